This is an optimization exercise on Yosys and OpenROAD, whose aim is small area, not a production implementation.
RTL that was checked went through simulation tests only; none was proved equivalent to the original.
Runs are listed by start time; runs that overlapped did not see each other's results, and the first one shown may already differ from the original design.
Not every run is shown, and edits may drop behaviour that the tests do not exercise.
The RTL of runs 3 to 6, 11 and 12 was laid out without a check of its function.
Power and IR drop assume default switching activity. No driver is modelled on the clock port, so clocking that relies on it looks cheaper here than on a real chip.

==> design/flow/design.v <==
module vga_timing(clk, rst, row, col, in_video, hsync, vsync);
	input clk;
	input rst;
	output [15:0] row, col;
	output in_video;
	output hsync, vsync;
	reg [9:0] CounterX;
	reg [8:0] CounterY;
	always @(posedge clk)
	begin
		if(rst) begin
			CounterX <= 0;
			CounterY <= 0;
		end else if(CounterX == 799) begin
			CounterX <= 0;
			if(CounterY == 524)  
				CounterY <= 0;
			else
				CounterY <= CounterY + 1;
		end else begin
			CounterX <= CounterX + 1;
		end
	end
	assign col = CounterX;
	assign row = CounterY;
	assign hsync = (656 <= CounterX && CounterX <= 752);
	assign vsync = (490 <= CounterY && CounterY <= 492);  
	assign in_video = CounterX < 640 && CounterY < 480;
endmodule
module capture_interface(clk, rst, in_vsync, in_hsync, in_video, row_index, row_data, row_ready);
	input clk, rst;
	input in_vsync, in_hsync, in_video;
	output reg [7:0] row_index;
	output reg [319:0] row_data;
	output row_ready;
	reg [7:0] pre_sync_pulses;
	reg [8:0] col_index;
	reg flag;
	reg flag2;
	reg hsync_q;
	wire hsync_fall;
	assign hsync_fall = hsync_q && !in_hsync;
	assign row_ready = in_hsync;
	always @(posedge clk) begin
		if(rst) begin
			hsync_q <= 0;
		end else begin
			hsync_q <= in_hsync;
		end
	end
	always @(posedge clk) begin
		if(rst) begin
			row_index <= 0;
			pre_sync_pulses <= 12;
			flag <= 1;
		end else if(hsync_fall) begin
			if(in_vsync == 0) begin
				row_index <= 0;		
				pre_sync_pulses <= 12;
			end
			if(pre_sync_pulses > 0) begin
				pre_sync_pulses <= pre_sync_pulses - 1;
			end else begin
				row_index <= row_index + 1;
				flag <= ~flag;
			end
		end
	end
	reg [8:0] col_next;
	reg [319:0] row_next;
	always @(*) begin
		col_next = col_index;
		row_next = row_data;
		if(flag2 != flag) begin
			col_next = 0;
			row_next = 320'd0;
		end
		if(col_next < 321) begin
			if(col_next < 320)
				row_next[col_next] = in_video;
			col_next = col_next + 1;
		end
	end
	always @(posedge clk) begin
		if(rst) begin
			flag2 <= 0;
			col_index <= 0;
			row_data <= 320'd0;
		end else begin
			flag2 <= flag;
			col_index <= col_next;
			row_data <= row_next;
		end
	end
endmodule
module capture_ram_interface(clk, rst, row_index, row_data, row_ready, ram_address, ram_data, write_enable);
	input clk, rst;
	input [7:0] row_index;
	input [319:0] row_data;
	input row_ready;
	output reg [7:0] ram_address;
	output reg [319:0] ram_data;
	output reg write_enable;
	reg state;  
	always @(posedge clk) begin
		if(rst) begin
			state <= 0;
			ram_address <= 0;
			ram_data <= 0;
			write_enable <= 0;
		end else if(row_ready == 1) begin
			if(state == 0) begin
				state <= 1;
				ram_address <= row_index;
				ram_data <= row_data;
				write_enable <= 1;
			end
		end else begin
			state <= 0;
			ram_address <= 0;
			ram_data <= 0;
			write_enable <= 0;
		end
	end
endmodule
module ram_vga_interface(vga_clk, rst, vga_row, vga_col, ram_address, ram_data, vga_data);
	input vga_clk, rst;
	input [15:0] vga_row, vga_col;
	output reg [7:0] ram_address;
	input [319:0] ram_data;
	output reg vga_data;
	wire next_col_next_row;
	assign next_col_next_row = vga_col+1 >= 639;
	always @(posedge vga_clk) begin 
		if(rst) begin
			vga_data <= 0;
			ram_address <= 0;
		end else begin
			if(vga_col / 2 < 320)
				vga_data <= ram_data[vga_col / 2];
			else
				vga_data <= 0;
			if(next_col_next_row) begin
				ram_address <= vga_row/2 + 1;
			end else begin
				ram_address <= vga_row/2;
			end
		end
	end
endmodule
module vga_adapter(clk, rst, video_in, hsync_in, vsync_in, video_out, hsync_out, vsync_out,
	vga_hsync, vga_vsync, vga_R, vga_G, vga_B,
	fb_waddr, fb_wdata, fb_we, fb_raddr, fb_rdata);
	input clk, rst;
	input video_in, hsync_in, vsync_in;
	output video_out, hsync_out, vsync_out;
	assign video_out = video_in;
	assign hsync_out = hsync_in;
	assign vsync_out = vsync_in;
	output vga_hsync, vga_vsync;
	output reg [3:0] vga_R, vga_G, vga_B;
	output [7:0] fb_waddr;
	output [319:0] fb_wdata;
	output fb_we;
	output [7:0] fb_raddr;
	input [319:0] fb_rdata;
	wire [15:0] vga_row, vga_col;
	wire vga_in_video_area;
	wire vga_hs, vga_vs;
	vga_timing timing1(.clk(clk), .rst(rst), .row(vga_row), .col(vga_col), .in_video(vga_in_video_area), .hsync(vga_hs), .vsync(vga_vs));
	assign vga_vsync = ~vga_vs;
	assign vga_hsync = ~vga_hs;
	wire vga_video;
	wire video;
	wire border;
	assign border = (vga_row < 3) || (vga_col < 3) || (vga_row > 480-3) || (vga_col > 640-3);
	assign video = vga_in_video_area && (border || vga_video);
	always @(posedge clk) begin
		if(rst) begin
			vga_R <= 0;
			vga_G <= 0;
			vga_B <= 0;
		end else begin
			vga_R[0] <= video;
			vga_R[1] <= video;
			vga_R[2] <= video;
			vga_R[3] <= video;
			vga_G[0] <= video;
			vga_G[1] <= video;
			vga_G[2] <= video;
			vga_G[3] <= video;
			vga_B[0] <= video;
			vga_B[1] <= video;
			vga_B[2] <= video;
			vga_B[3] <= video;
		end
	end
	ram_vga_interface ramvgaif(.vga_clk(clk), .rst(rst), .vga_row(vga_row), .vga_col(vga_col), .ram_address(fb_raddr), .ram_data(fb_rdata), .vga_data(vga_video));
	wire [7:0] capture_row_index;
	wire [319:0] capture_row_data;
	wire capture_row_ready;
	capture_interface c_if1(.clk(clk), .rst(rst), .in_vsync(vsync_in), .in_hsync(hsync_in), .in_video(video_in), .row_index(capture_row_index), .row_data(capture_row_data), .row_ready(capture_row_ready));
	capture_ram_interface c_ram_if(.clk(clk), .rst(rst), .row_index(capture_row_index), .row_data(capture_row_data), .row_ready(capture_row_ready), .ram_address(fb_waddr), .ram_data(fb_wdata), .write_enable(fb_we));
endmodule
==> design/flow/run.sh <==
#!/bin/bash
# synth_recipe.tcl (not shown) runs the flow's synth.tcl, then flattens the netlist and writes it again
# the make line also repeats each setting of config.mk as NAME=value (left out here)
make -C /OpenROAD-flow-scripts/flow DESIGN_CONFIG=/design/flow/config.mk WORK_HOME=/design/flow/orfs CLKGATE_MAP_FILE= SYNTH_SCRIPT=/design/flow/synth_recipe.tcl finish
==> design/flow/config.mk <==
export PLATFORM = sky130hd
export DESIGN_NAME = vga_adapter
export DESIGN_NICKNAME = vga_adapter
export VERILOG_FILES = /design/flow/design.v
export SDC_FILE = /design/flow/constraint.sdc
export NUM_CORES = 4
export LEC_CHECK = 0
export CAP_MARGIN = 30
export CORE_MARGIN = 2
export CORE_UTILIZATION = 40
export SLEW_MARGIN = 50
==> design/flow/constraint.sdc <==
create_clock -name core_clock -period 7.5 [get_ports {clk}]
set_input_delay 1.5000 -clock core_clock [delete_from_list [all_inputs] [get_ports {clk}]]
set_output_delay 1.5000 -clock core_clock [all_outputs]
set_load 0.01 [all_outputs]
==> Implementation_results.wiki, run 1 <==
{| class="wikitable"
! Metric !! Value
|-
| Crit Path Max Fanout || 29
|-
| Post-Syn Instances || 3307
|-
| Final setup violation count || 0
|-
| Share of the synthesized area in the top cell type || 0.4591
|-
| Synthesized area || 30790 µm²
|-
| NumNets Final || 4126
|-
| Placed Instance Area || 38620 µm²
|-
| Main synth FF type || dfxtp_1
|-
| Number of buffer cells added on primary ports || 678
|-
| Detail Placement HPWL || 87570 µm
|-
| Endpoint required time on the critical path || 6000 ps
|-
| Endpoint kind of the worst setup timing path || primary output
|-
| Arrival time of data at the critical path endpoint || 2900 ps
|-
| Number of synthesized register bits || 706
|-
| CTS tree || built
|-
| Classification of the worst-slack hold path || flip-flop to flip-flop
|-
| Area of combinational cells with multiple inputs || 15520 µm²
|-
| Net switching share of the total power || 0.2471
|-
| Sequential cell area || 14150 µm²
|-
| Post-synth top area cell || dfxtp_1
|-
| Number of instances resized during post-cts repair || 0
|-
| Overall track demand over capacity in global routing || 0.3006
|-
| Worst-case clock buffer depth || 3
|-
| Count of different cell masters after synthesis || 69
|-
| Slowest cell on the critical path || clkdlybuf4s50_1
|-
| Effective utilization at floorplan || 0.4047
|-
| Antenna violations before repair || 9
|-
| Register-to-register setup slack || 3260 ps
|-
| Power per unit of standard cell area || 202.9 nW/µm²
|-
| Largest stage delay on the critical path || 720 ps
|-
| Result of the run || timing/DRC/antenna clean
|-
| Count of buffer and inverter cells on the critical path || 3
|-
| I/O pin total || 679
|-
| Hold Violations, Final || 0
|-
| Cell count after placement || 4736
|-
| Layout cells sized above 1 || 0.08861
|-
| Startpoint Class || flip-flop
|-
| Clock net sink count || 706
|-
| Gate family responsible for the most delay along the worst path || buffers and inverters
|-
| Final routed wirelength across all metal layers || 123000 µm
|-
| Combinational share of power || 0.098
|-
| Non-filler instance count after layout || 4874
|-
| Clock root buffer master || clkbuf_16
|-
| Nets in the synthesized netlist || 3650
|-
| Via count || 27635
|-
| Vias per std cell || 5.670
|-
| Post-route standard cell area excluding fillers || 41130 µm²
|-
| Largest net degree at the start of global routing || 106
|-
| Final core utilization || 0.5406
|-
| Maximum VDD drop || 0.1593 mV
|-
| Synth warnings || 5
|-
| Final TNS setup || 0 ps
|-
| Die boundary width || 281.4 µm
|-
| Slew Limit Fails || 0
|-
| Time the worst path needs with I/O delays and setup || 4399 ps
|-
| Count of flip-flops with a built-in enable after synthesis || 0
|-
| Routability congestion estimate || 0.9257
|-
| Per-cell routed wire length || 25.24 µm
|-
| Fraction of synthesis flops using an asynchronous set or reset pin || 0
|-
| Total clock buffers created by CTS || 74
|-
| Internal power of the cells || 6.282 mW
|-
| Crit path kind || flip-flop to primary output
|-
| # Max-Cap Violations || 0
|-
| DRC errors left || 0
|-
| Worst Tran Pin Value || 791.2 ps
|-
| Number of rows created at floorplan || 101
|-
| Core Area || 76080 µm²
|-
| Worst max-slew margin expressed relative to the limit || 0.4725
|-
| Area added between synthesis and finish || 33.58%
|-
| Ranking of synthesized cells by area || dfxtp_1, mux2i_1, nand3_1
|-
| Source-to-sink clock delay at the later pin of the worst-skew pair || 630 ps
|-
| Fin Clk Skew || 27.49 ps
|-
| Ordered list of cells on the worst path || buf_12, inv_1, ha_1, a21oi_1, or3_1, clkdlybuf4s50_1
|-
| Vias in the first global route || 25958
|-
| Routed Antenna Nets || 0
|-
| Final cycle utilization of the critical path || 0.5865
|-
| DRC marker count from the first detailed-route iteration || 2759
|-
| Hold buffer count at cts || 0
|-
| Clk slew on worst S/H paths || 60 ps
|-
| Avg Synthesized Cell Area || 9.310 µm²
|-
| Filler cell count || 6975
|-
| Clock share of power || 0.450
|-
| Leakage power figure || 13.98 nW
|-
| GRT Residual Overflow || 0
|-
| Deepest level of the CTS H-tree || 3
|-
| First-pass DRT Iterations || 6
|-
| Global-route wire length before repair || 177000 µm
|-
| Die height || 281.4 µm
|-
| Reported net switching power || 2.062 mW
|-
| Achievable clock frequency || 0.2273 GHz
|-
| Sequential share of the synthesized area || 0.4591
|-
| Part of the total power dissipated in sequential elements || 0.452
|-
| RSZ-0062 raised after global routing || false
|-
| Post-CTS Setup Inserts || 0
|-
| Die area || 79210 µm²
|}
[routing by layer]
metal,global-route usage,vias up,wire (µm)
met5,0,-,0
met4,0.1598,0,7334
met3,0.04665,239,8129
met2,0.5044,1207,59590
met1,0.3716,13361,47950
li1,-,12828,-
[layout make-up]
cell class                      instances  share of cell area
Antenna cell                            7           0.0004259
Clock buffer                          104             0.05193
Clock inverter                         26            0.007514
Inverter                               20            0.001825
Multi-Input combinational cell       2236              0.3773
Sequential cell                       706              0.3440
Tap cell                             1030             0.03134
Timing Repair Buffer                  745              0.1856
[cell usage after synthesis (4+ instances only)]
cell      number
dfxtp_1      706
nor2_1       535
nand3_1      435
mux2i_1      411
clkbuf_1     203
a32oi_1      113
a21oi_1      112
nand2_1      108
buf_2         90
mux4_2        63
o21ai_0       51
a22oi_1       41
o211ai_1      41
a211oi_1      39
buf_1         36
xnor2_1       24
and3_1        23
nor3_1        22
inv_1         19
o21ai_1       19
ha_1          18
xor2_1        17
buf_4         16
nand4_1       13
nand2b_1      12
nor2b_1       12
and2_1        10
nor3_2        10
o311ai_0      10
a31oi_1        9
or3_1          9
mux2_2         8
nor4_1         6
a221oi_1       4
nand3b_1       4
o21a_1         4
o221ai_1       4
[path summary, 6_finish.rpt]
check | startpoint | to | cells past startpoint
min | c_ram_if.write_enable | c_ram_if.write_enable | 1
min reg2reg | c_ram_if.write_enable | c_ram_if.write_enable | 1
max | timing1.CounterX[1] | vga_hsync | 6
max reg2reg | c_if1.flag | c_if1.row_data[262] | 11
[state kept, by name, indices dropped and copies added, names as in the netlist]
name,cells
c_if1.flag2,1
c_if1.pre_sync_pulses,8
ramvgaif.ram_address,8
vga_B,1
c_ram_if.ram_address,8
c_if1.col_index,9
timing1.CounterX,10
c_if1.row_index,8
timing1.CounterY,9
c_ram_if.ram_data,320
ramvgaif.vga_data,1
c_if1.row_data,320
c_if1.flag,1
c_ram_if.write_enable,1
c_ram_if.state,1
[per-stage QoR]
stage	total power [mW]	setup WS (ps)	hold WS, ps
floorplan	4.290	4225	437.2
global placement	4.627	3029	444.8
detailed placement	4.660	3289	445.6
CTS	8.375	3051	460.9
global route	8.568	2896	480.9
finish	8.344	3101	458.8
[power by group through the flow]
| stage | registers (mW) | logic, mW | clock network (mW) |
|---|---|---|---|
| after floorplan | 3.84 | 0.446 | 0 |
| after global placement | 3.87 | 0.759 | 0 |
| after detailed placement | 3.86 | 0.804 | 0 |
| after CTS | 3.77 | 0.806 | 3.80 |
| after global routing | 3.77 | 0.853 | 3.94 |
| final | 3.77 | 0.816 | 3.76 |
[logic make-up after synthesis]
logic type                 synth area share
and+or+nand+nor                      0.1798
muxes                                0.1826
AOI/OAI and AO/OA                    0.1084
buffers and inverters               0.05011
xor gates and xnor gates            0.01272
DFF                                  0.4591
adders and majority gates          0.007315
[placed cells by master (no fill, tap or decap), types with 41 or more instances in the layout]
cell	count
a21oi_1	112
clkdlybuf4s50_1	676
nor2_1	518
o21ai_0	51
a22oi_1	41
dfxtp_1	701
nand3_1	433
mux2i_1	411
a32oi_1	113
o211ai_1	41
nand2_1	108
mux4_2	63
clkbuf_16	75
==> run 2, diff against run 1 <==
==> design/flow/design.v (replaced) <==
module vga_timing(clk, rst, row, col, in_video, hsync, vsync);
	input clk;
	input rst;
	output [8:0] row;
	output [9:0] col;
	output in_video;
	output hsync, vsync;
	reg [9:0] CounterX;
	reg [8:0] CounterY;
	wire x_end = CounterX[9] & CounterX[8] & (&CounterX[4:0]);   
	always @(posedge clk) begin
		if(rst) begin
			CounterX <= 0;
			CounterY <= 0;
		end else if(x_end) begin
			CounterX <= 0;
			CounterY <= CounterY + 1;
		end else begin
			CounterX <= CounterX + 1;
		end
	end
	assign col = CounterX;
	assign row = CounterY;
	assign hsync = (656 <= CounterX && CounterX <= 752);
	assign vsync = (490 <= CounterY && CounterY <= 492);
	assign in_video = CounterX < 640 && CounterY < 480;
endmodule
module capture_interface(clk, rst, in_vsync, in_hsync, in_video, row_index, row_data, row_ready);
	input clk, rst;
	input in_vsync, in_hsync, in_video;
	output reg [7:0] row_index;
	output reg [319:0] row_data;
	output row_ready;
	assign row_ready = in_hsync;
	reg hsync_q;
	reg [3:0] pre_sync_pulses;	 
	reg line_start;			 
	reg [8:0] col_index;		 
	wire hsync_fall = hsync_q & ~in_hsync;
	wire pre_zero = (pre_sync_pulses == 0);
	always @(posedge clk) begin
		if(rst) begin
			hsync_q <= 0;
			row_index <= 0;
			pre_sync_pulses <= 12;
			line_start <= 0;
		end else begin
			hsync_q <= in_hsync;
			line_start <= hsync_fall & pre_zero;
			if(hsync_fall) begin
				if(!pre_zero) begin
					pre_sync_pulses <= pre_sync_pulses - 1;
					if(!in_vsync)
						row_index <= 0;
				end else begin
					row_index <= row_index + 1;
					if(!in_vsync)
						pre_sync_pulses <= 12;
				end
			end
		end
	end
	wire [8:0] idx = line_start ? 9'd0 : col_index;
	wire idx_sat = idx[8] & idx[6] & idx[0];	 
	always @(posedge clk) begin
		if(rst)
			col_index <= 0;
		else if(!idx_sat)
			col_index <= idx + 1;
		else
			col_index <= idx;
	end
	wire clr = rst | line_start;
	reg [19:0] hi;
	reg [15:0] lo;
	integer j;
	always @(*) begin
		for(j = 0; j < 20; j = j + 1)
			hi[j] = (idx[8:4] == j) & in_video & ~rst;
		for(j = 0; j < 16; j = j + 1)
			lo[j] = (idx[3:0] == j);
	end
	integer i;
	always @(posedge clk) begin
		for(i = 0; i < 320; i = i + 1)
			row_data[i] <= (row_data[i] & ~clr) | (hi[i / 16] & lo[i % 16]);
	end
endmodule
module capture_ram_interface(clk, rst, row_index, row_data, row_ready, ram_address, ram_data, write_enable);
	input clk, rst;
	input [7:0] row_index;
	input [319:0] row_data;
	input row_ready;
	output [7:0] ram_address;
	output reg [319:0] ram_data;
	output reg write_enable;
	assign ram_address = row_index;
	wire load = row_ready & ~write_enable;
	always @(posedge clk) begin
		if(rst)
			write_enable <= 0;
		else
			write_enable <= row_ready;
	end
	always @(posedge clk) begin
		if(load)
			ram_data <= row_data;
	end
endmodule
module ram_vga_interface(vga_clk, rst, vga_row, vga_col, ram_address, ram_data, vga_data);
	input vga_clk, rst;
	input [8:0] vga_row;
	input [9:0] vga_col;
	output reg [7:0] ram_address;
	input [319:0] ram_data;
	output reg vga_data;
	wire [8:0] px = vga_col[9:1];
	always @(posedge vga_clk) begin
		vga_data <= px[8] ? ram_data[{3'b100, px[5:0]}] : ram_data[px[7:0]];
	end
	always @(posedge vga_clk) begin
		if(rst)
			ram_address <= 0;
		else if(vga_col >= 638)
			ram_address <= vga_row[8:1] + 1;
		else
			ram_address <= vga_row[8:1];
	end
endmodule
module vga_adapter(clk, rst, video_in, hsync_in, vsync_in, video_out, hsync_out, vsync_out,
	vga_hsync, vga_vsync, vga_R, vga_G, vga_B,
	fb_waddr, fb_wdata, fb_we, fb_raddr, fb_rdata);
	input clk, rst;
	input video_in, hsync_in, vsync_in;
	output video_out, hsync_out, vsync_out;
	assign video_out = video_in;
	assign hsync_out = hsync_in;
	assign vsync_out = vsync_in;
	output vga_hsync, vga_vsync;
	output [3:0] vga_R, vga_G, vga_B;
	output [7:0] fb_waddr;
	output [319:0] fb_wdata;
	output fb_we;
	output [7:0] fb_raddr;
	input [319:0] fb_rdata;
	wire [8:0] vga_row;
	wire [9:0] vga_col;
	wire vga_in_video_area;
	wire vga_hs, vga_vs;
	vga_timing timing1(.clk(clk), .rst(rst), .row(vga_row), .col(vga_col), .in_video(vga_in_video_area), .hsync(vga_hs), .vsync(vga_vs));
	assign vga_vsync = ~vga_vs;
	assign vga_hsync = ~vga_hs;
	wire vga_video;
	wire video;
	wire border;
	assign border = (vga_row < 3) || (vga_col < 3) || (vga_row > 480-3) || (vga_col > 640-3);
	assign video = vga_in_video_area && (border || vga_video);
	reg pixel;
	always @(posedge clk) begin
		if(rst)
			pixel <= 0;
		else
			pixel <= video;
	end
	assign vga_R = {4{pixel}};
	assign vga_G = {4{pixel}};
	assign vga_B = {4{pixel}};
	ram_vga_interface ramvgaif(.vga_clk(clk), .rst(rst), .vga_row(vga_row), .vga_col(vga_col), .ram_address(fb_raddr), .ram_data(fb_rdata), .vga_data(vga_video));
	wire [7:0] capture_row_index;
	wire [319:0] capture_row_data;
	wire capture_row_ready;
	capture_interface c_if1(.clk(clk), .rst(rst), .in_vsync(vsync_in), .in_hsync(hsync_in), .in_video(video_in), .row_index(capture_row_index), .row_data(capture_row_data), .row_ready(capture_row_ready));
	capture_ram_interface c_ram_if(.clk(clk), .rst(rst), .row_index(capture_row_index), .row_data(capture_row_data), .row_ready(capture_row_ready), .ram_address(fb_waddr), .ram_data(fb_wdata), .write_enable(fb_we));
endmodule
==> Implementation_results.wiki, run 2 <==
{| class="wikitable"
! Metric !! Value
|-
| Result of the run || timing/DRC/antenna clean
|-
| Count of different cell masters after synthesis || 64 (-7.2%)
|-
| Hold buffer count at cts || 0 (unchanged)
|-
| Synthesized area || 24800 µm² (-19%)
|-
| Nets in the synthesized netlist || 2287 (-37%)
|-
| Most repeated library cell on the critical path || clkdlybuf4s50_1
|-
| Post-synth top area cell || edfxtp_1
|-
| Fraction of synthesis flops using an asynchronous set or reset pin || 0 (unchanged)
|-
| Filler cell count || 5120 (-27%)
|-
| Hold Violations, Final || 0 (unchanged)
|-
| Number of rows created at floorplan || 91 (-9.9%)
|-
| Largest net degree at the start of global routing || 101 (-4.7%)
|-
| Worst max-slew margin expressed relative to the limit || 0.4663 (-0.006219)
|-
| Clock root buffer master || clkbuf_16
|-
| Achievable clock frequency || 0.2367 GHz (+4.1%)
|-
| Routed Antenna Nets || 0 (unchanged)
|-
| Post-CTS Setup Inserts || 0 (unchanged)
|-
| Routability congestion estimate || 0.8919 (-3.7%)
|-
| Via count || 17628 (-36%)
|-
| Count of buffer and inverter cells on the critical path || 2 (-1)
|-
| Core Area || 61480 µm² (-19%)
|-
| Post-Syn Instances || 1946 (-41%)
|-
| Cell with the most instances after synthesis || nand2_1
|-
| Ordered list of cells on the worst path || clkdlybuf4s50_1, clkdlybuf4s50_1
|-
| Share of the synthesized area in the top cell type || 0.3875 (-0.07155)
|-
| Count of flip-flops with a built-in enable after synthesis || 320 (+320)
|-
| Crit path kind || input port to primary output
|-
| Synth warnings || 5 (unchanged)
|-
| Registers with the most flip-flops || c_if1.row_data x320, c_ram_if.ram_data x320, timing1.CounterX x10
|-
| Antenna violations before repair || 1 (-8)
|-
| Effective utilization at floorplan || 0.4033 (-0.001390)
|-
| Crit Path Max Fanout || 4 (-86%)
|-
| Gate family responsible for the most delay along the worst path || buffers and inverters
|-
| Die area || 64000 µm² (-19%)
|-
| Final routed wirelength across all metal layers || 79060 µm (-36%)
|-
| Per-cell routed wire length || 23.10 µm (-8.5%)
|-
| DRC marker count from the first detailed-route iteration || 1085 (-61%)
|-
| NumNets Final || 2916 (-29%)
|-
| Power per unit of standard cell area || 239.0 nW/µm² (+18%)
|-
| Clk slew on worst S/H paths || 60 ps (about the same)
|-
| Clock net sink count || 692 (-2.0%)
|-
| Vias per std cell || 5.150 (-9.2%)
|-
| Number of instances resized during post-cts repair || 0 (unchanged)
|-
| Area added between synthesis and finish || 39.10%
|-
| Maximum VDD drop || 0.1380 mV (-13%)
|-
| Vias in the first global route || 17655 (-32%)
|-
| Slowest cell on the critical path || clkdlybuf4s50_1
|-
| Layout cells sized above 1 || 0.08473 (-0.003884)
|-
| Fin Clk Skew || 27.69 ps (+0.2008 ps)
|-
| Largest stage delay on the critical path || 630 ps (-90 ps)
|-
| Endpoint kind of the worst setup timing path || primary output
|-
| Final setup violation count || 0 (unchanged)
|-
| Top cell types by occurrence after synthesis || nand2_1, dfxtp_1, o21ai_0
|-
| Arrival time of data at the critical path endpoint || 2730 ps (-170 ps)
|-
| Die height || 253.0 µm (-10%)
|-
| Slew Limit Fails || 0 (unchanged)
|-
| Overall track demand over capacity in global routing || 0.2427 (-0.05783)
|-
| Leakage power figure || 11.95 nW (-15%)
|-
| DRC errors left || 0 (unchanged)
|-
| Final TNS setup || 0 ps (unchanged)
|-
| First-pass DRT Iterations || 7 (+1)
|-
| Worst Tran Pin Value || 778.3 ps (-12.94 ps)
|-
| Final cycle utilization of the critical path || 0.5634 (-0.02309)
|-
| Deepest level of the CTS H-tree || 3 (unchanged)
|-
| Number of synthesized register bits || 692 (-2.0%)
|-
| # Max-Cap Violations || 0 (unchanged)
|-
| RSZ-0062 raised after global routing || false
|-
| Number of buffer cells added on primary ports || 678 (unchanged)
|-
| Worst hold slack across all endpoints || 412.6 ps (-46.17 ps)
|-
| Avg Synthesized Cell Area || 12.74 µm² (+37%)
|-
| Top library cells by usage in the layout, fill and taps aside || clkdlybuf4s50_1, nand2_1, dfxtp_1
|-
| Main synth FF type || dfxtp_1
|-
| Source-to-sink clock delay at the later pin of the worst-skew pair || 600 ps (-30 ps)
|-
| CTS tree || built
|-
| Sequential share of the synthesized area || 0.6878 (+0.2288)
|-
| GRT Residual Overflow || 0 (unchanged)
|-
| I/O pin total || 679 (unchanged)
|-
| Startpoint Class || input port
|-
| Endpoint required time on the critical path || 6000 ps (about the same)
|-
| Total clock buffers created by CTS || 72 (-2.7%)
|-
| Global-route wire length before repair || 113500 µm (-36%)
|-
| Worst-case clock buffer depth || 3 (unchanged)
|-
| Die boundary width || 253.0 µm (-10%)
|-
| Detail Placement HPWL || 58040 µm (-34%)
|-
| Ranking of synthesized cells by area || edfxtp_1, dfxtp_1, o21ai_0
|-
| Time the worst path needs with I/O delays and setup || 4225 ps (-173.2 ps)
|-
| Classification of the worst-slack hold path || flip-flop to flip-flop
|-
| Most common cell after layout, fill and taps aside || clkdlybuf4s50_1
|}
run 2: changes by cell type in the layout (fill, tap and decap cells not counted), sizes merged, moves of 90 or more:
cell | previous run | this run
a32oi | 113 | 0
nand3 | 437 | 18
nor2 | 535 | 66
edfxtp | 0 | 320
o21ai | 70 | 333
a21oi | 113 | 23
dfxtp | 706 | 372
nand2 | 108 | 382
mux2i | 411 | 25
run 2: path summary, 6_finish.rpt:
path / start / endpoint / slack, ps / cells past startpoint
worst min-delay path: c_if1.row_data[91] / c_ram_if.ram_data[91] / 410 / 0
worst max register to register: timing1.CounterX[1] / ramvgaif.vga_data / 4190 / 7
worst min register to register: c_if1.row_data[91] / c_ram_if.ram_data[91] / 410 / 0
worst max-delay path: vsync_in / vsync_out / 3270 / 2
run 2: layout make-up:
class	count	area (µm²)	area share
inverters	15	56.30	0.001632
multi-input cells	1093	7041	0.2041
flip-flops and latches	692	17070	0.4947
diodes	1	2.502	0.00007255
clock inverters	29	291.5	0.008452
clock buffers	102	2017	0.05847
repair buffers	701	7033	0.2039
well taps	790	988.4	0.02866
run 2: layer usage:
layer	wire length [µm]	vias to the layer above	GRT usage
li1	-	8213	-
met1	28310	8646	0.2595
met2	43140	641	0.4633
met3	3787	128	0.03649
met4	3818	0	0.1182
met5	0	-	0
run 2: per-stage QoR:
step / worst slack, ps / instances / total power, mW / utilization / area, µm²
2_1_floorplan: 781.7 / 1946 / 4.442 / - / 24810
5_1_grt: 3224 / 3423 / 8.498 / 0.5610 / 34490
3_3_place_gp: 3304 / 3289 / 4.848 / 0.5215 / 32060
3_5_place_dp: 3286 / 3291 / 4.864 / 0.5231 / 32160
4_1_cts: 3280 / 3422 / 8.322 / 0.5607 / 34470
6_report: 3275 / 3423 / 8.244 / 0.5610 / 34490
run 2: logic make-up after synthesis:
| group | synth area share |
|---|---|
| DFF | 0.6878 |
| muxes | 0.08684 |
| adders and majority gates | 0.008073 |
| buffers and inverters | 0.03078 |
| AOI/OAI and AO/OA | 0.08542 |
| xor gates and xnor gates | 0.009183 |
| and+or+nand+nor | 0.09188 |
run 2: power by group:
part | internal, mW | leakage [nW] | switching, mW | total (mW)
sequential | 4.02 | 6.20 | 0.0511 | 4.07
combinational | 0.393 | 4.62 | 0.306 | 0.700
clock | 2.05 | 1.13 | 1.42 | 3.47
==> run 3, diff against run 2 <==
--- a/design/flow/design.v
+++ b/design/flow/design.v
@@ -111,20 +111,42 @@
 	input vga_clk, rst;
 	input [8:0] vga_row;
 	input [9:0] vga_col;
-	output reg [7:0] ram_address;
+	output [7:0] ram_address;
 	input [319:0] ram_data;
 	output reg vga_data;
+	wire inc = (vga_col >= 639) | ((vga_col == 0) & vga_row[0]);
+	assign ram_address = vga_row[8:1] + inc;
 	wire [8:0] px = vga_col[9:1];
-	always @(posedge vga_clk) begin
-		vga_data <= px[8] ? ram_data[{3'b100, px[5:0]}] : ram_data[px[7:0]];
+	reg [7:0] s0;
+	reg [39:0] g;
+	reg [7:0] s1;
+	reg [4:0] h;
+	integer i, k;
+	always @(*) begin
+		for(i = 0; i < 8; i = i + 1)
+			s0[i] = (px[2:0] == i);
+		for(i = 0; i < 40; i = i + 1) begin
+			g[i] = 1'b0;
+			for(k = 0; k < 8; k = k + 1)
+				g[i] = g[i] | (ram_data[8*i + k] & s0[k]);
+		end
+		for(i = 0; i < 8; i = i + 1)
+			s1[i] = (px[5:3] == i);
+		for(i = 0; i < 5; i = i + 1) begin
+			h[i] = 1'b0;
+			for(k = 0; k < 8; k = k + 1)
+				if(8*i + k < 40)
+					h[i] = h[i] | (g[8*i + k] & s1[k]);
+		end
 	end
 	always @(posedge vga_clk) begin
-		if(rst)
-			ram_address <= 0;
-		else if(vga_col >= 638)
-			ram_address <= vga_row[8:1] + 1;
-		else
-			ram_address <= vga_row[8:1];
+		case(px[8:6])
+			3'd0: vga_data <= h[0];
+			3'd1: vga_data <= h[1];
+			3'd2: vga_data <= h[2];
+			3'd3: vga_data <= h[3];
+			default: vga_data <= h[4];
+		endcase
 	end
 endmodule
 module vga_adapter(clk, rst, video_in, hsync_in, vsync_in, video_out, hsync_out, vsync_out,
==> design/flow/flow/run.sh (new file) <==
#!/bin/bash
# Standard ORFS layout (standard.sh, unchanged synthesis), with the
# port buffers made from the smallest buffer cell instead of the default.
set -euo pipefail
bash standard.sh BUFFER_PORTS_ARGS="-buffer_cell sky130_fd_sc_hd__buf_1" finish > orfs_make.log 2>&1
==> design/flow/standard.sh (new file) <==
#!/bin/bash
# synth_recipe.tcl (not shown) runs the flow's synth.tcl, then flattens the netlist and writes it again
# the make line also repeats each setting of config.mk as NAME=value (left out here)
make -C /OpenROAD-flow-scripts/flow DESIGN_CONFIG=/design/flow/config.mk WORK_HOME=/design/flow/orfs CLKGATE_MAP_FILE= SYNTH_SCRIPT=/design/flow/synth_recipe.tcl "${@:-finish}"
removed: design/flow/run.sh
==> Implementation_results.wiki, run 3 <==
{| class="wikitable"
! Metric !! Value
|-
| Result of the run || timing/DRC/antenna clean
|-
| Routed Antenna Nets || 0 (unchanged)
|-
| Final cycle utilization of the critical path || 0.7189 (+0.1555)
|-
| Achievable clock frequency || 0.1855 GHz (-22%)
|-
| Overall track demand over capacity in global routing || 0.2515 (+0.008741)
|-
| Most common cell after layout, fill and taps aside || buf_1
|-
| Final routed wirelength across all metal layers || 83070 µm (+5.1%)
|-
| Length of routed met2 wiring || 44020 µm (+2.0%)
|-
| DRC errors left || 0 (unchanged)
|-
| Top library cells by usage in the layout, fill and taps aside || buf_1, nand2_1, dfxtp_1
|-
| Post-CTS Setup Inserts || 0 (unchanged)
|-
| Time the worst path needs with I/O delays and setup || 5392 ps (+1166 ps)
|-
| # Max-Cap Violations || 0 (unchanged)
|-
| Sequential share of the synthesized area || 0.6810 (-0.006871)
|-
| Main synth FF type || dfxtp_1
|-
| Number of buffer cells added on primary ports || 678 (unchanged)
|-
| Source of the worst register-to-register timing path || timing1.CounterX[3]
|-
| Synthesized-area fraction occupied by ao, oa, aoi and oai cells || 0.1221 (+0.03671)
|-
| Source-to-sink clock delay at the later pin of the worst-skew pair || 610 ps (about the same)
|-
| Total clock buffers created by CTS || 68 (-5.6%)
|-
| Classification of the worst-slack hold path || flip-flop to flip-flop
|-
| Startpoint Class || flip-flop
|-
| Top cell types by occurrence after synthesis || nand2_1, dfxtp_1, o21ai_0
|-
| Post-synth top area cell || edfxtp_1
|-
| Arrival time of data at the critical path endpoint || 3890 ps (+1160 ps)
|-
| Post-Syn Instances || 2095 (+7.7%)
|-
| Share of the synthesized area in the top cell type || 0.3873 (about the same)
|-
| Avg Synthesized Cell Area || 11.84 µm² (-7.1%)
|-
| Via count || 18815 (+6.7%)
|-
| Deepest level of the CTS H-tree || 3 (unchanged)
|-
| Largest net degree at the start of global routing || 84 (-17%)
|-
| Vias per std cell || 5.273 (+2.4%)
|-
| Final setup violation count || 0 (unchanged)
|-
| Routability congestion estimate || 1.015 (+14%)
|-
| Core Area || 61480 µm² (unchanged)
|-
| Die boundary width || 253.1 µm (about the same)
|-
| Clk slew on worst S/H paths || 70 ps (about the same)
|-
| Per-cell routed wire length || 23.28 µm (+0.80%)
|-
| Effective utilization at floorplan || 0.4036 (about the same)
|-
| Worst hold slack across all endpoints || 401.3 ps (-11.34 ps)
|-
| Count of different cell masters after synthesis || 68 (+6.3%)
|-
| Global-route wire length before repair || 118200 µm (+4.1%)
|-
| Leakage power figure || 10.23 nW (-14%)
|-
| Number of rows created at floorplan || 91 (unchanged)
|-
| Power per unit of standard cell area || 263.1 nW/µm² (+10%)
|-
| Count of flip-flops with a built-in enable after synthesis || 320 (unchanged)
|-
| Fin Clk Skew || 28.27 ps (+0.5770 ps)
|-
| Clock net sink count || 684 (-1.2%)
|-
| CTS tree || built
|-
| Uppermost metal layer occupied by signal nets || met4
|-
| Crit Path Max Fanout || 40 (+36)
|-
| GRT Residual Overflow || 0 (unchanged)
|-
| First-pass DRT Iterations || 7 (unchanged)
|-
| Wl on met1 || 29690 µm (+4.9%)
|-
| Final TNS setup || 0 ps (unchanged)
|-
| DRC marker count from the first detailed-route iteration || 1557 (+44%)
|-
| Critical path destination || fb_raddr[6]
|-
| Combinational family with the most area after synthesis || compound AO/OA/AOI/OAI gates
|-
| RSZ-0062 raised after global routing || false
|-
| Endpoint required time on the critical path || 6000 ps (about the same)
|-
| Nets in the synthesized netlist || 2434 (+6.4%)
|-
| Maximum VDD drop || 0.1644 mV (+19%)
|-
| Ranking of synthesized cells by area || edfxtp_1, dfxtp_1, o21ai_0
|-
| Die area || 64040 µm² (about the same)
|-
| Fraction of synthesis flops using an asynchronous set or reset pin || 0 (unchanged)
|-
| Endpoint kind of the worst setup timing path || primary output
|-
| Area share of fa/ha/maj cells after synthesis || 0.007060 (-0.001013)
|-
| Worst Tran Pin Value || 717.8 ps (-60.51 ps)
|-
| Area added between synthesis and finish || 22.38%
|-
| I/O pin total || 679 (unchanged)
|-
| Cell depth of the worst flop-to-flop path || 8 (+1)
|-
| Die height || 253.1 µm (about the same)
|-
| Detail Placement HPWL || 60280 µm (+3.8%)
|-
| Synthesized area || 24810 µm² (about the same)
|-
| Slew Limit Fails || 0 (unchanged)
|-
| Synthesized-area fraction occupied by xor and xnor cells || 0.009884 (+0.0007004)
|-
| Launch point of the critical path || timing1.CounterX[2]
|-
| Worst-case clock buffer depth || 3 (unchanged)
|-
| Antenna violations before repair || 4 (+3)
|-
| Hold buffer count at cts || 0 (unchanged)
|-
| Number of synthesized register bits || 684 (-1.2%)
|-
| Clock root buffer master || clkbuf_16
|-
| Mux contribution to synthesized area || 0.04881 (-0.03802)
|-
| NumNets Final || 3056 (+4.8%)
|-
| Worst max-slew margin expressed relative to the limit || 0.5215 (+0.05518)
|-
| Vias in the first global route || 18329 (+3.8%)
|-
| Crit path kind || flip-flop to primary output
|-
| Registers with the most flip-flops || c_if1.row_data x320, c_ram_if.ram_data x320, timing1.CounterX x10
|-
| Met3 routed wirelength || 4460 µm (+18%)
|-
| Number of instances resized during post-cts repair || 0 (unchanged)
|-
| Synth warnings || 5 (unchanged)
|-
| Simple-gate share of the synthesized area || 0.09697 (+0.005088)
|-
| Cell with the most instances after synthesis || nand2_1
|-
| Capturing point of the worst reg2reg path || ramvgaif.vga_data
|-
| Hold Violations, Final || 0 (unchanged)
|-
| Layout cells sized above 1 || 0.08439 (-0.0003413)
|-
| Register-to-register setup slack || 3970 ps (-220 ps)
|}
run 3: cell types whose count changed after synthesis, sizes merged, moves of 12 or more:
| cell | previous run | this run |
|---|---|---|
| a221oi | 1 | 33 |
| a22oi | 9 | 30 |
| mux2 | 3 | 58 |
| mux4 | 81 | 11 |
| nand2 | 382 | 394 |
| o21ai | 333 | 347 |
run 3: logic make-up (layout without fill, tap and decap cells):
kind of cell | count (synthesis) | in the layout
buffers and inverters | 182 | 860
DFF | 684 | 684
adders and majority gates | 14 | 14
other | 0 | 5
xor gates and xnor gates | 28 | 28
muxes | 100 | 100
and+or+nand+nor | 573 | 573
AOI/OAI and AO/OA | 514 | 514
run 3: layer usage:
layer | vias up | global-route usage
met3 | 169 | 0.03814
li1 | 8741 | -
met4 | 0 | 0.1437
met1 | 9134 | 0.2730
met5 | - | 0
met2 | 771 | 0.4648
run 3: area by class of cell:
class                           count  area [µm²]
Fill cell                        5586       31120
Sequential cell                   684       16910
Multi-Input combinational cell   1229        7128
Timing Repair Buffer              716        2972
Clock buffer                      101        1981
Tap cell                          790       988.4
Clock inverter                     25       311.5
Inverter                           18       67.56
Antenna cell                        5       12.51
run 3: critical path, stage by stage, from the launching register on:
cell and delay, ps:
dfxtp_4 500, nor2_1 560, nor4b_1 520, a31oi_1 150, a21oi_1 440, ha_1 320
ha_1 200, nand3_1 130, nor2_1 160, xor2_1 140, buf_1 160
run 3: stage by stage:
step	std cells	area, µm²	utilization	total power [mW]	setup WS (ps)
6_report	3568	30370	0.4939	7.990	2108
5_1_grt	3566	30360	0.4938	8.223	1904
4_1_cts	3562	30320	0.4932	8.042	2080
3_3_place_gp	3430	27850	0.4529	4.601	2844
2_1_floorplan	2095	24820	-	4.365	781.7
3_5_place_dp	3436	28030	0.4559	4.614	2734
run 3: power by group:
group	switching, mW	total (mW)	internal, mW
sequential	0.0376	4.02	3.98
combinational	0.347	0.518	0.171
clock	1.41	3.46	2.05
run 3: how the worst min path moves through the flow:
stage,startpoint,endpoint,slack [ps],cells past startpoint
2_1_floorplan,c_if1.row_data[0],c_ram_if.ram_data[0],410,0
3_3_place_gp,c_if1.row_data[112],c_ram_if.ram_data[112],410,0
3_5_place_dp,c_if1.row_data[169],c_ram_if.ram_data[169],410,0
4_1_cts,c_if1.row_data[152],c_ram_if.ram_data[152],400,0
5_1_grt,c_if1.row_data[71],c_ram_if.ram_data[71],420,0
6_report,c_if1.row_data[152],c_ram_if.ram_data[152],400,0
==> run 4, diff against run 3 <==
--- a/design/flow/config.mk
+++ b/design/flow/config.mk
@@ -7,5 +7,6 @@
 export LEC_CHECK = 0
 export CAP_MARGIN = 30
 export CORE_MARGIN = 2
-export CORE_UTILIZATION = 40
+export CORE_UTILIZATION = 60
+export CTS_BUF_LIST = sky130_fd_sc_hd__clkbuf_4 sky130_fd_sc_hd__clkbuf_8
 export SLEW_MARGIN = 50
==> Implementation_results.wiki, run 4 <==
{| class="wikitable"
! Metric !! Value
|-
| Result of the run || timing/DRC/antenna clean
|-
| Post-CTS Setup Inserts || 0 (unchanged)
|-
| Routed Antenna Nets || 0 (unchanged)
|-
| Avg Synthesized Cell Area || 11.84 µm² (unchanged)
|-
| NumNets Final || 3068 (+0.39%)
|-
| RSZ-0062 raised after global routing || false
|-
| Count of flip-flops with a built-in enable after synthesis || 320 (unchanged)
|-
| Vias per std cell || 6.318 (+20%)
|-
| Cell count after placement || 3160 (-8.0%)
|-
| Number of synthesized register bits || 684 (unchanged)
|-
| Post-synth top area cell || edfxtp_1
|-
| Ranking of synthesized cells by area || edfxtp_1, dfxtp_1, o21ai_0
|-
| Per-cell routed wire length || 28.47 µm (+22%)
|-
| Filler cell count || 2511 (-55%)
|-
| Clk slew on worst S/H paths || 70 ps (about the same)
|-
| Post-Syn Instances || 2095 (unchanged)
|-
| Hold Violations, Final || 0 (unchanged)
|-
| Number of rows created at floorplan || 74 (-19%)
|-
| Final setup violation count || 0 (unchanged)
|-
| Hold buffer count at cts || 0 (unchanged)
|-
| Via count || 21260 (+13%)
|-
| Area of combinational cells with multiple inputs || 7157 µm² (+0.40%)
|-
| Endpoint required time on the critical path || 6000 ps (about the same)
|-
| Most common cell after layout, fill and taps aside || buf_1
|-
| Endpoint kind of the worst setup timing path || primary output
|-
| Achievable clock frequency || 0.1858 GHz (+0.18%)
|-
| DRC marker count from the first detailed-route iteration || 2913 (+87%)
|-
| First-pass DRT Iterations || 7 (unchanged)
|-
| Area added between synthesis and finish || 19.88%
|-
| Layout cells sized above 1 || 0.1098 (+0.02542)
|-
| Final routed wirelength across all metal layers || 95790 µm (+15%)
|-
| Worst max-slew margin expressed relative to the limit || 0.4839 (-0.03756)
|-
| GRT Residual Overflow || 0 (unchanged)
|-
| Sequential share of the synthesized area || 0.6810 (unchanged)
|-
| Fin Clk Skew || 49.91 ps (+21.64 ps)
|-
| CTS tree || built
|-
| Vias in the first global route || 20826 (+14%)
|-
| Registers with the most flip-flops || c_if1.row_data x320, c_ram_if.ram_data x320, timing1.CounterX x10
|-
| Top library cells by usage in the layout, fill and taps aside || buf_1, nand2_1, dfxtp_1
|-
| Routability congestion estimate || 1.128 (+11%)
|-
| Worst Tran Pin Value || 771.4 ps (+53.61 ps)
|-
| Worst-case clock buffer depth || 3 (unchanged)
|-
| Global-route wire length before repair || 137800 µm (+17%)
|-
| Time the worst path needs with I/O delays and setup || 5382 ps (-9.710 ps)
|-
| Power consumption || 7.692 mW (-3.7%)
|-
| Worst hold slack across all endpoints || 410.0 ps (+8.683 ps)
|-
| Crit path kind || flip-flop to primary output
|-
| Final core utilization || 0.7285 (+0.2346)
|-
| Core Area || 40830 µm² (-34%)
|-
| Deepest level of the CTS H-tree || 3 (unchanged)
|-
| Cell with the most instances after synthesis || nand2_1
|-
| Power per unit of standard cell area || 258.6 nW/µm² (-1.7%)
|-
| Clock root buffer master || clkbuf_8
|-
| Die height || 207.4 µm (-18%)
|-
| Synth warnings || 5 (unchanged)
|-
| Sequential cell area || 16910 µm² (about the same)
|-
| Synthesized area || 24810 µm² (unchanged)
|-
| Total clock buffers created by CTS || 98 (+44%)
|-
| I/O pin total || 679 (unchanged)
|-
| Slew Limit Fails || 0 (unchanged)
|-
| Reported net switching power || 1.912 mW (+6.7%)
|-
| Arrival time of data at the critical path endpoint || 3880 ps (about the same)
|-
| Part of the total power dissipated in sequential elements || 0.524 (+0.021)
|-
| Main synth FF type || dfxtp_1
|-
| Clock net sink count || 684 (unchanged)
|-
| Internal power of the cells || 5.780 mW (-6.8%)
|-
| Count of different cell masters after synthesis || 68 (unchanged)
|-
| DRC errors left || 0 (unchanged)
|-
| Die boundary width || 207.4 µm (-18%)
|-
| Share of the synthesized area in the top cell type || 0.3873 (unchanged)
|-
| Number of buffer cells added on primary ports || 678 (unchanged)
|-
| Largest net degree at the start of global routing || 116 (+38%)
|-
| Antenna violations before repair || 20 (+16)
|-
| Net switching share of the total power || 0.2486 (+0.02437)
|-
| Classification of the worst-slack hold path || flip-flop to flip-flop
|-
| Nets in the synthesized netlist || 2434 (unchanged)
|-
| # Max-Cap Violations || 0 (unchanged)
|-
| Final TNS setup || 0 ps (unchanged)
|-
| Overall track demand over capacity in global routing || 0.4349 (+0.1834)
|-
| Detail Placement HPWL || 63680 µm (+5.7%)
|-
| Crit Path Max Fanout || 46 (+15%)
|-
| Combinational share of power || 0.068 (+0.003)
|-
| Startpoint Class || flip-flop
|-
| Die area || 43000 µm² (-33%)
|-
| Number of instances resized during post-cts repair || 0 (unchanged)
|-
| Final cycle utilization of the critical path || 0.7176 (-0.001295)
|-
| Maximum VDD drop || 0.1722 mV (+4.8%)
|-
| Effective utilization at floorplan || 0.6077 (+0.2041)
|-
| Non-filler instance count after layout || 3365 (-5.7%)
|-
| Source-to-sink clock delay at the later pin of the worst-skew pair || 710 ps (+100 ps)
|-
| Clock share of power || 0.408 (-0.025)
|-
| Fraction of synthesis flops using an asynchronous set or reset pin || 0 (unchanged)
|-
| Top cell types by occurrence after synthesis || nand2_1, dfxtp_1, o21ai_0
|-
| Leakage power figure || 10.16 nW (-0.77%)
|}
[run 4: cell counts after synthesis]
Identical to the previous run, type by type.
[run 4: stage by stage]
stage	area, µm²	setup WS, ps
5_1_grt	29730	1883
3_3_place_gp	27400	2750
4_1_cts	29670	2138
2_1_floorplan	24820	781.7
3_5_place_dp	27580	2877
6_report	29750	2118
[run 4: kinds of logic after synthesis]
family,synth area share
AO/OA/AOI/OAI,0.1221
multiplexers,0.04881
buffers and inverters,0.03419
flip-flops,0.6810
XOR/XNOR,0.009883
adder cells (fa/ha/maj),0.007060
AND/OR/NAND/NOR,0.09697
[run 4: layout make-up]
| cell class | count | area share |
|---|---|---|
| Antenna cell | 19 | 0.001598 |
| Clock buffer | 164 | 0.06452 |
| Clock inverter | 21 | 0.005636 |
| Inverter | 18 | 0.002271 |
| Multi-Input combinational cell | 1229 | 0.2406 |
| Sequential cell | 684 | 0.5683 |
| Tap cell | 532 | 0.02238 |
| Timing Repair Buffer | 698 | 0.09468 |
[run 4: power by group through the flow]
stage	clock network [mW]	registers, mW	logic, mW
floorplan	0	4.14	0.228
global placement	0	4.10	0.482
detailed placement	0	4.11	0.502
CTS	3.11	4.03	0.507
global route	3.27	4.03	0.542
finish	3.14	4.03	0.521
[run 4: worst max-delay path, cell delays in order (launching register included)]
cell	delay [ps]
dfxtp_4	750
and2_1	700
nand2_1	170
nor2_1	170
nor3_1	60
a21oi_1	230
ha_1	270
ha_1	210
nand3_1	120
nor2_1	160
xor2_1	170
buf_1	180
[run 4: final timing paths]
path	startpoint	to	slack, ps	cells after the start
setup / recovery	timing1.CounterX[2]	fb_raddr[6]	2120	11
hold / removal	c_if1.row_data[253]	c_ram_if.ram_data[253]	410	0
setup reg to reg	timing1.CounterX[3]	ramvgaif.vga_data	4120	8
hold reg to reg	c_if1.row_data[253]	c_ram_if.ram_data[253]	410	0
[run 4: routing by layer]
metal  part of all wire  track usage  wire [µm]
met1               0.33       0.5057      31910
met2               0.48       0.7186      46000
met3               0.12       0.1295      11630
met4              0.065       0.2505       6216
met5            0.00037     0.007786         35
==> run 5, diff against run 4 <==
--- a/design/flow/design.v
+++ b/design/flow/design.v
@@ -102,10 +102,16 @@
 		else
 			write_enable <= row_ready;
 	end
-	always @(posedge clk) begin
-		if(load)
-			ram_data <= row_data;
-	end
+	wire [319:0] ram_next;
+	snapshot_select snap(.a(row_data), .sel_a(load), .b(ram_data), .sel_b(~load), .y(ram_next));
+	always @(posedge clk)
+		ram_data <= ram_next;
+endmodule
+module snapshot_select(a, sel_a, b, sel_b, y);
+	input [319:0] a, b;
+	input sel_a, sel_b;
+	output [319:0] y;
+	assign y = ({320{sel_a}} & a) | ({320{sel_b}} & b);
 endmodule
 module ram_vga_interface(vga_clk, rst, vga_row, vga_col, ram_address, ram_data, vga_data);
 	input vga_clk, rst;
@@ -117,37 +123,47 @@
 	wire inc = (vga_col >= 639) | ((vga_col == 0) & vga_row[0]);
 	assign ram_address = vga_row[8:1] + inc;
 	wire [8:0] px = vga_col[9:1];
-	reg [7:0] s0;
+	reg [7:0] s0, s1;
+	reg [4:0] s2;
+	integer i;
+	always @(*) begin
+		for(i = 0; i < 8; i = i + 1) begin
+			s0[i] = (px[2:0] == i);
+			s1[i] = (px[5:3] == i);
+		end
+		for(i = 0; i < 5; i = i + 1)
+			s2[i] = (px[8:6] == i);
+	end
+	wire pix;
+	pixel_select sel(.d(ram_data), .s0(s0), .s1(s1), .s2(s2), .y(pix));
+	always @(posedge vga_clk)
+		vga_data <= pix;
+endmodule
+module pixel_select(d, s0, s1, s2, y);
+	input [319:0] d;
+	input [7:0] s0, s1;
+	input [4:0] s2;
+	output y;
 	reg [39:0] g;
-	reg [7:0] s1;
 	reg [4:0] h;
+	reg r;
 	integer i, k;
 	always @(*) begin
-		for(i = 0; i < 8; i = i + 1)
-			s0[i] = (px[2:0] == i);
 		for(i = 0; i < 40; i = i + 1) begin
 			g[i] = 1'b0;
 			for(k = 0; k < 8; k = k + 1)
-				g[i] = g[i] | (ram_data[8*i + k] & s0[k]);
-		end
-		for(i = 0; i < 8; i = i + 1)
-			s1[i] = (px[5:3] == i);
+				g[i] = g[i] | (d[8*i + k] & s0[k]);
+		end
 		for(i = 0; i < 5; i = i + 1) begin
 			h[i] = 1'b0;
 			for(k = 0; k < 8; k = k + 1)
-				if(8*i + k < 40)
-					h[i] = h[i] | (g[8*i + k] & s1[k]);
-		end
-	end
-	always @(posedge vga_clk) begin
-		case(px[8:6])
-			3'd0: vga_data <= h[0];
-			3'd1: vga_data <= h[1];
-			3'd2: vga_data <= h[2];
-			3'd3: vga_data <= h[3];
-			default: vga_data <= h[4];
-		endcase
-	end
+				h[i] = h[i] | (g[8*i + k] & s1[k]);
+		end
+		r = 1'b0;
+		for(i = 0; i < 5; i = i + 1)
+			r = r | (h[i] & s2[i]);
+	end
+	assign y = r;
 endmodule
 module vga_adapter(clk, rst, video_in, hsync_in, vsync_in, video_out, hsync_out, vsync_out,
 	vga_hsync, vga_vsync, vga_R, vga_G, vga_B,
==> design/flow/flow/run.sh (replaced) <==
#!/bin/bash
# Standard ORFS layout (standard.sh, unchanged synthesis) with:
#  - port buffers made from the smallest buffer cell;
#  - clock tree from small clock buffers, larger sink clusters and no dummy loads.
set -euo pipefail
CTS="-sink_clustering_enable -repair_clock_nets -dont_use_dummy_load"
CTS="$CTS -buf_list {sky130_fd_sc_hd__clkbuf_4 sky130_fd_sc_hd__clkbuf_8}"
CTS="$CTS -sink_clustering_size 16 -sink_clustering_max_diameter 60"
bash standard.sh \
  BUFFER_PORTS_ARGS="-buffer_cell sky130_fd_sc_hd__buf_1" \
  CTS_ARGS="$CTS" \
  finish > orfs_make.log 2>&1
--- a/design/flow/config.mk
+++ b/design/flow/config.mk
@@ -7,6 +7,7 @@
 export LEC_CHECK = 0
 export CAP_MARGIN = 30
 export CORE_MARGIN = 2
-export CORE_UTILIZATION = 60
-export CTS_BUF_LIST = sky130_fd_sc_hd__clkbuf_4 sky130_fd_sc_hd__clkbuf_8
+export CORE_UTILIZATION = 45
 export SLEW_MARGIN = 50
+export SYNTH_HIERARCHICAL = 1
+export SYNTH_MINIMUM_KEEP_SIZE = 0
==> Implementation_results.wiki, run 5 <==
{| class="wikitable"
! Metric !! Value
|-
| Clock share of power || 0.295 (-0.113)
|-
| Final TNS setup || 0 ps (unchanged)
|-
| Combinational share of power || 0.074 (+0.006)
|-
| GRT Residual Overflow || 0 (unchanged)
|-
| Vias per std cell || 5.851 (-7.4%)
|-
| Die area || 56460 µm² (+31%)
|-
| Clock root buffer master || clkbuf_8
|-
| Part of the total power dissipated in sequential elements || 0.631 (+0.107)
|-
| Net switching share of the total power || 0.2469 (-0.001692)
|-
| Avg Synthesized Cell Area || 10.24 µm² (-14%)
|-
| Core Area || 53920 µm² (+32%)
|-
| Reported net switching power || 1.433 mW (-25%)
|-
| Number of instances resized during post-cts repair || 0 (unchanged)
|-
| Final setup violation count || 0 (unchanged)
|-
| Leakage power figure || 9.687 nW (-4.6%)
|-
| Achievable clock frequency || 0.2047 GHz (+10%)
|-
| Post-CTS Setup Inserts || 0 (unchanged)
|-
| Via count || 21422 (+0.76%)
|-
| Count of buffer and inverter cells on the critical path || 1 (unchanged)
|-
| Most repeated library cell on the critical path || nand3_1
|-
| Startpoint Class || flip-flop
|-
| Register-to-register setup slack || 4470 ps (+350 ps)
|-
| Final cycle utilization of the critical path || 0.6512 (-0.06635)
|-
| NumNets Final || 3295 (+7.4%)
|-
| Endpoint required time on the critical path || 6000 ps (about the same)
|-
| Total clock buffers created by CTS || 50 (-49%)
|-
| Number of buffer cells added on primary ports || 678 (unchanged)
|-
| Hold Violations, Final || 0 (unchanged)
|-
| Filler cell count || 5087 (+100%)
|-
| Worst-case clock buffer depth || 3 (unchanged)
|-
| Source-to-sink clock delay at the later pin of the worst-skew pair || 670 ps (-40 ps)
|-
| Most common cell after layout, fill and taps aside || dfxtp_1
|-
| Crit path kind || flip-flop to primary output
|-
| I/O pin total || 679 (unchanged)
|-
| Clock net sink count || 685 (+0.15%)
|-
| Arrival time of data at the critical path endpoint || 3380 ps (-500 ps)
|-
| Worst Slack Setup Final || 2616 ps (+497.7 ps)
|-
| Power per unit of standard cell area || 207.8 nW/µm² (-20%)
|-
| Post-place setup slack || 3305 ps (+427.9 ps)
|-
| Internal power of the cells || 4.369 mW (-24%)
|-
| Gate family responsible for the most delay along the worst path || simple AND/OR/NAND/NOR gates
|-
| Ranking of synthesized cells by area || dfxtp_1, a22o_1, o21ai_0
|-
| Crit Path Max Fanout || 41 (-11%)
|-
| Share of the synthesized area in the top cell type || 0.5584 (+0.1711)
|-
| Routability congestion estimate || 0.9519 (-16%)
|-
| Top library cells by usage in the layout, fill and taps aside || dfxtp_1, buf_1, nand2_1
|-
| Sequential share of the synthesized area || 0.5584 (-0.1225)
|-
| Result of the run || timing/DRC/antenna clean
|-
| Endpoint kind of the worst setup timing path || primary output
|-
| Main synth FF type || dfxtp_1
|-
| First-pass DRT Iterations || 6 (-1)
|-
| Area added between synthesis and finish || 13.69%
|-
| Post-route standard cell area excluding fillers || 27920 µm² (-6.1%)
|-
| Die height || 237.6 µm (+15%)
|-
| Count of flip-flops with a built-in enable after synthesis || 0 (-100%)
|-
| Worst max-slew margin expressed relative to the limit || 0.5218 (+0.03784)
|-
| Placed Instance Area || 27100 µm² (-1.7%)
|-
| # Max-Cap Violations || 0 (unchanged)
|-
| Routed Antenna Nets || 0 (unchanged)
|-
| Fraction of synthesis flops using an asynchronous set or reset pin || 0 (unchanged)
|-
| Final core utilization || 0.5178 (-0.2107)
|-
| Post-synth top area cell || dfxtp_1
|-
| Largest stage delay on the critical path || 750 ps (about the same)
|-
| Number of synthesized register bits || 685 (+0.15%)
|-
| Count of different cell masters after synthesis || 65 (-4.4%)
|-
| Classification of the worst-slack hold path || flip-flop to flip-flop
|-
| Per-cell routed wire length || 25.65 µm (-9.9%)
|-
| Die boundary width || 237.6 µm (+15%)
|-
| Global-route wire length before repair || 136600 µm (-0.86%)
|-
| Cell with the most instances after synthesis || dfxtp_1
|-
| Detail Placement HPWL || 66630 µm (+4.6%)
|-
| Ordered list of cells on the worst path || and3_4, nand3_1, a21oi_1, ha_1, and3_1, nand3_1, xnor2_1, buf_1
|-
| Fin Clk Skew || 88.67 ps (+38.76 ps)
|-
| Antenna violations before repair || 10 (-50%)
|-
| Post-Syn Instances || 2399 (+15%)
|-
| Slowest cell on the critical path || and3_4
|-
| Layout cells sized above 1 || 0.04873 (-0.06108)
|-
| Overall track demand over capacity in global routing || 0.3204 (-0.1146)
|-
| Number of rows created at floorplan || 85 (+15%)
|-
| DRC errors left || 0 (unchanged)
|-
| Non-filler instance count after layout || 3661 (+8.8%)
|-
| Hold buffer count at cts || 0 (unchanged)
|-
| Top cell types by occurrence after synthesis || dfxtp_1, nand2_1, a22o_1
|-
| Synthesized area || 24560 µm² (-1.0%)
|-
| Maximum VDD drop || 0.1509 mV (-12%)
|-
| Time the worst path needs with I/O delays and setup || 4884 ps (-497.7 ps)
|-
| Slew Limit Fails || 0 (unchanged)
|-
| DRC marker count from the first detailed-route iteration || 1743 (-40%)
|-
| Registers with the most flip-flops || c_if1.row_data x320, c_ram_if.ram_data x320, timing1.CounterX x10
|-
| RSZ-0062 raised after global routing || false
|-
| Vias in the first global route || 20401 (-2.0%)
|-
| Nets in the synthesized netlist || 2737 (+12%)
|-
| Synth warnings || 12 (+7)
|-
| CTS tree || built
|-
| Clk slew on worst S/H paths || 100 ps (+30 ps)
|-
| Largest net degree at the start of global routing || 155 (+34%)
|-
| Effective utilization at floorplan || 0.4554 (-0.1522)
|-
| Deepest level of the CTS H-tree || 2 (-1)
|-
| Worst Tran Pin Value || 715.6 ps (-55.76 ps)
|-
| Cell count after placement || 3599 (+14%)
|-
| Final routed wirelength across all metal layers || 93890 µm (-2.0%)
|}
[run 5: changes by cell type after synthesis, sizes merged, moves of 29 or more]
cell / before / now
buf: 53 / 149
nand2: 394 / 338
a221oi: 33 / 1
o21ai: 347 / 318
nor2: 75 / 21
a22oi: 30 / 182
a22o: 2 / 324
mux2: 58 / 2
clkbuf: 111 / 73
edfxtp: 320 / 0
nand4: 10 / 60
dfxtp: 364 / 685
[run 5: per-module statistics from Yosys, one instance, submodules excluded]
module	flops+latches	cell area, µm²	cells inside	copies in the design
snapshot_select	0	3582	392	1
vga_adapter	1	241.5	34	1
vga_timing	19	952.2	111	1
capture_interface	343	11160	1225	1
ram_vga_interface	1	319.1	44	1
pixel_select	0	1793	261	1
capture_ram_interface	321	6507	332	1
[run 5: stage by stage]
step	power, mW	hold slack (ps)
floorplan	3.988	425.4
global placement	4.142	434.7
detailed placement	4.160	443.1
CTS	5.832	438.0
global route	6.006	456.1
finish	5.802	441.8
[run 5: worst paths after layout]
check                      startpoint                    end  depth (start not counted)
setup / recovery  timing1.CounterX[3]            fb_raddr[7]                          8
setup reg to reg  timing1.CounterX[2]      ramvgaif.vga_data                          8
hold reg to reg    c_if1.row_data[47]  c_ram_if.ram_data[47]                          1
hold / removal     c_if1.row_data[47]  c_ram_if.ram_data[47]                          1
[run 5: kinds of logic after synthesis]
logic type,after synthesis,synth area share
compound gates,890,0.2558
xor+xnor,10,0.003566
fa+ha+maj,13,0.006624
buf+inv,238,0.06364
flops,685,0.5584
mux,11,0.004586
simple gates,552,0.1074
[run 5: final cells by class]
cell class | instances | area [µm²] | area share
Tap cell | 696 | 870.8 | 0.03119
Inverter | 16 | 60.06 | 0.002151
Timing Repair Buffer | 728 | 3128 | 0.1120
Sequential cell | 685 | 13710 | 0.4912
Antenna cell | 10 | 25.02 | 0.0008963
Multi-Input combinational cell | 1476 | 9433 | 0.3379
Clock buffer | 50 | 688.2 | 0.02465
[run 5: power by group through the flow]
stage | combinational, mW | clock [mW] | sequential, mW
6_report | 0.431 | 1.71 | 3.66
5_1_grt | 0.455 | 1.89 | 3.66
2_1_floorplan | 0.250 | 0 | 3.74
3_5_place_dp | 0.418 | 0 | 3.74
4_1_cts | 0.420 | 1.75 | 3.66
3_3_place_gp | 0.401 | 0 | 3.74
[run 5: per-layer routing]
layer	track usage	vias to the layer above	share of wire
met1	0.4460	10594	0.45
li1	-	9876	-
met2	0.4882	832	0.44
met4	0.1018	0	0.030
met5	0	-	0
met3	0.07932	120	0.078
[run 5: worst register-to-register path, delay by kind of cell, from the launching register on]
kind,cells,cell delay [ps]
and+or+nand+nor,4,960
AOI/OAI and AO/OA,3,900
DFF,1,720
buffers and inverters,1,300
==> run 6, diff against run 5 <==
--- a/design/flow/config.mk
+++ b/design/flow/config.mk
@@ -5,9 +5,9 @@
 export SDC_FILE = /design/flow/constraint.sdc
 export NUM_CORES = 4
 export LEC_CHECK = 0
-export CAP_MARGIN = 30
+export CAP_MARGIN = 10
 export CORE_MARGIN = 2
 export CORE_UTILIZATION = 45
-export SLEW_MARGIN = 50
+export SLEW_MARGIN = 10
 export SYNTH_HIERARCHICAL = 1
 export SYNTH_MINIMUM_KEEP_SIZE = 0
==> Implementation_results.wiki, run 6 <==
{| class="wikitable"
! Metric !! Value
|-
| Result of the run || timing/DRC/antenna clean
|-
| Maximum VDD drop || 0.1510 mV (about the same)
|-
| Cell with the most instances after synthesis || dfxtp_1
|-
| Routability congestion estimate || 0.9519 (unchanged)
|-
| Startpoint Class || flip-flop
|-
| Via count || 21465 (+0.20%)
|-
| Number of instances resized during post-cts repair || 0 (unchanged)
|-
| Internal power of the cells || 4.365 mW (-0.11%)
|-
| DRC marker count from the first detailed-route iteration || 1887 (+8.3%)
|-
| Classification of the worst-slack hold path || flip-flop to flip-flop
|-
| Global-route wire length before repair || 136000 µm (-0.41%)
|-
| Count of buffer and inverter cells on the critical path || 1 (unchanged)
|-
| Gate family responsible for the most delay along the worst path || simple AND/OR/NAND/NOR gates
|-
| Clock net sink count || 685 (unchanged)
|-
| Area share of fa/ha/maj cells after synthesis || 0.006624 (unchanged)
|-
| Synth warnings || 12 (unchanged)
|-
| Slew Limit Fails || 0 (unchanged)
|-
| NumNets Final || 3283 (-0.36%)
|-
| Reported net switching power || 1.427 mW (-0.42%)
|-
| Per-cell routed wire length || 25.63 µm (about the same)
|-
| Power per unit of standard cell area || 209.9 nW/µm² (+1.0%)
|-
| Most repeated library cell on the critical path || nand3_1
|-
| Number of buffer cells added on primary ports || 678 (unchanged)
|-
| Worst Slack Setup Final || 2335 ps (-280.7 ps)
|-
| Main synth FF type || dfxtp_1
|-
| Endpoint kind of the worst setup timing path || primary output
|-
| # Max-Cap Violations || 0 (unchanged)
|-
| Count of flip-flops with a built-in enable after synthesis || 0 (unchanged)
|-
| Count of different cell masters after synthesis || 65 (unchanged)
|-
| Clock root buffer master || clkbuf_8
|-
| Hold Violations, Final || 0 (unchanged)
|-
| Arrival time of data at the critical path endpoint || 3660 ps (+280 ps)
|-
| Clk slew on worst S/H paths || 100 ps (about the same)
|-
| Synthesized-area fraction occupied by xor and xnor cells || 0.003567 (unchanged)
|-
| Endpoint required time on the critical path || 6000 ps (about the same)
|-
| Sequential cell area || 13710 µm² (unchanged)
|-
| Vias per std cell || 5.879 (+0.48%)
|-
| Synthesized area || 24560 µm² (unchanged)
|-
| Filler cell count || 5169 (+1.6%)
|-
| Layout cells sized above 1 || 0.04077 (-0.007956)
|-
| Worst-case clock buffer depth || 3 (unchanged)
|-
| Post-synth top area cell || dfxtp_1
|-
| RSZ-0062 raised after global routing || false
|-
| Part of the total power dissipated in sequential elements || 0.632 (about the same)
|-
| Post-Syn Instances || 2399 (unchanged)
|-
| Ordered list of cells on the worst path || and3_2, nand3_1, a21oi_1, ha_1, and3_1, nand3_1, xnor2_1, buf_1
|-
| Deepest level of the CTS H-tree || 2 (unchanged)
|-
| Fin Clk Skew || 73.82 ps (-14.85 ps)
|-
| Share of the synthesized area in the top cell type || 0.5584 (unchanged)
|-
| Net switching share of the total power || 0.2464 (-0.0005782)
|-
| Worst Tran Pin Value || 1449 ps (+733.7 ps)
|-
| Simple-gate share of the synthesized area || 0.1074 (unchanged)
|-
| Top cell types by occurrence after synthesis || dfxtp_1, nand2_1, a22o_1
|-
| Combinational share of power || 0.071 (-0.003)
|-
| Source-to-sink clock delay at the later pin of the worst-skew pair || 670 ps (about the same)
|-
| Hold buffer count at cts || 0 (unchanged)
|-
| Number of synthesized register bits || 685 (unchanged)
|-
| Post-place setup slack || 3006 ps (-298.2 ps)
|-
| Final cycle utilization of the critical path || 0.6887 (+0.03743)
|-
| Total stage count of the critical path || 8 (unchanged)
|-
| Achievable clock frequency || 0.1936 GHz (-5.4%)
|-
| Core Area || 53920 µm² (unchanged)
|-
| Largest stage delay on the critical path || 1040 ps (+290 ps)
|-
| Fraction of synthesis flops using an asynchronous set or reset pin || 0 (unchanged)
|-
| Slowest cell on the critical path || and3_2
|-
| Crit path kind || flip-flop to primary output
|-
| Area added between synthesis and finish || 12.33%
|-
| Die boundary width || 237.6 µm (unchanged)
|-
| Overall track demand over capacity in global routing || 0.3185 (-0.001852)
|-
| First-pass DRT Iterations || 5 (-1)
|-
| Top library cells by usage in the layout, fill and taps aside || dfxtp_1, buf_1, nand2_1
|-
| Cell count of the worst hold path || 1 (unchanged)
|-
| Largest net degree at the start of global routing || 233 (+50%)
|-
| Clock share of power || 0.297 (+0.002)
|-
| Nets in the synthesized netlist || 2737 (unchanged)
|-
| CTS tree || built
|-
| Ranking of synthesized cells by area || dfxtp_1, a22o_1, o21ai_0
|-
| Registers with the most flip-flops || c_if1.row_data x320, c_ram_if.ram_data x320, timing1.CounterX x10
|-
| Antenna violations before repair || 11 (+1)
|-
| Vias in the first global route || 20274 (-0.62%)
|-
| Effective utilization at floorplan || 0.4554 (unchanged)
|-
| Final core utilization || 0.5116 (-0.006172)
|-
| Die height || 237.6 µm (unchanged)
|-
| GRT Residual Overflow || 0 (unchanged)
|-
| Cell depth of the worst flop-to-flop path || 7 (-1)
|-
| Final routed wirelength across all metal layers || 93570 µm (-0.35%)
|-
| Combinational family with the most area after synthesis || compound AO/OA/AOI/OAI gates
|-
| Area of combinational cells with multiple inputs || 9348 µm² (-0.90%)
|-
| Number of rows created at floorplan || 85 (unchanged)
|-
| Leakage power figure || 9.543 nW (-1.5%)
|-
| Total clock buffers created by CTS || 51 (+2.0%)
|-
| Sequential share of the synthesized area || 0.5584 (unchanged)
|-
| Crit Path Max Fanout || 41 (unchanged)
|-
| Avg Synthesized Cell Area || 10.24 µm² (unchanged)
|-
| Routed Antenna Nets || 0 (unchanged)
|-
| DRC errors left || 0 (unchanged)
|-
| Final TNS setup || 0 ps (unchanged)
|-
| I/O pin total || 679 (unchanged)
|-
| Detail Placement HPWL || 65540 µm (-1.6%)
|-
| Synthesized-area fraction occupied by ao, oa, aoi and oai cells || 0.2558 (unchanged)
|-
| Mux contribution to synthesized area || 0.004586 (unchanged)
|-
| Launch point of the critical path || timing1.CounterX[3]
|-
| Time the worst path needs with I/O delays and setup || 5165 ps (+280.7 ps)
|-
| Worst max-slew margin expressed relative to the limit || 0.03382 (-0.4880)
|-
| Startpoint of the most critical hold path || c_if1.row_data[248]
|-
| Die area || 56460 µm² (unchanged)
|-
| Most common cell after layout, fill and taps aside || dfxtp_1
|-
| Final setup violation count || 0 (unchanged)
|-
| Post-CTS Setup Inserts || 0 (unchanged)
|-
| Source of the worst register-to-register timing path || timing1.CounterX[3]
|}
==> run 6: cell counts after synthesis <==
Identical to the previous run, type by type.
==> run 6: metal layers <==
metal  part of all wire  vias up  global-route usage  routed length [µm]
met5            0.00013        -                   0                  12
li1                   -     9862                   -                   -
met4              0.026        2             0.09682                2454
met3              0.077      123             0.07235                7183
met2               0.45      844              0.4876               41660
met1               0.45    10634              0.4474               42250
==> run 6: area by class of cell <==
| type | instances | share of cell area |
|---|---|---|
| inverter | 16 | 0.002177 |
| sequential | 685 | 0.4971 |
| tap | 696 | 0.03157 |
| timing repair buffer | 715 | 0.1037 |
| clock buffer | 51 | 0.02545 |
| multi-input combinational | 1476 | 0.3389 |
| antenna | 12 | 0.001089 |
==> run 6: final timing paths <==
kind	slack [ps]	end
worst min register to register	420	c_ram_if.ram_data[248]
worst max-delay path	2340	fb_raddr[7]
worst max register to register	4500	ramvgaif.vga_data
worst min-delay path	420	c_ram_if.ram_data[248]
==> run 6: power groups by stage <==
stage	clock network (mW)	registers (mW)	logic, mW
after floorplan	0	3.74	0.250
final	1.72	3.66	0.412
after CTS	1.76	3.66	0.405
after global placement	0	3.74	0.401
after detailed placement	0	3.74	0.404
after global routing	1.89	3.66	0.435
==> run 6: per-module statistics from Yosys (local to each module, per instance) <==
module / flops+latches / area [µm²] / cells
pixel_select: 0 / 1793 / 261
vga_adapter: 1 / 241.5 / 34
capture_interface: 343 / 11160 / 1225
vga_timing: 19 / 952.2 / 111
snapshot_select: 0 / 3582 / 392
capture_ram_interface: 321 / 6507 / 332
ram_vga_interface: 1 / 319.1 / 44
==> run 6: through the flow <==
step | instances | hold slack [ps] | area [µm²] | total power, mW
5_1_grt | 3648 | 450.5 | 27580 | 5.983
6_report | 3651 | 420.7 | 27590 | 5.791
3_5_place_dp | 3588 | 443.3 | 26850 | 4.146
4_1_cts | 3639 | 430.3 | 27560 | 5.821
2_1_floorplan | 2399 | 425.4 | 24560 | 3.988
3_3_place_gp | 3588 | 434.7 | 26850 | 4.142
==> run 6: logic make-up (layout without fill, tap and decap cells) <==
family,Yosys count,count (layout)
other cells,0,12
flops,685,685
mux,11,11
fa+ha+maj,13,13
xor+xnor,10,10
simple gates,552,552
buf+inv,238,782
compound gates,890,890
==> run 6: worst register-to-register path, cell delays in order, from the launching register on <==
cell     delay [ps]
dfxtp_1         730
and3_2         1040
a22oi_1         390
nand4_1         300
a22oi_1         130
nand4_1         140
a22oi_1          70
nand3_1          80
==> run 7, diff against run 6 <==
--- a/design/flow/design.v
+++ b/design/flow/design.v
@@ -34,19 +34,17 @@
 	assign row_ready = in_hsync;
 	reg hsync_q;
 	reg [3:0] pre_sync_pulses;	 
-	reg line_start;			 
 	reg [8:0] col_index;		 
 	wire hsync_fall = hsync_q & ~in_hsync;
 	wire pre_zero = (pre_sync_pulses == 0);
+	wire line_end = hsync_fall & pre_zero;	 
 	always @(posedge clk) begin
 		if(rst) begin
 			hsync_q <= 0;
 			row_index <= 0;
 			pre_sync_pulses <= 12;
-			line_start <= 0;
 		end else begin
 			hsync_q <= in_hsync;
-			line_start <= hsync_fall & pre_zero;
 			if(hsync_fall) begin
 				if(!pre_zero) begin
 					pre_sync_pulses <= pre_sync_pulses - 1;
@@ -60,25 +58,21 @@
 			end
 		end
 	end
-	wire [8:0] idx = line_start ? 9'd0 : col_index;
-	wire idx_sat = idx[8] & idx[6] & idx[0];	 
-	always @(posedge clk) begin
-		if(rst)
+	always @(posedge clk) begin
+		if(rst | line_end)
 			col_index <= 0;
-		else if(!idx_sat)
-			col_index <= idx + 1;
-		else
-			col_index <= idx;
-	end
-	wire clr = rst | line_start;
+		else if(!(col_index[8] & col_index[6]))
+			col_index <= col_index + 1;
+	end
+	wire clr = rst | (col_index == 0);
 	reg [19:0] hi;
 	reg [15:0] lo;
 	integer j;
 	always @(*) begin
 		for(j = 0; j < 20; j = j + 1)
-			hi[j] = (idx[8:4] == j) & in_video & ~rst;
+			hi[j] = (col_index[8:4] == j) & in_video & ~rst;
 		for(j = 0; j < 16; j = j + 1)
-			lo[j] = (idx[3:0] == j);
+			lo[j] = (col_index[3:0] == j);
 	end
 	integer i;
 	always @(posedge clk) begin
==> Implementation_results.wiki, run 7 <==
{| class="wikitable"
! Metric !! Value
|-
| Simple-gate share of the synthesized area || 0.05814 (-0.04921)
|-
| Die boundary width || 237.2 µm (-0.17%)
|-
| Endpoint required time on the critical path || 6000 ps (about the same)
|-
| GRT Residual Overflow || 0 (unchanged)
|-
| Slew Limit Fails || 0 (unchanged)
|-
| Via count || 20367 (-5.1%)
|-
| Startpoint of the most critical hold path || c_if1.row_data[306]
|-
| Source-to-sink clock delay at the later pin of the worst-skew pair || 660 ps (about the same)
|-
| Mux contribution to synthesized area || 0.004551 (-0.00003472)
|-
| Fraction of synthesis flops using an asynchronous set or reset pin || 0 (unchanged)
|-
| Worst max-slew margin expressed relative to the limit || 0.1868 (+0.1530)
|-
| Number of buffer cells added on primary ports || 678 (unchanged)
|-
| Top library cells by usage in the layout, fill and taps aside || dfxtp_1, buf_1, a22o_1
|-
| Worst hold slack across all endpoints || 442.1 ps (+21.39 ps)
|-
| Clock net sink count || 684 (-0.15%)
|-
| Achievable clock frequency || 0.2131 GHz (+10%)
|-
| Cell with the most instances after synthesis || dfxtp_1
|-
| Die area || 56260 µm² (-0.35%)
|-
| Registers with the most flip-flops || c_if1.row_data x320, c_ram_if.ram_data x320, timing1.CounterX x10
|-
| Result of the run || timing/DRC/antenna clean
|-
| Post-place setup slack || 3403 ps (+396.3 ps)
|-
| NumNets Final || 2965 (-9.7%)
|-
| Avg Synthesized Cell Area || 11.70 µm² (+14%)
|-
| Count of different cell masters after synthesis || 56 (-14%)
|-
| Final TNS setup || 0 ps (unchanged)
|-
| Combinational family with the most area after synthesis || compound AO/OA/AOI/OAI gates
|-
| Post-synth top area cell || dfxtp_1
|-
| Crit path kind || flip-flop to primary output
|-
| Startpoint Class || flip-flop
|-
| Worst Slack Setup Final || 2808 ps (+473.1 ps)
|-
| Arrival time of data at the critical path endpoint || 3190 ps (-470 ps)
|-
| Area added between synthesis and finish || 11.92%
|-
| Layout cells sized above 1 || 0.03924 (-0.001537)
|-
| Routed Antenna Nets || 0 (unchanged)
|-
| Nets in the synthesized netlist || 2430 (-11%)
|-
| Source of the worst register-to-register timing path || timing1.CounterX[2]
|-
| Endpoint kind of the worst setup timing path || primary output
|-
| Post-Syn Instances || 2092 (-13%)
|-
| I/O pin total || 679 (unchanged)
|-
| RSZ-0062 raised after global routing || false
|-
| Routability congestion estimate || 1.063 (+12%)
|-
| Share of the synthesized area in the top cell type || 0.5596 (+0.001181)
|-
| Hold buffer count at cts || 0 (unchanged)
|-
| Core Area || 53810 µm² (-0.20%)
|-
| Synth warnings || 12 (unchanged)
|-
| Per-cell routed wire length || 27.42 µm (+7.0%)
|-
| Worst-case clock buffer depth || 3 (unchanged)
|-
| Ranking of synthesized cells by area || dfxtp_1, a22o_1, o2bb2ai_1
|-
| Classification of the worst-slack hold path || flip-flop to flip-flop
|-
| Area share of fa/ha/maj cells after synthesis || 0.006647 (+0.00002371)
|-
| Final setup violation count || 0 (unchanged)
|-
| Fin Clk Skew || 88.90 ps (+15.08 ps)
|-
| Vias in the first global route || 19187 (-5.4%)
|-
| Number of rows created at floorplan || 85 (unchanged)
|-
| Most common cell after layout, fill and taps aside || dfxtp_1
|-
| Clock root buffer master || clkbuf_8
|-
| Leakage power figure || 9.195 nW (-3.6%)
|-
| Post-CTS Setup Inserts || 0 (unchanged)
|-
| DRC errors left || 0 (unchanged)
|-
| Largest net degree at the start of global routing || 207 (-11%)
|-
| Clk slew on worst S/H paths || 100 ps (about the same)
|-
| Crit Path Max Fanout || 15 (-63%)
|-
| First-pass DRT Iterations || 5 (unchanged)
|-
| Die height || 237.2 µm (-0.17%)
|-
| Launch point of the critical path || timing1.CounterX[4]
|-
| Maximum VDD drop || 0.1091 mV (-28%)
|-
| Synthesized area || 24470 µm² (-0.36%)
|-
| Overall track demand over capacity in global routing || 0.3115 (-0.007033)
|-
| Count of flip-flops with a built-in enable after synthesis || 0 (unchanged)
|-
| Worst Tran Pin Value || 1217 ps (-232.3 ps)
|-
| Synthesized-area fraction occupied by xor and xnor cells || 0.004295 (+0.0007286)
|-
| Time the worst path needs with I/O delays and setup || 4692 ps (-473.1 ps)
|-
| Final cycle utilization of the critical path || 0.6256 (-0.06307)
|-
| Deepest level of the CTS H-tree || 2 (unchanged)
|-
| Final routed wirelength across all metal layers || 91410 µm (-2.3%)
|-
| Hold Violations, Final || 0 (unchanged)
|-
| Detail Placement HPWL || 63150 µm (-3.7%)
|-
| CTS tree || built
|-
| Top cell types by occurrence after synthesis || dfxtp_1, a22o_1, o2bb2ai_1
|-
| Effective utilization at floorplan || 0.4547 (-0.0007275)
|-
| Global-route wire length before repair || 131900 µm (-3.0%)
|-
| Total clock buffers created by CTS || 50 (-2.0%)
|-
| Vias per std cell || 6.109 (+3.9%)
|-
| Number of instances resized during post-cts repair || 0 (unchanged)
|-
| Antenna violations before repair || 14 (+3)
|-
| Sequential share of the synthesized area || 0.5596 (+0.001181)
|-
| Power per unit of standard cell area || 212.3 nW/µm² (+1.1%)
|-
| Synthesized-area fraction occupied by ao, oa, aoi and oai cells || 0.3017 (+0.04586)
|-
| DRC marker count from the first detailed-route iteration || 1653 (-12%)
|-
| # Max-Cap Violations || 0 (unchanged)
|-
| Number of synthesized register bits || 684 (-0.15%)
|-
| Main synth FF type || dfxtp_1
|}
-- run 7: critical path: stages, from the launching register on --
cell	delay, ps
dfxtp_1	620
and3_1	410
nand3_1	120
a21oi_1	250
ha_1	220
ha_1	200
nand3_1	110
xnor2_1	420
buf_1	210
-- run 7: Yosys stat by module (local to each module, per instance) --
module,flip-flops and latches,area (µm²),cells inside,times used
vga_timing,19,952.2,111,1
vga_adapter,1,241.5,34,1
snapshot_select,0,3582,392,1
capture_ram_interface,321,6507,332,1
ram_vga_interface,1,319.1,44,1
capture_interface,342,11070,918,1
pixel_select,0,1793,261,1
-- run 7: through the flow --
step / cells / utilization / power, mW / instance area (µm²)
after floorplan: 2092 / - / 4.028 / 24470
after global placement: 3271 / 0.4955 / 4.176 / 26670
after detailed placement: 3271 / 0.4955 / 4.180 / 26670
after CTS: 3321 / 0.5083 / 5.853 / 27360
after global routing: 3333 / 0.5089 / 6.027 / 27390
final: 3334 / 0.5089 / 5.814 / 27390
-- run 7: final timing paths --
check / endpoint / slack, ps / cells after the start
min: c_ram_if.ram_data[306] / 440 / 1
max: fb_raddr[4] / 2810 / 8
max reg2reg: ramvgaif.vga_data / 4450 / 8
min reg2reg: c_ram_if.ram_data[306] / 440 / 1
-- run 7: kinds of logic (layout without fill, tap and decap cells) --
kind of cell / after synthesis / count (layout)
AOI/OAI and AO/OA: 882 / 882
buffers and inverters: 241 / 774
xor gates and xnor gates: 12 / 12
other: 0 / 13
and+or+nand+nor: 249 / 249
muxes: 11 / 11
adders and majority gates: 13 / 13
DFF: 684 / 684
-- run 7: where the power goes --
group | leakage [nW] | internal, mW | switching, mW
sequential | 5.51 | 3.64 | 0.0158
clock | 0.360 | 0.598 | 1.11
combinational | 3.33 | 0.121 | 0.327
total | 9.19 | 4.36 | 1.46
-- run 7: final cells by class --
class,instances,area [µm²]
antenna,13,32.53
tap,696,870.8
inverter,17,63.81
timing repair buffer,707,2800
sequential,684,13690
fill,5026,26430
multi-input combinational,1167,9239
clock buffer,50,688.2
-- run 7: layer usage --
metal,wire [µm],vias to the layer above,track usage
li1,-,9256,-
met1,38380,10180,0.4047
met2,43890,764,0.5196
met3,5038,165,0.04912
met4,4086,2,0.1260
met5,13,-,0
==> run 8, diff against run 7 <==
==> design/flow/config.mk (replaced) <==
export PLATFORM = sky130hd
export DESIGN_NAME = vga_adapter
export DESIGN_NICKNAME = vga_adapter
export VERILOG_FILES = /design/flow/design.v
export SDC_FILE = /design/flow/constraint.sdc
export NUM_CORES = 4
export LEC_CHECK = 0
export CAP_MARGIN = 0
export CORE_MARGIN = 2
export CORE_UTILIZATION = 50
export SLEW_MARGIN = 0
export SYNTH_HIERARCHICAL = 1
export SYNTH_MINIMUM_KEEP_SIZE = 0
==> Implementation_results.wiki, run 8 <==
{| class="wikitable"
! Metric !! Value
|-
| Registers with the most flip-flops || c_if1.row_data x320, c_ram_if.ram_data x320, timing1.CounterX x10
|-
| Final cycle utilization of the critical path || 0.6342 (+0.008605)
|-
| Count of buffer and inverter cells on the critical path || 2 (+1)
|-
| Achievable clock frequency || 0.2102 GHz (-1.4%)
|-
| Source-to-sink clock delay at the later pin of the worst-skew pair || 680 ps (+20 ps)
|-
| Die height || 225.2 µm (-5.0%)
|-
| Simple-gate share of the synthesized area || 0.05814 (unchanged)
|-
| Vias in the first global route || 19421 (+1.2%)
|-
| Cell depth of the worst flop-to-flop path || 7 (-1)
|-
| Reported net switching power || 1.446 mW (-0.74%)
|-
| Ranking of synthesized cells by area || dfxtp_1, a22o_1, o2bb2ai_1
|-
| Source of the worst register-to-register timing path || c_if1.col_index[0]
|-
| Layout cells sized above 1 || 0.03924 (unchanged)
|-
| Combinational family with the most area after synthesis || compound AO/OA/AOI/OAI gates
|-
| Detail Placement HPWL || 66770 µm (+5.7%)
|-
| DRC marker count from the first detailed-route iteration || 2039 (+23%)
|-
| Number of buffer cells added on primary ports || 678 (unchanged)
|-
| Hold Violations, Final || 0 (unchanged)
|-
| Clock net sink count || 684 (unchanged)
|-
| Slew Limit Fails || 0 (unchanged)
|-
| Top cell types by occurrence after synthesis || dfxtp_1, a22o_1, o2bb2ai_1
|-
| Global-route wire length before repair || 133200 µm (+0.96%)
|-
| Routability congestion estimate || 1.049 (-1.3%)
|-
| Count of different cell masters after synthesis || 56 (unchanged)
|-
| Part of the total power dissipated in sequential elements || 0.630 (about the same)
|-
| Per-cell routed wire length || 28.58 µm (+4.3%)
|-
| Worst Tran Pin Value || 1245 ps (+28.52 ps)
|-
| Routed Antenna Nets || 0 (unchanged)
|-
| Number of rows created at floorplan || 81 (-4.7%)
|-
| Final TNS setup || 0 ps (unchanged)
|-
| # Max-Cap Violations || 0 (unchanged)
|-
| GRT Residual Overflow || 0 (unchanged)
|-
| DRC errors left || 0 (unchanged)
|-
| Nets in the synthesized netlist || 2430 (unchanged)
|-
| Launch point of the critical path || timing1.CounterX[3]
|-
| Die boundary width || 225.2 µm (-5.0%)
|-
| Leakage power figure || 9.201 nW (about the same)
|-
| Crit path kind || flip-flop to primary output
|-
| Die area || 50720 µm² (-9.8%)
|-
| Classification of the worst-slack hold path || flip-flop to flip-flop
|-
| Effective utilization at floorplan || 0.5030 (+0.04830)
|-
| Hold buffer count at cts || 0 (unchanged)
|-
| Endpoint required time on the critical path || 6000 ps (about the same)
|-
| Final routed wirelength across all metal layers || 93240 µm (+2.0%)
|-
| Capturing point of the worst reg2reg path || c_if1.row_data[144]
|-
| Area share of fa/ha/maj cells after synthesis || 0.006647 (unchanged)
|-
| Cell count after placement || 3197 (-2.3%)
|-
| Time the worst path needs with I/O delays and setup || 4756 ps (+64.54 ps)
|-
| Post-Syn Instances || 2092 (unchanged)
|-
| Overall track demand over capacity in global routing || 0.3530 (+0.04149)
|-
| Sequential share of the synthesized area || 0.5596 (unchanged)
|-
| Deepest level of the CTS H-tree || 2 (unchanged)
|-
| Top library cells by usage in the layout, fill and taps aside || dfxtp_1, buf_1, a22o_1
|-
| Clock share of power || 0.294 (about the same)
|-
| I/O pin total || 679 (unchanged)
|-
| Worst-case clock buffer depth || 3 (unchanged)
|-
| Slowest cell on the critical path || buf_4
|-
| Largest net degree at the start of global routing || 222 (+7.2%)
|-
| Cell count of the worst hold path || 1 (unchanged)
|-
| Crit Path Max Fanout || 41 (+26)
|-
| Net switching share of the total power || 0.2493 (-0.001327)
|-
| Via count || 20643 (+1.4%)
|-
| Synthesized-area fraction occupied by ao, oa, aoi and oai cells || 0.3017 (unchanged)
|-
| Register-to-register setup slack || 3880 ps (-570 ps)
|-
| Startpoint Class || flip-flop
|-
| Synthesized area || 24470 µm² (unchanged)
|-
| Synth warnings || 12 (unchanged)
|-
| Clock root buffer master || clkbuf_8
|-
| Ordered list of cells on the worst path || nor3_4, buf_4, a31oi_1, a21oi_1, ha_1, ha_1, nand3_1, xnor2_1, buf_1
|-
| Most repeated library cell on the critical path || ha_1
|-
| Antenna violations before repair || 15 (+1)
|-
| Gate family responsible for the most delay along the worst path || buffers and inverters
|-
| Largest stage delay on the critical path || 510 ps (-110 ps)
|-
| Power per unit of standard cell area || 212.6 nW/µm² (+0.12%)
|-
| Total clock buffers created by CTS || 50 (unchanged)
|-
| Main synth FF type || dfxtp_1
|-
| Synthesized-area fraction occupied by xor and xnor cells || 0.004295 (unchanged)
|-
| Count of flip-flops with a built-in enable after synthesis || 0 (unchanged)
|-
| Startpoint of the most critical hold path || c_if1.row_data[128]
|-
| Avg Synthesized Cell Area || 11.70 µm² (unchanged)
|-
| Most common cell after layout, fill and taps aside || dfxtp_1
|-
| Worst max-slew margin expressed relative to the limit || 0.1674 (-0.01941)
|-
| Clk slew on worst S/H paths || 100 ps (about the same)
|-
| Number of instances resized during post-cts repair || 0 (unchanged)
|-
| Maximum VDD drop || 0.1792 mV (+64%)
|-
| Cell with the most instances after synthesis || dfxtp_1
|-
| First-pass DRT Iterations || 5 (unchanged)
|-
| CTS tree || built
|-
| RSZ-0062 raised after global routing || false
|-
| Fin Clk Skew || 139.5 ps (+50.65 ps)
|-
| Area added between synthesis and finish || 11.55%
|-
| Endpoint of the worst hold-timing path || c_ram_if.ram_data[128]
|-
| Fraction of synthesis flops using an asynchronous set or reset pin || 0 (unchanged)
|-
| Final setup violation count || 0 (unchanged)
|-
| Internal power of the cells || 4.356 mW (about the same)
|-
| Result of the run || timing/DRC/antenna clean
|-
| Post-synth top area cell || dfxtp_1
|-
| Combinational share of power || 0.076 (about the same)
|-
| Vias per std cell || 6.328 (+3.6%)
|-
| Number of synthesized register bits || 684 (unchanged)
|-
| Core Area || 48650 µm² (-9.6%)
|-
| Arrival time of data at the critical path endpoint || 3260 ps (+70 ps)
|-
| Endpoint kind of the worst setup timing path || primary output
|-
| Post-CTS Setup Inserts || 0 (unchanged)
|-
| Non-filler instance count after layout || 3262 (-2.2%)
|-
| Share of the synthesized area in the top cell type || 0.5596 (unchanged)
|-
| Mux contribution to synthesized area || 0.004551 (unchanged)
|-
| NumNets Final || 2965 (unchanged)
|}
## run 8: changes by cell type in the layout (fill, tap and decap cells not counted)
cell / before / now
diode_2: 13 / 15
nor3b_2: 3 / 4
nor2_4: 2 / 1
nor2_2: 0 / 1
nor3b_1: 9 / 8
nand3_2: 2 / 1
nand3_1: 37 / 38
## run 8: metrics by stage
step / worst slack, ps / cell area (µm²) / utilization / power [mW] / hold WS [ps]
3_5_place_dp: 3304 / 26570 / 0.5462 / 4.173 / 447.5
5_1_grt: 2626 / 27290 / 0.5609 / 5.978 / 446.4
6_report: 2744 / 27290 / 0.5611 / 5.802 / 437.3
4_1_cts: 2802 / 27260 / 0.5603 / 5.811 / 437.4
3_3_place_gp: 2816 / 26560 / 0.5461 / 4.167 / 444.7
2_1_floorplan: 4249 / 24470 / - / 4.028 / 432.7
## run 8: per-layer routing
| metal | share of wire | global-route usage | wire length, µm |
|---|---|---|---|
| met1 | 0.41 | 0.4574 | 38350 |
| met2 | 0.47 | 0.5805 | 44130 |
| met3 | 0.067 | 0.05450 | 6206 |
| met4 | 0.049 | 0.1628 | 4544 |
| met5 | 0 | 0 | 0 |
## run 8: cells by family (layout without fill, tap and decap cells)
group	Yosys count	in the layout
DFF	684	684
xor gates and xnor gates	12	12
adders and majority gates	13	13
other	0	15
AOI/OAI and AO/OA	882	882
muxes	11	11
and+or+nand+nor	249	249
buffers and inverters	241	774
## run 8: final cells by class
cell class,instances,area (µm²)
repair buffers,707,2800
clock buffers,50,688.2
inverters,17,63.81
flip-flops and latches,684,13690
multi-input cells,1167,9234
fillers,4308,21350
well taps,622,778.2
diodes,15,37.54
## run 8: how the worst max path moves through the flow
stage	endpoint	slack, ps	cells after the start
final	fb_raddr[4]	2740	9
after global routing	fb_raddr[4]	2630	9
after CTS	fb_raddr[4]	2800	9
after detailed placement	c_if1.row_data[280]	3300	6
after global placement	c_if1.row_data[278]	2820	5
after floorplan	fb_raddr[5]	4250	7
## run 8: power groups by stage
stage / logic (mW) / clock network [mW] / registers [mW]
after detailed placement: 0.435 / 0 / 3.74
after floorplan: 0.295 / 0 / 3.73
after CTS: 0.436 / 1.72 / 3.65
final: 0.443 / 1.70 / 3.65
after global routing: 0.470 / 1.85 / 3.66
after global placement: 0.429 / 0 / 3.74
## run 8: worst register-to-register path: stages, from the launching register on
cell and delay (ps):
dfxtp_1 400, inv_1 100, ha_1 350, or3b_1 220
buf_4 360, o31a_2 780, buf_4 960, o2bb2ai_1 220
## run 8: modules after synthesis, one instance, submodules excluded
module	cells inside	times used	area (µm²)	flip-flops and latches
ram_vga_interface	44	1	319.1	1
vga_timing	111	1	952.2	19
capture_ram_interface	332	1	6507	321
pixel_select	261	1	1793	0
snapshot_select	392	1	3582	0
capture_interface	918	1	11070	342
vga_adapter	34	1	241.5	1
==> run 9, diff against run 8 <==
--- a/design/flow/design.v
+++ b/design/flow/design.v
@@ -65,20 +65,40 @@
 			col_index <= col_index + 1;
 	end
 	wire clr = rst | (col_index == 0);
+	wire wbit = in_video & ~rst;
+	reg [4:0] a;	 
+	reg [3:0] b, c, d;	 
 	reg [19:0] hi;
 	reg [15:0] lo;
 	integer j;
 	always @(*) begin
+		for(j = 0; j < 5; j = j + 1)
+			a[j] = (col_index[8:6] == j);
+		for(j = 0; j < 4; j = j + 1) begin
+			b[j] = (col_index[5:4] == j);
+			c[j] = (col_index[3:2] == j);
+			d[j] = (col_index[1:0] == j) & wbit;
+		end
 		for(j = 0; j < 20; j = j + 1)
-			hi[j] = (col_index[8:4] == j) & in_video & ~rst;
+			hi[j] = a[j / 4] & b[j % 4];
 		for(j = 0; j < 16; j = j + 1)
-			lo[j] = (col_index[3:0] == j);
-	end
+			lo[j] = c[j / 4] & d[j % 4];
+	end
+	wire [319:0] row_next;
+	line_update upd(.row(row_data), .keep(~clr), .hi(hi), .lo(lo), .y(row_next));
+	always @(posedge clk)
+		row_data <= row_next;
+endmodule
+module line_update(row, keep, hi, lo, y);
+	input [319:0] row;
+	input keep;
+	input [19:0] hi;
+	input [15:0] lo;
+	output reg [319:0] y;
 	integer i;
-	always @(posedge clk) begin
+	always @(*)
 		for(i = 0; i < 320; i = i + 1)
-			row_data[i] <= (row_data[i] & ~clr) | (hi[i / 16] & lo[i % 16]);
-	end
+			y[i] = (row[i] & keep) | (hi[i / 16] & lo[i % 16]);
 endmodule
 module capture_ram_interface(clk, rst, row_index, row_data, row_ready, ram_address, ram_data, write_enable);
 	input clk, rst;
==> Implementation_results.wiki, run 9 <==
{| class="wikitable"
! Metric !! Value
|-
| Result of the run || timing/DRC/antenna clean
|-
| Sequential share of the synthesized area || 0.5533 (-0.006253)
|-
| Source-to-sink clock delay at the later pin of the worst-skew pair || 660 ps (-20 ps)
|-
| Clk slew on worst S/H paths || 100 ps (about the same)
|-
| Fraction of synthesis flops using an asynchronous set or reset pin || 0 (unchanged)
|-
| Number of rows created at floorplan || 81 (unchanged)
|-
| Leakage power figure || 9.933 nW (+8.0%)
|-
| Post-CTS Setup Inserts || 0 (unchanged)
|-
| Detail Placement HPWL || 65540 µm (-1.8%)
|-
| CTS tree || built
|-
| Antenna violations before repair || 12 (-3)
|-
| Worst-case clock buffer depth || 3 (unchanged)
|-
| Core Area || 48850 µm² (+0.42%)
|-
| Filler cell count || 4352 (+1.0%)
|-
| Area added between synthesis and finish || 11.13%
|-
| Time the worst path needs with I/O delays and setup || 5311 ps (+554.7 ps)
|-
| RSZ-0062 raised after global routing || false
|-
| Effective utilization at floorplan || 0.5066 (+0.003573)
|-
| Worst Slack Setup Final || 2189 ps (-554.7 ps)
|-
| Worst Tran Pin Value || 1346 ps (+100.2 ps)
|-
| Ranking of synthesized cells by area || dfxtp_1, a22o_1, a22oi_1
|-
| Global-route wire length before repair || 132700 µm (-0.31%)
|-
| Clock root buffer master || clkbuf_8
|-
| Routability congestion estimate || 1.058 (+0.90%)
|-
| Layout cells sized above 1 || 0.05448 (+0.01525)
|-
| Reported net switching power || 1.413 mW (-2.3%)
|-
| Endpoint kind of the worst setup timing path || primary output
|-
| Register-to-register setup slack || 4450 ps (+570 ps)
|-
| I/O pin total || 679 (unchanged)
|-
| Net switching share of the total power || 0.2459 (-0.003387)
|-
| Vias in the first global route || 19673 (+1.3%)
|-
| Post-place setup slack || 2950 ps (-354.0 ps)
|-
| Final setup violation count || 0 (unchanged)
|-
| Nets in the synthesized netlist || 2454 (+0.99%)
|-
| Sequential cell area || 13690 µm² (unchanged)
|-
| Per-cell routed wire length || 27.93 µm (-2.3%)
|-
| Share of the synthesized area in the top cell type || 0.5533 (-0.006253)
|-
| Main synth FF type || dfxtp_1
|-
| Synth warnings || 13 (+1)
|-
| Maximum VDD drop || 0.1353 mV (-24%)
|-
| # Max-Cap Violations || 0 (unchanged)
|-
| Number of synthesized register bits || 684 (unchanged)
|-
| Post-synth top area cell || dfxtp_1
|-
| Routed Antenna Nets || 0 (unchanged)
|-
| Final core utilization || 0.5630 (+0.001898)
|-
| Avg Synthesized Cell Area || 11.69 µm² (about the same)
|-
| Synthesized area || 24750 µm² (+1.1%)
|-
| Crit Path Max Fanout || 41 (unchanged)
|-
| DRC marker count from the first detailed-route iteration || 2038 (-0.049%)
|-
| Die height || 226.5 µm (+0.56%)
|-
| Largest stage delay on the critical path || 740 ps (+230 ps)
|-
| GRT Residual Overflow || 0 (unchanged)
|-
| Total clock buffers created by CTS || 49 (-2.0%)
|-
| Final cycle utilization of the critical path || 0.7081 (+0.07395)
|-
| NumNets Final || 2983 (+0.61%)
|-
| Final routed wirelength across all metal layers || 92690 µm (-0.59%)
|-
| First-pass DRT Iterations || 5 (unchanged)
|-
| Most common cell after layout, fill and taps aside || dfxtp_1
|-
| Top cell types by occurrence after synthesis || dfxtp_1, a22o_1, a22oi_1
|-
| Slew Limit Fails || 0 (unchanged)
|-
| Slowest cell on the critical path || dfxtp_1
|-
| Die area || 51290 µm² (+1.1%)
|-
| Area of combinational cells with multiple inputs || 9263 µm² (+0.31%)
|-
| Fin Clk Skew || 110.4 ps (-29.17 ps)
|-
| Startpoint Class || flip-flop
|-
| Combinational share of power || 0.071 (-0.005)
|-
| Clock net sink count || 684 (unchanged)
|-
| Die boundary width || 226.5 µm (+0.56%)
|-
| Classification of the worst-slack hold path || flip-flop to flip-flop
|-
| Post-Syn Instances || 2116 (+1.1%)
|-
| Vias per std cell || 6.196 (-2.1%)
|-
| Power per unit of standard cell area || 209.0 nW/µm² (-1.7%)
|-
| Count of different cell masters after synthesis || 57 (+1.8%)
|-
| Crit path kind || flip-flop to primary output
|-
| Hold Violations, Final || 0 (unchanged)
|-
| Part of the total power dissipated in sequential elements || 0.635 (+0.005)
|-
| Number of instances resized during post-cts repair || 0 (unchanged)
|-
| Count of flip-flops with a built-in enable after synthesis || 0 (unchanged)
|-
| DRC errors left || 0 (unchanged)
|-
| Endpoint required time on the critical path || 6000 ps (about the same)
|-
| Overall track demand over capacity in global routing || 0.3475 (-0.005431)
|-
| Arrival time of data at the critical path endpoint || 3810 ps (+550 ps)
|-
| Top library cells by usage in the layout, fill and taps aside || dfxtp_1, buf_1, a22o_1
|-
| Deepest level of the CTS H-tree || 2 (unchanged)
|-
| Internal power of the cells || 4.335 mW (-0.48%)
|-
| Power consumption || 5.748 mW (-0.92%)
|-
| Achievable clock frequency || 0.1883 GHz (-10%)
|-
| Cell with the most instances after synthesis || dfxtp_1
|-
| Registers with the most flip-flops || c_if1.row_data x320, c_ram_if.ram_data x320, timing1.CounterX x10
|-
| Via count || 20566 (-0.37%)
|-
| Ordered list of cells on the worst path || and3_4, nand3_1, a21oi_1, ha_1, and4_1, nand4_1, xnor2_1, buf_1
|-
| Worst max-slew margin expressed relative to the limit || 0.09804 (-0.06933)
|-
| Number of buffer cells added on primary ports || 678 (unchanged)
|-
| Largest net degree at the start of global routing || 274 (+23%)
|-
| Final TNS setup || 0 ps (unchanged)
|-
| Clock share of power || 0.294 (about the same)
|-
| Hold buffer count at cts || 0 (unchanged)
|}
-- run 9: modules after synthesis, one instance, submodules excluded, excerpt --
module,times used,flops+latches,cells
pixel_select,1,0,261
vga_adapter,1,1,34
line_update,1,0,428
capture_interface,1,342,514
ram_vga_interface,1,1,44
vga_timing,1,19,111
-- run 9: through the flow --
step / cells / hold WS [ps] / cell area [µm²]
final: 3319 / 430.9 / 27500
after global routing: 3317 / 452.1 / 27500
after CTS: 3307 / 425.8 / 27470
after detailed placement: 3258 / 450.7 / 26800
after global placement: 3258 / 450.9 / 26790
after floorplan: 2116 / 439.6 / 24750
-- run 9: logic make-up (layout without fill, tap and decap cells) --
| family | Yosys count | in the layout | synth area share |
|---|---|---|---|
| xor gates and xnor gates | 12 | 12 | 0.004247 |
| adders and majority gates | 13 | 13 | 0.006573 |
| and+or+nand+nor | 246 | 246 | 0.05648 |
| muxes | 9 | 9 | 0.003843 |
| other | 0 | 12 | 0 |
| AOI/OAI and AO/OA | 885 | 885 | 0.2969 |
| DFF | 684 | 684 | 0.5533 |
| buffers and inverters | 267 | 794 | 0.07862 |
-- run 9: area by class of cell --
type	count	share of cell area
sequential	684	0.4979
clock buffer	49	0.02452
timing repair buffer	728	0.1071
multi-input combinational	1165	0.3368
tap	664	0.03021
antenna	12	0.001092
inverter	17	0.002320
-- run 9: power by group through the flow --
stage	clock network (mW)	registers (mW)	logic, mW
final	1.69	3.65	0.407
after floorplan	0	3.73	0.297
after detailed placement	0	3.74	0.400
after CTS	1.71	3.65	0.401
after global routing	1.84	3.65	0.434
after global placement	0	3.73	0.397
-- run 9: path summary, 6_finish.rpt --
check / end / cells past startpoint / start
setup reg to reg: ramvgaif.vga_data / 8 / timing1.CounterX[2]
setup / recovery: fb_raddr[7] / 8 / timing1.CounterX[3]
hold reg to reg: c_ram_if.ram_data[286] / 1 / c_if1.row_data[286]
hold / removal: c_ram_if.ram_data[286] / 1 / c_if1.row_data[286]
-- run 9: routing by layer --
layer / GRT usage / wire length [µm]
met1: 0.4452 / 37410
met2: 0.5711 / 44090
met3: 0.06933 / 7028
met4: 0.1477 / 4164
met5: 0 / 0
-- run 9: worst max-delay path: cells and delay by family (launching register included) --
kind | cells | cell delay [ps]
buf+inv | 1 | 200
simple gates | 4 | 1200
compound gates | 1 | 390
fa+ha+maj | 1 | 290
xor+xnor | 1 | 330
flops | 1 | 740
==> run 10, diff against run 9 <==
==> design/flow/flow/run.sh (replaced) <==
#!/bin/bash
# Standard ORFS layout (standard.sh, unchanged synthesis) with:
#  - port buffers made from the smallest buffer cell;
#  - clock tree from small clock buffers, larger sink clusters and no dummy loads.
set -euo pipefail
CTS="-sink_clustering_enable -repair_clock_nets -dont_use_dummy_load"
CTS="$CTS -buf_list {sky130_fd_sc_hd__clkbuf_16}"
CTS="$CTS -sink_clustering_size 30 -sink_clustering_max_diameter 80"
bash standard.sh \
  BUFFER_PORTS_ARGS="-buffer_cell sky130_fd_sc_hd__buf_1" \
  CTS_ARGS="$CTS" \
  finish > orfs_make.log 2>&1
==> Implementation_results.wiki, run 10 <==
{| class="wikitable"
! Metric !! Value
|-
| Result of the run || timing/DRC/antenna clean
|-
| Area added between synthesis and finish || 11.14% (about the same)
|-
| Count of flip-flops with a built-in enable after synthesis || 0 (unchanged)
|-
| RSZ-0062 raised after global routing || false
|-
| Sequential share of the synthesized area || 0.5533 (unchanged)
|-
| Overall track demand over capacity in global routing || 0.3447 (-0.002870)
|-
| Cell with the most instances after synthesis || dfxtp_1
|-
| Maximum VDD drop || 0.1865 mV (+38%)
|-
| Clock root buffer master || clkbuf_16
|-
| Deepest level of the CTS H-tree || 1 (-1)
|-
| Vias in the first global route || 19487 (-0.95%)
|-
| Net switching share of the total power || 0.2368 (-0.009139)
|-
| Combinational share of power || 0.070 (about the same)
|-
| Die boundary width || 226.5 µm (unchanged)
|-
| Per-cell routed wire length || 28.01 µm (+0.29%)
|-
| Routability congestion estimate || 1.058 (unchanged)
|-
| Fraction of synthesis flops using an asynchronous set or reset pin || 0 (unchanged)
|-
| Share of the synthesized area in the top cell type || 0.5533 (unchanged)
|-
| Crit Path Max Fanout || 41 (unchanged)
|-
| Clk slew on worst S/H paths || 110 ps (about the same)
|-
| Vias per std cell || 6.228 (+0.51%)
|-
| Crit path kind || flip-flop to primary output
|-
| Startpoint of the most critical hold path || c_if1.row_data[58]
|-
| Most common cell after layout, fill and taps aside || dfxtp_1
|-
| DRC marker count from the first detailed-route iteration || 1946 (-4.5%)
|-
| DRC errors left || 0 (unchanged)
|-
| Die area || 51290 µm² (unchanged)
|-
| Number of synthesized register bits || 684 (unchanged)
|-
| Reported net switching power || 1.364 mW (-3.5%)
|-
| Final cycle utilization of the critical path || 0.6957 (-0.01241)
|-
| Via count || 20533 (-0.16%)
|-
| Clock share of power || 0.296 (+0.002)
|-
| Largest net degree at the start of global routing || 274 (unchanged)
|-
| Number of buffer cells added on primary ports || 678 (unchanged)
|-
| Final setup violation count || 0 (unchanged)
|-
| Number of rows created at floorplan || 81 (unchanged)
|-
| Source of the worst register-to-register timing path || timing1.CounterX[2]
|-
| Final TNS setup || 0 ps (unchanged)
|-
| Layout cells sized above 1 || 0.04655 (-0.007936)
|-
| NumNets Final || 2961 (-0.74%)
|-
| First-pass DRT Iterations || 7 (+2)
|-
| Registers with the most flip-flops || c_if1.row_data x320, c_ram_if.ram_data x320, timing1.CounterX x10
|-
| Number of instances resized during post-cts repair || 0 (unchanged)
|-
| Top cell types by occurrence after synthesis || dfxtp_1, a22o_1, a22oi_1
|-
| Endpoint required time on the critical path || 6000 ps (about the same)
|-
| Synthesized area || 24750 µm² (unchanged)
|-
| Power consumption || 5.763 mW (+0.26%)
|-
| Total clock buffers created by CTS || 27 (-45%)
|-
| Endpoint kind of the worst setup timing path || primary output
|-
| Clock net sink count || 684 (unchanged)
|-
| GRT Residual Overflow || 0 (unchanged)
|-
| Effective utilization at floorplan || 0.5066 (unchanged)
|-
| Antenna violations before repair || 13 (+1)
|-
| Worst hold slack across all endpoints || 460.3 ps (+29.37 ps)
|-
| Power per unit of standard cell area || 209.5 nW/µm² (+0.25%)
|-
| Slew Limit Fails || 0 (unchanged)
|-
| Post-CTS Setup Inserts || 0 (unchanged)
|-
| Main synth FF type || dfxtp_1
|-
| Worst Tran Pin Value || 1382 ps (+36.52 ps)
|-
| # Max-Cap Violations || 0 (unchanged)
|-
| Avg Synthesized Cell Area || 11.69 µm² (unchanged)
|-
| Achievable clock frequency || 0.1916 GHz (+1.8%)
|-
| Hold buffer count at cts || 0 (unchanged)
|-
| I/O pin total || 679 (unchanged)
|-
| Nets in the synthesized netlist || 2454 (unchanged)
|-
| Post-route standard cell area excluding fillers || 27500 µm² (about the same)
|-
| CTS tree || built
|-
| Worst max-slew margin expressed relative to the limit || 0.07858 (-0.01946)
|-
| Launch point of the critical path || timing1.CounterX[2]
|-
| Top library cells by usage in the layout, fill and taps aside || dfxtp_1, buf_1, a22o_1
|-
| Startpoint Class || flip-flop
|-
| Global-route wire length before repair || 132200 µm (-0.45%)
|-
| Part of the total power dissipated in sequential elements || 0.634 (about the same)
|-
| Fin Clk Skew || 55.64 ps (-54.74 ps)
|-
| Ranking of synthesized cells by area || dfxtp_1, a22o_1, a22oi_1
|-
| Arrival time of data at the critical path endpoint || 3720 ps (-90 ps)
|-
| Die height || 226.5 µm (unchanged)
|-
| Core Area || 48850 µm² (unchanged)
|-
| Synth warnings || 13 (unchanged)
|-
| Hold Violations, Final || 0 (unchanged)
|-
| Placed Instance Area || 26800 µm² (unchanged)
|-
| Count of different cell masters after synthesis || 57 (unchanged)
|-
| Classification of the worst-slack hold path || flip-flop to flip-flop
|-
| Worst-case clock buffer depth || 3 (unchanged)
|-
| Final routed wirelength across all metal layers || 92340 µm (-0.38%)
|-
| Detail Placement HPWL || 65540 µm (unchanged)
|-
| Time the worst path needs with I/O delays and setup || 5218 ps (-93.07 ps)
|-
| Post-Syn Instances || 2116 (unchanged)
|-
| Internal power of the cells || 4.399 mW (+1.5%)
|-
| Leakage power figure || 9.913 nW (-0.20%)
|-
| Post-synth top area cell || dfxtp_1
|-
| Source-to-sink clock delay at the later pin of the worst-skew pair || 610 ps (-50 ps)
|-
| Routed Antenna Nets || 0 (unchanged)
|}
run 10: cell counts after synthesis:
Identical to the previous run, type by type.
run 10: worst paths after layout:
| path | endpoint | slack [ps] | cells after the start |
|---|---|---|---|
| worst max-delay path | fb_raddr[7] | 2280 | 8 |
| worst max register to register | ramvgaif.vga_data | 4410 | 8 |
| worst min register to register | c_ram_if.ram_data[58] | 460 | 1 |
| worst min-delay path | c_ram_if.ram_data[58] | 460 | 1 |
run 10: metrics by stage:
stage | utilization | worst slack, ps | cells
6_report | 0.5630 | 2282 | 3297
5_1_grt | 0.5629 | 2165 | 3295
4_1_cts | 0.5624 | 2351 | 3285
3_5_place_dp | 0.5486 | 2950 | 3258
3_3_place_gp | 0.5484 | 3033 | 3258
2_1_floorplan | - | 4084 | 2116
run 10: per-module statistics from Yosys, one instance, submodules excluded:
module | cells | area, µm² | flops+latches
capture_interface | 514 | 7816 | 342
capture_ram_interface | 332 | 6507 | 321
line_update | 428 | 3527 | 0
pixel_select | 261 | 1793 | 0
ram_vga_interface | 44 | 326.6 | 1
snapshot_select | 392 | 3582 | 0
vga_adapter | 34 | 241.5 | 1
vga_timing | 111 | 952.2 | 19
run 10: logic make-up after synthesis:
family                   Yosys count  share of synthesized area
AO/OA/AOI/OAI                    885                     0.2969
XOR/XNOR                          12                   0.004247
adder cells (fa/ha/maj)           13                   0.006573
buffers and inverters            267                    0.07862
flip-flops                       684                     0.5533
multiplexers                       9                   0.003843
AND/OR/NAND/NOR                  246                    0.05648
run 10: final cells by class:
cell class	instances	area [µm²]
tap	664	830.8
multi-input combinational	1165	9263
fill	4354	21350
sequential	684	13690
inverter	17	63.81
timing repair buffer	728	2947
antenna	12	30.03
clock buffer	27	675.6
run 10: worst max-delay path: stages, from the launching register on:
cell and delay, ps:
dfxtp_1 740, and3_4 680, nand3_1 140, a21oi_1 390
ha_1 290, and4_1 240, nand4_1 120, xnor2_1 330
buf_1 200
run 10: metal layers:
metal  share of wire  track usage  vias up
li1                -            -     9177
met1            0.40       0.4421    10241
met2            0.48       0.5641      958
met4           0.046       0.1505        0
met3           0.077      0.06842      157
met5               0            0        -
run 10: power by group through the flow:
stage | Sequential, mW | Combinational [mW] | Clock, mW
after detailed placement | 3.74 | 0.400 | 0
after global routing | 3.66 | 0.435 | 1.85
after global placement | 3.73 | 0.397 | 0
final | 3.65 | 0.406 | 1.70
after CTS | 3.65 | 0.401 | 1.72
after floorplan | 3.73 | 0.297 | 0
==> run 11, diff against run 10 <==
--- a/design/flow/design.v
+++ b/design/flow/design.v
@@ -7,7 +7,9 @@
 	output hsync, vsync;
 	reg [9:0] CounterX;
 	reg [8:0] CounterY;
-	wire x_end = CounterX[9] & CounterX[8] & (&CounterX[4:0]);   
+	wire [9:0] X = CounterX;
+	wire [8:0] Y = CounterY;
+	wire x_end = X[9] & X[8] & (&X[4:0]);	 
 	always @(posedge clk) begin
 		if(rst) begin
 			CounterX <= 0;
@@ -21,9 +23,9 @@
 	end
 	assign col = CounterX;
 	assign row = CounterY;
-	assign hsync = (656 <= CounterX && CounterX <= 752);
-	assign vsync = (490 <= CounterY && CounterY <= 492);
-	assign in_video = CounterX < 640 && CounterY < 480;
+	assign hsync = X[9] & ~X[8] & X[7] & (X[6] | X[5] | X[4]) & ~(X[6] & X[5] & X[4] & (|X[3:0]));
+	assign vsync = (Y[8:4] == 5'b11110) & Y[3] & (Y[2] ? ~(Y[1] | Y[0]) : Y[1]);
+	assign in_video = ~(X[9] & (X[8] | X[7])) & ~(&Y[8:5]);
 endmodule
 module capture_interface(clk, rst, in_vsync, in_hsync, in_video, row_index, row_data, row_ready);
 	input clk, rst;
@@ -65,40 +67,20 @@
 			col_index <= col_index + 1;
 	end
 	wire clr = rst | (col_index == 0);
-	wire wbit = in_video & ~rst;
-	reg [4:0] a;	 
-	reg [3:0] b, c, d;	 
 	reg [19:0] hi;
 	reg [15:0] lo;
 	integer j;
 	always @(*) begin
-		for(j = 0; j < 5; j = j + 1)
-			a[j] = (col_index[8:6] == j);
-		for(j = 0; j < 4; j = j + 1) begin
-			b[j] = (col_index[5:4] == j);
-			c[j] = (col_index[3:2] == j);
-			d[j] = (col_index[1:0] == j) & wbit;
-		end
 		for(j = 0; j < 20; j = j + 1)
-			hi[j] = a[j / 4] & b[j % 4];
+			hi[j] = (col_index[8:4] == j) & in_video & ~rst;
 		for(j = 0; j < 16; j = j + 1)
-			lo[j] = c[j / 4] & d[j % 4];
-	end
-	wire [319:0] row_next;
-	line_update upd(.row(row_data), .keep(~clr), .hi(hi), .lo(lo), .y(row_next));
-	always @(posedge clk)
-		row_data <= row_next;
-endmodule
-module line_update(row, keep, hi, lo, y);
-	input [319:0] row;
-	input keep;
-	input [19:0] hi;
-	input [15:0] lo;
-	output reg [319:0] y;
+			lo[j] = (col_index[3:0] == j);
+	end
 	integer i;
-	always @(*)
+	always @(posedge clk) begin
 		for(i = 0; i < 320; i = i + 1)
-			y[i] = (row[i] & keep) | (hi[i / 16] & lo[i % 16]);
+			row_data[i] <= (row_data[i] & ~clr) | (hi[i / 16] & lo[i % 16]);
+	end
 endmodule
 module capture_ram_interface(clk, rst, row_index, row_data, row_ready, ram_address, ram_data, write_enable);
 	input clk, rst;
==> design/flow/flow/run.sh (replaced) <==
#!/bin/bash
# Standard ORFS layout (standard.sh, unchanged synthesis) with:
#  - port buffers made from the smallest buffer cell;
#  - clock tree from small clock buffers, larger sink clusters and no dummy loads.
set -euo pipefail
CTS="-sink_clustering_enable -repair_clock_nets -dont_use_dummy_load"
CTS="$CTS -buf_list {sky130_fd_sc_hd__clkbuf_4 sky130_fd_sc_hd__clkbuf_8}"
CTS="$CTS -sink_clustering_size 16 -sink_clustering_max_diameter 60"
bash standard.sh \
  BUFFER_PORTS_ARGS="-buffer_cell sky130_fd_sc_hd__buf_1" \
  CTS_ARGS="$CTS" \
  finish > orfs_make.log 2>&1
--- a/design/flow/config.mk
+++ b/design/flow/config.mk
@@ -8,6 +8,8 @@
 export CAP_MARGIN = 0
 export CORE_MARGIN = 2
 export CORE_UTILIZATION = 50
+export GPL_ROUTABILITY_DRIVEN = 0
+export GPL_TIMING_DRIVEN = 0
 export SLEW_MARGIN = 0
 export SYNTH_HIERARCHICAL = 1
 export SYNTH_MINIMUM_KEEP_SIZE = 0
==> Implementation_results.wiki, run 11 <==
{| class="wikitable"
! Metric !! Value
|-
| Number of buffer cells added on primary ports || 678 (unchanged)
|-
| Routed Antenna Nets || 0 (unchanged)
|-
| Maximum VDD drop || 0.1525 mV (-18%)
|-
| GRT Residual Overflow || 0 (unchanged)
|-
| Power consumption || 5.931 mW (+2.9%)
|-
| Count of flip-flops with a built-in enable after synthesis || 0 (unchanged)
|-
| Hold Violations, Final || 0 (unchanged)
|-
| Post-route standard cell area excluding fillers || 28590 µm² (+3.9%)
|-
| Detail Placement HPWL || 73710 µm (+12%)
|-
| Cell with the most instances after synthesis || dfxtp_1
|-
| NumNets Final || 3159 (+6.7%)
|-
| Clk slew on worst S/H paths || 100 ps (about the same)
|-
| Per-cell routed wire length || 28.29 µm (+1.0%)
|-
| Result of the run || timing/DRC/antenna clean
|-
| Effective utilization at floorplan || 0.5031 (-0.003496)
|-
| Final cycle utilization of the critical path || 0.6120 (-0.08374)
|-
| Arrival time of data at the critical path endpoint || 3090 ps (-630 ps)
|-
| Deepest level of the CTS H-tree || 2 (+1)
|-
| Leakage power figure || 9.921 nW (about the same)
|-
| Time the worst path needs with I/O delays and setup || 4590 ps (-628.1 ps)
|-
| Vias in the first global route || 20443 (+4.9%)
|-
| Most common cell after layout, fill and taps aside || dfxtp_1
|-
| Die boundary width || 225.2 µm (-0.54%)
|-
| Crit path kind || flip-flop to primary output
|-
| Core Area || 48650 µm² (-0.41%)
|-
| Final TNS setup || 0 ps (unchanged)
|-
| Startpoint Class || flip-flop
|-
| Post-Syn Instances || 2091 (-1.2%)
|-
| Die height || 225.2 µm (-0.54%)
|-
| Endpoint of the worst hold-timing path || c_ram_if.ram_data[187]
|-
| Source of the worst register-to-register timing path || c_if1.col_index[0]
|-
| Endpoint required time on the critical path || 6000 ps (about the same)
|-
| Largest stage delay on the critical path || 630 ps (-110 ps)
|-
| Count of different cell masters after synthesis || 56 (-1.8%)
|-
| Worst max-slew margin expressed relative to the limit || 0.2263 (+0.1477)
|-
| # Max-Cap Violations || 0 (unchanged)
|-
| Part of the total power dissipated in sequential elements || 0.616 (-0.018)
|-
| Global-route wire length before repair || 139400 µm (+5.5%)
|-
| Achievable clock frequency || 0.2179 GHz (+14%)
|-
| Slowest cell on the critical path || dfxtp_1
|-
| Number of instances resized during post-cts repair || 0 (unchanged)
|-
| Reported net switching power || 1.507 mW (+10%)
|-
| Avg Synthesized Cell Area || 11.70 µm² (about the same)
|-
| Combinational share of power || 0.091 (+0.021)
|-
| Cell count of the worst hold path || 1 (unchanged)
|-
| Fraction of synthesis flops using an asynchronous set or reset pin || 0 (unchanged)
|-
| Slew Limit Fails || 0 (unchanged)
|-
| Top cell types by occurrence after synthesis || dfxtp_1, a22o_1, o2bb2ai_1
|-
| DRC errors left || 0 (unchanged)
|-
| Largest net degree at the start of global routing || 17 (-94%)
|-
| CTS tree || built
|-
| Number of synthesized register bits || 684 (unchanged)
|-
| Total clock buffers created by CTS || 51 (+89%)
|-
| Worst-case clock buffer depth || 3 (unchanged)
|-
| Overall track demand over capacity in global routing || 0.3756 (+0.03099)
|-
| Antenna violations before repair || 30 (+17)
|-
| Classification of the worst-slack hold path || flip-flop to flip-flop
|-
| Placed Instance Area || 27800 µm² (+3.7%)
|-
| Clock net sink count || 684 (unchanged)
|-
| Via count || 22108 (+7.7%)
|-
| Ranking of synthesized cells by area || dfxtp_1, a22o_1, o2bb2ai_1
|-
| Hold buffer count at cts || 0 (unchanged)
|-
| Die area || 50730 µm² (-1.1%)
|-
| Crit Path Max Fanout || 16 (-61%)
|-
| Post-place setup slack || 3641 ps (+690.6 ps)
|-
| Capturing point of the worst reg2reg path || c_if1.row_data[138]
|-
| Share of the synthesized area in the top cell type || 0.5595 (+0.006167)
|-
| Internal power of the cells || 4.424 mW (+0.58%)
|-
| Endpoint kind of the worst setup timing path || primary output
|-
| Registers with the most flip-flops || c_if1.row_data x320, c_ram_if.ram_data x320, timing1.CounterX x10
|-
| Main synth FF type || dfxtp_1
|-
| Fin Clk Skew || 95.56 ps (+39.92 ps)
|-
| Worst Slack Setup Final || 2910 ps (+628.1 ps)
|-
| Area added between synthesis and finish || 16.80%
|-
| Synth warnings || 12 (-1)
|-
| Worst Tran Pin Value || 1161 ps (-221.6 ps)
|-
| Final setup violation count || 0 (unchanged)
|-
| Source-to-sink clock delay at the later pin of the worst-skew pair || 680 ps (+70 ps)
|-
| Top library cells by usage in the layout, fill and taps aside || dfxtp_1, buf_1, a22o_1
|-
| Clock root buffer master || clkbuf_8
|-
| Final routed wirelength across all metal layers || 98360 µm (+6.5%)
|-
| Power per unit of standard cell area || 207.5 nW/µm² (-0.98%)
|-
| RSZ-0062 raised after global routing || false
|-
| Sequential share of the synthesized area || 0.5595 (+0.006167)
|-
| Clock share of power || 0.294 (-0.002)
|-
| Number of rows created at floorplan || 81 (unchanged)
|-
| Synthesized area || 24470 µm² (-1.1%)
|-
| Startpoint of the most critical hold path || c_if1.row_data[187]
|-
| Layout cells sized above 1 || 0.07730 (+0.03076)
|-
| Filler cell count || 4277 (-1.8%)
|-
| Register-to-register setup slack || 4520 ps (+110 ps)
|-
| Nets in the synthesized netlist || 2428 (-1.1%)
|-
| Net switching share of the total power || 0.2541 (+0.01735)
|-
| Final core utilization || 0.5876 (+0.02462)
|-
| DRC marker count from the first detailed-route iteration || 2348 (+21%)
|-
| Ordered list of cells on the worst path || and3_1, nand3_1, a21oi_1, ha_1, ha_1, nand3_1, xnor2_1, buf_1
|-
| Post-synth top area cell || dfxtp_1
|-
| Vias per std cell || 6.358 (+2.1%)
|-
| First-pass DRT Iterations || 9 (+2)
|-
| I/O pin total || 679 (unchanged)
|-
| Post-CTS Setup Inserts || 0 (unchanged)
|-
| Cell depth of the worst flop-to-flop path || 6 (-2)
|}
==> run 11: how the worst max path moves through the flow <==
stage | startpoint | endpoint | slack, ps | cells past startpoint
final | timing1.CounterX[4] | fb_raddr[6] | 2910 | 8
after CTS | timing1.CounterX[4] | fb_raddr[6] | 2930 | 8
after floorplan | timing1.CounterX[4] | fb_raddr[5] | 4220 | 7
after global placement | timing1.CounterX[4] | fb_raddr[6] | 3670 | 8
after detailed placement | timing1.CounterX[4] | fb_raddr[6] | 3640 | 8
after global routing | timing1.CounterX[4] | fb_raddr[5] | 2740 | 8
==> run 11: layout make-up <==
class / count / area [µm²] / share of cell area
inverters: 17 / 63.81 / 0.002232
plain buffers: 228 / 1548 / 0.05414
flip-flops and latches: 684 / 13690 / 0.4790
multi-input cells: 1162 / 9169 / 0.3207
clock buffers: 51 / 701.9 / 0.02455
well taps: 622 / 778.2 / 0.02722
repair buffers: 678 / 2545 / 0.08903
diodes: 35 / 87.58 / 0.003064
==> run 11: stage by stage <==
| stage | instances | hold slack (ps) |
|---|---|---|
| 2_1_floorplan | 2091 | 432.7 |
| 3_3_place_gp | 3391 | 445.1 |
| 3_5_place_dp | 3391 | 447.7 |
| 4_1_cts | 3442 | 425.7 |
| 5_1_grt | 3460 | 429.1 |
| 6_report | 3477 | 411.9 |
==> run 11: cell families after synthesis <==
kind of cell    count (synthesis)  share of synthesized area
simple gates                  244                    0.05818
fa+ha+maj                      12                   0.006135
flops                         684                     0.5595
xor+xnor                       12                   0.004294
compound gates                885                     0.3024
buf+inv                       245                    0.06585
mux                             9                   0.003681
==> run 11: power by group through the flow <==
stage	clock (mW)	sequential, mW	combinational, mW
3_3_place_gp	0	3.74	0.510
3_5_place_dp	0	3.74	0.518
2_1_floorplan	0	3.73	0.294
4_1_cts	1.76	3.65	0.519
5_1_grt	1.90	3.66	0.563
6_report	1.74	3.65	0.537
==> run 11: worst max-delay path: cells and delay by family, from the launching register on <==
| family | cells | cell delay, ps |
|---|---|---|
| fa+ha+maj | 2 | 420 |
| simple gates | 3 | 710 |
| buf+inv | 1 | 240 |
| xor+xnor | 1 | 190 |
| compound gates | 1 | 270 |
| flops | 1 | 630 |
==> run 11: metal layers <==
| layer | GRT usage | part of all wire | wire length [µm] |
|---|---|---|---|
| met5 | 0.01760 | 0.0035 | 346 |
| met4 | 0.1970 | 0.067 | 6570 |
| met3 | 0.1172 | 0.094 | 9212 |
| met2 | 0.5868 | 0.44 | 43320 |
| met1 | 0.4645 | 0.40 | 38910 |
==> run 11: Yosys stat by module (local to each module, per instance) <==
module / cells inside / copies in the design / cell area [µm²]
capture_interface: 918 / 1 / 11070
capture_ram_interface: 332 / 1 / 6507
vga_adapter: 34 / 1 / 241.5
vga_timing: 110 / 1 / 955.9
snapshot_select: 392 / 1 / 3582
ram_vga_interface: 44 / 1 / 319.1
pixel_select: 261 / 1 / 1793
==> run 12, diff against run 11 <==
--- a/design/flow/config.mk
+++ b/design/flow/config.mk
@@ -8,8 +8,6 @@
 export CAP_MARGIN = 0
 export CORE_MARGIN = 2
 export CORE_UTILIZATION = 50
-export GPL_ROUTABILITY_DRIVEN = 0
-export GPL_TIMING_DRIVEN = 0
 export SLEW_MARGIN = 0
 export SYNTH_HIERARCHICAL = 1
 export SYNTH_MINIMUM_KEEP_SIZE = 0
==> Implementation_results.wiki, run 12 <==
{| class="wikitable"
! Metric !! Value
|-
| # Max-Cap Violations || 0 (unchanged)
|-
| Cell depth of the worst flop-to-flop path || 6 (unchanged)
|-
| Antenna violations before repair || 12 (-60%)
|-
| Final setup violation count || 0 (unchanged)
|-
| Nets in the synthesized netlist || 2428 (unchanged)
|-
| Arrival time of data at the critical path endpoint || 3450 ps (+360 ps)
|-
| Global-route wire length before repair || 131900 µm (-5.4%)
|-
| Ranking of synthesized cells by area || dfxtp_1, a22o_1, o2bb2ai_1
|-
| Number of buffer cells added on primary ports || 678 (unchanged)
|-
| Number of instances resized during post-cts repair || 0 (unchanged)
|-
| Die height || 225.2 µm (unchanged)
|-
| Final cycle utilization of the critical path || 0.6595 (+0.04750)
|-
| Top cell types by occurrence after synthesis || dfxtp_1, a22o_1, o2bb2ai_1
|-
| Final core utilization || 0.5610 (-0.02659)
|-
| Fin Clk Skew || 98.74 ps (+3.180 ps)
|-
| Worst-case clock buffer depth || 3 (unchanged)
|-
| Worst Slack Setup Final || 2554 ps (-356.3 ps)
|-
| Startpoint of the most critical hold path || c_if1.row_data[317]
|-
| GRT Residual Overflow || 0 (unchanged)
|-
| Final routed wirelength across all metal layers || 92520 µm (-5.9%)
|-
| Layout cells sized above 1 || 0.04156 (-0.03575)
|-
| RSZ-0062 raised after global routing || false
|-
| Top library cells by usage in the layout, fill and taps aside || dfxtp_1, buf_1, a22o_1
|-
| CTS tree || built
|-
| Worst Tran Pin Value || 1231 ps (+70.76 ps)
|-
| Count of flip-flops with a built-in enable after synthesis || 0 (unchanged)
|-
| Via count || 20808 (-5.9%)
|-
| Post-place setup slack || 3241 ps (-400.2 ps)
|-
| Maximum VDD drop || 0.1366 mV (-10%)
|-
| Main synth FF type || dfxtp_1
|-
| Result of the run || timing/DRC/antenna clean
|-
| Vias per std cell || 6.391 (+0.51%)
|-
| Clock net sink count || 684 (unchanged)
|-
| Registers with the most flip-flops || c_if1.row_data x320, c_ram_if.ram_data x320, timing1.CounterX x10
|-
| Core Area || 48650 µm² (unchanged)
|-
| Per-cell routed wire length || 28.42 µm (+0.45%)
|-
| Effective utilization at floorplan || 0.5031 (unchanged)
|-
| Hold Violations, Final || 0 (unchanged)
|-
| Die boundary width || 225.2 µm (unchanged)
|-
| Synthesized area || 24470 µm² (unchanged)
|-
| Routed Antenna Nets || 0 (unchanged)
|-
| Endpoint required time on the critical path || 6000 ps (about the same)
|-
| Hold buffer count at cts || 0 (unchanged)
|-
| NumNets Final || 2962 (-6.2%)
|-
| Slew Limit Fails || 0 (unchanged)
|-
| Post-Syn Instances || 2091 (unchanged)
|-
| Overall track demand over capacity in global routing || 0.3502 (-0.02545)
|-
| Clock root buffer master || clkbuf_8
|-
| I/O pin total || 679 (unchanged)
|-
| Post-synth top area cell || dfxtp_1
|-
| Worst max-slew margin expressed relative to the limit || 0.1773 (-0.04895)
|-
| Capturing point of the worst reg2reg path || c_if1.row_data[144]
|-
| Detail Placement HPWL || 64510 µm (-12%)
|-
| Area added between synthesis and finish || 11.52%
|-
| DRC marker count from the first detailed-route iteration || 2266 (-3.5%)
|-
| Die area || 50730 µm² (unchanged)
|-
| Count of different cell masters after synthesis || 56 (unchanged)
|-
| Endpoint kind of the worst setup timing path || primary output
|-
| Final TNS setup || 0 ps (unchanged)
|-
| Cell with the most instances after synthesis || dfxtp_1
|-
| Power per unit of standard cell area || 213.0 nW/µm² (+2.7%)
|-
| Largest net degree at the start of global routing || 191 (+174)
|-
| Source of the worst register-to-register timing path || c_if1.col_index[0]
|-
| Total clock buffers created by CTS || 51 (unchanged)
|-
| Clk slew on worst S/H paths || 100 ps (about the same)
|-
| Source-to-sink clock delay at the later pin of the worst-skew pair || 690 ps (about the same)
|-
| Filler cell count || 4381 (+2.4%)
|-
| Post-CTS Setup Inserts || 0 (unchanged)
|-
| Register-to-register setup slack || 4350 ps (-170 ps)
|-
| Leakage power figure || 9.196 nW (-7.3%)
|-
| Number of synthesized register bits || 684 (unchanged)
|-
| Achievable clock frequency || 0.2022 GHz (-7.2%)
|-
| Number of rows created at floorplan || 81 (unchanged)
|-
| Routability congestion estimate || 1.021
|-
| Most common cell after layout, fill and taps aside || dfxtp_1
|-
| Vias in the first global route || 19339 (-5.4%)
|-
| Synth warnings || 12 (unchanged)
|-
| Launch point of the critical path || timing1.CounterX[3]
|-
| First-pass DRT Iterations || 5 (-4)
|-
| Critical path destination || fb_raddr[3]
|-
| Time the worst path needs with I/O delays and setup || 4946 ps (+356.3 ps)
|-
| Crit Path Max Fanout || 41 (+25)
|-
| DRC errors left || 0 (unchanged)
|-
| Deepest level of the CTS H-tree || 2 (unchanged)
|-
| Share of the synthesized area in the top cell type || 0.5595 (unchanged)
|-
| Classification of the worst-slack hold path || flip-flop to flip-flop
|-
| Avg Synthesized Cell Area || 11.70 µm² (unchanged)
|-
| Sequential share of the synthesized area || 0.5595 (unchanged)
|-
| Startpoint Class || flip-flop
|-
| Fraction of synthesis flops using an asynchronous set or reset pin || 0 (unchanged)
|-
| Crit path kind || flip-flop to primary output
|}
## run 12: cell counts after synthesis
No cell type changed its count.
## run 12: metrics by stage
stage	hold slack (ps)	cells	power, mW	area, µm²
2_1_floorplan	432.7	2091	4.027	24470
3_3_place_gp	445.0	3194	4.165	26560
3_5_place_dp	447.5	3194	4.171	26560
4_1_cts	443.5	3245	5.831	27260
5_1_grt	474.9	3252	6.002	27280
6_report	447.2	3256	5.813	27290
## run 12: cell families after synthesis
kind of cell	count (synthesis)	synth area share
AO/OA/AOI/OAI	885	0.3024
flip-flops	684	0.5595
buffers and inverters	245	0.06585
AND/OR/NAND/NOR	244	0.05818
XOR/XNOR	12	0.004294
adder cells (fa/ha/maj)	12	0.006135
multiplexers	9	0.003681
## run 12: cell type report
| class | instances | area (µm²) | share of cell area |
|---|---|---|---|
| sequential | 684 | 13690 | 0.5017 |
| multi-input combinational | 1162 | 9225 | 0.3380 |
| timing repair buffer | 709 | 2803 | 0.1027 |
| tap | 622 | 778.2 | 0.02852 |
| clock buffer | 51 | 701.9 | 0.02572 |
| inverter | 17 | 63.81 | 0.002338 |
| antenna | 11 | 27.53 | 0.001009 |
## run 12: worst max-delay path, cell delays in order, from the launching register on
cell and delay (ps):
dfxtp_1 510, nor3_4 250, buf_4 510, a31oi_1 140
a21oi_1 180, ha_1 190, and3_1 230, xor2_1 500
buf_1 230
## run 12: how the worst min path moves through the flow
stage / to / slack, ps / depth (start not counted)
after floorplan: c_if1.row_data[318] / 430 / 1
after global placement: c_if1.row_data[170] / 450 / 1
after detailed placement: c_if1.row_data[65] / 450 / 1
after CTS: c_ram_if.ram_data[47] / 440 / 1
after global routing: c_ram_if.ram_data[273] / 470 / 1
final: c_ram_if.ram_data[317] / 450 / 1
## run 12: per-module statistics from Yosys, one instance, submodules excluded
module	cells inside	area [µm²]	copies in the design	flip-flops and latches
vga_timing	110	955.9	1	19
capture_interface	918	11070	1	342
vga_adapter	34	241.5	1	1
capture_ram_interface	332	6507	1	321
pixel_select	261	1793	1	0
ram_vga_interface	44	319.1	1	1
snapshot_select	392	3582	1	0
## run 12: where the power goes
group	internal, mW	switching, mW	leakage [nW]	total (mW)
logic	0.120	0.323	3.32	0.442
registers	3.64	0.0145	5.51	3.65
clock network	0.608	1.11	0.367	1.72
## run 12: routing by layer
layer | wire (µm) | track usage
met5 | 8 | 0
met1 | 38370 | 0.4692
met2 | 43060 | 0.5595
met4 | 4018 | 0.1444
met3 | 7067 | 0.06232
==> run 13, diff against run 12 <==
--- a/design/flow/design.v
+++ b/design/flow/design.v
@@ -1,10 +1,10 @@
-module vga_timing(clk, rst, row, col, in_video, hsync, vsync);
+module vga_timing(clk, rst, ram_address, ram_data, hsync_n, vsync_n, pixel);
 	input clk;
 	input rst;
-	output [8:0] row;
-	output [9:0] col;
-	output in_video;
-	output hsync, vsync;
+	output [7:0] ram_address;
+	input [319:0] ram_data;
+	output hsync_n, vsync_n;
+	output reg pixel;
 	reg [9:0] CounterX;
 	reg [8:0] CounterY;
 	wire [9:0] X = CounterX;
@@ -21,11 +21,38 @@
 			CounterX <= CounterX + 1;
 		end
 	end
-	assign col = CounterX;
-	assign row = CounterY;
-	assign hsync = X[9] & ~X[8] & X[7] & (X[6] | X[5] | X[4]) & ~(X[6] & X[5] & X[4] & (|X[3:0]));
-	assign vsync = (Y[8:4] == 5'b11110) & Y[3] & (Y[2] ? ~(Y[1] | Y[0]) : Y[1]);
-	assign in_video = ~(X[9] & (X[8] | X[7])) & ~(&Y[8:5]);
+	wire hsync = X[9] & ~X[8] & X[7] & (X[6] | X[5] | X[4]) & ~(X[6] & X[5] & X[4] & (|X[3:0]));
+	wire vsync = (Y[8:4] == 5'b11110) & Y[3] & (Y[2] ? ~(Y[1] | Y[0]) : Y[1]);
+	wire in_video = ~(X[9] & (X[8] | X[7])) & ~(&Y[8:5]);
+	assign hsync_n = ~hsync;
+	assign vsync_n = ~vsync;
+	wire inc = (X >= 639) | ((X == 0) & Y[0]);
+	assign ram_address = Y[8:1] + inc;
+	wire [8:0] px = X[9:1];
+	reg [7:0] s0, s1;
+	reg [4:0] s2;
+	integer i;
+	always @(*) begin
+		for(i = 0; i < 8; i = i + 1) begin
+			s0[i] = (px[2:0] == i);
+			s1[i] = (px[5:3] == i);
+		end
+		for(i = 0; i < 5; i = i + 1)
+			s2[i] = (px[8:6] == i);
+	end
+	wire pix;
+	pixel_select sel(.d(ram_data), .s0(s0), .s1(s1), .s2(s2), .y(pix));
+	reg vga_data;
+	always @(posedge clk)
+		vga_data <= pix;
+	wire border = (Y < 3) || (X < 3) || (Y > 480-3) || (X > 640-3);
+	wire video = in_video && (border || vga_data);
+	always @(posedge clk) begin
+		if(rst)
+			pixel <= 0;
+		else
+			pixel <= video;
+	end
 endmodule
 module capture_interface(clk, rst, in_vsync, in_hsync, in_video, row_index, row_data, row_ready);
 	input clk, rst;
@@ -99,7 +126,7 @@
 			write_enable <= row_ready;
 	end
 	wire [319:0] ram_next;
-	snapshot_select snap(.a(row_data), .sel_a(load), .b(ram_data), .sel_b(~load), .y(ram_next));
+	snapshot_select snap(.a(row_data), .sel_a(load), .b(ram_data), .sel_b(write_enable), .y(ram_next));
 	always @(posedge clk)
 		ram_data <= ram_next;
 endmodule
@@ -108,32 +135,6 @@
 	input sel_a, sel_b;
 	output [319:0] y;
 	assign y = ({320{sel_a}} & a) | ({320{sel_b}} & b);
-endmodule
-module ram_vga_interface(vga_clk, rst, vga_row, vga_col, ram_address, ram_data, vga_data);
-	input vga_clk, rst;
-	input [8:0] vga_row;
-	input [9:0] vga_col;
-	output [7:0] ram_address;
-	input [319:0] ram_data;
-	output reg vga_data;
-	wire inc = (vga_col >= 639) | ((vga_col == 0) & vga_row[0]);
-	assign ram_address = vga_row[8:1] + inc;
-	wire [8:0] px = vga_col[9:1];
-	reg [7:0] s0, s1;
-	reg [4:0] s2;
-	integer i;
-	always @(*) begin
-		for(i = 0; i < 8; i = i + 1) begin
-			s0[i] = (px[2:0] == i);
-			s1[i] = (px[5:3] == i);
-		end
-		for(i = 0; i < 5; i = i + 1)
-			s2[i] = (px[8:6] == i);
-	end
-	wire pix;
-	pixel_select sel(.d(ram_data), .s0(s0), .s1(s1), .s2(s2), .y(pix));
-	always @(posedge vga_clk)
-		vga_data <= pix;
 endmodule
 module pixel_select(d, s0, s1, s2, y);
 	input [319:0] d;
@@ -177,29 +178,12 @@
 	output fb_we;
 	output [7:0] fb_raddr;
 	input [319:0] fb_rdata;
-	wire [8:0] vga_row;
-	wire [9:0] vga_col;
-	wire vga_in_video_area;
-	wire vga_hs, vga_vs;
-	vga_timing timing1(.clk(clk), .rst(rst), .row(vga_row), .col(vga_col), .in_video(vga_in_video_area), .hsync(vga_hs), .vsync(vga_vs));
-	assign vga_vsync = ~vga_vs;
-	assign vga_hsync = ~vga_hs;
-	wire vga_video;
-	wire video;
-	wire border;
-	assign border = (vga_row < 3) || (vga_col < 3) || (vga_row > 480-3) || (vga_col > 640-3);
-	assign video = vga_in_video_area && (border || vga_video);
-	reg pixel;
-	always @(posedge clk) begin
-		if(rst)
-			pixel <= 0;
-		else
-			pixel <= video;
-	end
+	wire pixel;
+	vga_timing timing1(.clk(clk), .rst(rst), .ram_address(fb_raddr), .ram_data(fb_rdata),
+		.hsync_n(vga_hsync), .vsync_n(vga_vsync), .pixel(pixel));
 	assign vga_R = {4{pixel}};
 	assign vga_G = {4{pixel}};
 	assign vga_B = {4{pixel}};
-	ram_vga_interface ramvgaif(.vga_clk(clk), .rst(rst), .vga_row(vga_row), .vga_col(vga_col), .ram_address(fb_raddr), .ram_data(fb_rdata), .vga_data(vga_video));
 	wire [7:0] capture_row_index;
 	wire [319:0] capture_row_data;
 	wire capture_row_ready;
==> Implementation_results.wiki, run 13 <==
{| class="wikitable"
! Metric !! Value
|-
| Register-to-register setup slack || 4430 ps (+80 ps)
|-
| Crit Path Max Fanout || 8 (-80%)
|-
| Cell depth of the worst flop-to-flop path || 4 (-2)
|-
| Avg Synthesized Cell Area || 11.72 µm² (+0.12%)
|-
| Net switching share of the total power || 0.2485 (-0.0004417)
|-
| Internal power of the cells || 4.377 mW (+0.26%)
|-
| Clock net sink count || 684 (unchanged)
|-
| Antenna violations before repair || 16 (+4)
|-
| Synthesized area || 24500 µm² (+0.12%)
|-
| Final TNS setup || 0 ps (unchanged)
|-
| Launch point of the critical path || timing1.CounterX[1]
|-
| Hold Violations, Final || 0 (unchanged)
|-
| Worst hold slack across all endpoints || 429.9 ps (-17.25 ps)
|-
| Worst max-slew margin expressed relative to the limit || 0.1331 (-0.04420)
|-
| Final routed wirelength across all metal layers || 94070 µm (+1.7%)
|-
| Achievable clock frequency || 0.2205 GHz (+9.1%)
|-
| Crit path kind || flip-flop to primary output
|-
| DRC marker count from the first detailed-route iteration || 2066 (-8.8%)
|-
| Source-to-sink clock delay at the later pin of the worst-skew pair || 680 ps (about the same)
|-
| Ranking of synthesized cells by area || dfxtp_1, a22o_1, o2bb2ai_1
|-
| Combinational share of power || 0.074 (-0.002)
|-
| Clock root buffer master || clkbuf_8
|-
| Post-route standard cell area excluding fillers || 27300 µm² (about the same)
|-
| Arrival time of data at the critical path endpoint || 3030 ps (-420 ps)
|-
| Number of synthesized register bits || 684 (unchanged)
|-
| Worst Slack Setup Final || 2965 ps (+411.3 ps)
|-
| I/O pin total || 679 (unchanged)
|-
| Die boundary width || 225.4 µm (about the same)
|-
| Cell count after placement || 3184 (-0.31%)
|-
| Registers with the most flip-flops || c_if1.row_data x320, c_ram_if.ram_data x320, timing1.CounterX x10
|-
| NumNets Final || 2956 (-0.20%)
|-
| Core Area || 48650 µm² (unchanged)
|-
| Layout cells sized above 1 || 0.04132 (-0.0002395)
|-
| Via count || 20543 (-1.3%)
|-
| Final core utilization || 0.5612 (about the same)
|-
| Vias per std cell || 6.319 (-1.1%)
|-
| Detail Placement HPWL || 66690 µm (+3.4%)
|-
| Classification of the worst-slack hold path || flip-flop to flip-flop
|-
| Synth warnings || 10 (-2)
|-
| GRT Residual Overflow || 0 (unchanged)
|-
| Placed Instance Area || 26550 µm² (about the same)
|-
| Area added between synthesis and finish || 11.42% (about the same)
|-
| Nets in the synthesized netlist || 2431 (+0.12%)
|-
| Sequential share of the synthesized area || 0.5589 (-0.0006571)
|-
| Top cell types by occurrence after synthesis || dfxtp_1, a22o_1, o2bb2ai_1
|-
| Vias in the first global route || 19419 (+0.41%)
|-
| Leakage power figure || 9.213 nW (+0.17%)
|-
| Critical path destination || fb_raddr[6]
|-
| Routed Antenna Nets || 0 (unchanged)
|-
| Post-Syn Instances || 2091 (unchanged)
|-
| Global-route wire length before repair || 133600 µm (+1.3%)
|-
| Power consumption || 5.825 mW (+0.20%)
|-
| Main synth FF type || dfxtp_1
|-
| Hold buffer count at cts || 0 (unchanged)
|-
| Effective utilization at floorplan || 0.5037 (+0.0005916)
|-
| Die area || 50790 µm² (+0.12%)
|-
| Time the worst path needs with I/O delays and setup || 4535 ps (-411.3 ps)
|-
| DRC errors left || 0 (unchanged)
|-
| Endpoint required time on the critical path || 6000 ps (about the same)
|-
| Worst-case clock buffer depth || 3 (unchanged)
|-
| First-pass DRT Iterations || 5 (unchanged)
|-
| Clk slew on worst S/H paths || 100 ps (about the same)
|-
| CTS tree || built
|-
| Part of the total power dissipated in sequential elements || 0.628 (about the same)
|-
| Result of the run || timing/DRC/antenna clean
|-
| Endpoint kind of the worst setup timing path || primary output
|-
| Capturing point of the worst reg2reg path || c_if1.row_data[150]
|-
| Worst Tran Pin Value || 1297 ps (+65.82 ps)
|-
| Number of instances resized during post-cts repair || 0 (unchanged)
|-
| Deepest level of the CTS H-tree || 2 (unchanged)
|-
| Number of buffer cells added on primary ports || 678 (unchanged)
|-
| Fin Clk Skew || 113.6 ps (+14.82 ps)
|-
| Per-cell routed wire length || 28.94 µm (+1.8%)
|-
| Filler cell count || 4293 (-2.0%)
|-
| Top library cells by usage in the layout, fill and taps aside || dfxtp_1, buf_1, a22o_1
|-
| Die height || 225.4 µm (about the same)
|-
| Maximum VDD drop || 0.1270 mV (-7.0%)
|-
| Clock share of power || 0.298 (+0.002)
|-
| Post-synth top area cell || dfxtp_1
|-
| Total clock buffers created by CTS || 52 (+2.0%)
|-
| Share of the synthesized area in the top cell type || 0.5589 (-0.0006571)
|-
| Slew Limit Fails || 0 (unchanged)
|-
| Number of rows created at floorplan || 81 (unchanged)
|-
| Most common cell after layout, fill and taps aside || dfxtp_1
|-
| Reported net switching power || 1.447 mW (about the same)
|-
| Final cycle utilization of the critical path || 0.6046 (-0.05485)
|-
| Largest net degree at the start of global routing || 218 (+14%)
|-
| Post-place setup slack || 3592 ps (+350.7 ps)
|-
| Count of different cell masters after synthesis || 58 (+3.6%)
|-
| RSZ-0062 raised after global routing || false
|-
| Count of flip-flops with a built-in enable after synthesis || 0 (unchanged)
|-
| Post-CTS Setup Inserts || 0 (unchanged)
|-
| # Max-Cap Violations || 0 (unchanged)
|-
| Non-filler instance count after layout || 3251 (-0.15%)
|-
| Final setup violation count || 0 (unchanged)
|-
| Cell with the most instances after synthesis || dfxtp_1
|-
| Routability congestion estimate || 1.040 (+1.8%)
|-
| Startpoint Class || flip-flop
|-
| Overall track demand over capacity in global routing || 0.3539 (+0.003756)
|-
| Fraction of synthesis flops using an asynchronous set or reset pin || 0 (unchanged)
|-
| Source of the worst register-to-register timing path || c_if1.col_index[2]
|-
| Power per unit of standard cell area || 213.4 nW/µm² (+0.17%)
|}
[run 13: area by class of cell]
cell class	instances	area [µm²]	area share
tap	622	778.2	0.02851
antenna	15	37.54	0.001375
timing repair buffer	710	2823	0.1034
inverter	16	60.06	0.002200
clock buffer	52	715.7	0.02622
multi-input combinational	1152	9189	0.3366
sequential	684	13700	0.5017
[run 13: how the worst min path moves through the flow]
stage | from | cells after the start | to | slack, ps
after detailed placement | c_if1.row_data[111] | 1 | c_if1.row_data[111] | 450
after floorplan | c_if1.row_data[318] | 1 | c_if1.row_data[318] | 430
after global placement | c_if1.row_data[139] | 1 | c_if1.row_data[139] | 450
after CTS | c_if1.row_data[139] | 1 | c_ram_if.ram_data[139] | 430
final | c_if1.row_data[139] | 1 | c_ram_if.ram_data[139] | 430
after global routing | c_if1.row_data[139] | 1 | c_ram_if.ram_data[139] | 440
[run 13: modules after synthesis (local to each module, per instance)]
module                 cells  area, µm²
snapshot_select          392       3582
capture_interface        918      11070
vga_adapter               15      112.6
vga_timing               174       1426
pixel_select             261       1793
capture_ram_interface    331       6514
[run 13: metal layers]
layer  global-route usage  vias up  part of all wire  wire (µm)
met5                    0        -                 0          0
met4               0.1512        0             0.042       3930
met3              0.06206      166             0.064       6066
met2               0.5970      918              0.49      45900
met1               0.4460    10281              0.41      38170
li1                     -     9178                 -          -
[run 13: power by group through the flow]
stage / logic, mW / clock network (mW) / registers (mW)
5_1_grt: 0.453 / 1.88 / 3.66
4_1_cts: 0.423 / 1.76 / 3.66
3_3_place_gp: 0.419 / 0 / 3.74
6_report: 0.430 / 1.74 / 3.66
3_5_place_dp: 0.421 / 0 / 3.74
2_1_floorplan: 0.287 / 0 / 3.73
[run 13: critical path, stage by stage (launching register included)]
cell	delay, ps
dfxtp_1	540
ha_1	280
nand3_1	150
nor2_1	150
o31ai_1	70
o21ai_0	130
ha_1	290
ha_1	240
nand2_1	70
nor2_1	130
xor2_1	200
buf_1	180
[run 13: cells by family (layout without fill, tap and decap cells)]
group,after synthesis,after routing,synth area share
AO/OA/AOI/OAI,864,864,0.2972
XOR/XNOR,21,21,0.007507
adder cells (fa/ha/maj),15,15,0.007660
buffers and inverters,255,778,0.06802
flip-flops,684,684,0.5589
multiplexers,9,9,0.003677
other,0,15,0
AND/OR/NAND/NOR,243,243,0.05709
==> run 14, diff against run 13 <==
--- a/design/flow/design.v
+++ b/design/flow/design.v
@@ -1,10 +1,10 @@
-module vga_timing(clk, rst, ram_address, ram_data, hsync_n, vsync_n, pixel);
+module vga_timing(clk, rst, row, col, in_video, hsync, vsync);
 	input clk;
 	input rst;
-	output [7:0] ram_address;
-	input [319:0] ram_data;
-	output hsync_n, vsync_n;
-	output reg pixel;
+	output [8:0] row;
+	output [9:0] col;
+	output in_video;
+	output hsync, vsync;
 	reg [9:0] CounterX;
 	reg [8:0] CounterY;
 	wire [9:0] X = CounterX;
@@ -21,38 +21,11 @@
 			CounterX <= CounterX + 1;
 		end
 	end
-	wire hsync = X[9] & ~X[8] & X[7] & (X[6] | X[5] | X[4]) & ~(X[6] & X[5] & X[4] & (|X[3:0]));
-	wire vsync = (Y[8:4] == 5'b11110) & Y[3] & (Y[2] ? ~(Y[1] | Y[0]) : Y[1]);
-	wire in_video = ~(X[9] & (X[8] | X[7])) & ~(&Y[8:5]);
-	assign hsync_n = ~hsync;
-	assign vsync_n = ~vsync;
-	wire inc = (X >= 639) | ((X == 0) & Y[0]);
-	assign ram_address = Y[8:1] + inc;
-	wire [8:0] px = X[9:1];
-	reg [7:0] s0, s1;
-	reg [4:0] s2;
-	integer i;
-	always @(*) begin
-		for(i = 0; i < 8; i = i + 1) begin
-			s0[i] = (px[2:0] == i);
-			s1[i] = (px[5:3] == i);
-		end
-		for(i = 0; i < 5; i = i + 1)
-			s2[i] = (px[8:6] == i);
-	end
-	wire pix;
-	pixel_select sel(.d(ram_data), .s0(s0), .s1(s1), .s2(s2), .y(pix));
-	reg vga_data;
-	always @(posedge clk)
-		vga_data <= pix;
-	wire border = (Y < 3) || (X < 3) || (Y > 480-3) || (X > 640-3);
-	wire video = in_video && (border || vga_data);
-	always @(posedge clk) begin
-		if(rst)
-			pixel <= 0;
-		else
-			pixel <= video;
-	end
+	assign col = CounterX;
+	assign row = CounterY;
+	assign hsync = X[9] & ~X[8] & X[7] & (X[6] | X[5] | X[4]) & ~(X[6] & X[5] & X[4] & (|X[3:0]));
+	assign vsync = (Y[8:4] == 5'b11110) & Y[3] & (Y[2] ? ~(Y[1] | Y[0]) : Y[1]);
+	assign in_video = ~(X[9] & (X[8] | X[7])) & ~(&Y[8:5]);
 endmodule
 module capture_interface(clk, rst, in_vsync, in_hsync, in_video, row_index, row_data, row_ready);
 	input clk, rst;
@@ -136,6 +109,32 @@
 	output [319:0] y;
 	assign y = ({320{sel_a}} & a) | ({320{sel_b}} & b);
 endmodule
+module ram_vga_interface(vga_clk, rst, vga_row, vga_col, ram_address, ram_data, vga_data);
+	input vga_clk, rst;
+	input [8:0] vga_row;
+	input [9:0] vga_col;
+	output [7:0] ram_address;
+	input [319:0] ram_data;
+	output reg vga_data;
+	wire inc = (vga_col >= 639) | ((vga_col == 0) & vga_row[0]);
+	assign ram_address = vga_row[8:1] + inc;
+	wire [8:0] px = vga_col[9:1];
+	reg [7:0] s0, s1;
+	reg [4:0] s2;
+	integer i;
+	always @(*) begin
+		for(i = 0; i < 8; i = i + 1) begin
+			s0[i] = (px[2:0] == i);
+			s1[i] = (px[5:3] == i);
+		end
+		for(i = 0; i < 5; i = i + 1)
+			s2[i] = (px[8:6] == i);
+	end
+	wire pix;
+	pixel_select sel(.d(ram_data), .s0(s0), .s1(s1), .s2(s2), .y(pix));
+	always @(posedge vga_clk)
+		vga_data <= pix;
+endmodule
 module pixel_select(d, s0, s1, s2, y);
 	input [319:0] d;
 	input [7:0] s0, s1;
@@ -178,12 +177,29 @@
 	output fb_we;
 	output [7:0] fb_raddr;
 	input [319:0] fb_rdata;
-	wire pixel;
-	vga_timing timing1(.clk(clk), .rst(rst), .ram_address(fb_raddr), .ram_data(fb_rdata),
-		.hsync_n(vga_hsync), .vsync_n(vga_vsync), .pixel(pixel));
+	wire [8:0] vga_row;
+	wire [9:0] vga_col;
+	wire vga_in_video_area;
+	wire vga_hs, vga_vs;
+	vga_timing timing1(.clk(clk), .rst(rst), .row(vga_row), .col(vga_col), .in_video(vga_in_video_area), .hsync(vga_hs), .vsync(vga_vs));
+	assign vga_vsync = ~vga_vs;
+	assign vga_hsync = ~vga_hs;
+	wire vga_video;
+	wire video;
+	wire border;
+	assign border = (vga_row < 3) || (vga_col < 3) || (vga_row > 480-3) || (vga_col > 640-3);
+	assign video = vga_in_video_area && (border || vga_video);
+	reg pixel;
+	always @(posedge clk) begin
+		if(rst)
+			pixel <= 0;
+		else
+			pixel <= video;
+	end
 	assign vga_R = {4{pixel}};
 	assign vga_G = {4{pixel}};
 	assign vga_B = {4{pixel}};
+	ram_vga_interface ramvgaif(.vga_clk(clk), .rst(rst), .vga_row(vga_row), .vga_col(vga_col), .ram_address(fb_raddr), .ram_data(fb_rdata), .vga_data(vga_video));
 	wire [7:0] capture_row_index;
 	wire [319:0] capture_row_data;
 	wire capture_row_ready;
==> Implementation_results.wiki, run 14 <==
{| class="wikitable"
! Metric !! Value
|-
| Result of the run || timing/DRC/antenna clean
|-
| Overall track demand over capacity in global routing || 0.3432 (-0.01078)
|-
| Synthesized area || 24480 µm² (about the same)
|-
| Cell count after placement || 3190 (+0.19%)
|-
| Source of the worst register-to-register timing path || timing1.CounterX[2]
|-
| Area added between synthesis and finish || 11.38% (about the same)
|-
| Per-cell routed wire length || 27.89 µm (-3.6%)
|-
| Endpoint kind of the worst setup timing path || primary output
|-
| Total clock buffers created by CTS || 49 (-5.8%)
|-
| Non-filler instance count after layout || 3258 (+0.22%)
|-
| GRT Residual Overflow || 0 (unchanged)
|-
| Maximum VDD drop || 0.1116 mV (-12%)
|-
| Effective utilization at floorplan || 0.5032 (about the same)
|-
| Arrival time of data at the critical path endpoint || 3800 ps (+770 ps)
|-
| Time the worst path needs with I/O delays and setup || 5299 ps (+764.2 ps)
|-
| Final setup violation count || 0 (unchanged)
|-
| CTS tree || built
|-
| Sequential cell area || 13700 µm² (unchanged)
|-
| Share of the synthesized area in the top cell type || 0.5594 (about the same)
|-
| Count of flip-flops with a built-in enable after synthesis || 0 (unchanged)
|-
| Classification of the worst-slack hold path || flip-flop to flip-flop
|-
| Count of different cell masters after synthesis || 56 (-3.4%)
|-
| Largest net degree at the start of global routing || 251 (+15%)
|-
| Worst hold slack across all endpoints || 466.6 ps (+36.65 ps)
|-
| Final cycle utilization of the critical path || 0.7065 (+0.1019)
|-
| I/O pin total || 679 (unchanged)
|-
| DRC marker count from the first detailed-route iteration || 2484 (+20%)
|-
| Power consumption || 5.782 mW (-0.73%)
|-
| Fraction of synthesis flops using an asynchronous set or reset pin || 0 (unchanged)
|-
| Vias per std cell || 6.388 (+1.1%)
|-
| Die area || 50740 µm² (about the same)
|-
| Ranking of synthesized cells by area || dfxtp_1, a22o_1, o2bb2ai_1
|-
| Achievable clock frequency || 0.1887 GHz (-14%)
|-
| Placed Instance Area || 26540 µm² (about the same)
|-
| Leakage power figure || 9.139 nW (-0.80%)
|-
| Global-route wire length before repair || 129900 µm (-2.7%)
|-
| Slowest cell on the critical path || dfxtp_1
|-
| Number of instances resized during post-cts repair || 0 (unchanged)
|-
| Die boundary width || 225.3 µm (about the same)
|-
| Endpoint required time on the critical path || 6000 ps (about the same)
|-
| Source-to-sink clock delay at the later pin of the worst-skew pair || 660 ps (-20 ps)
|-
| Via count || 20813 (+1.3%)
|-
| Count of buffer and inverter cells on the critical path || 2 (+1)
|-
| Post-synth top area cell || dfxtp_1
|-
| Crit Path Max Fanout || 41 (+33)
|-
| Final TNS setup || 0 ps (unchanged)
|-
| Vias in the first global route || 19356 (-0.32%)
|-
| Core Area || 48650 µm² (unchanged)
|-
| Deepest level of the CTS H-tree || 2 (unchanged)
|-
| Clock root buffer master || clkbuf_8
|-
| # Max-Cap Violations || 0 (unchanged)
|-
| Nets in the synthesized netlist || 2427 (-0.16%)
|-
| Routed Antenna Nets || 0 (unchanged)
|-
| Cell with the most instances after synthesis || dfxtp_1
|-
| Startpoint Class || flip-flop
|-
| Cell depth of the worst flop-to-flop path || 7 (+3)
|-
| Area of combinational cells with multiple inputs || 9213 µm² (+0.26%)
|-
| Length of routed met2 wiring || 40970 µm (-11%)
|-
| Slew Limit Fails || 0 (unchanged)
|-
| Synth warnings || 12 (+2)
|-
| Clock net sink count || 684 (unchanged)
|-
| Power per unit of standard cell area || 212.1 nW/µm² (-0.60%)
|-
| NumNets Final || 2956 (unchanged)
|-
| Wl on met1 || 38040 µm (-0.36%)
|-
| Cell count of the worst hold path || 1 (unchanged)
|-
| Capturing point of the worst reg2reg path || ramvgaif.vga_data
|-
| DRC errors left || 0 (unchanged)
|-
| Routability congestion estimate || 1.220 (+17%)
|-
| Largest stage delay on the critical path || 710 ps (+170 ps)
|-
| Filler cell count || 4335 (+0.98%)
|-
| Crit path kind || flip-flop to primary output
|-
| RSZ-0062 raised after global routing || false
|-
| Post-Syn Instances || 2090 (-0.048%)
|-
| Number of rows created at floorplan || 81 (unchanged)
|-
| Layout cells sized above 1 || 0.03936 (-0.001958)
|-
| Sequential share of the synthesized area || 0.5594 (about the same)
|-
| Detail Placement HPWL || 63300 µm (-5.1%)
|-
| Final routed wirelength across all metal layers || 90880 µm (-3.4%)
|-
| Registers with the most flip-flops || c_if1.row_data x320, c_ram_if.ram_data x320, timing1.CounterX x10
|-
| Main synth FF type || dfxtp_1
|-
| Post-route standard cell area excluding fillers || 27270 µm² (-0.12%)
|-
| Clk slew on worst S/H paths || 100 ps (about the same)
|-
| Gate family responsible for the most delay along the worst path || simple AND/OR/NAND/NOR gates
|-
| Number of buffer cells added on primary ports || 678 (unchanged)
|-
| Top library cells by usage in the layout, fill and taps aside || dfxtp_1, buf_1, a22o_1
|-
| First-pass DRT Iterations || 8 (+3)
|-
| Met3 routed wirelength || 7370 µm (+21%)
|-
| Worst Tran Pin Value || 1284 ps (-13.25 ps)
|-
| Uppermost metal layer occupied by signal nets || met5
|-
| Worst max-slew margin expressed relative to the limit || 0.1441 (+0.01093)
|-
| Endpoint of the worst hold-timing path || c_ram_if.ram_data[224]
|-
| Register-to-register setup slack || 4360 ps (-70 ps)
|-
| Avg Synthesized Cell Area || 11.71 µm² (about the same)
|-
| Hold buffer count at cts || 0 (unchanged)
|-
| Die height || 225.3 µm (about the same)
|-
| Number of synthesized register bits || 684 (unchanged)
|-
| Most common cell after layout, fill and taps aside || dfxtp_1
|-
| Worst-case clock buffer depth || 3 (unchanged)
|-
| Top cell types by occurrence after synthesis || dfxtp_1, a22o_1, o2bb2ai_1
|-
| Ordered list of cells on the worst path || and3_1, buf_4, nand3_1, a21oi_1, ha_1, and3_1, nand3_1, xnor2_1, buf_1
|-
| Fin Clk Skew || 54.22 ps (-59.33 ps)
|-
| Antenna violations before repair || 18 (+2)
|-
| Post-CTS Setup Inserts || 0 (unchanged)
|-
| Hold Violations, Final || 0 (unchanged)
|-
| Startpoint of the most critical hold path || c_if1.row_data[224]
|}
[run 14: how the worst max path moves through the flow]
stage	startpoint	to	slack (ps)	cells past startpoint
floorplan	timing1.CounterX[4]	fb_raddr[5]	4220	7
global placement	timing1.CounterX[3]	fb_raddr[7]	3150	9
detailed placement	timing1.CounterX[3]	fb_raddr[7]	3080	9
CTS	timing1.CounterX[2]	fb_raddr[7]	2370	9
global route	timing1.CounterX[2]	fb_raddr[7]	2080	9
finish	timing1.CounterX[2]	fb_raddr[7]	2200	9
[run 14: kinds of logic after synthesis]
group,after synthesis,share of synthesized area
xor+xnor,12,0.004293
buf+inv,245,0.06583
simple gates,243,0.05842
mux,9,0.003680
flops,684,0.5594
fa+ha+maj,12,0.006133
compound gates,885,0.3023
[run 14: cell type report]
class,count,area share
flip-flops and latches,684,0.5023
multi-input cells,1161,0.3379
repair buffers,706,0.1024
well taps,622,0.02854
clock buffers,49,0.02473
inverters,17,0.002340
diodes,19,0.001744
[run 14: modules after synthesis, one instance, submodules excluded]
| module | flops+latches | cells inside | area (µm²) |
|---|---|---|---|
| snapshot_select | 0 | 392 | 3582 |
| capture_ram_interface | 321 | 331 | 6514 |
| ram_vga_interface | 1 | 44 | 319.1 |
| vga_adapter | 1 | 34 | 241.5 |
| capture_interface | 342 | 918 | 11070 |
| pixel_select | 0 | 261 | 1793 |
| vga_timing | 19 | 110 | 955.9 |
[run 14: through the flow]
| step | setup slack [ps] | util |
|---|---|---|
| 6_report | 2201 | 0.5605 |
| 5_1_grt | 2079 | 0.5601 |
| 4_1_cts | 2371 | 0.5595 |
| 3_5_place_dp | 3077 | 0.5457 |
| 3_3_place_gp | 3154 | 0.5457 |
| 2_1_floorplan | 4224 | - |
[run 14: where the power goes]
group / leakage (nW) / internal [mW] / switching [mW]
Sequential: 5.51 / 3.64 / 0.0142
Clock: 0.352 / 0.587 / 1.11
Combinational: 3.28 / 0.119 / 0.316
[run 14: metal layers]
| layer | vias up | global-route usage |
|---|---|---|
| met5 | - | 0.01564 |
| met1 | 10231 | 0.4480 |
| li1 | 9252 | - |
| met2 | 1102 | 0.5382 |
| met4 | 4 | 0.1425 |
| met3 | 224 | 0.09009 |
==> run 15, diff against run 14 <==
--- a/design/flow/design.v
+++ b/design/flow/design.v
@@ -1,10 +1,10 @@
-module vga_timing(clk, rst, row, col, in_video, hsync, vsync);
+module vga_timing(clk, rst, ram_address, ram_data, hsync_n, vsync_n, pixel);
 	input clk;
 	input rst;
-	output [8:0] row;
-	output [9:0] col;
-	output in_video;
-	output hsync, vsync;
+	output [7:0] ram_address;
+	input [319:0] ram_data;
+	output hsync_n, vsync_n;
+	output reg pixel;
 	reg [9:0] CounterX;
 	reg [8:0] CounterY;
 	wire [9:0] X = CounterX;
@@ -21,11 +21,38 @@
 			CounterX <= CounterX + 1;
 		end
 	end
-	assign col = CounterX;
-	assign row = CounterY;
-	assign hsync = X[9] & ~X[8] & X[7] & (X[6] | X[5] | X[4]) & ~(X[6] & X[5] & X[4] & (|X[3:0]));
-	assign vsync = (Y[8:4] == 5'b11110) & Y[3] & (Y[2] ? ~(Y[1] | Y[0]) : Y[1]);
-	assign in_video = ~(X[9] & (X[8] | X[7])) & ~(&Y[8:5]);
+	wire hsync = X[9] & ~X[8] & X[7] & (X[6] | X[5] | X[4]) & ~(X[6] & X[5] & X[4] & (|X[3:0]));
+	wire vsync = (Y[8:4] == 5'b11110) & Y[3] & (Y[2] ? ~(Y[1] | Y[0]) : Y[1]);
+	wire in_video = ~(X[9] & (X[8] | X[7])) & ~(&Y[8:5]);
+	assign hsync_n = ~hsync;
+	assign vsync_n = ~vsync;
+	wire inc = (X >= 639) | ((X == 0) & Y[0]);
+	assign ram_address = Y[8:1] + inc;
+	wire [8:0] px = X[9:1];
+	reg [7:0] s0, s1;
+	reg [4:0] s2;
+	integer i;
+	always @(*) begin
+		for(i = 0; i < 8; i = i + 1) begin
+			s0[i] = (px[2:0] == i);
+			s1[i] = (px[5:3] == i);
+		end
+		for(i = 0; i < 5; i = i + 1)
+			s2[i] = (px[8:6] == i);
+	end
+	wire pix;
+	pixel_select sel(.d(ram_data), .s0(s0), .s1(s1), .s2(s2), .y(pix));
+	reg vga_data;
+	always @(posedge clk)
+		vga_data <= pix;
+	wire border = (Y < 3) || (X < 3) || (Y > 480-3) || (X > 640-3);
+	wire video = in_video && (border || vga_data);
+	always @(posedge clk) begin
+		if(rst)
+			pixel <= 0;
+		else
+			pixel <= video;
+	end
 endmodule
 module capture_interface(clk, rst, in_vsync, in_hsync, in_video, row_index, row_data, row_ready);
 	input clk, rst;
@@ -67,20 +94,42 @@
 			col_index <= col_index + 1;
 	end
 	wire clr = rst | (col_index == 0);
-	reg [19:0] hi;
-	reg [15:0] lo;
+	wire wbit = in_video & ~rst;
+	reg [4:0] na;		 
+	reg [3:0] nb, nc, nd;	 
 	integer j;
 	always @(*) begin
-		for(j = 0; j < 20; j = j + 1)
-			hi[j] = (col_index[8:4] == j) & in_video & ~rst;
-		for(j = 0; j < 16; j = j + 1)
-			lo[j] = (col_index[3:0] == j);
-	end
+		for(j = 0; j < 5; j = j + 1)
+			na[j] = ~(col_index[8:6] == j);
+		for(j = 0; j < 4; j = j + 1) begin
+			nb[j] = ~(col_index[5:4] == j);
+			nc[j] = ~(col_index[3:2] == j);
+			nd[j] = ~((col_index[1:0] == j) & wbit);
+		end
+	end
+	wire [19:0] hi;
+	wire [15:0] lo;
+	nor_plane #(5, 4) hip(.a(na), .b(nb), .y(hi));
+	nor_plane #(4, 4) lop(.a(nc), .b(nd), .y(lo));
 	integer i;
 	always @(posedge clk) begin
 		for(i = 0; i < 320; i = i + 1)
 			row_data[i] <= (row_data[i] & ~clr) | (hi[i / 16] & lo[i % 16]);
 	end
+endmodule
+module nor_plane(a, b, y);
+	parameter N = 1, M = 1;
+	input [N-1:0] a;
+	input [M-1:0] b;
+	output [N*M-1:0] y;
+	genvar i, j;
+	generate
+		for(i = 0; i < N; i = i + 1) begin : r
+			for(j = 0; j < M; j = j + 1) begin : c
+				assign y[M*i + j] = ~(a[i] | b[j]);
+			end
+		end
+	endgenerate
 endmodule
 module capture_ram_interface(clk, rst, row_index, row_data, row_ready, ram_address, ram_data, write_enable);
 	input clk, rst;
@@ -108,32 +157,6 @@
 	input sel_a, sel_b;
 	output [319:0] y;
 	assign y = ({320{sel_a}} & a) | ({320{sel_b}} & b);
-endmodule
-module ram_vga_interface(vga_clk, rst, vga_row, vga_col, ram_address, ram_data, vga_data);
-	input vga_clk, rst;
-	input [8:0] vga_row;
-	input [9:0] vga_col;
-	output [7:0] ram_address;
-	input [319:0] ram_data;
-	output reg vga_data;
-	wire inc = (vga_col >= 639) | ((vga_col == 0) & vga_row[0]);
-	assign ram_address = vga_row[8:1] + inc;
-	wire [8:0] px = vga_col[9:1];
-	reg [7:0] s0, s1;
-	reg [4:0] s2;
-	integer i;
-	always @(*) begin
-		for(i = 0; i < 8; i = i + 1) begin
-			s0[i] = (px[2:0] == i);
-			s1[i] = (px[5:3] == i);
-		end
-		for(i = 0; i < 5; i = i + 1)
-			s2[i] = (px[8:6] == i);
-	end
-	wire pix;
-	pixel_select sel(.d(ram_data), .s0(s0), .s1(s1), .s2(s2), .y(pix));
-	always @(posedge vga_clk)
-		vga_data <= pix;
 endmodule
 module pixel_select(d, s0, s1, s2, y);
 	input [319:0] d;
@@ -177,29 +200,12 @@
 	output fb_we;
 	output [7:0] fb_raddr;
 	input [319:0] fb_rdata;
-	wire [8:0] vga_row;
-	wire [9:0] vga_col;
-	wire vga_in_video_area;
-	wire vga_hs, vga_vs;
-	vga_timing timing1(.clk(clk), .rst(rst), .row(vga_row), .col(vga_col), .in_video(vga_in_video_area), .hsync(vga_hs), .vsync(vga_vs));
-	assign vga_vsync = ~vga_vs;
-	assign vga_hsync = ~vga_hs;
-	wire vga_video;
-	wire video;
-	wire border;
-	assign border = (vga_row < 3) || (vga_col < 3) || (vga_row > 480-3) || (vga_col > 640-3);
-	assign video = vga_in_video_area && (border || vga_video);
-	reg pixel;
-	always @(posedge clk) begin
-		if(rst)
-			pixel <= 0;
-		else
-			pixel <= video;
-	end
+	wire pixel;
+	vga_timing timing1(.clk(clk), .rst(rst), .ram_address(fb_raddr), .ram_data(fb_rdata),
+		.hsync_n(vga_hsync), .vsync_n(vga_vsync), .pixel(pixel));
 	assign vga_R = {4{pixel}};
 	assign vga_G = {4{pixel}};
 	assign vga_B = {4{pixel}};
-	ram_vga_interface ramvgaif(.vga_clk(clk), .rst(rst), .vga_row(vga_row), .vga_col(vga_col), .ram_address(fb_raddr), .ram_data(fb_rdata), .vga_data(vga_video));
 	wire [7:0] capture_row_index;
 	wire [319:0] capture_row_data;
 	wire capture_row_ready;
==> Implementation_results.wiki, run 15 <==
{| class="wikitable"
! Metric !! Value
|-
| Result of the run || timing/DRC/antenna clean
|-
| Clock net sink count || 684 (unchanged)
|-
| RSZ-0062 raised after global routing || false
|-
| Slowest cell on the critical path || dfxtp_1
|-
| Global-route wire length before repair || 129100 µm (-0.65%)
|-
| Power per unit of standard cell area || 211.4 nW/µm² (-0.34%)
|-
| Most repeated library cell on the critical path || ha_1
|-
| Largest stage delay on the critical path || 580 ps (-130 ps)
|-
| Leakage power figure || 9.788 nW (+7.1%)
|-
| Final setup violation count || 0 (unchanged)
|-
| Post-place setup slack || 3422 ps (+345.2 ps)
|-
| Synth warnings || 10 (-2)
|-
| Avg Synthesized Cell Area || 11.58 µm² (-1.2%)
|-
| CTS tree || built
|-
| Count of buffer and inverter cells on the critical path || 1 (-1)
|-
| Share of the synthesized area in the top cell type || 0.5600 (+0.0006583)
|-
| Synthesized area || 24450 µm² (-0.12%)
|-
| Area added between synthesis and finish || 11.57%
|-
| GRT Residual Overflow || 0 (unchanged)
|-
| Maximum VDD drop || 0.1194 mV (+7.1%)
|-
| I/O pin total || 679 (unchanged)
|-
| Deepest level of the CTS H-tree || 2 (unchanged)
|-
| Achievable clock frequency || 0.2101 GHz (+11%)
|-
| Fraction of synthesis flops using an asynchronous set or reset pin || 0 (unchanged)
|-
| Slew Limit Fails || 0 (unchanged)
|-
| Ordered list of cells on the worst path || ha_1, nand3_1, nor2_1, o31ai_1, o21ai_0, ha_1, ha_1, and3_1, nand3_1, xnor2_1, buf_1
|-
| Endpoint kind of the worst setup timing path || primary output
|-
| Crit path kind || flip-flop to primary output
|-
| Via count || 20322 (-2.4%)
|-
| Hold Violations, Final || 0 (unchanged)
|-
| Nets in the synthesized netlist || 2452 (+1.0%)
|-
| First-pass DRT Iterations || 6 (-2)
|-
| Cell with the most instances after synthesis || dfxtp_1
|-
| Number of instances resized during post-cts repair || 0 (unchanged)
|-
| Routability congestion estimate || 1.034 (-15%)
|-
| Final core utilization || 0.5608 (about the same)
|-
| Gate family responsible for the most delay along the worst path || adder cells
|-
| Number of rows created at floorplan || 81 (unchanged)
|-
| # Max-Cap Violations || 0 (unchanged)
|-
| Startpoint Class || flip-flop
|-
| Vias per std cell || 6.268 (-1.9%)
|-
| Count of flip-flops with a built-in enable after synthesis || 0 (unchanged)
|-
| Worst-case clock buffer depth || 3 (unchanged)
|-
| Registers with the most flip-flops || c_if1.row_data x320, c_ram_if.ram_data x320, timing1.CounterX x10
|-
| Clk slew on worst S/H paths || 100 ps (about the same)
|-
| Fin Clk Skew || 130.7 ps (+76.50 ps)
|-
| Vias in the first global route || 18959 (-2.1%)
|-
| Top cell types by occurrence after synthesis || dfxtp_1, a22o_1, a22oi_1
|-
| Per-cell routed wire length || 27.71 µm (-0.66%)
|-
| Final routed wirelength across all metal layers || 89840 µm (-1.1%)
|-
| Die boundary width || 225.1 µm (about the same)
|-
| NumNets Final || 2958 (+0.068%)
|-
| Post-Syn Instances || 2112 (+1.1%)
|-
| Ranking of synthesized cells by area || dfxtp_1, a22o_1, a22oi_1
|-
| Main synth FF type || dfxtp_1
|-
| Die area || 50690 µm² (-0.12%)
|-
| Routed Antenna Nets || 0 (unchanged)
|-
| Most common cell after layout, fill and taps aside || dfxtp_1
|-
| Worst Tran Pin Value || 1219 ps (-64.73 ps)
|-
| Arrival time of data at the critical path endpoint || 3260 ps (-540 ps)
|-
| Detail Placement HPWL || 61700 µm (-2.5%)
|-
| Number of buffer cells added on primary ports || 678 (unchanged)
|-
| Time the worst path needs with I/O delays and setup || 4759 ps (-539.8 ps)
|-
| Post-CTS Setup Inserts || 0 (unchanged)
|-
| Final TNS setup || 0 ps (unchanged)
|-
| Crit Path Max Fanout || 9 (-78%)
|-
| Antenna violations before repair || 5 (-13)
|-
| Effective utilization at floorplan || 0.5026 (-0.0005916)
|-
| Layout cells sized above 1 || 0.04893 (+0.009572)
|-
| Hold buffer count at cts || 0 (unchanged)
|-
| Count of different cell masters after synthesis || 48 (-14%)
|-
| Top library cells by usage in the layout, fill and taps aside || dfxtp_1, buf_1, a22o_1
|-
| Final cycle utilization of the critical path || 0.6346 (-0.07198)
|-
| Clock root buffer master || clkbuf_8
|-
| Core Area || 48650 µm² (unchanged)
|-
| Overall track demand over capacity in global routing || 0.3398 (-0.003382)
|-
| Endpoint required time on the critical path || 6000 ps (about the same)
|-
| Classification of the worst-slack hold path || flip-flop to flip-flop
|-
| Worst Slack Setup Final || 2741 ps (+539.8 ps)
|-
| Die height || 225.1 µm (about the same)
|-
| Worst max-slew margin expressed relative to the limit || 0.1842 (+0.04015)
|-
| DRC marker count from the first detailed-route iteration || 1903 (-23%)
|-
| Largest net degree at the start of global routing || 180 (-28%)
|-
| Total clock buffers created by CTS || 51 (+4.1%)
|-
| Power consumption || 5.766 mW (-0.29%)
|-
| DRC errors left || 0 (unchanged)
|-
| Number of synthesized register bits || 684 (unchanged)
|-
| Post-synth top area cell || dfxtp_1
|-
| Source-to-sink clock delay at the later pin of the worst-skew pair || 680 ps (+20 ps)
|-
| Sequential share of the synthesized area || 0.5600 (+0.0006583)
|}
-- run 15: final cells by class --
| cell class | count | area (µm²) |
|---|---|---|
| multi-input combinational | 1152 | 9213 |
| antenna | 4 | 10.01 |
| timing repair buffer | 713 | 2820 |
| sequential | 684 | 13700 |
| tap | 622 | 778.2 |
| clock buffer | 51 | 701.9 |
| fill | 4385 | 21370 |
| inverter | 16 | 60.06 |
-- run 15: cells by family after synthesis --
| kind of cell | count (synthesis) | share of synthesized area |
|---|---|---|
| xor gates and xnor gates | 22 | 0.007881 |
| DFF | 684 | 0.5600 |
| buffers and inverters | 276 | 0.07057 |
| muxes | 4 | 0.001638 |
| and+or+nand+nor | 243 | 0.05562 |
| AOI/OAI and AO/OA | 868 | 0.2966 |
| adders and majority gates | 15 | 0.007676 |
-- run 15: worst register-to-register path, stage by stage, from the launching register on --
cell,delay [ps]
dfxtp_1,450
inv_1,130
ha_1,280
a31oi_4,240
buf_4,570
buf_4,920
a22o_1,300
-- run 15: stage by stage --
stage	cells	hold WS [ps]	cell area, µm²
2_1_floorplan	2112	439.8	24450
3_3_place_gp	3187	451.4	26570
3_5_place_dp	3187	450.5	26570
4_1_cts	3238	423.4	27270
5_1_grt	3242	432.2	27280
6_report	3242	415.6	27280
-- run 15: layer usage --
metal / track usage / share of wire
met1: 0.4577 / 0.42
met2: 0.5425 / 0.46
met3: 0.06558 / 0.077
met4: 0.1260 / 0.039
met5: 0 / 0
-- run 15: final timing paths --
path / start / endpoint / slack (ps) / cells past startpoint
max: timing1.CounterX[1] / fb_raddr[6] / 2740 / 11
min: c_if1.row_data[42] / c_ram_if.ram_data[42] / 420 / 1
min reg2reg: c_if1.row_data[42] / c_ram_if.ram_data[42] / 420 / 1
max reg2reg: c_if1.col_index[0] / c_if1.row_data[81] / 4460 / 6
-- run 15: report_power, final --
part | internal (mW) | switching (mW)
logic | 0.108 | 0.285
registers | 3.64 | 0.0199
clock network | 0.608 | 1.11
total | 4.35 | 1.41
-- run 15: modules after synthesis, one instance, submodules excluded, a selection --
module,cells inside,flip-flops and latches
snapshot_select,392,0
vga_timing,177,21
vga_adapter,15,0
capture_interface,900,342
capture_ram_interface,331,321
pixel_select,261,0

==> static timing again, ports no longer ideal <==
The results above use ideal ports. As a check the final layouts listed here were re-extracted and re-timed, cells and wires unchanged. Step 1: set_driving_cell puts a clkbuf_16 on clk and a buf_2 on each other input, an assumption about the parent block. Step 2 moves the port delays by t, midway between the first and last clock arrival at a register: inputs arrive t later, outputs are due t later. That takes back most of the time a late clock gives input paths. Slacks: ideal ports / drivers / drivers and shift; pairs: ideal ports / drivers.
run | t, ns | slack for setup (ns) | worst setup path after step 2 | worst register clock-pin slew, ns
run 1 | 0.683 | 3.101 / 3.035 / 3.264 | register to register | 0.07 / 0.07
run 2 | 0.648 | 3.275 / 3.238 / 3.238 | input to output | 0.06 / 0.06
run 3 | 0.646 | 2.108 / 2.056 / 2.702 | register to output | 0.07 / 0.07
run 4 | 0.738 | 2.118 / 2.062 / 2.800 | register to output | 0.08 / 0.08
run 5 | 0.688 | 2.616 / 2.557 / 3.245 | register to output | 0.10 / 0.10
run 6 | 0.678 | 2.335 / 2.273 / 2.951 | register to output | 0.10 / 0.10
run 7 | 0.682 | 2.808 / 2.746 / 3.278 | input to register | 0.10 / 0.10
run 8 | 0.674 | 2.744 / 2.684 / 3.203 | input to register | 0.10 / 0.10
run 9 | 0.673 | 2.189 / 2.131 / 2.805 | register to output | 0.10 / 0.10
run 10 | 0.647 | 2.282 / 2.220 / 2.866 | register to output | 0.12 / 0.12
run 11 | 0.691 | 2.910 / 2.853 / 3.543 | register to output | 0.11 / 0.11
run 12 | 0.700 | 2.554 / 2.496 / 3.166 | input to register | 0.10 / 0.10
run 13 | 0.685 | 2.965 / 2.906 / 3.523 | input to register | 0.10 / 0.10
run 14 | 0.692 | 2.201 / 2.143 / 2.834 | register to output | 0.10 / 0.10
run 15 | 0.672 | 2.741 / 2.683 / 3.355 | register to output | 0.10 / 0.10
After both steps every run listed still meets setup and hold. For run 2, which loses most, drivers alone change the setup slack by -0.037 ns; drivers and shift together by -0.037 ns.
